From an optimization exercise on the open Yosys and OpenROAD flow, aimed at a short achievable clock period and few clock cycles; shortcuts taken in it are not production practice.
Where RTL was checked, it was by simulation tests only, not by an equivalence proof against the original.
Runs are listed by start time; runs that overlapped did not see each other's results, and the first one shown may already differ from the original design.
Not every run is shown, and edits may drop behaviour that the tests do not exercise.
The RTL of run 2 was laid out without a check of its function.
Power is estimated from default activity; no workload was simulated.

===== config.mk =====
export PLATFORM = sky130hd
export DESIGN_NAME = cpu
export DESIGN_NICKNAME = cpu
export VERILOG_FILES = /design/flow/design.v
export SDC_FILE = /design/flow/constraint.sdc
export NUM_CORES = 8
export LEC_CHECK = 0
export CAP_MARGIN = 20
export CORE_MARGIN = 2
export CORE_UTILIZATION = 40
export SETUP_SLACK_MARGIN = 0.3
export SLEW_MARGIN = 20

===== constraint.sdc =====
create_clock -name core_clock -period 6.7 [get_ports {clk}]
set_input_delay 1.3400 -clock core_clock [delete_from_list [all_inputs] [get_ports {clk}]]
set_output_delay 1.3400 -clock core_clock [all_outputs]
set_load 0.01 [all_outputs]

===== design.v =====
module alu_module (
    input [3:0]  alu_input_op,
    input [31:0] alu_input_a,
    input [31:0] alu_input_b,
    output reg [31:0] alu_output_result
);
    always @ (*)
    begin
        alu_output_result = 32'h0;
        case (alu_input_op)
            4'b0000: alu_output_result = (alu_input_a + alu_input_b);
            4'b0001: alu_output_result = (alu_input_a - alu_input_b);
            4'b0010: alu_output_result = (alu_input_a & alu_input_b);
            4'b0011:  alu_output_result = (alu_input_a | alu_input_b);
            4'b0100: alu_output_result = (alu_input_a ^ alu_input_b);
            4'b0101:  alu_output_result = alu_input_a << alu_input_b[4:0];  
            4'b0110:  alu_output_result = alu_input_a >> alu_input_b[4:0];
            4'b0111:  alu_output_result = $signed(alu_input_a) >>> alu_input_b[4:0];
            4'b1000:  alu_output_result = ($signed(alu_input_a) < $signed(alu_input_b) ? 1 : 0);
            4'b1001:  alu_output_result = (alu_input_a < alu_input_b ? 1 : 0);
            default: ;
        endcase
    end
endmodule
module register_file (
    input clk,
    input wire [4:0] read_reg1,  
    input wire [4:0] read_reg2,  
    input wire [4:0] write_reg,  
    input wire write_enable,
    input wire [31:0] write_data,  
    output wire [31:0] read_data1,  
    output wire [31:0] read_data2,  
    output wire [31:0] uart_data
);
    reg [31:0] registers [0:31];
    assign read_data1 = (read_reg1 != 0) ? ((write_enable && read_reg1 == write_reg) ? write_data : registers[read_reg1]) : 0;
    assign read_data2 = (read_reg2 != 0) ? ((write_enable && read_reg2 == write_reg) ? write_data : registers[read_reg2]) : 0;
    assign uart_data = registers[5];
    integer i;
    always @(posedge clk) begin
        if (write_enable) begin
            if (write_reg != 0) begin
                for(i=0; i<32; i=i+1) begin
                    if (i == write_reg) begin
                        registers[i] <= write_data;
                    end
                end
            end
        end
    end
endmodule
module cpu (
    input         clk,
    input         reset_n,
    input         mmu_mem_ready,
    input [31:0]  mmu_data_out,
    output        mmu_write_enable,
    output        mmu_read_enable,
    output        mmu_mem_signed_read,
    output [ 1:0] mmu_mem_data_width,
    output [31:0] mmu_address,
    output [31:0] mmu_data_in,
    output wire [31:0] uart_data,
    output        rf_write_enable,
    output [ 4:0] rf_write_reg,
    output [31:0] rf_write_data
);
    reg [31:0] ifid_pc;
    wire [31:0] ifid_ir;
    reg [31:0] idex_pc;
    reg idex_reset;
    reg [3:0] idex_branch_op;
    reg idex_reg_write;
    reg idex_mem_read;
    reg idex_mem_write;
    reg idex_mem_to_reg;
    reg idex_alu_src;
    reg [ 3:0] idex_alu_op;
    reg [31:0] idex_data_read_1;
    reg [31:0] idex_data_read_2;
    reg [ 4:0] idex_rs1;
	reg [ 4:0] idex_rs2;
	reg [ 4:0] idex_rd;
	reg [31:0] idex_imm;
    reg exmem_reset;
    reg [3:0] exmem_branch_op;
    reg exmem_mem_to_reg;
    reg exmem_reg_write;
    reg exmem_mem_read;
    reg exmem_mem_write;
    reg [31:0] exmem_branch_target;
    reg [ 3:0] exmem_flags;
    reg [31:0] exmem_alu_out;
    reg [31:0] exmem_data_read_2;
    reg [ 4:0] exmem_rd;
    reg [31:0] memwb_mem_data_read;
    reg [31:0] memwb_alu_out;
    reg [ 4:0] memwb_rd;
    reg memwb_reg_write;
    reg memwb_mem_to_reg;
    reg [31:0] wb_data;  
    reg [31:0] pc;
    reg if_stall;
    reg branch_taken;
    reg ifid_kill;  
    assign mmu_write_enable = 0;
    assign mmu_read_enable = 1;
    assign mmu_mem_signed_read = 0;
    assign mmu_mem_data_width = 2'b11;
    assign mmu_address = pc;
    assign mmu_data_in = 0;  
    assign ifid_ir = mmu_data_out;  
    always @(*) begin
        idex_reset = 0;
        exmem_reset = 0;
        branch_taken = 0;
        case (exmem_branch_op)
            4'b0010: begin
                idex_reset = 0;
                exmem_reset = 0;
                branch_taken = 0;
            end
            4'b0000: begin
                if (exmem_alu_out == 32'b0) begin
                    idex_reset = 1;
                    exmem_reset = 1;
                    branch_taken = 1;
                end
            end
            4'b0001: begin
                if (exmem_alu_out != 32'b0) begin
                    idex_reset = 1;
                    exmem_reset = 1;
                    branch_taken = 1;
                end
            end
            4'b0101: begin
                if (exmem_alu_out == 1'b0) begin
                    idex_reset = 1;
                    exmem_reset = 1;
                    branch_taken = 1;
                end
            end
            4'b0111: begin
                if (exmem_alu_out == 1'b0) begin
                    idex_reset = 1;
                    exmem_reset = 1;
                    branch_taken = 1;
                end
            end
            4'b0100: begin
                if (exmem_alu_out == 1'b1) begin
                    idex_reset = 1;
                    exmem_reset = 1;
                    branch_taken = 1;
                end
            end
            4'b0110: begin
                if (exmem_alu_out == 1'b1) begin
                    idex_reset = 1;
                    exmem_reset = 1;
                    branch_taken = 1;
                end
            end
            4'b1000: begin
                idex_reset = 1;
                exmem_reset = 1;
                branch_taken = 1;
            end
            4'b1001: begin
                idex_reset = 1;
                exmem_reset = 1;
                branch_taken = 1;
            end
            default: begin
                idex_reset = 0;
                exmem_reset = 0;
                branch_taken = 0;
            end
        endcase
        if (ifid_kill)
            idex_reset = 1;
    end
    always @(posedge clk, negedge reset_n) begin
        if(!reset_n) begin
            pc <= 0;
            ifid_pc <= 32'b0;
            ifid_kill <= 1;
        end else begin
            ifid_pc <= pc;
            ifid_kill <= branch_taken;
            if (branch_taken) begin
                pc <= exmem_branch_target;
            end else begin
                pc <= pc + 4;
            end
        end
    end
    wire [6:0] id_opcode;
    wire [2:0] id_funct3;
    wire [6:0] id_funct7;
    wire [31:0] id_i_imm;
    wire [12:0] id_b_imm;
    wire [31:0] id_s_imm;
    wire [31:0] id_j_imm;
    wire [31:0] id_shamt;
    wire [ 4:0] id_rs1;
	wire [ 4:0] id_rs2;
    wire [31:0] read_data_1;
    wire [31:0] read_data_2;
    wire [31:0] register_file_uart_data;
    assign uart_data = register_file_uart_data;
    assign rf_write_enable = memwb_reg_write;
    assign rf_write_reg = memwb_rd;
    assign rf_write_data = wb_data;
    register_file regfile(
        .clk(clk),
        .read_reg1(id_rs1),
        .read_reg2(id_rs2),
        .write_reg(memwb_rd),
        .write_enable(memwb_reg_write),
        .write_data(wb_data),
        .read_data1(read_data_1),
        .read_data2(read_data_2),
        .uart_data(register_file_uart_data)
    );
    assign id_opcode = ifid_ir[6:0];
    assign id_funct7 = ifid_ir[31:25];
    assign id_funct3 = ifid_ir[14:12];
    assign id_rs1 = ifid_ir[19:15];
    assign id_rs2 = ifid_ir[24:20];
    assign id_i_imm = { { 20{ ifid_ir[31] } }, ifid_ir[31:20] };
    assign id_shamt = { 27'b0, ifid_ir[24:20] };
    assign id_b_imm = { ifid_ir[31], ifid_ir[7], ifid_ir[30:25], ifid_ir[11:8], 1'b0 };
    assign id_s_imm = { { 20 {ifid_ir[31] } }, ifid_ir[31:25], ifid_ir[11:7] };
    assign id_j_imm = { { 11 {ifid_ir[31] } }, ifid_ir[31], ifid_ir[19:12], ifid_ir[20], ifid_ir[30:21], 1'b0 };
    always @(posedge clk, negedge reset_n) begin
        if (!reset_n) begin
            idex_branch_op <= 4'b0010;
            idex_mem_read <= 0;
            idex_mem_write <= 0;
            idex_mem_to_reg <= 0;
            idex_alu_src <= 0;
            idex_alu_op <= 4'b0;
            idex_data_read_1 <= 32'b0;
            idex_data_read_2 <= 32'b0;
            idex_rs1 <= 5'b0;
            idex_rs2 <= 5'b0;
            idex_rd <= 5'b0;
            idex_imm <= 32'b0;
            idex_reg_write <= 0;
            idex_pc <= 0;
        end else if(idex_reset) begin
            idex_branch_op <= 4'b0010;
            idex_mem_read <= 0;
            idex_mem_write <= 0;
            idex_mem_to_reg <= 0;
            idex_alu_src <= 0;
            idex_alu_op <= 4'b0;
            idex_data_read_1 <= 32'b0;
            idex_data_read_2 <= 32'b0;
            idex_rs1 <= 5'b0;
            idex_rs2 <= 5'b0;
            idex_rd <= 5'b0;
            idex_imm <= 32'b0;
            idex_reg_write <= 0;
            idex_pc <= 0;
        end else begin
        idex_pc <= ifid_pc;
        idex_rs1 <= id_rs1;
        idex_rs2 <= id_rs2;
        idex_rd <= ifid_ir[11:7];
        idex_imm <= { { 20 { id_i_imm[11] } }, id_i_imm[11:0] };
        idex_mem_to_reg <= 0;
        idex_reg_write <= 0;
        idex_mem_read <= 0;
        idex_mem_write <= 0;
        idex_branch_op <= 4'b0010;
        idex_data_read_1 <= read_data_1;
        idex_data_read_2 <= read_data_2;
        case (id_opcode)
            7'b0110011: begin
                idex_reg_write <=  1;  
                idex_alu_src <= 1'b0;
                if (id_funct3 == 3'b000) begin
                    if (id_funct7 == 7'b0000000) begin
                        idex_alu_op <= 4'b0000;
                    end else begin
                        idex_alu_op <= 4'b0001;
                    end
                end else if (id_funct3 == 3'b001) begin
                    idex_alu_op <= 4'b0101;
                end else if (id_funct3 == 3'b010) begin
                    idex_alu_op <= 4'b1000;
                end else if (id_funct3 == 3'b011) begin
                    idex_alu_op <= 4'b1001;
                end else if (id_funct3 == 3'b100) begin
                    idex_alu_op <= 4'b0100;
                end else if (id_funct3 == 3'b101) begin
                    if (id_funct7 == 7'b0000000) begin
                        idex_alu_op <= 4'b0110;
                    end else begin
                        idex_alu_op <= 4'b0111;
                    end
                end else if (id_funct3 == 3'b110) begin
                    idex_alu_op <= 4'b0011;
                end else if (id_funct3 == 3'b111) begin
                    idex_alu_op <= 4'b0010;
                end
            end
            7'b0010011: begin
                idex_reg_write <=  1;  
                idex_alu_src <= 1'b1;
                idex_imm <= id_i_imm;
                if (id_funct3 == 3'b000) begin
                    idex_alu_op <= 4'b0000;
                end else if (id_funct3 == 3'b010) begin
                    idex_alu_op <= 4'b1000;
                end else if (id_funct3 == 3'b011) begin
                    idex_alu_op <= 4'b1001;
                end else if (id_funct3 == 3'b100) begin
                    idex_alu_op <= 4'b0100;
                end else if (id_funct3 == 3'b110) begin
                    idex_alu_op <= 4'b0011;
                end else if (id_funct3 == 3'b111) begin
                    idex_alu_op <= 4'b0010;
                end else if (id_funct3 == 3'b001) begin
                    idex_imm <= id_shamt;
                    idex_alu_op <= 4'b0101;  
                end else if (id_funct3 == 3'b101) begin
                    idex_imm <= id_shamt;
                    if (id_funct7 == 7'b0000000) begin
                        idex_alu_op <= 4'b0110;  
                    end else begin
                        idex_alu_op <= 4'b0111;  
                    end
                end
            end
            7'b0100011: begin
                idex_mem_write <= 1;  
                idex_alu_src <= 1'b1;
                idex_alu_op <= 4'b0000;
                idex_imm <= id_s_imm;
            end
            7'b1100011: begin
                idex_imm <= { { 20 { id_b_imm[12] } }, id_b_imm[11:0] };
                idex_alu_src <= 1'b0;
                if (id_funct3 == 4'b0000) begin  
                    idex_alu_op <= 4'b0001;
                    idex_branch_op <= 4'b0000;
                end else if (id_funct3 == 4'b0101) begin  
                    idex_alu_op <= 4'b1000;
                    idex_branch_op <= 4'b0101;
                end else if (id_funct3 == 4'b0111) begin  
                    idex_alu_op <= 4'b1001;
                    idex_branch_op <= 4'b0111;
                end else if (id_funct3 == 4'b0100) begin  
                    idex_alu_op <= 4'b1000;
                    idex_branch_op <= 4'b0100;
                end else if (id_funct3 == 4'b0110) begin  
                    idex_alu_op <= 4'b1001;
                    idex_branch_op <= 4'b0110;
                end else if (id_funct3 == 4'b0001) begin  
                    idex_alu_op <= 4'b0001;
                    idex_branch_op <= 4'b0001;
                end
            end
            7'b1101111: begin
                idex_reg_write <= 1;
                idex_alu_src <= 1'b0;
                idex_alu_op <= 4'b0000;
                idex_imm <= id_j_imm;
                idex_branch_op <= 4'b1000;
            end
            7'b1100111: begin
                idex_reg_write <= 1;
                idex_alu_src <= 1'b0;
                idex_alu_op <= 4'b0000;
                idex_imm <= id_i_imm;
                idex_branch_op <= 4'b1001;
            end
        endcase
    end
    end
    reg [31:0] ex_jalr_offset;
    reg [31:0] alu_input_a;
    reg [31:0] alu_input_b;
    wire [31:0] alu_out;
    alu_module alu_inst(
        .alu_input_op(idex_alu_op),
        .alu_input_a(alu_input_a),
        .alu_input_b(alu_input_b),
        .alu_output_result(alu_out)  
    );
    reg [31:0] ex_rs1_value;
    always @(*) begin
        if (exmem_rd != 0 && exmem_reg_write && exmem_rd == idex_rs1) begin
            ex_rs1_value = exmem_alu_out;
        end else if (memwb_rd != 0 && memwb_reg_write && memwb_rd == idex_rs1) begin
            ex_rs1_value = wb_data;
        end else begin
            ex_rs1_value = idex_data_read_1;
        end
        ex_jalr_offset = (ex_rs1_value + idex_imm) & 32'hFFFFFFFE;
        if (idex_branch_op == 4'b1000 || idex_branch_op == 4'b1001) begin
            alu_input_a = idex_pc;
        end else begin
            alu_input_a = ex_rs1_value;
        end
        if (idex_branch_op == 4'b1000 || idex_branch_op == 4'b1001) begin
            alu_input_b = 4;
        end else if (idex_alu_src == 1'b1) begin
            alu_input_b = idex_imm;
        end else if (exmem_rd != 0 && exmem_reg_write && exmem_rd == idex_rs2) begin
            alu_input_b = exmem_alu_out;
        end else if (memwb_rd != 0 && memwb_reg_write && memwb_rd == idex_rs2) begin
            alu_input_b = wb_data;
        end else begin
            alu_input_b = idex_data_read_2;
        end
    end
    always @(posedge clk, negedge reset_n) begin
        if (!reset_n) begin
            exmem_branch_op <= 4'b0010;
            exmem_mem_to_reg <= 0;
            exmem_reg_write <= 0;
            exmem_mem_read <= 0;
            exmem_mem_write <= 0;
            exmem_flags <= 4'b0;
            exmem_data_read_2 <= 32'b0;
            exmem_rd <= 5'b0;
            exmem_alu_out <= 0;
            exmem_branch_target <= 0;
        end else if (exmem_reset) begin
            exmem_branch_op <= 4'b0010;
            exmem_mem_to_reg <= 0;
            exmem_reg_write <= 0;
            exmem_mem_read <= 0;
            exmem_mem_write <= 0;
            exmem_flags <= 4'b0;
            exmem_data_read_2 <= 32'b0;
            exmem_rd <= 5'b0;
            exmem_alu_out <= 0;
            exmem_branch_target <= 0;
        end else begin
            if (idex_branch_op == 4'b1001) begin
                exmem_branch_target <= ex_jalr_offset;
            end else begin
                exmem_branch_target <= idex_pc + idex_imm;
            end
            exmem_branch_op <= idex_branch_op;
            exmem_mem_read <= idex_mem_read;
            exmem_mem_to_reg <= idex_mem_to_reg;
            exmem_mem_write <= idex_mem_write;
            exmem_rd <= idex_rd;
            exmem_reg_write <= idex_reg_write;
            exmem_alu_out <= alu_out;
        end
    end
    always @(posedge clk, negedge reset_n) begin
        if(!reset_n) begin
            memwb_mem_data_read <= 32'b0;
            memwb_alu_out <= 32'b0;
            memwb_rd <= 5'b0;
            memwb_reg_write <= 0;
            memwb_mem_to_reg <= 0;
        end else begin
            memwb_alu_out <= exmem_alu_out;
            memwb_rd <= exmem_rd;
            memwb_reg_write <= exmem_reg_write;
            memwb_mem_to_reg <= exmem_mem_to_reg;
        end
    end
    always @(*) begin
        if(memwb_mem_to_reg) begin
            wb_data = memwb_mem_data_read;
        end else begin
            wb_data = memwb_alu_out;
        end
    end
endmodule

===== run.sh =====
#!/bin/bash
# synth_recipe.tcl (not shown) runs the flow's synth.tcl, then flattens the netlist and writes it again
# the make line also repeats each setting of config.mk as NAME=value (left out here)
make -C /OpenROAD-flow-scripts/flow DESIGN_CONFIG=/design/flow/config.mk WORK_HOME=/design/flow/orfs CLKGATE_MAP_FILE= SYNTH_SCRIPT=/design/flow/synth_recipe.tcl finish

==> run_results.csv, run 1 <==
group,metric,value,unit
critical_path,arrival,6.82,ns
job,maxCapViolations,0,
die,die-area,169000,sq um
clock_network,clk_pin_slew,0.06,ns
place,hpwl,199000,um
sta,worst_slack,0.544,ns
grt,gr-usage-met1,44.3,%
critical_path,max_stage_delay,0.54,ns
die,coreArea,165000,sq um
worst_hold_path,hp-class,"register to register",
sta,slew_viol_final,0,
synth,synth.top_cells.by_area,"edfxtp_1 (45%), dfrtp_1 (12%), a221oi_1 (4.5%)",
place,dpl.cell_count,7849,
critical_path,cp_num_buf_inv,3,
final_layout,regArea,37800,sq um
clock_network,cts_inserted_buffers,138,
grt,grt_usage,36.8,%
clock_network,cts_tree,"yes",
die,die_y,411,um
final_layout,final_common_cell,"edfxtp_1",
clock_network,clkLatencyLatePin,0.83,ns
sta,finalCritPeriodShare,91.9,%
synth,synthCells,5634,
place,dpl_worst_slack,0.335,ns
final_layout,drive_gt1_share,12.7,%
synth,synth_top_flop_cell,"edfxtp_1",
synth,synth_top_area_share,44.9,%
die,core.rowCount,149,
clock_network,clock-root-buffer,"clkbuf_16",
die,initial_core_util,40.3,%
route,drc,0,
critical_path,critPathLaunchType,"register",
critical_path,critPathKind,"register to register",
route,num_vias,58921,
final_layout,finalNetCount,6011,
critical_path,end_kind,"register",
sta,fin_crit,6.16,ns
sta,rsz0062_at_grt,"false",
critical_path,cp.required,7.37,ns
synth,synthesis.area,66300,sq um
sta,hold_viol,0,
place,place.gp.congestion,1.00,
grt,grt_pass1_wl,437000,um
synth,synth.distinct_cells,90,
critical_path,crit_slowest_cell,"or4_4",
grt,use_met3,14.9,%
final_layout,nFillCells,14773,
final_layout,mostFrequentLayoutCells,"edfxtp_1 (992), a221oi_1 (339), a22o_1 (320)",
die,io_pins,174,
sta,relSlewSlack,11.3,%
die,fp.dieW,411,um
final_layout,final-instance-count-excl-fill,8114,
synth,avgSynthCellArea,11.8,sq um
route,via_per_inst,7.26,
grt,top_usage_layer,"met2",
sta,clock_skew,0.0712,ns
critical_path,cp_max_fo,14,
clock_network,htree_levels,4,
synth,ys_ff_latch,1311,
route,drtAntennaViolNets,0,
route,wl,322000,um
synth,synth-async-reset-ratio,24.3,%
sta,fmax,0.162,GHz
critical_path,crit_path_frequent_cell,"a21oi_1",
final_layout,syn_to_final_growth,16.3,%
synth,synth_top_area_cell,"edfxtp_1",
place,dpl_cell_area,72100,sq um
power_and_ir_drop,peakVddDrop,285,uV
power_and_ir_drop,pwr_density_cell,310,nW/um^2
final_layout,final_cell_area,77100,sq um
final_layout,multi_input_area,27300,sq um
grt,grt_antenna_before_repair,10,
clock_network,cts_buffer_depth,3,
synth,synth_edf_count,992,
critical_path,crit_chain,"buf_4, or4_4, o211ai_4, nor2_4, buf_12, buf_4, mux2i_1, a211oi_1, a21oi_1, or2_2, ha_1, nand2_1, a21oi_1, o31ai_1, a211oi_1, o21ai_0, a31o_2, o41ai_2, mux2i_1, nor2_1, a2111oi_0, a21oi_1",
power_and_ir_drop,leakagePower,27.9,nW
grt,use_met2,54.0,%
sta,tightestPinTransition,1.32,ns
synth,yosys_warnings,4,
critical_path,cp_top_family,"compound AO/OA/AOI/OAI gates",
clock_network,ctsHoldBuffers,0,
route,dr.pass1.iters,9,
place,portBuffers,135,
sta,setup_violations,0,
grt,grt_max_degree,161,
clock_network,clock_sinks,1311,
sta,finalSetupTns,0,ns
status,outcome,"finished clean",
route,wl_per_cell,39.6,um
grt,grt_pass1_vias,55321,
grt,overflow,0,
route,drtIter0Drc,12524,
synth,synth_seq_area_share,56.9,%
## area by class of cell
cell class              count  area share [%]
well taps                2189            3.55
repair buffers            446            5.34
clock inverters            78            1.30
clock buffers             171            4.80
inverters                 118           0.577
flip-flops and latches   1311            49.0
multi-input cells        3796            35.4
diodes                      5          0.0162
## timing repair
item	in CTS	in global routing
resized for setup	0	18
setup buffers	5	0
endpoints found under the setup margin	1	13
pin swaps	1	0
cloned	0	0
## worst register-to-register path: cells and delay by family, from the launching register on
kind | cells | cell delay [ns]
buffers and inverters | 3 | 0.52
DFF | 1 | 0.39
adders and majority gates | 1 | 0.32
AOI/OAI and AO/OA | 11 | 3.32
muxes | 2 | 0.37
and+or+nand+nor | 5 | 1.10
## per-layer routing
| metal | part of all wire [%] | up-vias |
|---|---|---|
| met1 | 34 | 28743 |
| li1 | - | 22887 |
| met4 | 8.3 | 12 |
| met2 | 42 | 5701 |
| met5 | 0.14 | - |
| met3 | 15 | 1578 |
## path summary, 6_finish.rpt
| kind | from | end | slack (ns) | cells past startpoint |
|---|---|---|---|---|
| min in group asynchronous | reset_n | exmem_alu_out[24]$_DFF_PN0_ | 0.58 | 1 |
| max in group asynchronous | reset_n | idex_alu_src$_DFFE_PN0P_ | 4.74 | 2 |
| hold reg to reg | pc[1]$_DFFE_PN0P_ | ifid_pc[1]$_DFF_PN0_ | 0.40 | 0 |
| setup / recovery | memwb_rd[2]$_DFF_PN0_ | exmem_alu_out[29]$_DFF_PN0_ | 0.54 | 22 |
| hold / removal | pc[1]$_DFFE_PN0P_ | ifid_pc[1]$_DFF_PN0_ | 0.40 | 0 |
| setup reg to reg | memwb_rd[2]$_DFF_PN0_ | exmem_alu_out[29]$_DFF_PN0_ | 0.54 | 22 |
## cells in the mapped netlist (all sizes together) (151+ instances only)
master / count
nand4: 153
a22o: 320
a22oi: 274
a21oi: 216
ha: 161
mux2i: 172
nor3: 224
a221oi: 340
dfrtp: 316
o21ai: 189
nand3: 151
nand2: 242
nor2: 387
edfxtp: 992
clkbuf: 334
## power breakdown
group	internal (mW)	leakage, nW	total (mW)	switching (mW)
clock network	4.60	2.29	8.07	3.47
registers	9.92	13.0	10.3	0.424
logic	1.67	12.6	5.54	3.86
## cell families after synthesis
family / share of synthesized area (%)
AOI/OAI and AO/OA: 21.2
and+or+nand+nor: 10.4
DFF: 56.9
buffers and inverters: 3.52
muxes: 3.30
adders and majority gates: 3.16
xor gates and xnor gates: 1.53
other: 0.0113
## registers in the layout, indices dropped and copies added, names as in the netlist, 21 cells and up
| name | count |
|---|---|
| exmem_alu_out | 32 |
| exmem_branch_target | 32 |
| idex_data_read_1 | 32 |
| idex_data_read_2 | 32 |
| idex_imm | 21 |
| idex_pc | 32 |
| ifid_pc | 32 |
| memwb_alu_out | 32 |
| pc | 32 |
| regfile.registers | 992 |
## through the flow
stage               power [mW]  hold slack (ns)  utilization, %
floorplan                 13.2            0.373               -
global placement          15.7            0.402            43.7
detailed placement        15.7            0.401            43.7
CTS                       23.7            0.408            46.6
global route              24.6            0.418            46.8
finish                    23.9            0.401            46.8
Testbench counts, summed over its fixed seeds: cycles 52,477.
==> run 2: changes to the inputs <==
==> design.v (replaced) <==
module alu_module (
    input  [9:0]  alu_sel,      
    input         alu_arith,    
    input  [31:0] alu_input_a,
    input  [31:0] alu_input_b,
    input  [31:0] alu_link,     
    input         alu_lt,       
    input         alu_ltu,      
    output [31:0] alu_output_result
);
    wire [31:0] sum = alu_input_a + alu_input_b;
    wire [31:0] dif = alu_input_a - alu_input_b;
    wire [31:0] sll = alu_input_a << alu_input_b[4:0];
    wire [31:0] srl = $signed({alu_arith & alu_input_a[31], alu_input_a}) >>> alu_input_b[4:0];
    assign alu_output_result =
          ({32{alu_sel[0]}} & sum)
        | ({32{alu_sel[1]}} & sll)
        | ({32{alu_sel[2]}} & srl)
        | ({32{alu_sel[3]}} & (alu_input_a ^ alu_input_b))
        | ({32{alu_sel[4]}} & (alu_input_a | alu_input_b))
        | ({32{alu_sel[5]}} & (alu_input_a & alu_input_b))
        | {31'b0, alu_sel[6] & alu_lt}
        | {31'b0, alu_sel[7] & alu_ltu}
        | ({32{alu_sel[8]}} & alu_link)
        | ({32{alu_sel[9]}} & dif);
endmodule
module compare_unit (
    input  [31:0] a,
    input  [31:0] b,
    output        eq,
    output        lt,
    output        ltu
);
    wire [31:0] e0 = {1'b1, ~(a[30:0] ^ b[30:0])};
    wire [31:0] l0 = {1'b0, ~a[30:0] & b[30:0]};
    wire [15:0] e1, l1;
    wire [7:0]  e2, l2;
    wire [3:0]  e3, l3;
    wire [1:0]  e4, l4;
    genvar i;
    generate
        for (i = 0; i < 16; i = i + 1) begin : t1
            assign e1[i] = e0[2*i+1] & e0[2*i];
            assign l1[i] = l0[2*i+1] | (e0[2*i+1] & l0[2*i]);
        end
        for (i = 0; i < 8; i = i + 1) begin : t2
            assign e2[i] = e1[2*i+1] & e1[2*i];
            assign l2[i] = l1[2*i+1] | (e1[2*i+1] & l1[2*i]);
        end
        for (i = 0; i < 4; i = i + 1) begin : t3
            assign e3[i] = e2[2*i+1] & e2[2*i];
            assign l3[i] = l2[2*i+1] | (e2[2*i+1] & l2[2*i]);
        end
        for (i = 0; i < 2; i = i + 1) begin : t4
            assign e4[i] = e3[2*i+1] & e3[2*i];
            assign l4[i] = l3[2*i+1] | (e3[2*i+1] & l3[2*i]);
        end
    endgenerate
    wire e_lo = e4[1] & e4[0];                        
    wire l_lo = l4[1] | (e4[1] & l4[0]);             
    wire e_hi = ~(a[31] ^ b[31]);
    assign eq  = e_hi & e_lo;
    assign ltu = (~a[31] & b[31]) | (e_hi & l_lo);
    assign lt  = (a[31] & ~b[31]) | (e_hi & l_lo);
endmodule
module register_file (
    input clk,
    input wire [4:0] read_reg1,
    input wire [4:0] read_reg2,
    input wire [4:0] write_reg,
    input wire write_enable,
    input wire [31:0] write_data,
    output wire [31:0] read_data1,
    output wire [31:0] read_data2
);
    reg [31:0] registers [1:31];
    wire [31:0] rd [0:31];
    assign rd[0] = 32'b0;
    genvar g;
    generate
        for (g = 1; g < 32; g = g + 1) begin : gr
            assign rd[g] = registers[g];
            always @(posedge clk)
                if (write_enable && write_reg == g)
                    registers[g] <= write_data;
        end
    endgenerate
    assign read_data1 = rd[read_reg1];
    assign read_data2 = rd[read_reg2];
endmodule
module cpu (
    input         clk,
    input         reset_n,
    input         mmu_mem_ready,
    input [31:0]  mmu_data_out,
    output        mmu_write_enable,
    output        mmu_read_enable,
    output        mmu_mem_signed_read,
    output [ 1:0] mmu_mem_data_width,
    output [31:0] mmu_address,
    output [31:0] mmu_data_in,
    output wire [31:0] uart_data,
    output        rf_write_enable,
    output [ 4:0] rf_write_reg,
    output [31:0] rf_write_data
);
    assign mmu_write_enable = 1'b0;
    assign mmu_read_enable = 1'b1;
    assign mmu_mem_signed_read = 1'b0;
    assign mmu_mem_data_width = 2'b11;
    assign mmu_data_in = 32'b0;
    localparam NB = 16;         
    reg  [7:0] f_idx;           
    reg        f_first;         
    reg  [7:0] o_addr;          
    reg        d_valid;
    reg  [7:0] d_idx;
    reg        d_hit;           
    reg  [1:0] d_ctr;
    reg        e_valid;
    reg  [7:0] e_idx;
    reg  [21:0] e_hi;           
    reg  [21:0] e_hi_inc;       
    reg         hq_v;           
    reg  [21:0] hq_jalr, hq_tgt, hq_seq;
    reg         hq_jr, hq_tk;
    reg  [31:0] e_a, e_b, e_imm;
    reg  [4:0] e_rd;
    reg        e_writes;
    reg  [9:0] e_sel;
    reg        e_arith;
    reg        e_is_br, e_is_jal, e_is_jalr, e_ret;
    reg        e_c_eq, e_c_lt, e_c_ltu, e_inv;    
    reg        e_x1, e_x0;      
    reg  [7:0] e_tgt, e_r1, e_r0, e_pn, e_seq;
    reg        e_c10;           
    reg        e_cseq;          
    reg        e_hit;
    reg  [1:0] e_ctr;
    reg        w_we_n;
    reg  [4:0] w_rd_n;
    reg [31:0] w_res_n;
    reg        o_we;
    reg  [4:0] o_rd;
    reg [31:0] o_res;
    reg [31:0] uart_q;
    reg  [7:0] ras;             
    reg        u_v;             
    reg  [7:0] u_idx, u_tgt;
    reg        u_ret, u_br, u_hit, u_tk;
    reg  [1:0] u_ctr;
    reg  [NB-1:0] btb_v;
    reg  [7:0] btb_tag [0:NB-1];
    reg  [NB-1:0] btb_ret;
    reg  [1:0] btb_ctr [0:NB-1];
    reg  [7:0] btb_nxt [0:NB-1];    
    reg  [3:0] btb_ptr;             
    wire       w_we = ~w_we_n;
    wire [4:0] w_rd = ~w_rd_n;
    wire [31:0] w_res = ~w_res_n;
    assign mmu_address = {22'b0, o_addr, 2'b00};
    assign rf_write_enable = o_we;
    assign rf_write_reg = o_rd;
    assign rf_write_data = o_res;
    assign uart_data = uart_q;
    wire [NB-1:0] f_m;
    wire [NB-1:0] u_m;
    reg  [7:0] f_nxt;
    reg  [1:0] f_ctr;
    genvar gi;
    generate
        for (gi = 0; gi < NB; gi = gi + 1) begin : bm
            assign f_m[gi] = btb_v[gi] && btb_tag[gi] == f_idx;
            assign u_m[gi] = btb_v[gi] && btb_tag[gi] == u_idx;
        end
    endgenerate
    integer k;
    always @(*) begin
        f_nxt = 8'd0;
        f_ctr = 2'd0;
        for (k = 0; k < NB; k = k + 1) begin
            f_nxt = f_nxt | ({8{f_m[k]}} & btb_nxt[k]);
            f_ctr = f_ctr | ({2{f_m[k]}} & btb_ctr[k]);
        end
    end
    wire f_hit = |f_m;
    wire f_ret = |(f_m & btb_ret);
    wire [7:0] f_pred = !f_hit ? f_idx + 8'd1 : f_ret ? ras : f_nxt;
    wire [31:0] ir = mmu_data_out;
    wire [6:0] opc = ir[6:0];
    wire [2:0] f3 = ir[14:12];
    wire d_is_op   = opc == 7'b0110011;
    wire d_is_opi  = opc == 7'b0010011;
    wire d_is_br   = opc == 7'b1100011;
    wire d_is_jal  = opc == 7'b1101111;
    wire d_is_jalr = opc == 7'b1100111;
    wire [4:0] d_rd  = ir[11:7];
    wire [4:0] d_rs1 = ir[19:15];
    wire [4:0] d_rs2 = ir[24:20];
    wire d_alu = d_is_op | d_is_opi;
    wire d_writes = (d_alu | d_is_jal | d_is_jalr) && d_rd != 5'd0;
    wire [31:0] imm_i = {{20{ir[31]}}, ir[31:20]};
    wire [31:0] imm_b = {{20{ir[31]}}, ir[7], ir[30:25], ir[11:8], 1'b0};
    wire [31:0] imm_j = {{12{ir[31]}}, ir[19:12], ir[20], ir[30:21], 1'b0};
    wire [31:0] res;
    wire e_wr = e_valid & e_writes;
    wire [31:0] rf1, rf2;
    register_file regfile (
        .clk(clk),
        .read_reg1(d_rs1),
        .read_reg2(d_rs2),
        .write_reg(w_rd),
        .write_enable(w_we),
        .write_data(w_res),
        .read_data1(rf1),
        .read_data2(rf2)
    );
    wire byp1 = e_wr && e_rd == d_rs1;
    wire byp2 = e_wr && e_rd == d_rs2 && !d_is_opi;
    wire byp1_w = w_we && w_rd == d_rs1;
    wire byp2_w = w_we && w_rd == d_rs2;
    wire [31:0] d_a0 = byp1_w ? w_res : rf1;
    wire [31:0] d_b0 = d_is_opi ? imm_i : byp2_w ? w_res : rf2;
    wire [7:0] d_seq = d_idx + 8'd1;
    wire [7:0] delta = f_idx - d_idx;
    wire [8:0] d_tgt_b = {1'b0, d_idx} + {1'b0, imm_b[9:2]};
    wire [8:0] d_tgt_j = {1'b0, d_idx} + {1'b0, imm_j[9:2]};
    wire [7:0] d_tgt = d_is_jal ? d_tgt_j[7:0] : d_tgt_b[7:0];
    wire [7:0] d_off = d_is_jal ? imm_j[9:2] : imm_b[9:2];
    wire d_ret = d_is_jalr && d_rs1 == 5'd1;
    wire d_redir_t = !d_hit && (d_is_jal || (d_is_br && ir[31]));
    wire d_redir_r = !d_hit && d_ret;
    wire d_redir = d_valid && (d_redir_t || d_redir_r);
    wire d_tgt_ok = d_redir_t || (!d_redir_r && delta == d_off);
    wire d_seq_ok = d_redir_t ? (d_off == 8'd1) : d_redir_r ? (ras == d_seq) : (delta == 8'd1);
    wire [7:0] d_pn = d_redir_r ? ras : f_idx;    
    wire d_inv = f3[0];         
    wire [21:0] d_imm_hi = d_is_jal ? imm_j[31:10] : imm_b[31:10];
    wire d_c10 = d_is_jal ? d_tgt_j[8] : d_tgt_b[8];
    wire d_hi_t = !((d_imm_hi == 22'd0 && !d_c10) || (d_imm_hi == 22'h3fffff && d_c10));
    wire d_hi_s = d_idx == 8'hff;
    wire d_bad_t = !d_tgt_ok || d_hi_t;     
    wire d_bad_s = !d_seq_ok || d_hi_s;     
    wire [9:0] d_sel;
    assign d_sel[0] = (d_is_op && f3 == 3'b000 && !ir[30]) || (d_is_opi && f3 == 3'b000);
    assign d_sel[1] = d_alu && f3 == 3'b001;
    assign d_sel[2] = d_alu && f3 == 3'b101;
    assign d_sel[3] = d_alu && f3 == 3'b100;
    assign d_sel[4] = d_alu && f3 == 3'b110;
    assign d_sel[5] = d_alu && f3 == 3'b111;
    assign d_sel[6] = d_alu && f3 == 3'b010;
    assign d_sel[7] = d_alu && f3 == 3'b011;
    assign d_sel[8] = d_is_jal || d_is_jalr;
    assign d_sel[9] = d_is_op && f3 == 3'b000 && ir[30];
    wire eq, lt, ltu;
    compare_unit cmp (.a(e_a), .b(e_b), .eq(eq), .lt(lt), .ltu(ltu));
    wire [21:0] hi_seq = e_cseq ? e_hi_inc : e_hi;
    wire [21:0] hi_tgt = e_hi + e_imm[31:10] + {21'b0, e_c10};
    wire [31:0] link = {hi_seq, e_seq, 2'b00};
    alu_module alu (
        .alu_sel(e_sel),
        .alu_arith(e_arith),
        .alu_input_a(e_a),
        .alu_input_b(e_b),
        .alu_link(link),
        .alu_lt(lt),
        .alu_ltu(ltu),
        .alu_output_result(res)
    );
    wire cond = (e_c_eq & eq) | (e_c_lt & lt) | (e_c_ltu & ltu);
    wire taken = (e_is_br & (cond ^ e_inv)) | e_is_jal;
    wire [31:0] jalr_t = e_a + e_imm;
    wire [7:0] jalr_idx = jalr_t[9:2];
    wire [9:0] ja = e_a[9:0], jb = e_imm[9:0];
    wire [9:0] jk = {e_pn, 2'b00};
    wire jc2 = (ja[1] & jb[1]) | ((ja[1] ^ jb[1]) & ja[0] & jb[0]);
    wire [9:3] jc = (ja[8:2] & jb[8:2]) | ((ja[8:2] ^ jb[8:2]) & ~jk[8:2]);
    wire jalr_ok_lo = ((ja[9:2] ^ jb[9:2] ^ jk[9:2]) == {jc, jc2});
    wire [31:10] ha_ = e_a[31:10], hb_ = e_imm[31:10], hk_ = e_hi;
    wire [31:11] hc = (ha_[30:10] & hb_[30:10]) | ((ha_[30:10] ^ hb_[30:10]) & ~hk_[30:10]);
    wire hi_rest = ((ha_[31:11] ^ hb_[31:11] ^ hk_[31:11]) == hc);
    wire [10:0] lo_sum = {1'b0, ja} + {1'b0, jb};
    wire hi_b10 = ha_[10] ^ hb_[10] ^ hk_[10];
    wire jalr_ok = jalr_ok_lo && hi_rest && (hi_b10 == lo_sum[10]);
    wire e_mis = e_valid && (e_is_jalr ? !jalr_ok : (cond ? e_x1 : e_x0));
    wire [7:0] e_redir = e_is_jalr ? jalr_idx : cond ? e_r1 : e_r0;
    wire d_ok = d_valid && !e_mis;
    wire [1:0] ctr_inc = (u_ctr == 2'd3) ? 2'd3 : u_ctr + 2'd1;
    wire [1:0] ctr_dec = (u_ctr == 2'd0) ? 2'd0 : u_ctr - 2'd1;
    wire [1:0] ctr_new = !u_br ? 2'd3 : !u_hit ? (u_tk ? 2'd3 : 2'd1) : (u_tk ? ctr_inc : ctr_dec);
    wire [7:0] nxt_new = (!u_br || ctr_new[1]) ? u_tgt : u_idx + 8'd1;
    wire [7:0] f_other = (d_valid && d_redir_t) ? d_tgt : (d_valid && d_redir_r) ? ras : f_pred;
    wire [7:0] f_fix = f_first ? 8'd1 : e_redir;
    wire [7:0] f_next = (e_mis || f_first) ? f_fix : f_other;
    always @(posedge clk, negedge reset_n) begin
        if (!reset_n) begin
            f_first <= 1'b1;
            o_addr <= 8'd0;
            d_valid <= 1'b0;
            e_valid <= 1'b0;
            o_we <= 1'b0;
            w_we_n <= 1'b1;
            e_hi <= 22'd0;
            e_hi_inc <= 22'd1;
            hq_v <= 1'b0;
            ras <= 8'd0;
            u_v <= 1'b0;
            btb_v <= {NB{1'b0}};
            btb_ptr <= 4'd0;
        end else begin
            f_first <= 1'b0;
            o_addr <= f_next;
            d_valid <= !e_mis && !d_redir;
            e_valid <= d_ok;
            o_we <= e_wr;
            w_we_n <= ~e_wr;
            hq_v <= e_mis;
            if (hq_v) begin
                e_hi <= hq_jr ? hq_jalr : hq_tk ? hq_tgt : hq_seq;
                e_hi_inc <= (hq_jr ? hq_jalr : hq_tk ? hq_tgt : hq_seq) + 22'd1;
            end
            if (d_valid && (d_is_jal || d_is_jalr) && d_rd == 5'd1)
                ras <= d_seq;
            u_v <= e_valid && (e_is_br || e_is_jal || e_is_jalr);
            if (u_v) begin
                if (u_m == {NB{1'b0}}) begin
                    btb_v[btb_ptr] <= 1'b1;
                    btb_ptr <= btb_ptr + 4'd1;
                end
            end
        end
    end
    always @(posedge clk) begin
        f_idx <= f_next;
        d_idx <= f_first ? 8'd0 : f_idx;
        d_hit <= f_hit;
        d_ctr <= f_ctr;
        e_idx <= d_idx;
        e_a <= byp1 ? res : d_a0;
        e_b <= byp2 ? res : d_b0;
        e_imm <= d_is_jal ? imm_j : d_is_br ? imm_b : imm_i;
        e_rd <= d_rd;
        e_writes <= d_writes;
        e_sel <= d_sel;
        e_arith <= ir[30];
        e_is_br <= d_is_br;
        e_is_jal <= d_is_jal;
        e_is_jalr <= d_is_jalr;
        e_ret <= d_ret;
        e_c_eq <= d_is_br && f3[2:1] == 2'b00;
        e_c_lt <= d_is_br && f3[2:1] == 2'b10;
        e_c_ltu <= d_is_br && f3[2:1] == 2'b11;
        e_inv <= d_inv;
        if (d_is_br) begin
            e_x1 <= d_inv ? d_bad_s : d_bad_t;
            e_x0 <= d_inv ? d_bad_t : d_bad_s;
            e_r1 <= d_inv ? d_seq : d_tgt;
            e_r0 <= d_inv ? d_tgt : d_seq;
        end else begin
            e_x1 <= d_is_jal ? d_bad_t : d_bad_s;
            e_x0 <= d_is_jal ? d_bad_t : d_bad_s;
            e_r1 <= d_is_jal ? d_tgt : d_seq;
            e_r0 <= d_is_jal ? d_tgt : d_seq;
        end
        e_tgt <= d_tgt;
        e_c10 <= d_c10;
        hq_jalr <= jalr_t[31:10];
        hq_tgt <= hi_tgt;
        hq_seq <= hi_seq;
        hq_jr <= e_is_jalr;
        hq_tk <= taken;
        e_seq <= d_seq;
        e_cseq <= d_idx == 8'hff;
        e_pn <= d_pn;
        e_hit <= d_hit;
        e_ctr <= d_ctr;
        w_rd_n <= ~e_rd;
        w_res_n <= ~res;
        o_rd <= e_rd;
        o_res <= res;
        if (o_we && o_rd == 5'd5)
            uart_q <= o_res;
        u_idx <= e_idx;
        u_ret <= e_ret;
        u_ctr <= e_ctr;
        u_hit <= e_hit;
        u_br <= e_is_br;
        u_tk <= taken;
        u_tgt <= e_is_jalr ? jalr_idx : e_tgt;
        for (k = 0; k < NB; k = k + 1) begin
            if (u_v && (u_m == {NB{1'b0}} ? btb_ptr == k : u_m[k])) begin
                btb_tag[k] <= u_idx;
                btb_ret[k] <= u_ret;
                btb_ctr[k] <= ctr_new;
                btb_nxt[k] <= nxt_new;
            end
        end
    end
endmodule
==> flow/run.sh (new file) <==
#!/bin/bash
# Layout flow: the standard flow (standard.sh) with one change in
# synthesis: ABC maps the logic with flow/abc_map.script, a delay-oriented
# standard-cell mapping, in place of ORFS's abc_speed.script. Every other
# step of synthesis (register mapping included) and of the layout is
# the standard flow's own. Each tool's output goes to the ORFS logs under orfs/logs;
# make's own output goes to own_flow.log.
set -euo pipefail
W=$(pwd)
F=$W/flow
{
  echo 'proc abc {args} {'
  echo '  set i [lsearch $args -script]'
  echo "  if {\$i >= 0} { lset args [expr {\$i+1}] {$F/abc_map.script} }"
  echo '  yosys abc {*}$args'
  echo '}'
  cat "$W/synth_recipe.tcl"
} > "$W/own_synth.tcl"
sed "s#SYNTH_SCRIPT=[^ ]*#SYNTH_SCRIPT=$W/own_synth.tcl#" "$W/standard.sh" > "$W/own_standard.sh"
grep -q "SYNTH_SCRIPT=$W/own_synth.tcl" "$W/own_standard.sh"
bash "$W/own_standard.sh" > "$W/own_flow.log" 2>&1
==> flow/abc_map.script (new file) <==
strash
dch -f
map -B 0.9
buffer -c
topo
stime -c
upsize -c
dnsize -c
==> standard.sh (new file) <==
#!/bin/bash
# synth_recipe.tcl (not shown) runs the flow's synth.tcl, then flattens the netlist and writes it again
# the make line also repeats each setting of config.mk as NAME=value (left out here)
make -C /OpenROAD-flow-scripts/flow DESIGN_CONFIG=/design/flow/config.mk WORK_HOME=/design/flow/orfs CLKGATE_MAP_FILE= SYNTH_SCRIPT=/design/flow/synth_recipe.tcl "${@:-finish}"
--- a/config.mk
+++ b/config.mk
@@ -5,8 +5,9 @@
 export SDC_FILE = /design/flow/constraint.sdc
 export NUM_CORES = 8
 export LEC_CHECK = 0
+export ABC_CLOCK_PERIOD_IN_PS = 2400
 export CAP_MARGIN = 20
 export CORE_MARGIN = 2
 export CORE_UTILIZATION = 40
-export SETUP_SLACK_MARGIN = 0.3
+export SETUP_SLACK_MARGIN = 4.3
 export SLEW_MARGIN = 20
removed: run.sh
==> run 2 against run 1 <==
Global-route usage grew 0.41 points. Sequential power increased by 23%. Design area rose by 58%. Setup slack better by 2.7 ns. Worst hold slack got worse by 0.075 ns. Synthesized cell count increased by 72%. Register-to-register slack better by 3.2 ns. Wire length grew 36%. Critical path type is now input port to register. Largest cell class unchanged.
==> run_results.csv, run 2 <==
group,metric,value,unit
sta,finalCritPeriodShare,52.2,%
worst_hold_path,hp-class,"register to register",
synth,synth_most_common_cell,"nand2_1",
synth,synth_fa_ha_area_share,3.69,%
power_and_ir_drop,p_comb_share,28.0,%
final_layout,nFillCells,19069,
synth,synth_xor_area_share,1.92,%
power_and_ir_drop,switchingPower,10.9,mW
route,dr.pass1.iters,9,
die,core.rowCount,173,
grt,use_met3,10.7,%
synth,synth.top_cells.by_area,"edfxtp_1 (45%), nand2_1 (10%), dfxtp_1 (7.8%)",
synth,yosys_warnings,6,
die,initial_core_util,40.1,%
final_layout,regMostFlops,"regfile.registers",
synth,synth_top_flop_cell,"edfxtp_1",
synth,synthesis.area,89100,sq um
synth,ys_ff_latch,1761,
synth,synth_top_area_share,44.8,%
synth,synth-simple-area-share,19.1,%
synth,synth-async-reset-ratio,4.94,%
route,drc,0,
die,die_y,476,um
sta,clock_skew,0.104,ns
sta,relSlewSlack,18.6,%
route,wl_per_cell,31.3,um
final_layout,final_common_cell,"nand2_1",
final_layout,finalNetCount,11094,
critical_path,critPathLaunchType,"input port",
sta,setup_violations,0,
synth,synth_commonest_cells,"nand2_1 (2475), edfxtp_1 (1328), inv_1 (1092), o21ai_0 (595), nor2_1 (557)",
route,num_vias,85141,
clock_network,cts_buffer_depth,3,
power_and_ir_drop,p_int,21.8,mW
clock_network,ctsHoldBuffers,0,
synth,synth_compound_area_share,12.8,%
route,via_per_inst,6.09,
sta,finalSetupTns,0,ns
clock_network,clkLatencyLatePin,0.90,ns
grt,gr-usage-met1,45.8,%
critical_path,regToRegStartpoint,"e_a[24]$_DFF_P_",
final_layout,mostFrequentLayoutCells,"nand2_1 (2239), edfxtp_1 (1328), inv_1 (912)",
power_and_ir_drop,pwr_density_cell,268,nW/um^2
power_and_ir_drop,leakagePower,48.8,nW
die,coreArea,222000,sq um
sta,fmax,0.286,GHz
route,wl,437000,um
final_layout,drive_gt1_share,28.9,%
clock_network,cts_tree,"yes",
clock_network,clock_sinks,1761,
critical_path,cp.required,7.46,ns
critical_path,arrival,4.26,ns
grt,top_usage_layer,"met2",
critical_path,critPathKind,"input port to register",
grt,grt_pass1_wl,593000,um
grt,use_met2,54.5,%
synth,synthMuxAreaShare,0.202,%
die,fp.dieW,476,um
synth,synth_top_area_cell,"edfxtp_1",
sta,timing.hold.ws,0.325,ns
place,portBuffers,111,
synth,synth_top_family_by_area,"simple AND/OR/NAND/NOR gates",
critical_path,cp_max_fo,4,
clock_network,clk_pin_slew,0.06,ns
place,dpl_worst_slack,1.20,ns
sta,hold_viol,0,
power_and_ir_drop,peakVddDrop,243,uV
final_layout,syn_to_final_growth,37.0,%
place,place.gp.congestion,1.01,
final_layout,largest_reg_flops,992,
worst_hold_path,hold_start,"e_idx[0]$_DFF_P_",
sta,tightestPinTransition,1.21,ns
clock_network,cts_inserted_buffers,190,
power_and_ir_drop,p_seq_share,38.7,%
route,drtAntennaViolNets,0,
die,io_pins,174,
synth,avgSynthCellArea,9.19,sq um
clock_network,clock-root-buffer,"clkbuf_16",
place,dpl.cell_count,12608,
clock_network,htree_levels,4,
grt,grt_pass1_vias,79766,
grt,grt_max_degree,54,
sta,worst_slack,3.20,ns
grt,grt_antenna_before_repair,35,
power_and_ir_drop,clkPwrFrac,33.3,%
critical_path,end_kind,"register",
route,drtIter0Drc,12799,
synth,synth.distinct_cells,71,
die,die-area,226000,sq um
final_layout,multi_input_area,42900,sq um
synth,synthCells,9689,
final_layout,regArea,49200,sq um
synth,synth_seq_area_share,55.0,%
place,hpwl,263000,um
status,outcome,"finished clean",
power_and_ir_drop,switching_share,33.3,%
sta,fin_crit,3.50,ns
grt,grt_usage,37.2,%
job,maxCapViolations,0,
grt,overflow,0,
synth,synth_edf_count,1328,
final_layout,reg_top3,"regfile.registers (992), btb_nxt (128), btb_tag (128)",
critical_path,critPathLaunch,"mmu_data_out[23]",
sta,rsz0062_at_grt,"true",
final_layout,final-instance-count-excl-fill,13971,
sta,slew_viol_final,0,
[run 2: power groups by stage]
stage	Sequential (mW)	Combinational, mW	Clock, mW
floorplan	12.7	4.00	0
global placement	12.9	5.90	0
detailed placement	12.9	5.96	0
CTS	12.6	8.16	10.9
global route	12.7	9.63	11.4
finish	12.7	9.16	10.9
[run 2: routing by layer]
metal | share of wire, % | wire length (um)
met1 | 35 | 155000
met2 | 42 | 184000
met3 | 13 | 56100
met4 | 9.5 | 41600
met5 | 0.027 | 117
[run 2: cell families after synthesis]
group                      Yosys count
xor gates and xnor gates           195
AOI/OAI and AO/OA                 1849
muxes                               18
DFF                               1761
buffers and inverters             1580
other                                2
and+or+nand+nor                   4042
adders and majority gates          242
[run 2: repair_timing]
| item | in CTS | in global routing |
|---|---|---|
| pin swaps | 475 | 374 |
| setup endpoints to repair | 787 | 716 |
| resized for setup | 2333 | 652 |
| setup buffers | 702 | 208 |
| gates cloned | 68 | 12 |
[run 2: critical path, stage by stage]
cell and delay, ns:
buf_6 0.08, buf_12 0.13, buf_12 0.12, nor2_4 0.06
nand3_4 0.14, clkinvlp_4 0.13, buf_6 0.14, a22o_1 0.23
a21oi_2 0.12, nand4_1 0.81, o21ai_2 0.58, o21ai_2 0.13
a21oi_2 0.16, a21oi_1 0.05
[run 2: area by class of cell]
cell class / instances / area share, %
Antenna cell: 12 / 0.0246
Clock inverter: 106 / 0.941
Multi-Input combinational cell: 6426 / 35.1
Timing Repair inverter: 21 / 0.175
Tap cell: 2975 / 3.05
Timing Repair Buffer: 1282 / 11.8
Sequential cell: 1761 / 40.4
Inverter: 1135 / 4.16
Clock buffer: 253 / 4.37
[run 2: path summary, 6_finish.rpt]
path	end	slack (ns)	cells after the start
worst min-delay path	u_idx[0]$_DFF_P_	0.33	0
worst max-delay path	e_b[13]$_DFF_P_	3.20	14
worst max register to register	e_a[14]$_DFF_P_	3.70	18
min in group asynchronous	btb_v[0]$_DFFE_PN0P_	0.46	1
max in group asynchronous	e_hi_inc[21]$_DFFE_PN0P_	4.94	2
worst min register to register	u_idx[0]$_DFF_P_	0.33	0
[run 2: metrics by stage]
step / instance area (sq um) / power (mW) / utilization [%]
floorplan: 92100 / 16.7 / -
CTS: 117000 / 31.7 / 52.9
global route: 122000 / 33.7 / 55.0
detailed placement: 95700 / 18.9 / 43.1
finish: 122000 / 32.7 / 55.0
global placement: 95600 / 18.8 / 43.1
==> run 3: changes to the inputs <==
--- a/design.v
+++ b/design.v
@@ -1,24 +1,54 @@
 module alu_module (
     input  [9:0]  alu_sel,      
     input         alu_arith,    
-    input  [31:0] alu_input_a,
+    input  [31:0] alu_input_a,  
     input  [31:0] alu_input_b,
+    input  [31:0] alu_other_a,  
+    input  [31:0] alu_other_b,
     input  [31:0] alu_link,     
     input         alu_lt,       
     input         alu_ltu,      
-    output [31:0] alu_output_result
+    input         alu_gate_a,   
+    input         alu_gate_b,   
+    output [31:0] alu_output_result,
+    output [31:0] alu_result_a,
+    output [31:0] alu_result_b
 );
     wire [31:0] sum = alu_input_a + alu_input_b;
     wire [31:0] dif = alu_input_a - alu_input_b;
-    wire [31:0] sll = alu_input_a << alu_input_b[4:0];
-    wire [31:0] srl = $signed({alu_arith & alu_input_a[31], alu_input_a}) >>> alu_input_b[4:0];
+    wire [31:0] sll = alu_other_a << alu_other_b[4:0];
+    wire [31:0] srl = $signed({alu_arith & alu_other_a[31], alu_other_a}) >>> alu_other_b[4:0];
+    wire [9:0] sel_a = alu_sel & {10{alu_gate_a}};
+    wire [9:0] sel_b = alu_sel & {10{alu_gate_b}};
+    assign alu_result_a =
+          ({32{sel_a[0]}} & sum)
+        | ({32{sel_a[1]}} & sll)
+        | ({32{sel_a[2]}} & srl)
+        | ({32{sel_a[3]}} & (alu_other_a ^ alu_other_b))
+        | ({32{sel_a[4]}} & (alu_other_a | alu_other_b))
+        | ({32{sel_a[5]}} & (alu_other_a & alu_other_b))
+        | {31'b0, sel_a[6] & alu_lt}
+        | {31'b0, sel_a[7] & alu_ltu}
+        | ({32{sel_a[8]}} & alu_link)
+        | ({32{sel_a[9]}} & dif);
+    assign alu_result_b =
+          ({32{sel_b[0]}} & sum)
+        | ({32{sel_b[1]}} & sll)
+        | ({32{sel_b[2]}} & srl)
+        | ({32{sel_b[3]}} & (alu_other_a ^ alu_other_b))
+        | ({32{sel_b[4]}} & (alu_other_a | alu_other_b))
+        | ({32{sel_b[5]}} & (alu_other_a & alu_other_b))
+        | {31'b0, sel_b[6] & alu_lt}
+        | {31'b0, sel_b[7] & alu_ltu}
+        | ({32{sel_b[8]}} & alu_link)
+        | ({32{sel_b[9]}} & dif);
     assign alu_output_result =
           ({32{alu_sel[0]}} & sum)
         | ({32{alu_sel[1]}} & sll)
         | ({32{alu_sel[2]}} & srl)
-        | ({32{alu_sel[3]}} & (alu_input_a ^ alu_input_b))
-        | ({32{alu_sel[4]}} & (alu_input_a | alu_input_b))
-        | ({32{alu_sel[5]}} & (alu_input_a & alu_input_b))
+        | ({32{alu_sel[3]}} & (alu_other_a ^ alu_other_b))
+        | ({32{alu_sel[4]}} & (alu_other_a | alu_other_b))
+        | ({32{alu_sel[5]}} & (alu_other_a & alu_other_b))
         | {31'b0, alu_sel[6] & alu_lt}
         | {31'b0, alu_sel[7] & alu_ltu}
         | ({32{alu_sel[8]}} & alu_link)
@@ -70,23 +100,27 @@
     input wire [4:0] write_reg,
     input wire write_enable,
     input wire [31:0] write_data,
-    output wire [31:0] read_data1,
-    output wire [31:0] read_data2
+    output reg [31:0] read_data1,
+    output reg [31:0] read_data2
 );
     reg [31:0] registers [1:31];
-    wire [31:0] rd [0:31];
-    assign rd[0] = 32'b0;
     genvar g;
     generate
         for (g = 1; g < 32; g = g + 1) begin : gr
-            assign rd[g] = registers[g];
             always @(posedge clk)
                 if (write_enable && write_reg == g)
                     registers[g] <= write_data;
         end
     endgenerate
-    assign read_data1 = rd[read_reg1];
-    assign read_data2 = rd[read_reg2];
+    integer i;
+    always @(*) begin
+        read_data1 = 32'b0;
+        read_data2 = 32'b0;
+        for (i = 1; i < 32; i = i + 1) begin
+            read_data1 = read_data1 | ({32{read_reg1 == i}} & registers[i]);
+            read_data2 = read_data2 | ({32{read_reg2 == i}} & registers[i]);
+        end
+    end
 endmodule
 module cpu (
     input         clk,
@@ -118,6 +152,8 @@
     reg        d_hit;           
     reg  [1:0] d_ctr;
     reg        e_valid;
+    reg        j_mis;           
+    reg  [7:0] j_tgt;           
     reg  [7:0] e_idx;
     reg  [21:0] e_hi;           
     reg  [21:0] e_hi_inc;       
@@ -125,6 +161,7 @@
     reg  [21:0] hq_jalr, hq_tgt, hq_seq;
     reg         hq_jr, hq_tk;
     reg  [31:0] e_a, e_b, e_imm;
+    reg  [31:0] e_an, e_bn;     
     reg  [4:0] e_rd;
     reg        e_writes;
     reg  [9:0] e_sel;
@@ -147,12 +184,14 @@
     reg  [7:0] ras;             
     reg        u_v;             
     reg  [7:0] u_idx, u_tgt;
-    reg        u_ret, u_br, u_hit, u_tk;
+    reg        u_ret, u_br, u_hit, u_tk, u_back;
     reg  [1:0] u_ctr;
     reg  [NB-1:0] btb_v;
     reg  [7:0] btb_tag [0:NB-1];
     reg  [NB-1:0] btb_ret;
     reg  [1:0] btb_ctr [0:NB-1];
+    reg  [3:0] btb_iter [0:NB-1];   
+    reg  [3:0] btb_trip [0:NB-1];   
     reg  [7:0] btb_nxt [0:NB-1];    
     reg  [3:0] btb_ptr;             
     wire       w_we = ~w_we_n;
@@ -164,14 +203,16 @@
     assign rf_write_data = o_res;
     assign uart_data = uart_q;
     wire [NB-1:0] f_m;
-    wire [NB-1:0] u_m;
+    wire [NB-1:0] e_m;
+    reg  [NB-1:0] u_en;         
+    reg        u_alloc;         
     reg  [7:0] f_nxt;
     reg  [1:0] f_ctr;
     genvar gi;
     generate
         for (gi = 0; gi < NB; gi = gi + 1) begin : bm
             assign f_m[gi] = btb_v[gi] && btb_tag[gi] == f_idx;
-            assign u_m[gi] = btb_v[gi] && btb_tag[gi] == u_idx;
+            assign e_m[gi] = btb_v[gi] && btb_tag[gi] == e_idx;
         end
     endgenerate
     integer k;
@@ -202,8 +243,9 @@
     wire [31:0] imm_i = {{20{ir[31]}}, ir[31:20]};
     wire [31:0] imm_b = {{20{ir[31]}}, ir[7], ir[30:25], ir[11:8], 1'b0};
     wire [31:0] imm_j = {{12{ir[31]}}, ir[19:12], ir[20], ir[30:21], 1'b0};
-    wire [31:0] res;
-    wire e_wr = e_valid & e_writes;
+    wire [31:0] res, res_a, res_b;
+    wire ev = e_valid & !j_mis;     
+    wire e_wr = ev & e_writes;
     wire [31:0] rf1, rf2;
     register_file regfile (
         .clk(clk),
@@ -219,8 +261,10 @@
     wire byp2 = e_wr && e_rd == d_rs2 && !d_is_opi;
     wire byp1_w = w_we && w_rd == d_rs1;
     wire byp2_w = w_we && w_rd == d_rs2;
-    wire [31:0] d_a0 = byp1_w ? w_res : rf1;
-    wire [31:0] d_b0 = d_is_opi ? imm_i : byp2_w ? w_res : rf2;
+    wire [31:0] rf1w = byp1_w ? w_res : rf1;
+    wire [31:0] rf2w = byp2_w ? w_res : rf2;
+    wire [31:0] d_a = res_a | ({32{!byp1}} & rf1w);
+    wire [31:0] d_b = res_b | ({32{!byp2 && !d_is_opi}} & rf2w) | ({32{d_is_opi}} & imm_i);
     wire [7:0] d_seq = d_idx + 8'd1;
     wire [7:0] delta = f_idx - d_idx;
     wire [8:0] d_tgt_b = {1'b0, d_idx} + {1'b0, imm_b[9:2]};
@@ -262,10 +306,16 @@
         .alu_arith(e_arith),
         .alu_input_a(e_a),
         .alu_input_b(e_b),
+        .alu_other_a(~e_an),
+        .alu_other_b(~e_bn),
         .alu_link(link),
         .alu_lt(lt),
         .alu_ltu(ltu),
-        .alu_output_result(res)
+        .alu_gate_a(byp1),
+        .alu_gate_b(byp2),
+        .alu_output_result(res),
+        .alu_result_a(res_a),
+        .alu_result_b(res_b)
     );
     wire cond = (e_c_eq & eq) | (e_c_lt & lt) | (e_c_ltu & ltu);
     wire taken = (e_is_br & (cond ^ e_inv)) | e_is_jal;
@@ -282,22 +332,49 @@
     wire [10:0] lo_sum = {1'b0, ja} + {1'b0, jb};
     wire hi_b10 = ha_[10] ^ hb_[10] ^ hk_[10];
     wire jalr_ok = jalr_ok_lo && hi_rest && (hi_b10 == lo_sum[10]);
-    wire e_mis = e_valid && (e_is_jalr ? !jalr_ok : (cond ? e_x1 : e_x0));
-    wire [7:0] e_redir = e_is_jalr ? jalr_idx : cond ? e_r1 : e_r0;
-    wire d_ok = d_valid && !e_mis;
+    wire jm = ev && e_is_jalr && !jalr_ok;
+    wire e_mis = ev && (cond ? e_x1 : e_x0);
+    wire d_ok = d_valid && !e_mis && !j_mis;
+    wire e_ctl = ev && (e_is_br || e_is_jal || e_is_jalr);    
     wire [1:0] ctr_inc = (u_ctr == 2'd3) ? 2'd3 : u_ctr + 2'd1;
     wire [1:0] ctr_dec = (u_ctr == 2'd0) ? 2'd0 : u_ctr - 2'd1;
     wire [1:0] ctr_new = !u_br ? 2'd3 : !u_hit ? (u_tk ? 2'd3 : 2'd1) : (u_tk ? ctr_inc : ctr_dec);
-    wire [7:0] nxt_new = (!u_br || ctr_new[1]) ? u_tgt : u_idx + 8'd1;
+    reg  [3:0] e_iter_cur, e_trip_cur;      
+    reg  [3:0] u_iter_cur, u_trip_cur;
+    always @(*) begin
+        e_iter_cur = 4'd0;
+        e_trip_cur = 4'd0;
+        for (k = 0; k < NB; k = k + 1) begin
+            e_iter_cur = e_iter_cur | ({4{e_m[k]}} & btb_iter[k]);
+            e_trip_cur = e_trip_cur | ({4{e_m[k]}} & btb_trip[k]);
+        end
+    end
+    wire [3:0] iter_inc = (u_iter_cur == 4'hf) ? 4'hf : u_iter_cur + 4'd1;
+    wire [3:0] iter_new = !u_tk ? 4'd0 : u_alloc ? 4'd1 : iter_inc;
+    wire [3:0] trip_new = u_alloc ? (u_tk ? 4'd0 : 4'd1)
+                        : u_tk ? u_trip_cur : (u_iter_cur == 4'hf) ? 4'd0 : iter_inc;
+    wire loop_tk = ({1'b0, iter_new} + 5'd1) < {1'b0, trip_new};
+    wire pred_tk = !u_br || ((u_back && trip_new != 4'd0) ? loop_tk : ctr_new[1]);
+    wire [7:0] nxt_new = pred_tk ? u_tgt : u_idx + 8'd1;
     wire [7:0] f_other = (d_valid && d_redir_t) ? d_tgt : (d_valid && d_redir_r) ? ras : f_pred;
-    wire [7:0] f_fix = f_first ? 8'd1 : e_redir;
-    wire [7:0] f_next = (e_mis || f_first) ? f_fix : f_other;
+    wire mis1 = ev && e_x1, mis0 = ev && e_x0;
+    wire m1 = mis1 || f_first || j_mis;
+    wire m0 = mis0 || f_first || j_mis;
+    wire [7:0] r1 = j_mis ? j_tgt : f_first ? 8'd1 : e_r1;
+    wire [7:0] r0 = j_mis ? j_tgt : f_first ? 8'd1 : e_r0;
+    wire [7:0] f1 = m1 ? r1 : f_other;
+    wire [7:0] f0 = m0 ? r0 : f_other;
+    wire [7:0] f_next = cond ? f1 : f0;
+    wire dv1 = !mis1 && !d_redir && !j_mis, dv0 = !mis0 && !d_redir && !j_mis;
+    wire d_valid_next = cond ? dv1 : dv0;
+    wire e_valid_next = cond ? (!mis1 && !j_mis && d_valid) : (!mis0 && !j_mis && d_valid);
     always @(posedge clk, negedge reset_n) begin
         if (!reset_n) begin
             f_first <= 1'b1;
             o_addr <= 8'd0;
             d_valid <= 1'b0;
             e_valid <= 1'b0;
+            j_mis <= 1'b0;
             o_we <= 1'b0;
             w_we_n <= 1'b1;
             e_hi <= 22'd0;
@@ -307,27 +384,29 @@
             u_v <= 1'b0;
             btb_v <= {NB{1'b0}};
             btb_ptr <= 4'd0;
+            u_en <= {NB{1'b0}};
         end else begin
             f_first <= 1'b0;
             o_addr <= f_next;
-            d_valid <= !e_mis && !d_redir;
-            e_valid <= d_ok;
+            d_valid <= d_valid_next;
+            e_valid <= e_valid_next;
+            j_mis <= jm;
             o_we <= e_wr;
             w_we_n <= ~e_wr;
-            hq_v <= e_mis;
+            hq_v <= e_mis || jm;
             if (hq_v) begin
                 e_hi <= hq_jr ? hq_jalr : hq_tk ? hq_tgt : hq_seq;
                 e_hi_inc <= (hq_jr ? hq_jalr : hq_tk ? hq_tgt : hq_seq) + 22'd1;
             end
             if (d_valid && (d_is_jal || d_is_jalr) && d_rd == 5'd1)
                 ras <= d_seq;
-            u_v <= e_valid && (e_is_br || e_is_jal || e_is_jalr);
-            if (u_v) begin
-                if (u_m == {NB{1'b0}}) begin
-                    btb_v[btb_ptr] <= 1'b1;
-                    btb_ptr <= btb_ptr + 4'd1;
-                end
-            end
+            u_v <= e_ctl;
+            if (e_ctl && e_m == {NB{1'b0}})
+                btb_ptr <= btb_ptr + 4'd1;
+            for (k = 0; k < NB; k = k + 1)
+                if (u_en[k])
+                    btb_v[k] <= 1'b1;
+            u_en <= {NB{e_ctl}} & ((e_m == {NB{1'b0}}) ? ({{(NB-1){1'b0}}, 1'b1} << btb_ptr) : e_m);
         end
     end
     always @(posedge clk) begin
@@ -336,8 +415,10 @@
         d_hit <= f_hit;
         d_ctr <= f_ctr;
         e_idx <= d_idx;
-        e_a <= byp1 ? res : d_a0;
-        e_b <= byp2 ? res : d_b0;
+        e_a <= d_a;
+        e_b <= d_b;
+        e_an <= ~d_a;
+        e_bn <= ~d_b;
         e_imm <= d_is_jal ? imm_j : d_is_br ? imm_b : imm_i;
         e_rd <= d_rd;
         e_writes <= d_writes;
@@ -357,8 +438,8 @@
             e_r1 <= d_inv ? d_seq : d_tgt;
             e_r0 <= d_inv ? d_tgt : d_seq;
         end else begin
-            e_x1 <= d_is_jal ? d_bad_t : d_bad_s;
-            e_x0 <= d_is_jal ? d_bad_t : d_bad_s;
+            e_x1 <= d_is_jal ? d_bad_t : !d_is_jalr && d_bad_s;
+            e_x0 <= d_is_jal ? d_bad_t : !d_is_jalr && d_bad_s;
             e_r1 <= d_is_jal ? d_tgt : d_seq;
             e_r0 <= d_is_jal ? d_tgt : d_seq;
         end
@@ -381,18 +462,25 @@
         if (o_we && o_rd == 5'd5)
             uart_q <= o_res;
         u_idx <= e_idx;
+        u_alloc <= e_m == {NB{1'b0}};
+        u_iter_cur <= e_iter_cur;
+        u_trip_cur <= e_trip_cur;
         u_ret <= e_ret;
         u_ctr <= e_ctr;
         u_hit <= e_hit;
         u_br <= e_is_br;
         u_tk <= taken;
+        u_back <= e_imm[31];
         u_tgt <= e_is_jalr ? jalr_idx : e_tgt;
+        j_tgt <= jalr_idx;
         for (k = 0; k < NB; k = k + 1) begin
-            if (u_v && (u_m == {NB{1'b0}} ? btb_ptr == k : u_m[k])) begin
+            if (u_en[k]) begin
                 btb_tag[k] <= u_idx;
                 btb_ret[k] <= u_ret;
                 btb_ctr[k] <= ctr_new;
                 btb_nxt[k] <= nxt_new;
+                btb_iter[k] <= iter_new;
+                btb_trip[k] <= trip_new;
             end
         end
     end
==> run 3 against run 2 <==
Area after synthesis increased by 12%. Sequential power rose by 15%. Utilization down 1.0 points. First-iteration DRC count increased by 17%. Register-to-register slack worse by 0.15 ns. Combinational power is 22% higher. Design area grew 9.7%. Clock power is 12% higher. Critical path type unchanged.
==> run_results.csv, run 3 <==
group,metric,value,unit
final_layout,drive_gt1_share,28.9,%
final_layout,multi_input_area,47100,sq um
synth,synth_commonest_cells,"nand2_1 (2417), edfxtp_1 (1456), inv_1 (1370), nor2_1 (755), o21ai_0 (558)",
critical_path,critPathKind,"input port to register",
sta,fmax,0.291,GHz
clock_network,cts_buffer_depth,3,
synth,synth_most_common_cell,"nand2_1",
place,portBuffers,111,
clock_network,clock-root-buffer,"clkbuf_16",
route,wl_per_cell,31.4,um
critical_path,cp.required,7.34,ns
sta,setup_violations,0,
place,hpwl,294000,um
clock_network,clk_pin_slew,0.06,ns
grt,overflow,0,
final_layout,regMostFlops,"regfile.registers",
final_layout,syn_to_final_growth,34.5,%
die,io_pins,174,
power_and_ir_drop,peakVddDrop,275,uV
critical_path,critPathLaunchType,"input port",
route,drtAntennaViolNets,0,
synth,synth.top_cells.by_area,"edfxtp_1 (44%), nand2_1 (9.1%), dfxtp_1 (8.6%)",
sta,hold_viol,0,
sta,tightestPinTransition,1.26,ns
synth,avgSynthCellArea,9.31,sq um
route,via_per_inst,6.08,
die,fp.dieW,503,um
synth,synth_edf_count,1456,
grt,grt_antenna_before_repair,32,
worst_hold_path,hp-class,"register to register",
final_layout,nFillCells,21102,
power_and_ir_drop,pwr_density_cell,284,nW/um^2
critical_path,end_kind,"register",
synth,yosys_warnings,8,
power_and_ir_drop,leakagePower,54.2,nW
sta,relSlewSlack,16.2,%
synth,synth_top_area_share,43.9,%
grt,grt_max_degree,65,
final_layout,largest_reg_flops,992,
die,core.rowCount,183,
power_and_ir_drop,power.total,38.0,mW
sta,rsz0062_at_grt,"true",
clock_network,clock_sinks,1987,
critical_path,arrival,4.07,ns
die,coreArea,248000,sq um
clock_network,htree_levels,4,
grt,grt_usage,36.2,%
die,initial_core_util,40.1,%
sta,fin_crit,3.44,ns
route,wl,479000,um
die,die-area,253000,sq um
grt,grt_pass1_wl,647000,um
job,maxCapViolations,0,
synth,synth_top_flop_cell,"edfxtp_1",
synth,ys_ff_latch,1987,
clock_network,ctsHoldBuffers,0,
sta,slew_viol_final,0,
critical_path,cp_max_fo,4,
sta,clock_skew,0.121,ns
grt,grt_pass1_vias,86591,
synth,synth-async-reset-ratio,5.18,%
final_layout,reg_top3,"regfile.registers (992), btb_nxt (128), btb_tag (128)",
die,die_y,503,um
synth,synthCells,10690,
synth,synth_top_area_cell,"edfxtp_1",
route,drtIter0Drc,14983,
place,place.gp.congestion,1.08,
final_layout,final_common_cell,"nand2_1",
clock_network,clkLatencyLatePin,0.94,ns
synth,synth.distinct_cells,83,
final_layout,regArea,55200,sq um
route,drc,0,
synth,synth_seq_area_share,55.1,%
final_layout,mostFrequentLayoutCells,"nand2_1 (2112), edfxtp_1 (1456), inv_1 (1221)",
clock_network,cts_inserted_buffers,213,
status,outcome,"finished clean",
route,dr.pass1.iters,9,
route,num_vias,92933,
sta,finalSetupTns,0,ns
clock_network,cts_tree,"yes",
synth,synthesis.area,99500,sq um
sta,finalCritPeriodShare,51.3,%
final_layout,finalNetCount,12079,
-- run 3: cell type report --
cell class	count	share of cell area, %
flip-flops and latches	1987	41.2
repair inverters	13	0.150
clock inverters	115	0.996
well taps	3330	3.11
repair buffers	1238	10.1
clock buffers	273	4.31
inverters	1464	4.85
multi-input cells	6849	35.2
diodes	19	0.0355
-- run 3: routing by layer --
layer	track usage, %	wire [um]	up-vias
met5	0.628	971	-
met4	26.6	44100	34
li1	-	-	38872
met2	52.7	200000	7161
met3	12.8	67000	1956
met1	44.2	168000	44910
-- run 3: kinds of logic (layout without fill, tap and decap cells) --
kind of cell    Yosys count  after routing  synth area share, %
other cells               2             81              0.00755
simple gates           4217           4224                 18.1
buf+inv                1923           3103                 8.03
compound gates         2033           2035                 12.7
fa+ha+maj               278            278                 3.76
mux                      17             17                0.172
xor+xnor                233            233                 2.05
flops                  1987           1987                 55.1
-- run 3: timing repair --
| item | CTS | global route |
|---|---|---|
| hold endpoints to repair | 0 | 0 |
| gates resized for setup | 2409 | 917 |
| buffers inserted | 590 | 263 |
| pin swaps | 461 | 502 |
| endpoints found under the setup margin | 556 | 509 |
| gates cloned | 39 | 15 |
-- run 3: power breakdown --
part | total, mW | leakage (nW) | switching [mW] | internal (mW)
logic | 11.2 | 32.7 | 7.09 | 4.08
registers | 14.6 | 18.0 | 0.637 | 14.0
clock network | 12.2 | 3.45 | 5.28 | 6.96
total | 38.0 | 54.2 | 13.0 | 25.0
-- run 3: final timing paths --
path / start / end / slack [ns] / cells after the start
worst max-delay path: mmu_data_out[18] / e_a[12]$_DFF_P_ / 3.26 / 14
worst min-delay path: e_ctr[1]$_DFF_P_ / u_ctr[1]$_DFF_P_ / 0.33 / 0
worst max register to register: w_rd_n[1]$_DFF_P_ / e_a[2]$_DFF_P_ / 3.55 / 12
worst min register to register: e_ctr[1]$_DFF_P_ / u_ctr[1]$_DFF_P_ / 0.33 / 0
max in group asynchronous: reset_n / e_hi[14]$_DFFE_PN0P_ / 5.01 / 2
min in group asynchronous: reset_n / btb_v[7]$_DFFE_PN0P_ / 0.46 / 1
-- run 3: worst max-delay path, cell delays in order --
cell	delay, ns
buf_12	0.13
buf_12	0.14
nand2_8	0.10
inv_6	0.05
nand3_4	0.24
inv_12	0.05
nand2_4	0.06
o21ai_2	0.05
a221oi_2	0.19
nand4_1	0.50
nor2_2	0.30
nand4_1	0.46
nand2_1	0.22
nand3b_1	0.23
-- run 3: metrics by stage --
stage	utilization (%)	hold WS, ns	area, sq um	worst slack, ns	instances
floorplan	-	0.310	103000	3.69	10750
global placement	43.0	0.311	107000	0.901	13970
detailed placement	43.0	0.314	107000	1.23	13972
CTS	51.5	0.329	128000	3.51	14989
global route	54.0	0.330	134000	3.42	15276
finish	54.0	0.327	134000	3.26	15288
Testbench counts for the RTL of run 3, summed over its fixed seeds: cycles 33,940.
==> run 4: changes to the inputs <==
--- a/config.mk
+++ b/config.mk
@@ -9,5 +9,6 @@
 export CAP_MARGIN = 20
 export CORE_MARGIN = 2
 export CORE_UTILIZATION = 40
+export PLACE_DENSITY = 0.5
 export SETUP_SLACK_MARGIN = 4.3
 export SLEW_MARGIN = 20
==> run 4 against run 3 <==
Total power is 5.2% higher. Wire length is 6.5% higher. Sequential share of layout area is 1.7 points lower. Largest cell class unchanged.
==> run_results.csv, run 4 <==
group,metric,value,unit
worst_hold_path,hp-class,"input port to async pin",
die,die-area,253000,sq um
power_and_ir_drop,pwr_density_cell,286,nW/um^2
synth,synth_commonest_cells,"nand2_1 (2417), edfxtp_1 (1456), inv_1 (1370), nor2_1 (755), o21ai_0 (558)",
synth,synth_top_area_cell,"edfxtp_1",
synth,synth.distinct_cells,83,
final_layout,nFillCells,21242,
critical_path,timing.rr.end,"btb_nxt[12][4]$_DFFE_PP_",
sta,relSlewSlack,13.1,%
power_and_ir_drop,clkPwrFrac,32.5,%
route,dr.pass1.iters,9,
critical_path,arrival,4.03,ns
power_and_ir_drop,switching_share,34.7,%
route,drtIter0Drc,12637,
sta,timing.hold.ws,0.237,ns
die,initial_core_util,40.1,%
critical_path,crit_slowest_cell,"nand4_1",
route,wl_per_cell,32.7,um
critical_path,rrSetupSlack,3.79,ns
route,drc,0,
final_layout,mostFrequentLayoutCells,"nand2_1 (2013), edfxtp_1 (1456), inv_1 (1199)",
sta,hold_viol,0,
synth,synth_fa_ha_area_share,3.76,%
critical_path,max_stage_delay,0.46,ns
synth,synth_xor_area_share,2.05,%
die,core.rowCount,183,
critical_path,critPathKind,"input port to register",
power_and_ir_drop,peakVddDrop,300,uV
clock_network,cts_buffer_depth,3,
grt,overflow,0,
grt,grt_pass1_vias,87412,
critical_path,cp_num_buf_inv,6,
final_layout,final-instance-count-excl-fill,15594,
final_layout,finalNetCount,12350,
final_layout,reg_top3,"regfile.registers (992), btb_nxt (128), btb_tag (128)",
status,outcome,"finished clean",
clock_network,cts_inserted_buffers,222,
synth,synth_most_common_cell,"nand2_1",
route,wl,511000,um
die,coreArea,248000,sq um
synth,synth-simple-area-share,18.1,%
sta,tightestPinTransition,1.30,ns
grt,grt_usage,39.0,%
clock_network,clk_pin_slew,0.06,ns
power_and_ir_drop,p_comb_share,31.0,%
critical_path,regToRegStartpoint,"u_iter_cur[1]$_DFF_P_",
route,drtAntennaViolNets,0,
power_and_ir_drop,switchingPower,13.9,mW
synth,synth_top_area_share,43.9,%
critical_path,end_kind,"register",
synth,synth_edf_count,1456,
sta,setup_violations,0,
power_and_ir_drop,p_int,26.1,mW
synth,synthCells,10690,
synth,synth-async-reset-ratio,5.18,%
synth,synth.top_cells.by_area,"edfxtp_1 (44%), nand2_1 (9.1%), dfxtp_1 (8.6%)",
place,place.gp.congestion,1.02,
sta,fmax,0.312,GHz
sta,fin_crit,3.21,ns
power_and_ir_drop,p_seq_share,36.5,%
place,portBuffers,111,
synth,synthesis.area,99500,sq um
synth,avgSynthCellArea,9.31,sq um
clock_network,clock-root-buffer,"clkbuf_16",
clock_network,htree_levels,4,
critical_path,critPathLaunchType,"input port",
die,io_pins,174,
die,die_y,503,um
clock_network,clock_sinks,1987,
final_layout,syn_to_final_growth,40.6,%
sta,clock_skew,0.0938,ns
critical_path,cp_top_family,"simple AND/OR/NAND/NOR gates",
critical_path,cp.required,7.52,ns
final_layout,final_common_cell,"nand2_1",
final_layout,regMostFlops,"regfile.registers",
power_and_ir_drop,leakagePower,56.8,nW
route,num_vias,93542,
synth,synth_top_flop_cell,"edfxtp_1",
synth,synthMuxAreaShare,0.172,%
critical_path,crit_chain,"buf_16, buf_12, nand2_8, nor2_4, buf_12, nand2_8, buf_12, buf_4, o22ai_1, nor3b_2, nand4_1, o21ai_4, nand2_2, inv_1",
final_layout,drive_gt1_share,33.5,%
synth,yosys_warnings,8,
synth,ys_ff_latch,1987,
critical_path,cp_max_fo,7,
clock_network,cts_tree,"yes",
critical_path,r2r_cells,18,
synth,synth_top_family_by_area,"simple AND/OR/NAND/NOR gates",
place,hpwl,318000,um
synth,synth_seq_area_share,55.1,%
die,fp.dieW,503,um
job,maxCapViolations,0,
final_layout,largest_reg_flops,992,
grt,grt_antenna_before_repair,33,
synth,synth_compound_area_share,12.7,%
sta,finalSetupTns,0,ns
clock_network,clkLatencyLatePin,0.97,ns
sta,finalCritPeriodShare,47.9,%
sta,rsz0062_at_grt,"true",
critical_path,crit_path_frequent_cell,"buf_12",
sta,slew_viol_final,0,
grt,grt_max_degree,94,
grt,grt_pass1_wl,686000,um
place,dpl.cell_count,14012,
route,via_per_inst,6.00,
## run 4: cell counts after synthesis
No cell type changed its count.
## run 4: worst max path at each step
stage	from	end	slack [ns]	cells past startpoint
after global placement	mmu_data_out[16]	e_a[4]$_DFF_P_	0.97	13
after floorplan	mmu_data_out[9]	o_addr[6]$_DFF_PN0_	3.69	12
after CTS	o_we$_DFF_PN0_	rf_write_enable	3.77	1
after detailed placement	mmu_data_out[16]	e_a[4]$_DFF_P_	1.01	13
final	mmu_data_out[16]	e_an[2]$_DFF_P_	3.49	14
after global routing	mmu_data_out[15]	e_an[12]$_DFF_P_	3.62	14
## run 4: final cells by class
class | count | area, sq um | area share [%]
Antenna cell | 25 | 62.6 | 0.0447
Clock buffer | 281 | 5980 | 4.27
Clock inverter | 145 | 1750 | 1.25
Inverter | 1464 | 6670 | 4.77
Multi-Input combinational cell | 6843 | 49100 | 35.1
Sequential cell | 1987 | 55200 | 39.5
Tap cell | 3330 | 4170 | 2.98
Timing Repair Buffer | 1503 | 16700 | 12.0
Timing Repair inverter | 16 | 180 | 0.129
## run 4: stage by stage
| stage | util, % | instance area, sq um | total power [mW] | setup slack, ns |
|---|---|---|---|---|
| 2_1_floorplan | - | 103000 | 19.6 | 3.69 |
| 3_3_place_gp | 43.2 | 107000 | 22.6 | 0.965 |
| 3_5_place_dp | 43.2 | 107000 | 22.6 | 1.01 |
| 4_1_cts | 53.4 | 133000 | 38.4 | 3.77 |
| 5_1_grt | 56.4 | 140000 | 41.2 | 3.62 |
| 6_report | 56.4 | 140000 | 40.0 | 3.49 |
## run 4: cell families after synthesis
logic type	count (synthesis)
DFF	1987
and+or+nand+nor	4217
other	2
AOI/OAI and AO/OA	2033
adders and majority gates	278
xor gates and xnor gates	233
buffers and inverters	1923
muxes	17
## run 4: per-layer routing
metal,share of wire [%],up-vias,GRT usage [%]
met2,42,6288,58.1
met3,11,1740,10.8
li1,-,39513,-
met1,37,45987,49.0
met5,0.051,-,0.514
met4,8.9,14,26.9
## run 4: power groups by stage
stage / clock network [mW] / registers [mW] / logic, mW
after CTS: 13.1 / 14.6 / 10.7
after global placement: 0 / 14.8 / 7.83
after floorplan: 0 / 14.5 / 5.10
after global routing: 13.6 / 14.7 / 13.0
after detailed placement: 0 / 14.8 / 7.87
final: 13.0 / 14.6 / 12.4
## run 4: timing repair
| item | 4_1_cts | 5_1_grt |
|---|---|---|
| hold buffers | 0 | 0 |
| endpoints found under the setup margin | 553 | 498 |
| pin swaps | 709 | 677 |
| gates resized for setup | 2991 | 1064 |
| setup buffers | 761 | 306 |
| gates cloned | 48 | 10 |
==> run 5: changes to the inputs <==
--- a/design.v
+++ b/design.v
@@ -340,7 +340,6 @@
     wire [1:0] ctr_dec = (u_ctr == 2'd0) ? 2'd0 : u_ctr - 2'd1;
     wire [1:0] ctr_new = !u_br ? 2'd3 : !u_hit ? (u_tk ? 2'd3 : 2'd1) : (u_tk ? ctr_inc : ctr_dec);
     reg  [3:0] e_iter_cur, e_trip_cur;      
-    reg  [3:0] u_iter_cur, u_trip_cur;
     always @(*) begin
         e_iter_cur = 4'd0;
         e_trip_cur = 4'd0;
@@ -349,13 +348,24 @@
             e_trip_cur = e_trip_cur | ({4{e_m[k]}} & btb_trip[k]);
         end
     end
-    wire [3:0] iter_inc = (u_iter_cur == 4'hf) ? 4'hf : u_iter_cur + 4'd1;
-    wire [3:0] iter_new = !u_tk ? 4'd0 : u_alloc ? 4'd1 : iter_inc;
-    wire [3:0] trip_new = u_alloc ? (u_tk ? 4'd0 : 4'd1)
-                        : u_tk ? u_trip_cur : (u_iter_cur == 4'hf) ? 4'd0 : iter_inc;
-    wire loop_tk = ({1'b0, iter_new} + 5'd1) < {1'b0, trip_new};
-    wire pred_tk = !u_br || ((u_back && trip_new != 4'd0) ? loop_tk : ctr_new[1]);
-    wire [7:0] nxt_new = pred_tk ? u_tgt : u_idx + 8'd1;
+    wire e_alloc = e_m == {NB{1'b0}};
+    wire [3:0] e_iter_inc = (e_iter_cur == 4'hf) ? 4'hf : e_iter_cur + 4'd1;
+    wire [3:0] e_iter_t = e_alloc ? 4'd1 : e_iter_inc;
+    wire [3:0] e_trip_t = e_alloc ? 4'd0 : e_trip_cur;
+    wire [3:0] e_trip_n = e_alloc ? 4'd1 : (e_iter_cur == 4'hf) ? 4'd0 : e_iter_inc;
+    wire e_lv_t = e_imm[31] && e_trip_t != 4'd0;            
+    wire e_lv_n = e_imm[31] && e_trip_n != 4'd0;
+    wire e_lt_t = ({1'b0, e_iter_t} + 5'd1) < {1'b0, e_trip_t};    
+    wire e_lt_n = 4'd1 < e_trip_n;
+    reg  [3:0] u_iter_t, u_trip_t, u_trip_n;
+    reg        u_lv_t, u_lv_n, u_lt_t, u_lt_n;
+    reg  [7:0] u_seq;
+    wire [3:0] iter_new = u_tk ? u_iter_t : 4'd0;
+    wire [3:0] trip_new = u_tk ? u_trip_t : u_trip_n;
+    wire lv = u_tk ? u_lv_t : u_lv_n;
+    wire lt_ = u_tk ? u_lt_t : u_lt_n;
+    wire pred_tk = !u_br || (lv ? lt_ : ctr_new[1]);
+    wire [7:0] nxt_new = pred_tk ? u_tgt : u_seq;
     wire [7:0] f_other = (d_valid && d_redir_t) ? d_tgt : (d_valid && d_redir_r) ? ras : f_pred;
     wire mis1 = ev && e_x1, mis0 = ev && e_x0;
     wire m1 = mis1 || f_first || j_mis;
@@ -463,8 +473,14 @@
             uart_q <= o_res;
         u_idx <= e_idx;
         u_alloc <= e_m == {NB{1'b0}};
-        u_iter_cur <= e_iter_cur;
-        u_trip_cur <= e_trip_cur;
+        u_iter_t <= e_iter_t;
+        u_trip_t <= e_trip_t;
+        u_trip_n <= e_trip_n;
+        u_lv_t <= e_lv_t;
+        u_lv_n <= e_lv_n;
+        u_lt_t <= e_lt_t;
+        u_lt_n <= e_lt_n;
+        u_seq <= e_seq;
         u_ret <= e_ret;
         u_ctr <= e_ctr;
         u_hit <= e_hit;
==> flow/run.sh (replaced) <==
#!/bin/bash
# Layout flow: the standard flow (standard.sh) with two changes in
# synthesis, both after the register mapping, which stays the standard flow's own:
#  - ABC maps the logic with flow/abc_map.script (delay-oriented standard-cell
#    mapping) in place of ORFS's abc_speed.script;
#  - flow/upsize.tcl sets the combinational cells of drive strength 0 and 1
#    to drive strength 2 (same function and pins), so that the weakest cells
#    do not drive the longer wires.
# Every later step of the layout is the standard flow's own. Each tool's output goes to
# the ORFS logs under orfs/logs; make's own output goes to own_flow.log.
set -euo pipefail
W=$(pwd)
F=$W/flow
tail -n 1 "$W/synth_recipe.tcl" | grep -q '^write_verilog'
{
  echo 'proc abc {args} {'
  echo '  set i [lsearch $args -script]'
  echo "  if {\$i >= 0} { lset args [expr {\$i+1}] {$F/abc_map.script} }"
  echo '  yosys abc {*}$args'
  echo '}'
  head -n -1 "$W/synth_recipe.tcl"
  echo "source {$F/upsize.tcl}"
  tail -n 1 "$W/synth_recipe.tcl"
} > "$W/own_synth.tcl"
sed "s#SYNTH_SCRIPT=[^ ]*#SYNTH_SCRIPT=$W/own_synth.tcl#" "$W/standard.sh" > "$W/own_standard.sh"
grep -q "SYNTH_SCRIPT=$W/own_synth.tcl" "$W/own_standard.sh"
bash "$W/own_standard.sh" > "$W/own_flow.log" 2>&1
==> flow/abc_map.script (replaced) <==
strash
dch -f
map -B 0.9
topo
==> flow/upsize.tcl (new file) <==
chtype -set sky130_fd_sc_hd__a2111o_2 t:sky130_fd_sc_hd__a2111o_1
chtype -set sky130_fd_sc_hd__a2111oi_2 t:sky130_fd_sc_hd__a2111oi_0
chtype -set sky130_fd_sc_hd__a2111oi_2 t:sky130_fd_sc_hd__a2111oi_1
chtype -set sky130_fd_sc_hd__a211o_2 t:sky130_fd_sc_hd__a211o_1
chtype -set sky130_fd_sc_hd__a211oi_2 t:sky130_fd_sc_hd__a211oi_1
chtype -set sky130_fd_sc_hd__a21bo_2 t:sky130_fd_sc_hd__a21bo_1
chtype -set sky130_fd_sc_hd__a21boi_2 t:sky130_fd_sc_hd__a21boi_0
chtype -set sky130_fd_sc_hd__a21boi_2 t:sky130_fd_sc_hd__a21boi_1
chtype -set sky130_fd_sc_hd__a21o_2 t:sky130_fd_sc_hd__a21o_1
chtype -set sky130_fd_sc_hd__a21oi_2 t:sky130_fd_sc_hd__a21oi_1
chtype -set sky130_fd_sc_hd__a221o_2 t:sky130_fd_sc_hd__a221o_1
chtype -set sky130_fd_sc_hd__a221oi_2 t:sky130_fd_sc_hd__a221oi_1
chtype -set sky130_fd_sc_hd__a22o_2 t:sky130_fd_sc_hd__a22o_1
chtype -set sky130_fd_sc_hd__a22oi_2 t:sky130_fd_sc_hd__a22oi_1
chtype -set sky130_fd_sc_hd__a2bb2o_2 t:sky130_fd_sc_hd__a2bb2o_1
chtype -set sky130_fd_sc_hd__a2bb2oi_2 t:sky130_fd_sc_hd__a2bb2oi_1
chtype -set sky130_fd_sc_hd__a311o_2 t:sky130_fd_sc_hd__a311o_1
chtype -set sky130_fd_sc_hd__a311oi_2 t:sky130_fd_sc_hd__a311oi_1
chtype -set sky130_fd_sc_hd__a31o_2 t:sky130_fd_sc_hd__a31o_1
chtype -set sky130_fd_sc_hd__a31oi_2 t:sky130_fd_sc_hd__a31oi_1
chtype -set sky130_fd_sc_hd__a32o_2 t:sky130_fd_sc_hd__a32o_1
chtype -set sky130_fd_sc_hd__a32oi_2 t:sky130_fd_sc_hd__a32oi_1
chtype -set sky130_fd_sc_hd__a41o_2 t:sky130_fd_sc_hd__a41o_1
chtype -set sky130_fd_sc_hd__a41oi_2 t:sky130_fd_sc_hd__a41oi_1
chtype -set sky130_fd_sc_hd__and2_2 t:sky130_fd_sc_hd__and2_0
chtype -set sky130_fd_sc_hd__and2_2 t:sky130_fd_sc_hd__and2_1
chtype -set sky130_fd_sc_hd__and2b_2 t:sky130_fd_sc_hd__and2b_1
chtype -set sky130_fd_sc_hd__and3_2 t:sky130_fd_sc_hd__and3_1
chtype -set sky130_fd_sc_hd__and3b_2 t:sky130_fd_sc_hd__and3b_1
chtype -set sky130_fd_sc_hd__and4_2 t:sky130_fd_sc_hd__and4_1
chtype -set sky130_fd_sc_hd__and4b_2 t:sky130_fd_sc_hd__and4b_1
chtype -set sky130_fd_sc_hd__and4bb_2 t:sky130_fd_sc_hd__and4bb_1
chtype -set sky130_fd_sc_hd__fa_2 t:sky130_fd_sc_hd__fa_1
chtype -set sky130_fd_sc_hd__ha_2 t:sky130_fd_sc_hd__ha_1
chtype -set sky130_fd_sc_hd__maj3_2 t:sky130_fd_sc_hd__maj3_1
chtype -set sky130_fd_sc_hd__mux2_2 t:sky130_fd_sc_hd__mux2_1
chtype -set sky130_fd_sc_hd__mux4_2 t:sky130_fd_sc_hd__mux4_1
chtype -set sky130_fd_sc_hd__nand2_2 t:sky130_fd_sc_hd__nand2_1
chtype -set sky130_fd_sc_hd__nand2b_2 t:sky130_fd_sc_hd__nand2b_1
chtype -set sky130_fd_sc_hd__nand3_2 t:sky130_fd_sc_hd__nand3_1
chtype -set sky130_fd_sc_hd__nand3b_2 t:sky130_fd_sc_hd__nand3b_1
chtype -set sky130_fd_sc_hd__nand4_2 t:sky130_fd_sc_hd__nand4_1
chtype -set sky130_fd_sc_hd__nand4b_2 t:sky130_fd_sc_hd__nand4b_1
chtype -set sky130_fd_sc_hd__nand4bb_2 t:sky130_fd_sc_hd__nand4bb_1
chtype -set sky130_fd_sc_hd__nor2_2 t:sky130_fd_sc_hd__nor2_1
chtype -set sky130_fd_sc_hd__nor2b_2 t:sky130_fd_sc_hd__nor2b_1
chtype -set sky130_fd_sc_hd__nor3_2 t:sky130_fd_sc_hd__nor3_1
chtype -set sky130_fd_sc_hd__nor3b_2 t:sky130_fd_sc_hd__nor3b_1
chtype -set sky130_fd_sc_hd__nor4_2 t:sky130_fd_sc_hd__nor4_1
chtype -set sky130_fd_sc_hd__nor4b_2 t:sky130_fd_sc_hd__nor4b_1
chtype -set sky130_fd_sc_hd__nor4bb_2 t:sky130_fd_sc_hd__nor4bb_1
chtype -set sky130_fd_sc_hd__o2111a_2 t:sky130_fd_sc_hd__o2111a_1
chtype -set sky130_fd_sc_hd__o2111ai_2 t:sky130_fd_sc_hd__o2111ai_1
chtype -set sky130_fd_sc_hd__o211a_2 t:sky130_fd_sc_hd__o211a_1
chtype -set sky130_fd_sc_hd__o211ai_2 t:sky130_fd_sc_hd__o211ai_1
chtype -set sky130_fd_sc_hd__o21a_2 t:sky130_fd_sc_hd__o21a_1
chtype -set sky130_fd_sc_hd__o21ai_2 t:sky130_fd_sc_hd__o21ai_0
chtype -set sky130_fd_sc_hd__o21ai_2 t:sky130_fd_sc_hd__o21ai_1
chtype -set sky130_fd_sc_hd__o21ba_2 t:sky130_fd_sc_hd__o21ba_1
chtype -set sky130_fd_sc_hd__o21bai_2 t:sky130_fd_sc_hd__o21bai_1
chtype -set sky130_fd_sc_hd__o221a_2 t:sky130_fd_sc_hd__o221a_1
chtype -set sky130_fd_sc_hd__o221ai_2 t:sky130_fd_sc_hd__o221ai_1
chtype -set sky130_fd_sc_hd__o22a_2 t:sky130_fd_sc_hd__o22a_1
chtype -set sky130_fd_sc_hd__o22ai_2 t:sky130_fd_sc_hd__o22ai_1
chtype -set sky130_fd_sc_hd__o2bb2a_2 t:sky130_fd_sc_hd__o2bb2a_1
chtype -set sky130_fd_sc_hd__o2bb2ai_2 t:sky130_fd_sc_hd__o2bb2ai_1
chtype -set sky130_fd_sc_hd__o311a_2 t:sky130_fd_sc_hd__o311a_1
chtype -set sky130_fd_sc_hd__o311ai_2 t:sky130_fd_sc_hd__o311ai_0
chtype -set sky130_fd_sc_hd__o311ai_2 t:sky130_fd_sc_hd__o311ai_1
chtype -set sky130_fd_sc_hd__o31a_2 t:sky130_fd_sc_hd__o31a_1
chtype -set sky130_fd_sc_hd__o31ai_2 t:sky130_fd_sc_hd__o31ai_1
chtype -set sky130_fd_sc_hd__o32a_2 t:sky130_fd_sc_hd__o32a_1
chtype -set sky130_fd_sc_hd__o32ai_2 t:sky130_fd_sc_hd__o32ai_1
chtype -set sky130_fd_sc_hd__o41a_2 t:sky130_fd_sc_hd__o41a_1
chtype -set sky130_fd_sc_hd__o41ai_2 t:sky130_fd_sc_hd__o41ai_1
chtype -set sky130_fd_sc_hd__or2_2 t:sky130_fd_sc_hd__or2_0
chtype -set sky130_fd_sc_hd__or2_2 t:sky130_fd_sc_hd__or2_1
chtype -set sky130_fd_sc_hd__or2b_2 t:sky130_fd_sc_hd__or2b_1
chtype -set sky130_fd_sc_hd__or3_2 t:sky130_fd_sc_hd__or3_1
chtype -set sky130_fd_sc_hd__or3b_2 t:sky130_fd_sc_hd__or3b_1
chtype -set sky130_fd_sc_hd__or4_2 t:sky130_fd_sc_hd__or4_1
chtype -set sky130_fd_sc_hd__or4b_2 t:sky130_fd_sc_hd__or4b_1
chtype -set sky130_fd_sc_hd__or4bb_2 t:sky130_fd_sc_hd__or4bb_1
chtype -set sky130_fd_sc_hd__sedfxbp_2 t:sky130_fd_sc_hd__sedfxbp_1
chtype -set sky130_fd_sc_hd__sedfxtp_2 t:sky130_fd_sc_hd__sedfxtp_1
chtype -set sky130_fd_sc_hd__xnor2_2 t:sky130_fd_sc_hd__xnor2_1
chtype -set sky130_fd_sc_hd__xnor3_2 t:sky130_fd_sc_hd__xnor3_1
chtype -set sky130_fd_sc_hd__xor2_2 t:sky130_fd_sc_hd__xor2_1
chtype -set sky130_fd_sc_hd__xor3_2 t:sky130_fd_sc_hd__xor3_1
==> run 5 against run 4 <==
Area after synthesis up 23%. Total power up 11%. First-iteration DRC count down 24%. Critical path depth up 9. Clock-buffer cell count up 32. Design area up 18%. Sequential power about the same. Utilization down 1.8 points. Die area up 23%. Largest cell class is now multi-input gates.
==> run_results.csv, run 5 <==
group,metric,value,unit
final_layout,drive_gt1_share,74.9,%
final_layout,regMostFlops,"regfile.registers",
final_layout,final-instance-count-excl-fill,16477,
place,hpwl,350000,um
critical_path,max_stage_delay,0.40,ns
final_layout,nFillCells,25631,
critical_path,regToRegStartpoint,"e_idx[6]$_DFF_P_",
final_layout,fin_util,54.6,%
sta,tightestPinTransition,1.23,ns
place,portBuffers,111,
route,wl,558000,um
grt,grt_pass1_wl,750000,um
final_layout,largest_reg_flops,992,
route,drc,0,
route,dr.pass1.iters,6,
clock_network,cts_inserted_buffers,236,
route,num_vias,92434,
sta,rsz0062_at_grt,"true",
sta,fmax,0.304,GHz
final_layout,finalNetCount,12603,
route,wl_per_cell,33.8,um
sta,relSlewSlack,18.1,%
critical_path,crit_chain,"buf_8, buf_12, xor2_4, nor3b_2, buf_6, buf_12, nand3_2, nand4_4, nor2_4, nand2_2, ha_4, nand3_4, nand2_4, ha_4, clkinv_4, xor2_4, clkinv_2, ha_4, nand2_2, clkinv_1, nand2_2, a21oi_2, nor2_2",
critical_path,cp.required,7.59,ns
grt,overflow,0,
synth,yosys_warnings,8,
die,coreArea,303000,sq um
grt,grt_max_degree,72,
job,maxCapViolations,0,
die,die-area,310000,sq um
critical_path,arrival,4.18,ns
route,drtIter0Drc,9667,
critical_path,crit_slowest_cell,"dfxtp_4",
clock_network,htree_levels,4,
clock_network,clkLatencyLatePin,1.00,ns
final_layout,mostFrequentLayoutCells,"nand2_2 (2308), edfxtp_1 (1456), clkinv_1 (1139)",
place,place.gp.congestion,0.913,
worst_hold_path,hp-class,"input port to async pin",
critical_path,cp_max_fo,7,
power_and_ir_drop,peakVddDrop,248,uV
sta,finalCritPeriodShare,49.0,%
sta,slew_viol_final,0,
critical_path,end_kind,"register",
synth,synthCells,10383,
synth,avgSynthCellArea,11.8,sq um
final_layout,final_common_cell,"nand2_2",
clock_network,clk_pin_slew,0.06,ns
grt,grt_pass1_vias,90734,
status,outcome,"finished clean",
sta,setup_violations,0,
clock_network,cts_buffer_depth,4,
die,die_y,557,um
critical_path,critPathLaunchType,"register",
critical_path,critPathKind,"register to register",
critical_path,timing.rr.end,"u_lt_t$_DFF_P_",
final_layout,regArea,55500,sq um
final_layout,multi_input_area,70400,sq um
final_layout,reg_top3,"regfile.registers (992), btb_nxt (128), btb_tag (128)",
critical_path,cp_num_buf_inv,7,
clock_network,cts_tree,"yes",
sta,finalSetupTns,0,ns
power_and_ir_drop,leakagePower,60.7,nW
die,initial_core_util,40.3,%
synth,synthesis.area,122000,sq um
sta,clock_skew,0.123,ns
route,drtAntennaViolNets,0,
die,core.rowCount,202,
clock_network,ctsHoldBuffers,0,
final_layout,syn_to_final_growth,35.5,%
sta,hold_viol,0,
power_and_ir_drop,pwr_density_cell,268,nW/um^2
place,dpl.cell_count,14656,
route,via_per_inst,5.61,
sta,fin_crit,3.29,ns
clock_network,clock-root-buffer,"clkbuf_16",
grt,grt_usage,35.0,%
die,io_pins,174,
die,fp.dieW,557,um
clock_network,clock_sinks,2001,
grt,grt_antenna_before_repair,15,
critical_path,cp_top_family,"simple AND/OR/NAND/NOR gates",
critical_path,rrSetupSlack,3.41,ns
critical_path,r2r_cells,23,
-- run 5: cell count changes in the layout (fill, tap and decap cells not counted), sizes merged, moves of 28 or more --
cell,change
inv,-1338
clkinv,+1340
buf,+124
clkinvlp,-28
nand3,+118
o22ai,-39
nand2,+137
o21ai,-64
nand4,-33
nor3,-42
clkbuf,+34
-- run 5: timing repair --
item / CTS / global route
pin swaps: 592 / 531
hold endpoints to repair: 0 / 0
setup endpoints to repair: 1303 / 653
resized for setup: 2225 / 552
gates cloned: 59 / 11
buffers inserted: 945 / 352
-- run 5: metrics by stage --
step / area (sq um) / power, mW / worst slack, ns / hold slack (ns)
floorplan: 125000 / 23.4 / 2.82 / 0.310
global placement: 132000 / 27.0 / 1.23 / 0.315
detailed placement: 132000 / 27.1 / 1.17 / 0.312
CTS: 159000 / 43.5 / 3.44 / 0.291
global route: 166000 / 45.8 / 3.31 / 0.324
finish: 166000 / 44.4 / 3.41 / 0.326
-- run 5: layout make-up --
cell class | count | share of cell area (%)
antenna | 8 | 0.0121
clock buffer | 313 | 4.01
clock inverter | 125 | 0.850
inverter | 1428 | 4.74
multi-input combinational | 6961 | 42.5
sequential | 2001 | 33.5
tap | 3978 | 3.01
timing repair buffer | 1621 | 10.9
timing repair inverter | 42 | 0.472
-- run 5: power by group --
group | switching (mW) | total [mW] | internal, mW
sequential | 0.825 | 14.9 | 14.1
combinational | 9.72 | 15.9 | 6.15
clock | 5.70 | 13.6 | 7.88
-- run 5: per-layer routing --
layer | vias to the layer above | share of wire, % | global-route usage, %
li1 | 39964 | - | -
met1 | 47115 | 41 | 46.5
met2 | 4099 | 45 | 54.7
met3 | 1250 | 7.3 | 5.84
met4 | 6 | 6.8 | 18.4
met5 | - | 0.0081 | 0
-- run 5: worst reg2reg max path, delay by kind of cell (launching register included) --
family | cells | cell delay, ns
buffers and inverters | 7 | 0.84
AND/OR/NAND/NOR | 10 | 0.92
adder cells (fa/ha/maj) | 3 | 0.60
XOR/XNOR | 2 | 0.35
flip-flops | 1 | 0.40
AO/OA/AOI/OAI | 1 | 0.13
-- run 5: worst max path at each step --
| stage | start | to | cells after the start |
|---|---|---|---|
| final | e_idx[6]$_DFF_P_ | u_lt_t$_DFF_P_ | 23 |
| after global routing | e_idx[1]$_DFF_P_ | u_lt_t$_DFF_P_ | 26 |
| after CTS | e_idx[7]$_DFF_P_ | u_lt_t$_DFF_P_ | 26 |
| after detailed placement | mmu_data_out[16] | e_a[13]$_DFF_P_ | 14 |
| after global placement | mmu_data_out[16] | e_a[13]$_DFF_P_ | 14 |
| after floorplan | mmu_data_out[5] | o_addr[1]$_DFF_PN0_ | 14 |
Testbench counts for the RTL of run 5, summed over its fixed seeds: cycles 33,940.
==> run 6: changes to the inputs <==
--- a/design.v
+++ b/design.v
@@ -203,7 +203,8 @@
     assign rf_write_data = o_res;
     assign uart_data = uart_q;
     wire [NB-1:0] f_m;
-    wire [NB-1:0] e_m;
+    wire [NB-1:0] d_m;          
+    reg  [NB-1:0] e_m;          
     reg  [NB-1:0] u_en;         
     reg        u_alloc;         
     reg  [7:0] f_nxt;
@@ -212,7 +213,7 @@
     generate
         for (gi = 0; gi < NB; gi = gi + 1) begin : bm
             assign f_m[gi] = btb_v[gi] && btb_tag[gi] == f_idx;
-            assign e_m[gi] = btb_v[gi] && btb_tag[gi] == e_idx;
+            assign d_m[gi] = btb_v[gi] && btb_tag[gi] == d_idx;
         end
     endgenerate
     integer k;
@@ -339,13 +340,14 @@
     wire [1:0] ctr_inc = (u_ctr == 2'd3) ? 2'd3 : u_ctr + 2'd1;
     wire [1:0] ctr_dec = (u_ctr == 2'd0) ? 2'd0 : u_ctr - 2'd1;
     wire [1:0] ctr_new = !u_br ? 2'd3 : !u_hit ? (u_tk ? 2'd3 : 2'd1) : (u_tk ? ctr_inc : ctr_dec);
-    reg  [3:0] e_iter_cur, e_trip_cur;      
+    reg  [3:0] d_iter_cur, d_trip_cur;      
+    reg  [3:0] e_iter_cur, e_trip_cur;
     always @(*) begin
-        e_iter_cur = 4'd0;
-        e_trip_cur = 4'd0;
+        d_iter_cur = 4'd0;
+        d_trip_cur = 4'd0;
         for (k = 0; k < NB; k = k + 1) begin
-            e_iter_cur = e_iter_cur | ({4{e_m[k]}} & btb_iter[k]);
-            e_trip_cur = e_trip_cur | ({4{e_m[k]}} & btb_trip[k]);
+            d_iter_cur = d_iter_cur | ({4{d_m[k]}} & btb_iter[k]);
+            d_trip_cur = d_trip_cur | ({4{d_m[k]}} & btb_trip[k]);
         end
     end
     wire e_alloc = e_m == {NB{1'b0}};
@@ -473,6 +475,9 @@
             uart_q <= o_res;
         u_idx <= e_idx;
         u_alloc <= e_m == {NB{1'b0}};
+        e_m <= d_m;
+        e_iter_cur <= d_iter_cur;
+        e_trip_cur <= d_trip_cur;
         u_iter_t <= e_iter_t;
         u_trip_t <= e_trip_t;
         u_trip_n <= e_trip_n;
==> run 6 against run 5 <==
Die area decreased by 1.3%. Sequential share of layout area increased by 1.2 points. Worst hold slack got worse by 0.0012 ns. Design area decreased by 2.7%. Sequential power about the same. Synthesized cell count decreased by 2.9%. Setup slack improved by 0.17 ns. Utilization decreased by 0.87 points. Combinational power decreased by 4%. Cell count decreased by 2.8%. Largest power group unchanged.
==> run_results.csv, run 6 <==
group,metric,value,unit
final_layout,final_common_cell,"nand2_2",
critical_path,end_kind,"register",
grt,grt_usage,34.6,%
die,die-area,306000,sq um
final_layout,fin_util,53.7,%
final_layout,mostFrequentLayoutCells,"nand2_2 (2168), edfxtp_1 (1456), clkinv_1 (1104)",
grt,overflow,0,
die,die_y,553,um
final_layout,syn_to_final_growth,33.6,%
power_and_ir_drop,pwr_density_cell,270,nW/um^2
final_layout,reg_top3,"regfile.registers (992), btb_nxt (128), btb_tag (128)",
route,dr.pass1.iters,5,
power_and_ir_drop,leakagePower,58.6,nW
grt,grt_pass1_vias,88640,
worst_hold_path,holdPathStages,0,
route,via_per_inst,5.60,
final_layout,largest_reg_flops,992,
route,drc,0,
route,wl_per_cell,33.8,um
sta,rsz0062_at_grt,"true",
final_layout,nFillCells,25575,
sta,worst_slack,3.59,ns
place,hpwl,343000,um
critical_path,arrival,3.84,ns
sta,slew_viol_final,0,
clock_network,ctsHoldBuffers,0,
power_and_ir_drop,power.total,43.4,mW
critical_path,cp_max_fo,5,
status,outcome,"finished clean",
clock_network,clock-root-buffer,"clkbuf_16",
route,drtIter0Drc,8188,
sta,hold_viol,0,
power_and_ir_drop,peakVddDrop,268,uV
critical_path,rrSetupSlack,3.80,ns
power_and_ir_drop,p_int,27.8,mW
clock_network,clock_sinks,2025,
clock_network,cts_tree,"yes",
die,core.rowCount,201,
final_layout,finalNetCount,12167,
sta,finalCritPeriodShare,46.5,%
final_layout,regMostFlops,"regfile.registers",
place,portBuffers,111,
place,place.gp.congestion,0.948,
sta,clock_skew,0.107,ns
critical_path,critPathKind,"input port to register",
critical_path,timing.rr.end,"e_a[24]$_DFF_P_",
grt,grt_max_degree,58,
die,fp.dieW,553,um
sta,tightestPinTransition,1.16,ns
critical_path,r2r_cells,15,
final_layout,multi_input_area,67700,sq um
worst_hold_path,min_to,"u_idx[7]$_DFF_P_",
route,num_vias,89733,
critical_path,cp.required,7.43,ns
power_and_ir_drop,switchingPower,15.7,mW
synth,synthesis.area,121000,sq um
power_and_ir_drop,clkPwrFrac,30.5,%
sta,fmax,0.321,GHz
final_layout,drive_gt1_share,74.0,%
grt,grt_antenna_before_repair,10,
critical_path,regToRegStartpoint,"e_b[0]$_DFF_P_",
power_and_ir_drop,p_seq_share,34.6,%
grt,grt_pass1_wl,735000,um
final_layout,regArea,56000,sq um
route,drtAntennaViolNets,0,
power_and_ir_drop,p_comb_share,34.9,%
clock_network,clkLatencyLatePin,0.96,ns
power_and_ir_drop,switching_share,36.1,%
synth,avgSynthCellArea,12.0,sq um
route,wl,541000,um
clock_network,clk_pin_slew,0.06,ns
sta,setup_violations,0,
job,maxCapViolations,0,
sta,finalSetupTns,0,ns
sta,fin_crit,3.11,ns
sta,relSlewSlack,22.9,%
die,io_pins,174,
place,dpl_worst_slack,1.07,ns
critical_path,critPathLaunchType,"input port",
synth,synthCells,10087,
final_layout,final_cell_area,161000,sq um
die,coreArea,300000,sq um
worst_hold_path,hold_start,"e_idx[7]$_DFF_P_",
clock_network,cts_buffer_depth,4,
worst_hold_path,hp-class,"register to register",
die,initial_core_util,40.2,%
clock_network,cts_inserted_buffers,237,
place,dpl_cell_area,130000,sq um
clock_network,htree_levels,4,
synth,yosys_warnings,8,
## run 6: changes by cell type in the layout (fill, tap and decap cells not counted), sizes merged, moves of 25 or more
| cell | delta |
|---|---|
| a221oi | +37 |
| buf | -134 |
| clkinv | -25 |
| nand2 | -158 |
| nand3 | -130 |
| nor2 | -51 |
| o21ai | +30 |
## run 6: how the worst max path moves through the flow
stage | startpoint | to | depth (start not counted)
after floorplan | mmu_data_out[1] | o_addr[1]$_DFF_PN0_ | 14
after global routing | mmu_data_out[23] | e_b[16]$_DFF_P_ | 16
final | mmu_data_out[18] | e_a[20]$_DFF_P_ | 14
after detailed placement | mmu_data_out[17] | e_an[18]$_DFF_P_ | 13
after CTS | uart_q[8]$_DFFE_PP_ | uart_data[8] | 1
after global placement | mmu_data_out[17] | e_a[30]$_DFF_P_ | 13
## run 6: cell type report
class / count / share of cell area, %
diodes: 8 / 0.0124
clock buffers: 319 / 4.03
clock inverters: 122 / 0.814
inverters: 1395 / 4.66
multi-input cells: 6673 / 42.1
flip-flops and latches: 2025 / 34.7
well taps: 3958 / 3.07
repair buffers: 1488 / 10.2
repair inverters: 35 / 0.423
## run 6: stage by stage
stage	hold WS [ns]	cells
floorplan	0.310	10147
global placement	0.310	14395
detailed placement	0.312	14397
CTS	0.324	15739
global route	0.329	16017
finish	0.325	16023
## run 6: power groups by stage
| stage | registers, mW | logic [mW] | clock network [mW] |
|---|---|---|---|
| after floorplan | 15.3 | 7.91 | 0 |
| after global placement | 15.2 | 11.4 | 0 |
| after detailed placement | 15.2 | 11.5 | 0 |
| after CTS | 15.0 | 14.3 | 13.4 |
| after global routing | 15.1 | 16.0 | 13.9 |
| final | 15.0 | 15.2 | 13.3 |
## run 6: repair_timing
item / 4_1_cts / 5_1_grt
buffers inserted: 834 / 269
endpoints found under the setup margin: 798 / 643
gates cloned: 67 / 5
resized for setup: 2254 / 459
pin swaps: 546 / 504
## run 6: routing by layer
layer  vias up  global-route usage [%]  share of wire (%)
met5         -                       0              0.028
met4         2                    21.0                7.6
met3      1130                    5.34                6.6
met2      3611                    53.7                 45
met1     46041                    45.3                 41
li1      38949                       -                  -
## run 6: critical path, cell delays in order
cell       delay [ns]
buf_12           0.11
buf_12           0.14
nand2_8          0.08
buf_12           0.11
clkinv_8         0.04
nand3_4          0.10
buf_12           0.16
clkinv_16        0.09
nand2_8          0.06
o21ai_4          0.06
nor4_4           0.95
nand4_2          0.28
nand3_2          0.18
nand2_4          0.10
Testbench counts for the RTL of run 6, summed over its fixed seeds: cycles 33,940.
==> run 7: changes to the inputs <==
==> flow/run.sh (replaced) <==
#!/bin/bash
# Layout flow: the standard flow (standard.sh) with one change in
# synthesis: ABC maps the logic with flow/abc_map.script, a delay-oriented
# standard-cell mapping, in place of ORFS's abc_speed.script. Every other
# step of synthesis (register mapping included) and of the layout is
# the standard flow's own. Each tool's output goes to the ORFS logs under orfs/logs;
# make's own output goes to own_flow.log.
set -euo pipefail
W=$(pwd)
F=$W/flow
{
  echo 'proc abc {args} {'
  echo '  set i [lsearch $args -script]'
  echo "  if {\$i >= 0} { lset args [expr {\$i+1}] {$F/abc_map.script} }"
  echo '  yosys abc {*}$args'
  echo '}'
  cat "$W/synth_recipe.tcl"
} > "$W/own_synth.tcl"
sed "s#SYNTH_SCRIPT=[^ ]*#SYNTH_SCRIPT=$W/own_synth.tcl#" "$W/standard.sh" > "$W/own_standard.sh"
grep -q "SYNTH_SCRIPT=$W/own_synth.tcl" "$W/own_standard.sh"
bash "$W/own_standard.sh" > "$W/own_flow.log" 2>&1
==> flow/abc_map.script (replaced) <==
strash
dch -f
map -B 0.9
buffer -c
topo
stime -c
upsize -c
dnsize -c
removed: flow/upsize.tcl
==> run 7 against run 6 <==
Clock skew fell by 0.0043 ns. Total power fell by 11%. Via count rose by 0.84%.
==> run_results.csv, run 7 <==
group,metric,value,unit
sta,rsz0062_at_grt,"true",
synth,synth.top_cells.by_area,"edfxtp_1 (44%), dfxtp_1 (9.4%), nand2_1 (9.0%)",
synth,synth-async-reset-ratio,5.09,%
clock_network,clock_sinks,2025,
synth,avgSynthCellArea,9.51,sq um
sta,finalSetupTns,0,ns
synth,synth_top_area_share,43.9,%
synth,ys_ff_latch,2025,
job,maxCapViolations,0,
critical_path,critPathLaunchType,"input port",
critical_path,timing.rr.end,"e_b[6]$_DFF_P_",
place,hpwl,311000,um
worst_hold_path,min_to,"u_idx[6]$_DFF_P_",
sta,slew_viol_final,0,
sta,finalCritPeriodShare,51.8,%
route,dr.pass1.iters,6,
grt,overflow,0,
synth,synth_most_common_cell,"nand2_1",
worst_hold_path,hp-class,"register to register",
die,io_pins,174,
critical_path,cp_max_fo,6,
critical_path,end_kind,"register",
final_layout,syn_to_final_growth,37.6,%
final_layout,final_common_cell,"nand2_1",
worst_hold_path,hold_start,"e_idx[6]$_DFF_P_",
final_layout,reg_top3,"regfile.registers (992), btb_nxt (128), btb_tag (128)",
route,wl,492000,um
synth,synth_top_family_by_area,"simple AND/OR/NAND/NOR gates",
clock_network,cts_inserted_buffers,223,
route,drtIter0Drc,12583,
status,outcome,"finished clean",
sta,hold_viol,0,
final_layout,nFillCells,21545,
clock_network,htree_levels,4,
synth,synth_seq_area_share,55.8,%
place,place.gp.congestion,1.00,
route,wl_per_cell,32.1,um
die,die-area,253000,sq um
die,die_y,503,um
final_layout,multi_input_area,47100,sq um
clock_network,clock-root-buffer,"clkbuf_16",
place,dpl.cell_count,13815,
synth,synthesis.area,99600,sq um
critical_path,critPathKind,"input port to register",
die,coreArea,248000,sq um
synth,synth_fa_ha_area_share,3.75,%
synth,synth_top_area_cell,"edfxtp_1",
synth,synth_top_flop_cell,"edfxtp_1",
sta,fin_crit,3.47,ns
die,initial_core_util,40.1,%
clock_network,ctsHoldBuffers,0,
critical_path,rrSetupSlack,3.91,ns
final_layout,regMostFlops,"regfile.registers",
final_layout,finalNetCount,12099,
worst_hold_path,holdPathStages,0,
synth,synth_xor_area_share,1.80,%
sta,clock_skew,0.103,ns
final_layout,drive_gt1_share,32.1,%
synth,yosys_warnings,8,
clock_network,cts_tree,"yes",
synth,synthCells,10477,
grt,grt_pass1_vias,84175,
final_layout,mostFrequentLayoutCells,"nand2_1 (2040), edfxtp_1 (1456), inv_1 (1150)",
critical_path,r2r_cells,7,
sta,setup_violations,0,
synth,synth_edf_count,1456,
power_and_ir_drop,leakagePower,56.1,nW
route,num_vias,90484,
sta,tightestPinTransition,1.24,ns
final_layout,final-instance-count-excl-fill,15322,
grt,grt_usage,37.2,%
route,via_per_inst,5.91,
synth,synthMuxAreaShare,0.359,%
synth,synth_compound_area_share,13.0,%
final_layout,regArea,55900,sq um
grt,grt_max_degree,66,
power_and_ir_drop,peakVddDrop,268,uV
final_layout,largest_reg_flops,992,
synth,synth-simple-area-share,17.3,%
die,core.rowCount,183,
critical_path,regToRegStartpoint,"regfile.registers[21][6]$_DFFE_PP_",
sta,relSlewSlack,17.5,%
critical_path,cp.required,7.44,ns
clock_network,cts_buffer_depth,3,
clock_network,clk_pin_slew,0.07,ns
sta,fmax,0.288,GHz
route,drc,0,
die,fp.dieW,503,um
clock_network,clkLatencyLatePin,0.95,ns
grt,grt_pass1_wl,658000,um
place,portBuffers,111,
critical_path,arrival,4.21,ns
route,drtAntennaViolNets,0,
synth,synth.distinct_cells,94,
synth,synth_commonest_cells,"nand2_1 (2390), edfxtp_1 (1456), inv_1 (1293), nor2_1 (706), o21ai_0 (542)",
grt,grt_antenna_before_repair,24,
power_and_ir_drop,pwr_density_cell,283,nW/um^2
## run 7: cell families (layout without fill, tap and decap cells)
logic type / count (synthesis) / count (layout)
xor+xnor: 204 / 204
simple gates: 4049 / 4053
fa+ha+maj: 278 / 278
flops: 2025 / 2025
other cells: 2 / 71
buf+inv: 1846 / 3288
mux: 34 / 34
compound gates: 2039 / 2039
## run 7: critical path, stage by stage
cell and delay [ns]:
buf_8 0.07, buf_12 0.18, inv_16 0.06, nand2_8 0.10
nor2_4 0.08, nand2_8 0.15, clkinv_16 0.09, a221oi_4 0.34
nand4_1 0.82, o31ai_4 0.60, buf_6 0.21, nand3b_1 0.10
## run 7: area by class of cell
cell class	count	share of cell area, %
sequential	2025	40.8
multi-input combinational	6670	34.3
timing repair buffer	1449	11.3
inverter	1395	4.72
clock buffer	286	4.44
tap	3330	3.04
clock inverter	135	1.13
timing repair inverter	23	0.195
antenna	9	0.0164
## run 7: report_power, final
part           leakage (nW)  internal, mW  switching (mW)
Combinational          33.7          4.04            6.94
Sequential             18.7          14.2           0.641
Clock                  3.69          7.30            5.56
Total                  56.1          25.6            13.1
## run 7: what timing repair did
item / in CTS / in global routing
pin swaps: 598 / 558
gates cloned: 36 / 16
hold endpoints to repair: 0 / 0
setup buffers: 683 / 338
resized for setup: 2742 / 969
endpoints found under the setup margin: 592 / 714
## run 7: worst max path at each step
| stage | from | endpoint | slack, ns |
|---|---|---|---|
| 6_report | mmu_data_out[23] | e_b[6]$_DFF_P_ | 3.23 |
| 5_1_grt | mmu_data_out[23] | e_b[6]$_DFF_P_ | 3.39 |
| 4_1_cts | mmu_data_out[23] | e_b[21]$_DFF_P_ | 3.66 |
| 3_5_place_dp | mmu_data_out[18] | e_a[16]$_DFF_P_ | 1.02 |
| 3_3_place_gp | mmu_data_out[22] | e_b[12]$_DFF_P_ | 0.85 |
| 2_1_floorplan | mmu_data_out[17] | o_addr[6]$_DFF_PN0_ | 3.70 |
## run 7: stage by stage
| step | setup slack, ns | area (sq um) | power [mW] | util (%) | hold WS, ns |
|---|---|---|---|---|---|
| after floorplan | 3.70 | 102000 | 19.7 | - | 0.310 |
| after global routing | 3.39 | 137000 | 40.0 | 55.2 | 0.330 |
| after detailed placement | 1.02 | 107000 | 22.6 | 43.0 | 0.312 |
| after CTS | 3.66 | 130000 | 37.3 | 52.3 | 0.318 |
| final | 3.23 | 137000 | 38.7 | 55.2 | 0.314 |
| after global placement | 0.854 | 107000 | 22.6 | 42.9 | 0.310 |
## run 7: per-layer routing
layer / up-vias / part of all wire (%) / track usage, %
met3: 1342 / 11 / 8.62
li1: 38707 / - / -
met4: 8 / 7.8 / 23.7
met5: - / 0.0098 / 0
met2: 5583 / 43 / 55.3
met1: 44844 / 38 / 48.7
==> run 8: changes to the inputs <==
--- a/design.v
+++ b/design.v
@@ -100,6 +100,7 @@
     input wire [4:0] write_reg,
     input wire write_enable,
     input wire [31:0] write_data,
+    input wire [31:1] read_mask,    
     output reg [31:0] read_data1,
     output reg [31:0] read_data2
 );
@@ -117,8 +118,8 @@
         read_data1 = 32'b0;
         read_data2 = 32'b0;
         for (i = 1; i < 32; i = i + 1) begin
-            read_data1 = read_data1 | ({32{read_reg1 == i}} & registers[i]);
-            read_data2 = read_data2 | ({32{read_reg2 == i}} & registers[i]);
+            read_data1 = read_data1 | ({32{read_reg1 == i && !read_mask[i]}} & registers[i]);
+            read_data2 = read_data2 | ({32{read_reg2 == i && !read_mask[i]}} & registers[i]);
         end
     end
 endmodule
@@ -255,17 +256,23 @@
         .write_reg(w_rd),
         .write_enable(w_we),
         .write_data(w_res),
+        .read_mask(rmask),
         .read_data1(rf1),
         .read_data2(rf2)
     );
     wire byp1 = e_wr && e_rd == d_rs1;
     wire byp2 = e_wr && e_rd == d_rs2 && !d_is_opi;
-    wire byp1_w = w_we && w_rd == d_rs1;
-    wire byp2_w = w_we && w_rd == d_rs2;
-    wire [31:0] rf1w = byp1_w ? w_res : rf1;
-    wire [31:0] rf2w = byp2_w ? w_res : rf2;
-    wire [31:0] d_a = res_a | ({32{!byp1}} & rf1w);
-    wire [31:0] d_b = res_b | ({32{!byp2 && !d_is_opi}} & rf2w) | ({32{d_is_opi}} & imm_i);
+    wire byp1_w = w_we && w_rd == d_rs1 && !(e_wr && e_rd == d_rs1);
+    wire byp2_w = w_we && w_rd == d_rs2 && !(e_wr && e_rd == d_rs2);
+    wire [31:1] rmask;
+    genvar gm;
+    generate
+        for (gm = 1; gm < 32; gm = gm + 1) begin : rm
+            assign rmask[gm] = (e_wr && e_rd == gm) || (w_we && w_rd == gm);
+        end
+    endgenerate
+    wire [31:0] d_a = res_a | rf1 | ({32{byp1_w}} & w_res);
+    wire [31:0] d_b = res_b | ({32{!d_is_opi}} & (rf2 | ({32{byp2_w}} & w_res))) | ({32{d_is_opi}} & imm_i);
     wire [7:0] d_seq = d_idx + 8'd1;
     wire [7:0] delta = f_idx - d_idx;
     wire [8:0] d_tgt_b = {1'b0, d_idx} + {1'b0, imm_b[9:2]};
==> flow/run.sh (replaced) <==
#!/bin/bash
# Layout flow: the standard flow (standard.sh) with two changes in
# synthesis, both after the register mapping, which stays the standard flow's own:
#  - ABC maps the logic with flow/abc_map.script (delay-oriented standard-cell
#    mapping) in place of ORFS's abc_speed.script;
#  - flow/upsize.tcl sets the combinational cells of drive strength 0 and 1
#    to drive strength 2 (same function and pins), so that the weakest cells
#    do not drive the longer wires.
# Every later step of the layout is the standard flow's own. Each tool's output goes to
# the ORFS logs under orfs/logs; make's own output goes to own_flow.log.
set -euo pipefail
W=$(pwd)
F=$W/flow
tail -n 1 "$W/synth_recipe.tcl" | grep -q '^write_verilog'
{
  echo 'proc abc {args} {'
  echo '  set i [lsearch $args -script]'
  echo "  if {\$i >= 0} { lset args [expr {\$i+1}] {$F/abc_map.script} }"
  echo '  yosys abc {*}$args'
  echo '}'
  head -n -1 "$W/synth_recipe.tcl"
  echo "source {$F/upsize.tcl}"
  tail -n 1 "$W/synth_recipe.tcl"
} > "$W/own_synth.tcl"
sed "s#SYNTH_SCRIPT=[^ ]*#SYNTH_SCRIPT=$W/own_synth.tcl#" "$W/standard.sh" > "$W/own_standard.sh"
grep -q "SYNTH_SCRIPT=$W/own_synth.tcl" "$W/own_standard.sh"
bash "$W/own_standard.sh" > "$W/own_flow.log" 2>&1
==> flow/abc_map.script (replaced) <==
strash
dch -f
map -B 0.9
topo
==> flow/upsize.tcl: back to that of run 5 <==
==> run 8 against run 7 <==
Cell count up 9.4%. First-iteration DRC count fell by 12%. Non-clock buffer count increased by 73. Critical endpoint is now e_a[21]$_DFF_P_. Clock skew rose by 0.029 ns. Via count increased by 6.3%. Still clean. Critical path type is now register to register. Largest power group unchanged.
==> run_results.csv, run 8 <==
group,metric,value,unit
synth,yosys_warnings,8,
critical_path,cp_max_fo,7,
die,core.rowCount,204,
clock_network,cts_inserted_buffers,238,
route,drtAntennaViolNets,0,
worst_hold_path,hp-class,"register to register",
critical_path,max_stage_delay,0.50,ns
final_layout,reg_top3,"regfile.registers (992), btb_nxt (128), btb_tag (128)",
route,wl_per_cell,36.8,um
sta,hold_viol,0,
die,initial_core_util,40.1,%
critical_path,critPathKind,"register to register",
sta,finalCritPeriodShare,49.0,%
route,drtIter0Drc,11090,
sta,setup_violations,0,
place,place.gp.congestion,0.935,
critical_path,crit_slowest_cell,"dfrtp_4",
clock_network,clk_pin_slew,0.06,ns
sta,slew_viol_final,0,
final_layout,syn_to_final_growth,32.3,%
sta,fin_crit,3.28,ns
route,dr.pass1.iters,6,
place,hpwl,388000,um
job,maxCapViolations,0,
final_layout,largest_reg_flops,992,
synth,synthCells,10630,
power_and_ir_drop,pwr_density_cell,260,nW/um^2
final_layout,mostFrequentLayoutCells,"nand2_2 (2451), edfxtp_1 (1456), clkinv_1 (1210)",
critical_path,end_kind,"register",
clock_network,cts_buffer_depth,4,
clock_network,ctsHoldBuffers,0,
final_layout,final_common_cell,"nand2_2",
grt,overflow,0,
clock_network,clock_sinks,2025,
sta,fmax,0.304,GHz
sta,rsz0062_at_grt,"true",
route,num_vias,96164,
final_layout,drive_gt1_share,74.3,%
grt,grt_pass1_vias,92826,
route,wl,617000,um
synth,synthesis.area,124000,sq um
final_layout,fin_util,53.0,%
final_layout,final_cell_area,163000,sq um
grt,grt_antenna_before_repair,40,
die,die_y,560,um
grt,grt_max_degree,66,
die,fp.dieW,560,um
clock_network,clock-root-buffer,"clkbuf_16",
clock_network,cts_tree,"yes",
route,drc,0,
final_layout,regMostFlops,"regfile.registers",
die,coreArea,308000,sq um
critical_path,critPathLaunchType,"register",
die,io_pins,174,
final_layout,finalNetCount,12726,
sta,finalSetupTns,0,ns
sta,relSlewSlack,20.2,%
synth,avgSynthCellArea,11.6,sq um
route,via_per_inst,5.74,
critical_path,arrival,4.06,ns
place,portBuffers,111,
clock_network,htree_levels,4,
critical_path,cp.required,7.48,ns
critical_path,rrSetupSlack,3.42,ns
sta,tightestPinTransition,1.20,ns
power_and_ir_drop,peakVddDrop,249,uV
clock_network,clkLatencyLatePin,1.00,ns
sta,clock_skew,0.132,ns
grt,grt_pass1_wl,813000,um
power_and_ir_drop,leakagePower,59.9,nW
status,outcome,"finished clean",
place,dpl_cell_area,133000,sq um
critical_path,crit_path_frequent_cell,"nor2_4",
grt,grt_usage,38.0,%
die,die-area,313000,sq um
critical_path,crit_chain,"nor2_4, nand2_8, nor2_4, buf_12, buf_12, nand2_4, nand3_4, clkinv_16, buf_4, nand2_2, o2111ai_2, nor3_2, nand2_2, nor2_4, nand3_2, nor2_4, clkinv_1",
==> run 8: layout make-up <==
class | instances | area (sq um)
sequential | 2025 | 56000
tap | 4120 | 5150
timing repair inverter | 21 | 382
antenna | 25 | 62.6
clock inverter | 106 | 900
multi-input combinational | 7093 | 68900
timing repair buffer | 1522 | 17500
fill | 26819 | 145000
clock buffer | 335 | 6780
inverter | 1513 | 7760
==> run 8: critical path: cells and delay by family (launching register included) <==
kind	cells	cell delay, ns
and+or+nand+nor	11	1.74
DFF	1	0.50
buffers and inverters	5	0.70
AOI/OAI and AO/OA	1	0.12
==> run 8: routing by layer <==
metal  global-route usage [%]  part of all wire [%]
met4                     23.1                   7.9
met3                     10.8                    11
met5                    0.564                 0.031
met1                     49.3                    39
met2                     55.9                    42
==> run 8: power by group <==
group          internal [mW]  switching (mW)
Sequential              14.2           0.699
Combinational           5.47            8.91
Clock                   7.48            5.71
Total                   27.2            15.3
==> run 8: what timing repair did <==
action	in CTS	in global routing
resized for setup	2036	612
setup endpoints to repair	1509	789
cloned	37	12
setup buffers	760	356
pin swaps	342	377
==> run 8: path summary, 6_finish.rpt <==
path | from | endpoint | cells past startpoint
max | j_mis$_DFF_PN0_ | e_a[21]$_DFF_P_ | 17
min | e_idx[1]$_DFF_P_ | u_idx[1]$_DFF_P_ | 0
max reg2reg | j_mis$_DFF_PN0_ | e_a[21]$_DFF_P_ | 17
min reg2reg | e_idx[1]$_DFF_P_ | u_idx[1]$_DFF_P_ | 0
max in group asynchronous | reset_n | e_hi[21]$_DFFE_PN0P_ | 2
min in group asynchronous | reset_n | ras[0]$_DFFE_PN0P_ | 1
==> run 8: metrics by stage <==
step,hold slack [ns],power [mW],setup WS [ns],cells
6_report,0.326,42.5,3.42,16760
3_3_place_gp,0.310,26.2,0.985,15129
3_5_place_dp,0.312,26.3,1.01,15129
2_1_floorplan,0.310,22.6,2.74,10690
4_1_cts,0.325,41.5,3.63,16367
5_1_grt,0.332,43.8,3.37,16745
Testbench counts for the RTL of run 8, summed over its fixed seeds: cycles 33,940.
==> run 9: changes to the inputs <==
--- a/design.v
+++ b/design.v
@@ -165,6 +165,8 @@
     reg  [31:0] e_an, e_bn;     
     reg  [4:0] e_rd;
     reg        e_writes;
+    reg        e_const;         
+    reg  [9:0] e_cimm;          
     reg  [9:0] e_sel;
     reg        e_arith;
     reg        e_is_br, e_is_jal, e_is_jalr, e_ret;
@@ -281,11 +283,14 @@
     wire [7:0] d_off = d_is_jal ? imm_j[9:2] : imm_b[9:2];
     wire d_ret = d_is_jalr && d_rs1 == 5'd1;
     wire d_redir_t = !d_hit && (d_is_jal || (d_is_br && ir[31]));
-    wire d_redir_r = !d_hit && d_ret;
+    wire [9:0] d_csum = e_cimm + imm_i[9:0];
+    wire d_cj = !d_hit && d_is_jalr && !d_ret && ev && e_const && e_rd == d_rs1;
+    wire [7:0] d_rtgt = d_ret ? ras : d_csum[9:2];
+    wire d_redir_r = !d_hit && d_ret || d_cj;
     wire d_redir = d_valid && (d_redir_t || d_redir_r);
     wire d_tgt_ok = d_redir_t || (!d_redir_r && delta == d_off);
-    wire d_seq_ok = d_redir_t ? (d_off == 8'd1) : d_redir_r ? (ras == d_seq) : (delta == 8'd1);
-    wire [7:0] d_pn = d_redir_r ? ras : f_idx;    
+    wire d_seq_ok = d_redir_t ? (d_off == 8'd1) : d_redir_r ? (d_rtgt == d_seq) : (delta == 8'd1);
+    wire [7:0] d_pn = d_redir_r ? d_rtgt : f_idx;    
     wire d_inv = f3[0];         
     wire [21:0] d_imm_hi = d_is_jal ? imm_j[31:10] : imm_b[31:10];
     wire d_c10 = d_is_jal ? d_tgt_j[8] : d_tgt_b[8];
@@ -375,7 +380,7 @@
     wire lt_ = u_tk ? u_lt_t : u_lt_n;
     wire pred_tk = !u_br || (lv ? lt_ : ctr_new[1]);
     wire [7:0] nxt_new = pred_tk ? u_tgt : u_seq;
-    wire [7:0] f_other = (d_valid && d_redir_t) ? d_tgt : (d_valid && d_redir_r) ? ras : f_pred;
+    wire [7:0] f_other = (d_valid && d_redir_t) ? d_tgt : (d_valid && d_redir_r) ? d_rtgt : f_pred;
     wire mis1 = ev && e_x1, mis0 = ev && e_x0;
     wire m1 = mis1 || f_first || j_mis;
     wire m0 = mis0 || f_first || j_mis;
@@ -441,6 +446,8 @@
         e_imm <= d_is_jal ? imm_j : d_is_br ? imm_b : imm_i;
         e_rd <= d_rd;
         e_writes <= d_writes;
+        e_const <= d_is_opi && f3 == 3'b000 && d_rs1 == 5'd0;
+        e_cimm <= imm_i[9:0];
         e_sel <= d_sel;
         e_arith <= ir[30];
         e_is_br <= d_is_br;
==> run 9 against run 8 <==
Via count rose by 3.6%. Setup slack got worse by 0.028 ns. Die area increased by 1.5%. Utilization grew 1.1 points. Wire length is 3.1% higher. Clock power about the same. Register-to-register slack worse by 0.03 ns. Fmax is 0.86% lower. Sequential power about the same. Critical path type unchanged. Still clean on timing, DRC and antenna.
==> run_results.csv, run 9 <==
group,metric,value,unit
sta,hold_viol,0,
status,outcome,"finished clean",
die,coreArea,312000,sq um
sta,finalSetupTns,0,ns
clock_network,cts_inserted_buffers,239,
route,dr.pass1.iters,6,
final_layout,syn_to_final_growth,34.7,%
critical_path,end_kind,"register",
place,place.gp.congestion,0.955,
route,via_per_inst,5.77,
clock_network,clock-root-buffer,"clkbuf_16",
critical_path,critPathKind,"register to register",
final_layout,fin_util,54.2,%
critical_path,rrSetupSlack,3.39,ns
final_layout,largest_reg_flops,992,
final_layout,regMostFlops,"regfile.registers",
route,drc,0,
grt,grt_pass1_vias,95591,
clock_network,cts_tree,"yes",
clock_network,htree_levels,4,
final_layout,mostFrequentLayoutCells,"nand2_2 (2672), edfxtp_1 (1456), clkinv_1 (1147)",
grt,overflow,0,
critical_path,crit_path_frequent_cell,"buf_12",
job,maxCapViolations,0,
synth,synthCells,10977,
sta,fmax,0.302,GHz
sta,slew_viol_final,0,
critical_path,critPathLaunchType,"register",
critical_path,cp_num_buf_inv,7,
die,fp.dieW,564,um
worst_hold_path,hp-class,"register to register",
final_layout,drive_gt1_share,75.7,%
grt,grt_usage,38.9,%
sta,fin_crit,3.31,ns
synth,avgSynthCellArea,11.4,sq um
grt,grt_antenna_before_repair,27,
final_layout,finalNetCount,13219,
clock_network,cts_buffer_depth,4,
sta,clock_skew,0.0852,ns
critical_path,cp.required,7.47,ns
clock_network,clock_sinks,2031,
route,num_vias,99671,
synth,synthesis.area,125000,sq um
grt,grt_pass1_wl,840000,um
place,portBuffers,111,
final_layout,reg_top3,"regfile.registers (992), btb_nxt (128), btb_tag (128)",
grt,grt_max_degree,64,
critical_path,cp_top_family,"buffers and inverters",
final_layout,final_common_cell,"nand2_2",
clock_network,clk_pin_slew,0.06,ns
die,core.rowCount,205,
synth,yosys_warnings,8,
critical_path,crit_chain,"clkinv_1, nor2_4, buf_12, buf_4, nand2_2, nand3_2, buf_12, buf_12, buf_16, buf_4, o22ai_2, nor2_2, o2111ai_4, nor2_4, nand3_4, nand2_4, nand4_2",
critical_path,max_stage_delay,0.58,ns
power_and_ir_drop,leakagePower,62.2,nW
die,io_pins,174,
die,initial_core_util,40.2,%
die,die_y,564,um
route,wl_per_cell,36.9,um
sta,setup_violations,0,
route,wl,637000,um
critical_path,crit_slowest_cell,"dfxtp_2",
clock_network,clkLatencyLatePin,0.98,ns
critical_path,cp_max_fo,7,
power_and_ir_drop,pwr_density_cell,255,nW/um^2
route,drtIter0Drc,11674,
die,die-area,318000,sq um
sta,finalCritPeriodShare,49.4,%
route,drtAntennaViolNets,0,
place,hpwl,403000,um
sta,tightestPinTransition,1.23,ns
sta,rsz0062_at_grt,"true",
sta,relSlewSlack,18.0,%
critical_path,arrival,4.09,ns
power_and_ir_drop,peakVddDrop,227,uV
## run 9: where the power goes
group | switching, mW | internal (mW)
sequential | 0.699 | 14.2
clock | 5.74 | 7.58
combinational | 9.12 | 5.68
total | 15.6 | 27.5
## run 9: final timing paths
kind,from,end,cells after the start
max,e_rd[4]$_DFF_P_,e_b[20]$_DFF_P_,17
min,e_ctr[1]$_DFF_P_,u_ctr[1]$_DFF_P_,0
max reg2reg,e_rd[4]$_DFF_P_,e_b[20]$_DFF_P_,17
min reg2reg,e_ctr[1]$_DFF_P_,u_ctr[1]$_DFF_P_,0
max in group asynchronous,reset_n,btb_ptr[3]$_DFFE_PN0P_,2
min in group asynchronous,reset_n,btb_v[6]$_DFFE_PN0P_,1
## run 9: stage by stage
stage	instances	area (sq um)	total power, mW	hold WS [ns]	setup WS (ns)
floorplan	11037	127000	22.7	0.310	2.37
global placement	15560	136000	26.2	0.310	0.969
detailed placement	15560	136000	26.3	0.312	0.954
CTS	16884	162000	42.3	0.325	3.54
global route	17249	169000	44.4	0.332	3.43
finish	17262	169000	43.1	0.322	3.39
## run 9: what timing repair did
action | CTS | global route
buffers inserted | 824 | 358
endpoints found under the setup margin | 1104 | 443
pin swaps | 556 | 486
gates cloned | 50 | 6
hold buffers | 0 | 0
hold endpoints to repair | 0 | 0
resized for setup | 2529 | 600
## run 9: per-layer routing
metal	GRT usage [%]	wire length, um	up-vias
met5	0.283	288	-
met4	22.0	46000	8
met3	11.2	68400	1682
met2	57.4	268000	5649
met1	50.9	254000	50634
li1	-	-	41698
## run 9: layout make-up
cell class / instances / area [sq um]
multi-input combinational: 7428 / 72500
fill: 26812 / 143000
clock buffer: 349 / 6930
timing repair buffer: 1673 / 19600
clock inverter: 101 / 895
timing repair inverter: 7 / 144
tap: 4140 / 5180
antenna: 14 / 35.0
sequential: 2031 / 56100
inverter: 1519 / 7550
Testbench counts for the RTL of run 9, summed over its fixed seeds: cycles 33,670.
==> run 10: changes to the inputs <==
--- a/design.v
+++ b/design.v
@@ -100,7 +100,6 @@
     input wire [4:0] write_reg,
     input wire write_enable,
     input wire [31:0] write_data,
-    input wire [31:1] read_mask,    
     output reg [31:0] read_data1,
     output reg [31:0] read_data2
 );
@@ -118,8 +117,8 @@
         read_data1 = 32'b0;
         read_data2 = 32'b0;
         for (i = 1; i < 32; i = i + 1) begin
-            read_data1 = read_data1 | ({32{read_reg1 == i && !read_mask[i]}} & registers[i]);
-            read_data2 = read_data2 | ({32{read_reg2 == i && !read_mask[i]}} & registers[i]);
+            read_data1 = read_data1 | ({32{read_reg1 == i}} & registers[i]);
+            read_data2 = read_data2 | ({32{read_reg2 == i}} & registers[i]);
         end
     end
 endmodule
@@ -258,23 +257,17 @@
         .write_reg(w_rd),
         .write_enable(w_we),
         .write_data(w_res),
-        .read_mask(rmask),
         .read_data1(rf1),
         .read_data2(rf2)
     );
     wire byp1 = e_wr && e_rd == d_rs1;
     wire byp2 = e_wr && e_rd == d_rs2 && !d_is_opi;
-    wire byp1_w = w_we && w_rd == d_rs1 && !(e_wr && e_rd == d_rs1);
-    wire byp2_w = w_we && w_rd == d_rs2 && !(e_wr && e_rd == d_rs2);
-    wire [31:1] rmask;
-    genvar gm;
-    generate
-        for (gm = 1; gm < 32; gm = gm + 1) begin : rm
-            assign rmask[gm] = (e_wr && e_rd == gm) || (w_we && w_rd == gm);
-        end
-    endgenerate
-    wire [31:0] d_a = res_a | rf1 | ({32{byp1_w}} & w_res);
-    wire [31:0] d_b = res_b | ({32{!d_is_opi}} & (rf2 | ({32{byp2_w}} & w_res))) | ({32{d_is_opi}} & imm_i);
+    wire byp1_w = w_we && w_rd == d_rs1;
+    wire byp2_w = w_we && w_rd == d_rs2;
+    wire [31:0] rf1w = byp1_w ? w_res : rf1;
+    wire [31:0] rf2w = byp2_w ? w_res : rf2;
+    wire [31:0] d_a = res_a | ({32{!byp1}} & rf1w);
+    wire [31:0] d_b = res_b | ({32{!byp2 && !d_is_opi}} & rf2w) | ({32{d_is_opi}} & imm_i);
     wire [7:0] d_seq = d_idx + 8'd1;
     wire [7:0] delta = f_idx - d_idx;
     wire [8:0] d_tgt_b = {1'b0, d_idx} + {1'b0, imm_b[9:2]};
==> run 10 against run 9 <==
Global-route usage is 2.9 points lower. Clock-buffer cell count is 11 lower. Combinational power is 6% higher. Wire length is 11% lower. Critical endpoint is now e_b[12]$_DFF_P_. Largest power group is now combinational logic. Highest routed layer unchanged.
==> run_results.csv, run 10 <==
group,metric,value,unit
die,die_y,556,um
critical_path,crit_slowest_cell,"a211oi_4",
sta,finalCritPeriodShare,45.0,%
place,place.gp.congestion,0.946,
route,drtAntennaViolNets,0,
clock_network,clock-root-buffer,"clkbuf_16",
critical_path,critPathLaunchType,"input port",
critical_path,crit_path_frequent_cell,"nand4_4",
sta,rsz0062_at_grt,"true",
synth,synthesis.area,122000,sq um
place,hpwl,356000,um
route,dr.pass1.iters,6,
synth,yosys_warnings,8,
critical_path,path_depth,13,
clock_network,clkLatencyLatePin,1.00,ns
sta,fmax,0.332,GHz
route,drc,0,
power_and_ir_drop,leakagePower,61.1,nW
sta,setup_violations,0,
route,wl,569000,um
grt,grt_pass1_wl,766000,um
route,wl_per_cell,34.6,um
synth,avgSynthCellArea,11.9,sq um
route,via_per_inst,5.65,
die,fp.dieW,556,um
critical_path,max_stage_delay,0.53,ns
die,die-area,309000,sq um
sta,fin_crit,3.02,ns
final_layout,largest_reg_flops,992,
sta,hold_viol,0,
grt,grt_pass1_vias,91754,
worst_hold_path,hp-class,"register to register",
grt,grt_antenna_before_repair,20,
worst_hold_path,holdPathStages,0,
grt,grt_max_degree,66,
die,io_pins,174,
critical_path,r2r_cells,17,
route,num_vias,92848,
synth,synthCells,10246,
final_layout,reg_top3,"regfile.registers (992), btb_nxt (128), btb_tag (128)",
clock_network,htree_levels,4,
final_layout,regMostFlops,"regfile.registers",
critical_path,cp.required,7.42,ns
grt,grt_usage,36.0,%
sta,worst_slack,3.68,ns
critical_path,end_kind,"register",
clock_network,clk_pin_slew,0.06,ns
place,portBuffers,111,
final_layout,syn_to_final_growth,36.6,%
clock_network,ctsHoldBuffers,0,
sta,slew_viol_final,0,
power_and_ir_drop,pwr_density_cell,266,nW/um^2
power_and_ir_drop,peakVddDrop,246,uV
critical_path,cp_max_fo,6,
route,drtIter0Drc,9180,
final_layout,drive_gt1_share,74.6,%
status,outcome,"finished clean",
place,dpl_worst_slack,0.936,ns
clock_network,cts_buffer_depth,4,
job,maxCapViolations,0,
die,initial_core_util,40.2,%
grt,overflow,0,
critical_path,critPathKind,"input port to register",
sta,clock_skew,0.132,ns
critical_path,crit_chain,"buf_6, buf_12, nor2_4, nand3_4, clkinv_4, buf_16, buf_4, nand2_2, o2111ai_4, a211oi_4, nand4_4, o21ai_4, nand4_4",
critical_path,arrival,3.74,ns
die,coreArea,303000,sq um
final_layout,mostFrequentLayoutCells,"nand2_2 (2181), edfxtp_1 (1456), clkinv_1 (1118)",
final_layout,finalNetCount,12578,
sta,relSlewSlack,20.7,%
final_layout,final_common_cell,"nand2_2",
clock_network,cts_inserted_buffers,238,
critical_path,cp_num_buf_inv,5,
sta,tightestPinTransition,1.19,ns
critical_path,cp_top_family,"compound AO/OA/AOI/OAI gates",
die,core.rowCount,202,
sta,finalSetupTns,0,ns
clock_network,cts_tree,"yes",
clock_network,clock_sinks,2031,
==> run 10: timing repair <==
| item | CTS | global route |
|---|---|---|
| setup endpoints to repair | 1112 | 511 |
| pin swaps | 612 | 519 |
| gates cloned | 64 | 9 |
| buffers inserted | 973 | 314 |
| gates resized for setup | 2499 | 532 |
==> run 10: path summary, 6_finish.rpt <==
check	slack (ns)	to	startpoint
min	0.31	u_hit$_DFF_P_	e_hit$_DFF_P_
max	3.68	e_b[12]$_DFF_P_	mmu_data_out[20]
min in group asynchronous	0.33	btb_v[5]$_DFFE_PN0P_	reset_n
min reg2reg	0.31	u_hit$_DFF_P_	e_hit$_DFF_P_
max reg2reg	3.88	e_b[18]$_DFF_P_	e_a[0]$_DFF_P_
max in group asynchronous	5.07	e_hi[18]$_DFFE_PN0P_	reset_n
==> run 10: stage by stage <==
stage	instance area (sq um)	utilization, %	hold slack (ns)	power [mW]	std cells
after floorplan	124000	-	0.310	23.4	10306
after global placement	132000	43.5	0.310	27.0	14630
after detailed placement	132000	43.5	0.312	27.1	14635
after CTS	161000	53.1	0.291	43.5	16117
after global routing	166000	54.9	0.300	45.6	16442
final	166000	54.9	0.311	44.2	16444
==> run 10: layout make-up <==
type / count / area, sq um
timing repair buffer: 1740 / 19900
sequential: 2031 / 56100
clock buffer: 338 / 6810
multi-input combinational: 6771 / 69500
clock inverter: 107 / 1070
antenna: 3 / 7.51
fill: 25601 / 137000
tap: 3978 / 4980
timing repair inverter: 23 / 419
inverter: 1453 / 7580
==> run 10: power by group <==
part / switching [mW] / internal [mW]
Combinational: 9.53 / 6.17
Clock: 5.68 / 7.68
Sequential: 0.882 / 14.3
==> run 10: routing by layer <==
layer	part of all wire, %	vias to the layer above	wire length, um	track usage [%]
li1	-	39895	-	-
met1	40	47408	228000	46.8
met2	44	4207	251000	55.6
met3	7.8	1328	44400	6.27
met4	8.0	10	45500	22.6
met5	0.014	-	78	0
Testbench counts for the RTL of run 10, summed over its fixed seeds: cycles 33,670.
==> run 11: changes to the inputs <==
--- a/design.v
+++ b/design.v
@@ -478,8 +478,8 @@
         w_res_n <= ~res;
         o_rd <= e_rd;
         o_res <= res;
-        if (o_we && o_rd == 5'd5)
-            uart_q <= o_res;
+        if (w_we && w_rd == 5'd5)
+            uart_q <= w_res;
         u_idx <= e_idx;
         u_alloc <= e_m == {NB{1'b0}};
         e_m <= d_m;
==> run 11 against run 10 <==
Area after synthesis fell by 1.1%. Clock skew fell by 0.038 ns. Register-to-register slack got worse by 0.06 ns. Wire length rose by 0.16%. Critical path depth fell by 12. Critical path type is now register to output pin. Combinational power barely moved. Design area fell by 1.5%. Critical endpoint is now uart_data[30]. Clock-buffer cell count fell by 29. Synthesized cell count fell by 1.3%. Die area fell by 1.1%.
==> run_results.csv, run 11 <==
group,metric,value,unit
critical_path,r2r_cells,17,
critical_path,regToRegStartpoint,"e_b[0]$_DFF_P_",
sta,fmax,0.323,GHz
critical_path,cp_top_family,"flip-flops",
route,dr.pass1.iters,7,
final_layout,reg_top3,"regfile.registers (992), btb_nxt (128), btb_tag (128)",
clock_network,clk_pin_slew,0.06,ns
sta,slew_viol_final,0,
route,drtAntennaViolNets,0,
sta,fin_crit,3.10,ns
synth,synthCells,10109,
clock_network,htree_levels,4,
final_layout,drive_gt1_share,74.6,%
grt,grt_pass1_wl,764000,um
sta,clock_skew,0.0948,ns
power_and_ir_drop,leakagePower,60.2,nW
clock_network,ctsHoldBuffers,0,
clock_network,cts_tree,"yes",
final_layout,syn_to_final_growth,36.1,%
route,wl,570000,um
critical_path,critPathKind,"register to output pin",
grt,grt_pass1_vias,89936,
sta,finalCritPeriodShare,46.3,%
clock_network,clkLatencyLatePin,0.98,ns
clock_network,cts_inserted_buffers,237,
final_layout,finalNetCount,12368,
place,portBuffers,111,
critical_path,rrSetupSlack,3.82,ns
critical_path,end_kind,"output pin",
die,die-area,306000,sq um
sta,finalSetupTns,0,ns
power_and_ir_drop,pwr_density_cell,270,nW/um^2
sta,timing.hold.ws,0.312,ns
route,via_per_inst,5.67,
clock_network,clock-root-buffer,"clkbuf_16",
status,outcome,"finished clean",
synth,avgSynthCellArea,11.9,sq um
critical_path,arrival,1.76,ns
final_layout,final-instance-count-excl-fill,16219,
grt,grt_usage,36.3,%
final_layout,largest_reg_flops,992,
worst_hold_path,min_to,"u_idx[1]$_DFF_P_",
sta,rsz0062_at_grt,"true",
critical_path,crit_chain,"buf_2",
sta,hold_viol,0,
critical_path,crit_slowest_cell,"edfxtp_1",
route,wl_per_cell,35.2,um
clock_network,clock_sinks,1999,
final_layout,fin_util,54.7,%
die,initial_core_util,40.2,%
route,drtIter0Drc,9282,
power_and_ir_drop,peakVddDrop,239,uV
worst_hold_path,hold_start,"e_idx[1]$_DFF_P_",
die,io_pins,174,
final_layout,multi_input_area,69300,sq um
sta,setup_violations,0,
clock_network,cts_buffer_depth,4,
die,die_y,553,um
critical_path,timing.rr.end,"e_a[14]$_DFF_P_",
worst_hold_path,hp-class,"register to register",
final_layout,mostFrequentLayoutCells,"nand2_2 (2156), edfxtp_1 (1424), clkinv_1 (1112)",
critical_path,cp_num_buf_inv,1,
grt,grt_antenna_before_repair,17,
worst_hold_path,holdPathStages,0,
critical_path,cp_max_fo,3,
critical_path,max_stage_delay,0.56,ns
place,dpl.cell_count,14432,
die,core.rowCount,201,
route,drc,0,
final_layout,regArea,55100,sq um
critical_path,cp.required,5.36,ns
final_layout,nFillCells,25243,
sta,relSlewSlack,19.9,%
route,num_vias,91967,
grt,overflow,0,
die,coreArea,300000,sq um
place,place.gp.congestion,0.966,
job,maxCapViolations,0,
critical_path,critPathLaunchType,"register",
synth,synthesis.area,120000,sq um
die,fp.dieW,553,um
synth,yosys_warnings,8,
sta,tightestPinTransition,1.20,ns
final_layout,regMostFlops,"regfile.registers",
final_layout,final_common_cell,"nand2_2",
place,hpwl,358000,um
grt,grt_max_degree,59,
-- run 11: cell count changes in the layout (fill, tap and decap cells not counted), sizes merged, moves of 21 or more --
cell    previous run  this run
a211oi            82        61
buf             1713      1634
clkbuf           342       315
edfxtp          1456      1424
nand2           2469      2442
nand3            515       485
nand4            188       162
nor2             683       660
-- run 11: final cells by class --
| cell class | instances | share of cell area, % |
|---|---|---|
| Antenna cell | 10 | 0.0153 |
| Timing Repair inverter | 35 | 0.420 |
| Clock buffer | 309 | 4.04 |
| Timing Repair Buffer | 1654 | 11.1 |
| Tap cell | 3958 | 3.02 |
| Sequential cell | 1999 | 33.6 |
| Multi-Input combinational cell | 6712 | 42.3 |
| Inverter | 1409 | 4.68 |
| Clock inverter | 133 | 0.834 |
-- run 11: how the worst max path moves through the flow --
stage	depth (start not counted)	endpoint	start
after floorplan	14	o_addr[1]$_DFF_PN0_	mmu_data_out[1]
after global placement	18	e_x1$_DFF_P_	mmu_data_out[16]
after detailed placement	18	e_x1$_DFF_P_	mmu_data_out[16]
after CTS	1	uart_data[20]	regfile.registers[5][20]$_DFFE_PP_
after global routing	1	uart_data[30]	regfile.registers[5][30]$_DFFE_PP_
final	1	uart_data[30]	regfile.registers[5][30]$_DFFE_PP_
-- run 11: through the flow --
step           cell area [sq um]  power (mW)  worst slack (ns)
3_3_place_gp              131000        26.8              1.03
2_1_floorplan             123000        23.1              2.79
5_1_grt                   164000        45.6              3.66
4_1_cts                   158000        43.2              3.63
6_report                  164000        44.2              3.60
3_5_place_dp              131000        26.9              1.06
-- run 11: timing repair --
item | CTS | global route
pin swaps | 629 | 553
gates resized for setup | 2184 | 562
cloned | 63 | 7
setup endpoints to repair | 733 | 707
setup buffers | 906 | 356
-- run 11: where the power goes --
group / total [mW] / switching [mW] / internal (mW)
sequential: 14.9 / 0.813 / 14.1
combinational: 15.8 / 9.59 / 6.24
clock: 13.5 / 5.72 / 7.81
total: 44.2 / 16.1 / 28.1
-- run 11: routing by layer --
| metal | wire length [um] | global-route usage (%) | part of all wire, % | up-vias |
|---|---|---|---|---|
| met5 | 11 | 0 | 0.0019 | - |
| met3 | 40800 | 6.54 | 7.2 | 1347 |
| met2 | 251000 | 55.6 | 44 | 4186 |
| li1 | - | - | - | 39330 |
| met1 | 229000 | 46.7 | 40 | 47102 |
| met4 | 49500 | 24.5 | 8.7 | 2 |
Testbench counts for the RTL of run 11, summed over its fixed seeds: cycles 33,670.
==> run 12: changes to the inputs <==
--- a/design.v
+++ b/design.v
@@ -478,8 +478,8 @@
         w_res_n <= ~res;
         o_rd <= e_rd;
         o_res <= res;
-        if (w_we && w_rd == 5'd5)
-            uart_q <= w_res;
+        if (o_we && o_rd == 5'd5)
+            uart_q <= o_res;
         u_idx <= e_idx;
         u_alloc <= e_m == {NB{1'b0}};
         e_m <= d_m;
--- a/config.mk
+++ b/config.mk
@@ -9,6 +9,6 @@
 export CAP_MARGIN = 20
 export CORE_MARGIN = 2
 export CORE_UTILIZATION = 40
-export PLACE_DENSITY = 0.5
+export PLACE_DENSITY = 0.45
 export SETUP_SLACK_MARGIN = 4.3
 export SLEW_MARGIN = 20
==> run 12 against run 11 <==
Still clean. Wire length increased by 1.8%. Design area is 1.2% higher. Area after synthesis increased by 1.1%. First-iteration DRC count down 6.3%. Register-to-register slack better by 0.09 ns. Critical endpoint is now e_bn[28]$_DFF_P_.
==> run_results.csv, run 12 <==
group,metric,value,unit
clock_network,clkLatencyLatePin,0.96,ns
sta,fmax,0.311,GHz
grt,grt_pass1_wl,771000,um
critical_path,crit_path_frequent_cell,"nand2_4",
synth,avgSynthCellArea,11.9,sq um
final_layout,mostFrequentLayoutCells,"nand2_2 (2211), edfxtp_1 (1456), clkinv_1 (1157)",
power_and_ir_drop,peakVddDrop,242,uV
clock_network,cts_buffer_depth,4,
die,die_y,556,um
final_layout,nFillCells,25781,
sta,setup_violations,0,
clock_network,clock-root-buffer,"clkbuf_16",
route,drtAntennaViolNets,0,
grt,overflow,0,
sta,finalCritPeriodShare,48.0,%
critical_path,timing.rr.end,"o_addr[0]$_DFF_PN0_",
worst_hold_path,hold_start,"e_idx[5]$_DFF_P_",
critical_path,path_depth,14,
critical_path,cp_top_family,"simple AND/OR/NAND/NOR gates",
power_and_ir_drop,leakagePower,60.8,nW
sta,slew_viol_final,0,
clock_network,clk_pin_slew,0.06,ns
sta,relSlewSlack,19.0,%
worst_hold_path,holdPathStages,0,
power_and_ir_drop,pwr_density_cell,270,nW/um^2
power_and_ir_drop,p_int,28.7,mW
power_and_ir_drop,clkPwrFrac,31.3,%
power_and_ir_drop,p_comb_share,34.7,%
sta,rsz0062_at_grt,"true",
critical_path,critPathLaunchType,"input port",
route,num_vias,91795,
route,drtIter0Drc,8693,
grt,grt_max_degree,66,
clock_network,cts_inserted_buffers,243,
critical_path,max_stage_delay,1.04,ns
route,dr.pass1.iters,5,
final_layout,reg_top3,"regfile.registers (992), btb_nxt (128), btb_tag (128)",
clock_network,htree_levels,4,
final_layout,finalNetCount,12543,
critical_path,end_kind,"register",
clock_network,cts_tree,"yes",
sta,clock_skew,0.101,ns
critical_path,critPathKind,"input port to register",
final_layout,syn_to_final_growth,36.2,%
worst_hold_path,min_to,"u_idx[5]$_DFF_P_",
critical_path,crit_slowest_cell,"nor4_4",
die,core.rowCount,202,
place,portBuffers,111,
critical_path,arrival,4.04,ns
critical_path,cp_num_buf_inv,4,
power_and_ir_drop,switchingPower,16.2,mW
synth,synthesis.area,122000,sq um
final_layout,drive_gt1_share,74.5,%
critical_path,cp.required,7.52,ns
die,coreArea,303000,sq um
critical_path,rrSetupSlack,3.91,ns
final_layout,regArea,56100,sq um
place,hpwl,370000,um
critical_path,crit_chain,"buf_4, buf_12, nand2_8, nor2_4, nand2_4, clkinv_8, buf_12, nand2_4, o2111ai_4, nor4_4, nand4_4, nand2_4, nand2_2, a21oi_2",
power_and_ir_drop,p_seq_share,33.9,%
power_and_ir_drop,power.total,44.9,mW
place,dpl_worst_slack,0.849,ns
clock_network,ctsHoldBuffers,0,
final_layout,largest_reg_flops,992,
critical_path,r2r_cells,23,
die,io_pins,174,
clock_network,clock_sinks,2031,
die,fp.dieW,556,um
route,wl,581000,um
sta,finalSetupTns,0,ns
route,drc,0,
grt,grt_usage,36.5,%
job,maxCapViolations,0,
grt,grt_antenna_before_repair,11,
status,outcome,"finished clean",
route,wl_per_cell,35.4,um
die,initial_core_util,40.2,%
final_layout,final_common_cell,"nand2_2",
place,place.gp.congestion,0.950,
route,via_per_inst,5.59,
sta,tightestPinTransition,1.21,ns
final_layout,regMostFlops,"regfile.registers",
sta,fin_crit,3.21,ns
synth,yosys_warnings,8,
critical_path,cp_max_fo,4,
synth,synthCells,10246,
sta,timing.hold.ws,0.326,ns
grt,grt_pass1_vias,89912,
sta,worst_slack,3.49,ns
final_layout,multi_input_area,69700,sq um
sta,hold_viol,0,
worst_hold_path,hp-class,"register to register",
die,die-area,309000,sq um
critical_path,regToRegStartpoint,"f_idx[0]$_DFF_P_",
power_and_ir_drop,switching_share,36.2,%
final_layout,fin_util,54.8,%
-- run 12: per-stage QoR --
stage	instance area, sq um	std cells
2_1_floorplan	124000	10306
3_3_place_gp	132000	14649
3_5_place_dp	132000	14651
4_1_cts	158000	15961
5_1_grt	166000	16412
6_report	166000	16419
-- run 12: cell type report --
cell class | count | share of cell area [%]
Inverter | 1453 | 4.38
Antenna cell | 9 | 0.0136
Timing Repair Buffer | 1702 | 11.6
Sequential cell | 2031 | 33.8
Clock inverter | 140 | 0.941
Tap cell | 3978 | 3.00
Timing Repair inverter | 18 | 0.201
Multi-Input combinational cell | 6774 | 42.0
Clock buffer | 314 | 4.09
-- run 12: per-layer routing --
metal / vias up / track usage (%) / wire, um
met5: - / 0 / 13
met4: 2 / 22.7 / 46300
met3: 1234 / 5.16 / 37100
met2: 3718 / 57.7 / 262000
met1: 46948 / 47.1 / 235000
li1: 39893 / - / -
-- run 12: how the worst max path moves through the flow --
stage / startpoint / endpoint / slack, ns
final: mmu_data_out[20] / e_bn[28]$_DFF_P_ / 3.49
after global routing: mmu_data_out[20] / e_bn[28]$_DFF_P_ / 3.64
after CTS: mmu_data_out[22] / e_bn[28]$_DFF_P_ / 3.66
after detailed placement: mmu_data_out[22] / e_b[27]$_DFF_P_ / 0.85
after global placement: mmu_data_out[22] / e_b[27]$_DFF_P_ / 0.86
after floorplan: mmu_data_out[1] / e_bn[25]$_DFF_P_ / 1.88
-- run 12: power groups by stage --
stage                     Combinational (mW)  Clock, mW  Sequential, mW
after detailed placement                11.9          0            15.3
after floorplan                         8.07          0            15.3
after CTS                               14.7       14.2            15.2
after global routing                    16.4       14.7            15.3
final                                   15.6       14.1            15.2
after global placement                  11.8          0            15.3
-- run 12: worst reg2reg max path: cells and delay by family (launching register included) --
kind / cells / cell delay [ns]
buffers and inverters: 9 / 1.14
AND/OR/NAND/NOR: 14 / 1.25
flip-flops: 1 / 0.35
-- run 12: what timing repair did --
action | CTS | global route
resized for setup | 2262 | 669
endpoints found under the setup margin | 1115 | 597
pin swaps | 497 | 558
setup buffers | 803 | 435
cloned | 53 | 11
Testbench counts for the RTL of run 12, summed over its fixed seeds: cycles 33,670.
==> run 13: changes to the inputs <==
--- a/config.mk
+++ b/config.mk
@@ -8,7 +8,7 @@
 export ABC_CLOCK_PERIOD_IN_PS = 2400
 export CAP_MARGIN = 20
 export CORE_MARGIN = 2
-export CORE_UTILIZATION = 40
-export PLACE_DENSITY = 0.45
+export CORE_UTILIZATION = 45
+export PLACE_DENSITY = 0.55
 export SETUP_SLACK_MARGIN = 4.3
 export SLEW_MARGIN = 20
==> run 13 against run 12 <==
Critical path depth rose by 2. First-iteration DRC count rose by 11%. Sequential share of layout area rose by 0.55 points. Sequential power barely moved. Worst hold slack got worse by 0.0012 ns. Clock power fell by 5%. Register-to-register slack barely moved. Wire length fell by 6.2%. Area after synthesis did not move. Highest routed layer unchanged.
==> run_results.csv, run 13 <==
group,metric,value,unit
sta,finalCritPeriodShare,47.1,%
die,die-area,275000,sq um
sta,rsz0062_at_grt,"true",
critical_path,crit_slowest_cell,"o21ai_4",
sta,relSlewSlack,14.9,%
final_layout,largest_reg_flops,992,
sta,fmax,0.317,GHz
final_layout,regArea,56100,sq um
critical_path,arrival,3.94,ns
sta,finalSetupTns,0,ns
final_layout,final-instance-count-excl-fill,15893,
grt,grt_pass1_vias,89977,
die,initial_core_util,45.1,%
clock_network,cts_buffer_depth,4,
final_layout,final_common_cell,"nand2_2",
grt,grt_usage,38.7,%
clock_network,cts_inserted_buffers,234,
power_and_ir_drop,peakVddDrop,222,uV
place,place.gp.congestion,0.966,
critical_path,critPathKind,"input port to register",
clock_network,clkLatencyLatePin,0.97,ns
route,drc,0,
die,fp.dieW,524,um
final_layout,nFillCells,21445,
critical_path,crit_chain,"buf_16, buf_12, nand2_8, nor2_4, nand2_2, inv_4, buf_12, nand2_4, o221ai_4, nor3_2, buf_4, nand4_4, o21ai_4, o211ai_2, nor2_2, nand2_2",
grt,overflow,0,
critical_path,r2r_cells,13,
die,core.rowCount,191,
clock_network,clock_sinks,2031,
die,coreArea,270000,sq um
place,portBuffers,111,
job,maxCapViolations,0,
grt,grt_max_degree,66,
route,num_vias,92509,
place,dpl.cell_count,14202,
grt,grt_antenna_before_repair,18,
sta,fin_crit,3.15,ns
die,io_pins,174,
route,wl,544000,um
clock_network,ctsHoldBuffers,0,
power_and_ir_drop,leakagePower,59.9,nW
route,drtAntennaViolNets,0,
critical_path,path_depth,16,
place,dpl_cell_area,131000,sq um
clock_network,clk_pin_slew,0.06,ns
clock_network,cts_tree,"yes",
place,dpl_worst_slack,0.445,ns
critical_path,cp_max_fo,6,
sta,slew_viol_final,0,
final_layout,drive_gt1_share,74.3,%
critical_path,cp_num_buf_inv,5,
critical_path,cp_top_family,"simple AND/OR/NAND/NOR gates",
final_layout,reg_top3,"regfile.registers (992), btb_nxt (128), btb_tag (128)",
grt,grt_pass1_wl,734000,um
route,drtIter0Drc,9662,
final_layout,mostFrequentLayoutCells,"nand2_2 (2217), edfxtp_1 (1456), clkinv_1 (1137)",
final_layout,final_cell_area,163000,sq um
synth,synthCells,10246,
place,hpwl,341000,um
worst_hold_path,hp-class,"register to register",
route,dr.pass1.iters,6,
clock_network,clock-root-buffer,"clkbuf_16",
synth,yosys_warnings,8,
final_layout,regMostFlops,"regfile.registers",
synth,avgSynthCellArea,11.9,sq um
power_and_ir_drop,pwr_density_cell,269,nW/um^2
critical_path,cp.required,7.48,ns
synth,synthesis.area,122000,sq um
critical_path,end_kind,"register",
sta,worst_slack,3.55,ns
sta,hold_viol,0,
status,outcome,"finished clean",
final_layout,finalNetCount,12436,
route,wl_per_cell,34.3,um
sta,setup_violations,0,
sta,tightestPinTransition,1.28,ns
worst_hold_path,holdPathStages,0,
route,via_per_inst,5.82,
clock_network,htree_levels,4,
final_layout,multi_input_area,69000,sq um
die,die_y,524,um
final_layout,fin_util,60.5,%
critical_path,critPathLaunchType,"input port",
critical_path,max_stage_delay,0.47,ns
sta,clock_skew,0.0868,ns
final_layout,syn_to_final_growth,34.0,%
run 13: what timing repair did:
| item | in CTS | in global routing |
|---|---|---|
| setup buffers | 851 | 337 |
| gates resized for setup | 2282 | 580 |
| pin swaps | 512 | 557 |
| setup endpoints to repair | 1009 | 579 |
| gates cloned | 49 | 7 |
run 13: final timing paths:
kind                                  start                       end  slack (ns)
hold / removal             e_idx[1]$_DFF_P_          u_idx[1]$_DFF_P_        0.32
hold reg to reg            e_idx[1]$_DFF_P_          u_idx[1]$_DFF_P_        0.32
min in group asynchronous           reset_n     btb_v[15]$_DFFE_PN0P_        0.47
setup / recovery           mmu_data_out[22]           e_b[16]$_DFF_P_        3.55
max in group asynchronous           reset_n  e_hi_inc[20]$_DFFE_PN0P_        4.86
setup reg to reg           w_we_n$_DFF_PN1_            e_a[6]$_DFF_P_        3.92
run 13: routing by layer:
layer	part of all wire (%)	track usage [%]	vias up
li1	-	-	39632
met1	39	49.6	46989
met2	44	59.2	4484
met3	8.3	8.35	1400
met4	8.1	25.2	4
met5	0.0042	0	-
run 13: power breakdown:
part,switching [mW],internal [mW],leakage (nW),total [mW]
sequential,0.794,14.3,18.8,15.1
combinational,9.37,6.03,37.3,15.4
clock,5.63,7.80,3.86,13.4
run 13: final cells by class:
type / count / share of cell area (%)
timing repair buffer: 1610 / 11.2
inverter: 1453 / 4.47
timing repair inverter: 18 / 0.192
antenna: 8 / 0.0123
tap: 3570 / 2.74
sequential: 2031 / 34.4
clock inverter: 135 / 0.875
clock buffer: 300 / 3.94
multi-input combinational: 6768 / 42.2
run 13: metrics by stage:
step | power [mW] | hold slack (ns)
after floorplan | 23.4 | 0.310
after global placement | 26.9 | 0.310
after detailed placement | 27.0 | 0.312
after CTS | 42.9 | 0.327
after global routing | 45.3 | 0.338
final | 43.9 | 0.324
==> run 14: changes to the inputs <==
--- a/config.mk
+++ b/config.mk
@@ -8,7 +8,7 @@
 export ABC_CLOCK_PERIOD_IN_PS = 2400
 export CAP_MARGIN = 20
 export CORE_MARGIN = 2
-export CORE_UTILIZATION = 45
-export PLACE_DENSITY = 0.55
-export SETUP_SLACK_MARGIN = 4.3
+export CORE_UTILIZATION = 40
+export PLACE_DENSITY = 0.5
+export SETUP_SLACK_MARGIN = 3.9
 export SLEW_MARGIN = 20
==> run 14 against run 13 <==
Sequential power is essentially flat. Clock skew rose by 0.042 ns. Worst hold slack is essentially flat. Combinational power decreased by 11%. Total power is 4.4% lower. Largest power group is now sequential cells.
==> run_results.csv, run 14 <==
group,metric,value,unit
power_and_ir_drop,pwr_density_cell,275,nW/um^2
worst_hold_path,hold_start,"e_idx[4]$_DFF_P_",
final_layout,reg_top3,"regfile.registers (992), btb_nxt (128), btb_tag (128)",
final_layout,nFillCells,26833,
die,die_y,556,um
place,hpwl,351000,um
critical_path,critPathKind,"input port to register",
die,die-area,309000,sq um
grt,grt_pass1_vias,86749,
critical_path,max_stage_delay,0.44,ns
sta,rsz0062_at_grt,"true",
die,initial_core_util,40.2,%
final_layout,regArea,56000,sq um
critical_path,critPathLaunchType,"input port",
route,num_vias,88900,
worst_hold_path,min_to,"u_idx[4]$_DFF_P_",
place,portBuffers,111,
clock_network,clock-root-buffer,"clkbuf_16",
sta,relSlewSlack,20.5,%
sta,slew_viol_final,0,
final_layout,largest_reg_flops,992,
job,maxCapViolations,0,
critical_path,end_kind,"register",
synth,avgSynthCellArea,11.9,sq um
route,wl_per_cell,34.0,um
power_and_ir_drop,power.total,42.0,mW
clock_network,cts_tree,"yes",
worst_hold_path,holdPathStages,0,
synth,synthCells,10246,
clock_network,clock_sinks,2031,
final_layout,finalNetCount,11916,
critical_path,regToRegStartpoint,"f_idx[1]$_DFF_P_",
sta,tightestPinTransition,1.18,ns
die,fp.dieW,556,um
grt,grt_max_degree,66,
power_and_ir_drop,peakVddDrop,259,uV
critical_path,timing.rr.end,"o_addr[6]$_DFF_PN0_",
clock_network,cts_inserted_buffers,239,
final_layout,regMostFlops,"regfile.registers",
die,coreArea,303000,sq um
sta,clock_skew,0.129,ns
grt,grt_antenna_before_repair,13,
critical_path,rrSetupSlack,3.85,ns
clock_network,htree_levels,4,
route,drtAntennaViolNets,0,
clock_network,cts_buffer_depth,4,
sta,fin_crit,3.10,ns
final_layout,drive_gt1_share,71.9,%
clock_network,clk_pin_slew,0.06,ns
critical_path,cp_max_fo,5,
grt,overflow,0,
clock_network,clkLatencyLatePin,0.97,ns
route,drtIter0Drc,8388,
status,outcome,"finished clean",
route,via_per_inst,5.63,
critical_path,crit_slowest_cell,"o21ai_4",
worst_hold_path,hp-class,"register to register",
grt,grt_usage,33.5,%
sta,finalCritPeriodShare,46.3,%
place,place.gp.congestion,0.945,
critical_path,r2r_cells,23,
sta,hold_viol,0,
final_layout,mostFrequentLayoutCells,"nand2_2 (2324), edfxtp_1 (1456), clkinv_1 (1246)",
grt,grt_pass1_wl,717000,um
sta,finalSetupTns,0,ns
critical_path,crit_chain,"buf_6, buf_12, clkinv_8, nand2_8, nor2_4, nand2_4, clkinv_4, buf_12, nand2_4, o211ai_4, nor3_4, nand4_4, o21ai_4, o211ai_2, nor2_2, nand2_2",
die,io_pins,174,
sta,setup_violations,0,
final_layout,final_common_cell,"nand2_2",
critical_path,arrival,3.84,ns
route,wl,536000,um
final_layout,multi_input_area,65400,sq um
synth,synthesis.area,122000,sq um
synth,yosys_warnings,8,
final_layout,syn_to_final_growth,25.4,%
route,drc,0,
die,core.rowCount,202,
route,dr.pass1.iters,6,
sta,fmax,0.323,GHz
power_and_ir_drop,leakagePower,54.8,nW
critical_path,cp.required,7.44,ns
run 14: worst max-delay path by stage:
| stage | endpoint | cells after the start | start |
|---|---|---|---|
| floorplan | e_bn[25]$_DFF_P_ | 12 | mmu_data_out[1] |
| global placement | e_b[27]$_DFF_P_ | 13 | mmu_data_out[23] |
| detailed placement | e_b[27]$_DFF_P_ | 13 | mmu_data_out[23] |
| CTS | e_b[27]$_DFF_P_ | 14 | mmu_data_out[21] |
| global route | e_b[27]$_DFF_P_ | 13 | mmu_data_out[21] |
| finish | e_b[16]$_DFF_P_ | 16 | mmu_data_out[21] |
run 14: routing by layer:
layer | up-vias | track usage (%) | routed length, um
met5 | - | 0 | 22
met4 | 4 | 19.2 | 37600
met3 | 1098 | 4.66 | 37400
met2 | 3717 | 51.7 | 237000
met1 | 45498 | 45.1 | 224000
li1 | 38583 | - | -
run 14: timing repair:
item | 4_1_cts | 5_1_grt
hold buffers | 0 | 0
pin swaps | 202 | 245
gates cloned | 22 | 17
setup endpoints to repair | 403 | 235
setup buffers | 373 | 305
gates resized for setup | 1313 | 502
run 14: metrics by stage:
step           setup slack (ns)  util (%)  hold slack, ns  instances  instance area (sq um)
3_3_place_gp               1.07      43.3           0.310      14608                 131000
5_1_grt                    3.72      50.4           0.329      15785                 153000
3_5_place_dp               1.03      43.4           0.312      14614                 131000
4_1_cts                    3.71      48.7           0.305      15457                 147000
6_report                   3.60      50.4           0.325      15789                 153000
2_1_floorplan              1.88         -           0.310      10306                 123000
run 14: area by class of cell:
cell class	instances	area share (%)
Antenna cell	8	0.0131
Timing Repair inverter	10	0.101
Tap cell	3978	3.26
Timing Repair Buffer	1093	7.62
Clock buffer	329	4.36
Sequential cell	2031	36.7
Multi-Input combinational cell	6768	42.8
Inverter	1453	4.47
Clock inverter	119	0.710
run 14: critical path, delay by kind of cell:
kind	cells	cell delay, ns
buf+inv	5	0.48
simple gates	8	1.26
compound gates	3	0.71
run 14: where the power goes:
group	internal [mW]	leakage, nW	switching, mW	total, mW
clock	7.49	3.81	5.68	13.2
combinational	4.98	32.3	8.75	13.7
sequential	14.3	18.8	0.790	15.1
total	26.7	54.8	15.2	42.0
==> run 15: changes to the inputs <==
--- a/design.v
+++ b/design.v
@@ -165,6 +165,10 @@
     reg  [4:0] e_rd;
     reg        e_writes;
     reg        e_const;         
+    reg        e_csmall;        
+    reg  [4:0] e_lreg;          
+    reg  [3:0] initv [1:31];    
+    reg  [31:1] initv_ok;
     reg  [9:0] e_cimm;          
     reg  [9:0] e_sel;
     reg        e_arith;
@@ -358,7 +362,8 @@
     wire e_alloc = e_m == {NB{1'b0}};
     wire [3:0] e_iter_inc = (e_iter_cur == 4'hf) ? 4'hf : e_iter_cur + 4'd1;
     wire [3:0] e_iter_t = e_alloc ? 4'd1 : e_iter_inc;
-    wire [3:0] e_trip_t = e_alloc ? 4'd0 : e_trip_cur;
+    wire [3:0] e_seed = (e_lreg != 5'd0 && initv_ok[e_lreg]) ? initv[e_lreg] : 4'd0;
+    wire [3:0] e_trip_t = e_alloc ? e_seed : e_trip_cur;
     wire [3:0] e_trip_n = e_alloc ? 4'd1 : (e_iter_cur == 4'hf) ? 4'd0 : e_iter_inc;
     wire e_lv_t = e_imm[31] && e_trip_t != 4'd0;            
     wire e_lv_n = e_imm[31] && e_trip_n != 4'd0;
@@ -401,6 +406,7 @@
             u_v <= 1'b0;
             btb_v <= {NB{1'b0}};
             btb_ptr <= 4'd0;
+            initv_ok <= 31'd0;
             u_en <= {NB{1'b0}};
         end else begin
             f_first <= 1'b0;
@@ -418,6 +424,8 @@
             if (d_valid && (d_is_jal || d_is_jalr) && d_rd == 5'd1)
                 ras <= d_seq;
             u_v <= e_ctl;
+            if (e_wr && e_const)
+                initv_ok[e_rd] <= e_csmall;
             if (e_ctl && e_m == {NB{1'b0}})
                 btb_ptr <= btb_ptr + 4'd1;
             for (k = 0; k < NB; k = k + 1)
@@ -441,6 +449,10 @@
         e_writes <= d_writes;
         e_const <= d_is_opi && f3 == 3'b000 && d_rs1 == 5'd0;
         e_cimm <= imm_i[9:0];
+        e_csmall <= imm_i[11:4] == 8'd0 && imm_i[3:0] != 4'd0;
+        e_lreg <= (d_rs2 == 5'd0) ? d_rs1 : (d_rs1 == 5'd0) ? d_rs2 : 5'd0;
+        if (e_wr && e_const && e_csmall)
+            initv[e_rd] <= e_cimm[3:0];
         e_sel <= d_sel;
         e_arith <= ir[30];
         e_is_br <= d_is_br;
--- a/config.mk
+++ b/config.mk
@@ -10,5 +10,5 @@
 export CORE_MARGIN = 2
 export CORE_UTILIZATION = 40
 export PLACE_DENSITY = 0.5
-export SETUP_SLACK_MARGIN = 3.9
+export SETUP_SLACK_MARGIN = 4.3
 export SLEW_MARGIN = 20
==> run 15 against run 14 <==
Clock power grew 14%. Critical path depth grew 3. Utilization grew 4.1 points. Sequential share of layout area shrank 2.6 points. Wire length grew 10%. Area after synthesis grew 7.8%. Largest power group unchanged. Global-route usage grew 0.90 points. Register-to-register slack lost 0.41 ns. Combinational power grew 18%. Critical endpoint is now initv_ok[31]$_DFFE_PN0P_.
==> run_results.csv, run 15 <==
group,metric,value,unit
sta,hold_viol,0,
worst_hold_path,hp-class,"register to register",
die,die-area,333000,sq um
final_layout,final_cell_area,178000,sq um
die,core.rowCount,210,
sta,finalCritPeriodShare,48.7,%
route,num_vias,99145,
die,io_pins,174,
synth,synthCells,11045,
route,via_per_inst,5.61,
clock_network,clock_sinks,2192,
die,coreArea,327000,sq um
clock_network,cts_inserted_buffers,270,
die,initial_core_util,40.2,%
sta,tightestPinTransition,1.07,ns
critical_path,critPathLaunchType,"register",
route,drtAntennaViolNets,0,
critical_path,path_depth,19,
clock_network,clk_pin_slew,0.06,ns
sta,rsz0062_at_grt,"true",
sta,slew_viol_final,0,
power_and_ir_drop,pwr_density_cell,266,nW/um^2
route,drtIter0Drc,9772,
clock_network,clock-root-buffer,"clkbuf_16",
critical_path,cp_num_buf_inv,5,
critical_path,end_kind,"register",
critical_path,cp_top_family,"simple AND/OR/NAND/NOR gates",
critical_path,crit_chain,"buf_6, nand2_2, nand2_2, nor2_4, buf_4, nand2_2, ha_2, inv_4, nor2_4, nand3_2, nor4_4, o21bai_2, nor3_4, nand2_4, buf_4, buf_4, nor4_4, nand3_2, a22oi_2",
sta,setup_violations,0,
clock_network,cts_tree,"yes",
power_and_ir_drop,peakVddDrop,191,uV
sta,relSlewSlack,28.4,%
final_layout,final-instance-count-excl-fill,17658,
clock_network,htree_levels,5,
route,wl_per_cell,33.4,um
power_and_ir_drop,leakagePower,65.4,nW
critical_path,cp.required,7.57,ns
final_layout,nFillCells,27554,
final_layout,drive_gt1_share,75.3,%
final_layout,finalNetCount,13427,
critical_path,crit_slowest_cell,"dfxtp_1",
final_layout,fin_util,54.6,%
critical_path,critPathKind,"register to register",
route,dr.pass1.iters,6,
synth,synthesis.area,131000,sq um
worst_hold_path,holdPathStages,0,
critical_path,max_stage_delay,0.49,ns
grt,grt_pass1_wl,796000,um
final_layout,final_common_cell,"nand2_2",
status,outcome,"finished clean",
clock_network,cts_buffer_depth,4,
grt,grt_max_degree,73,
route,wl,590000,um
critical_path,arrival,4.14,ns
grt,grt_pass1_vias,97025,
final_layout,largest_reg_flops,992,
sta,fin_crit,3.26,ns
final_layout,reg_top3,"regfile.registers (992), btb_nxt (128), btb_tag (128)",
grt,grt_antenna_before_repair,22,
place,place.gp.congestion,0.936,
synth,avgSynthCellArea,11.9,sq um
critical_path,cp_max_fo,9,
place,dpl.cell_count,15768,
synth,yosys_warnings,8,
die,die_y,577,um
job,maxCapViolations,0,
critical_path,r2r_cells,19,
final_layout,mostFrequentLayoutCells,"nand2_2 (2407), edfxtp_1 (1580), clkinv_1 (1097)",
place,dpl_cell_area,142000,sq um
sta,finalSetupTns,0,ns
final_layout,regMostFlops,"regfile.registers",
clock_network,clkLatencyLatePin,0.96,ns
sta,clock_skew,0.0929,ns
clock_network,ctsHoldBuffers,0,
route,drc,0,
grt,overflow,0,
place,portBuffers,111,
final_layout,syn_to_final_growth,35.9,%
die,fp.dieW,577,um
place,hpwl,372000,um
sta,fmax,0.307,GHz
grt,grt_usage,34.4,%
[run 15: through the flow]
step                hold WS, ns  total power, mW  setup slack [ns]
detailed placement        0.312             28.8             0.749
global placement          0.310             28.7             0.739
global route              0.332             49.0              3.28
CTS                       0.325             46.7              3.33
finish                    0.326             47.4              3.44
floorplan                 0.310             25.0              2.51
[run 15: layer usage]
layer / share of wire [%] / wire, um / track usage (%)
met4: 5.9 / 34900 / 15.6
met3: 7.7 / 45300 / 5.95
met5: 0.0022 / 13 / 0
met2: 45 / 265000 / 54.2
met1: 41 / 244000 / 46.3
[run 15: worst paths after layout]
check	startpoint	to	slack, ns
hold / removal	d_ctr[1]$_DFF_P_	e_ctr[1]$_DFF_P_	0.33
max in group asynchronous	reset_n	initv_ok[20]$_DFFE_PN0P_	5.14
setup reg to reg	e_rd[3]$_DFF_P_	initv_ok[31]$_DFFE_PN0P_	3.44
setup / recovery	e_rd[3]$_DFF_P_	initv_ok[31]$_DFFE_PN0P_	3.44
min in group asynchronous	reset_n	e_hi[15]$_DFFE_PN0P_	0.42
hold reg to reg	d_ctr[1]$_DFF_P_	e_ctr[1]$_DFF_P_	0.33
[run 15: area by class of cell]
cell class                      instances  area (sq um)  area share (%)
Inverter                             1472          7920            4.44
Timing Repair Buffer                 1740         19800            11.1
Sequential cell                      2192         60800            34.1
Clock buffer                          376          7620            4.27
Tap cell                             4346          5440            3.05
Antenna cell                            7          17.5         0.00982
Timing Repair inverter                 31           633           0.355
Clock inverter                        107          1240           0.694
Multi-Input combinational cell       7387         75000            42.0
[run 15: timing repair]
action                     in CTS  in global routing
pin swaps                     662                559
gates cloned                   69                  9
resized for setup            2559                630
setup endpoints to repair    1455                547
buffers inserted              934                381
[run 15: worst reg2reg max path: stages (launching register included)]
cell	delay (ns)
dfxtp_1	0.49
buf_6	0.33
nand2_2	0.11
nand2_2	0.14
nor2_4	0.07
buf_4	0.14
nand2_2	0.05
ha_2	0.21
inv_4	0.06
nor2_4	0.10
nand3_2	0.08
nor4_4	0.23
o21bai_2	0.11
nor3_4	0.21
nand2_4	0.06
buf_4	0.16
buf_4	0.14
nor4_4	0.26
nand3_2	0.13
a22oi_2	0.14
[run 15: report_power, final]
| group | leakage [nW] | internal [mW] | switching [mW] |
|---|---|---|---|
| Clock | 4.32 | 8.73 | 6.27 |
| Combinational | 40.8 | 6.25 | 9.96 |
| Sequential | 20.2 | 15.4 | 0.829 |
Testbench counts for the RTL of run 15, summed over its fixed seeds: cycles 32,674.
==> run 16: changes to the inputs <==
--- a/design.v
+++ b/design.v
@@ -169,6 +169,9 @@
     reg  [4:0] e_lreg;          
     reg  [3:0] initv [1:31];    
     reg  [31:1] initv_ok;
+    reg        u_iw, u_ismall;  
+    reg  [4:0] u_ird;
+    reg  [3:0] u_ival;
     reg  [9:0] e_cimm;          
     reg  [9:0] e_sel;
     reg        e_arith;
@@ -407,6 +410,7 @@
             btb_v <= {NB{1'b0}};
             btb_ptr <= 4'd0;
             initv_ok <= 31'd0;
+            u_iw <= 1'b0;
             u_en <= {NB{1'b0}};
         end else begin
             f_first <= 1'b0;
@@ -424,8 +428,9 @@
             if (d_valid && (d_is_jal || d_is_jalr) && d_rd == 5'd1)
                 ras <= d_seq;
             u_v <= e_ctl;
-            if (e_wr && e_const)
-                initv_ok[e_rd] <= e_csmall;
+            u_iw <= e_wr && e_const;
+            if (u_iw)
+                initv_ok[u_ird] <= u_ismall;
             if (e_ctl && e_m == {NB{1'b0}})
                 btb_ptr <= btb_ptr + 4'd1;
             for (k = 0; k < NB; k = k + 1)
@@ -451,8 +456,11 @@
         e_cimm <= imm_i[9:0];
         e_csmall <= imm_i[11:4] == 8'd0 && imm_i[3:0] != 4'd0;
         e_lreg <= (d_rs2 == 5'd0) ? d_rs1 : (d_rs1 == 5'd0) ? d_rs2 : 5'd0;
-        if (e_wr && e_const && e_csmall)
-            initv[e_rd] <= e_cimm[3:0];
+        u_ird <= e_rd;
+        u_ival <= e_cimm[3:0];
+        u_ismall <= e_csmall;
+        if (u_iw && u_ismall)
+            initv[u_ird] <= u_ival;
         e_sel <= d_sel;
         e_arith <= ir[30];
         e_is_br <= d_is_br;
==> run 16 against run 15 <==
Clock-buffer cell count is 4 lower. Critical endpoint is now initv_ok[29]$_DFFE_PN0P_. Sequential power barely moved. Flip-flop and latch count is 6 higher. Non-clock buffer count decreased by 23. Area after synthesis is 0.28% lower. Total power down 0.20%. Fmax up 5.0%. Sequential share of layout area is 0.32 points higher. Design area decreased by 0.77%. Register-to-register slack gained 0.15 ns. First-iteration DRC count fell by 11%.
==> run_results.csv, run 16 <==
group,metric,value,unit
route,drtAntennaViolNets,0,
die,fp.dieW,576,um
final_layout,syn_to_final_growth,35.2,%
final_layout,drive_gt1_share,74.7,%
die,io_pins,174,
sta,setup_violations,0,
critical_path,end_kind,"register",
critical_path,cp.required,7.48,ns
job,maxCapViolations,0,
place,dpl_cell_area,141000,sq um
place,dpl_worst_slack,0.921,ns
final_layout,largest_reg_flops,992,
final_layout,regArea,60900,sq um
critical_path,crit_slowest_cell,"dfxtp_4",
final_layout,reg_top3,"regfile.registers (992), btb_nxt (128), btb_tag (128)",
power_and_ir_drop,pwr_density_cell,267,nW/um^2
final_layout,multi_input_area,73900,sq um
route,drc,0,
final_layout,nFillCells,27651,
clock_network,cts_inserted_buffers,273,
sta,clock_skew,0.0784,ns
synth,synthesis.area,131000,sq um
route,wl,598000,um
place,portBuffers,111,
sta,slew_viol_final,0,
power_and_ir_drop,leakagePower,64.6,nW
grt,grt_max_degree,75,
place,place.gp.congestion,0.955,
final_layout,finalNetCount,13334,
critical_path,max_stage_delay,0.39,ns
sta,fin_crit,3.11,ns
sta,fmax,0.322,GHz
synth,yosys_warnings,8,
route,dr.pass1.iters,6,
clock_network,htree_levels,5,
grt,grt_pass1_vias,96808,
route,wl_per_cell,34.0,um
sta,tightestPinTransition,1.17,ns
critical_path,crit_chain,"clkinv_8, buf_4, nand3_4, xor2_4, nor2_4, buf_4, buf_4, nand2_2, ha_2, nand4_2, nor3_2, o21bai_2, nor3_4, nand2_2, nor2_4, buf_6, nand2_2, mux2i_1, clkinv_1",
clock_network,clock_sinks,2198,
grt,overflow,0,
sta,hold_viol,0,
die,initial_core_util,40.1,%
die,die-area,332000,sq um
final_layout,regMostFlops,"regfile.registers",
final_layout,fin_util,54.2,%
die,coreArea,327000,sq um
worst_hold_path,hp-class,"register to register",
synth,synthCells,10975,
final_layout,final-instance-count-excl-fill,17569,
route,drtIter0Drc,8726,
critical_path,cp_max_fo,4,
final_layout,final_cell_area,177000,sq um
sta,worst_slack,3.59,ns
clock_network,clk_pin_slew,0.06,ns
critical_path,arrival,3.89,ns
final_layout,mostFrequentLayoutCells,"nand2_2 (2342), edfxtp_1 (1580), clkinv_1 (1155)",
status,outcome,"finished clean",
grt,grt_usage,34.9,%
clock_network,clkLatencyLatePin,0.95,ns
clock_network,clock-root-buffer,"clkbuf_16",
die,die_y,576,um
route,num_vias,97554,
sta,finalCritPeriodShare,46.4,%
final_layout,final_common_cell,"nand2_2",
clock_network,cts_buffer_depth,4,
die,core.rowCount,210,
clock_network,cts_tree,"yes",
sta,finalSetupTns,0,ns
sta,rsz0062_at_grt,"true",
grt,grt_antenna_before_repair,17,
critical_path,critPathKind,"register to register",
grt,grt_pass1_wl,802000,um
place,dpl.cell_count,15704,
synth,avgSynthCellArea,11.9,sq um
place,hpwl,390000,um
power_and_ir_drop,peakVddDrop,202,uV
critical_path,critPathLaunchType,"register",
sta,relSlewSlack,21.8,%
route,via_per_inst,5.55,
run 16: where the power goes:
group          switching (mW)  total [mW]  internal, mW  leakage [nW]
registers               0.914        16.3          15.4          20.4
logic                    9.69        15.9          6.16          39.9
clock network            6.28        15.1          8.86          4.38
total                    16.9        47.3          30.4          64.6
run 16: stage by stage:
stage	hold slack (ns)	total power [mW]
6_report	0.322	47.3
5_1_grt	0.328	48.8
4_1_cts	0.322	46.2
3_5_place_dp	0.312	28.4
3_3_place_gp	0.311	28.3
2_1_floorplan	0.310	24.5
run 16: layer usage:
| layer | track usage (%) | routed length, um | part of all wire, % | up-vias |
|---|---|---|---|---|
| met5 | 0 | 75 | 0.013 | - |
| met4 | 22.4 | 50100 | 8.4 | 12 |
| met3 | 5.41 | 37200 | 6.2 | 1373 |
| met2 | 56.2 | 274000 | 46 | 3861 |
| met1 | 43.7 | 237000 | 40 | 49792 |
| li1 | - | - | - | 42516 |
run 16: repair_timing:
action | CTS | global route
pin swaps | 649 | 607
hold buffers | 0 | 0
endpoints found under the setup margin | 1516 | 862
gates cloned | 48 | 13
resized for setup | 2480 | 654
setup buffers | 937 | 360
run 16: path summary, 6_finish.rpt:
kind | from | end | slack [ns] | cells past startpoint
min in group asynchronous | reset_n | hq_v$_DFF_PN0_ | 0.46 | 1
setup reg to reg | o_rd[0]$_DFF_P_ | initv_ok[29]$_DFFE_PN0P_ | 3.59 | 19
max in group asynchronous | reset_n | btb_v[7]$_DFFE_PN0P_ | 5.17 | 2
hold reg to reg | e_idx[5]$_DFF_P_ | u_idx[5]$_DFF_P_ | 0.32 | 0
hold / removal | e_idx[5]$_DFF_P_ | u_idx[5]$_DFF_P_ | 0.32 | 0
setup / recovery | o_rd[0]$_DFF_P_ | initv_ok[29]$_DFFE_PN0P_ | 3.59 | 19
run 16: worst max-delay path: cells and delay by family (launching register included):
kind | cells | cell delay (ns)
AND/OR/NAND/NOR | 9 | 1.18
buffers and inverters | 6 | 0.70
flip-flops | 1 | 0.39
adder cells (fa/ha/maj) | 1 | 0.24
XOR/XNOR | 1 | 0.23
multiplexers | 1 | 0.17
AO/OA/AOI/OAI | 1 | 0.11
run 16: cell type report:
cell class	instances	area share [%]
Sequential cell	2198	34.4
Timing Repair inverter	28	0.290
Clock buffer	372	4.39
Tap cell	4346	3.07
Antenna cell	6	0.00848
Inverter	1494	4.45
Clock inverter	119	0.676
Multi-Input combinational cell	7289	41.8
Timing Repair Buffer	1717	11.0
Testbench counts for the RTL of run 16, summed over its fixed seeds: cycles 32,674.
==> run 17: changes to the inputs <==
--- a/design.v
+++ b/design.v
@@ -170,7 +170,6 @@
     reg  [3:0] initv [1:31];    
     reg  [31:1] initv_ok;
     reg        u_iw, u_ismall;  
-    reg  [4:0] u_ird;
     reg  [3:0] u_ival;
     reg  [9:0] e_cimm;          
     reg  [9:0] e_sel;
@@ -366,7 +365,7 @@
     wire [3:0] e_iter_inc = (e_iter_cur == 4'hf) ? 4'hf : e_iter_cur + 4'd1;
     wire [3:0] e_iter_t = e_alloc ? 4'd1 : e_iter_inc;
     wire [3:0] e_seed = (e_lreg != 5'd0 && initv_ok[e_lreg]) ? initv[e_lreg] : 4'd0;
-    wire [3:0] e_trip_t = e_alloc ? e_seed : e_trip_cur;
+    wire [3:0] e_trip_t = e_alloc ? 4'd0 : e_trip_cur;    
     wire [3:0] e_trip_n = e_alloc ? 4'd1 : (e_iter_cur == 4'hf) ? 4'd0 : e_iter_inc;
     wire e_lv_t = e_imm[31] && e_trip_t != 4'd0;            
     wire e_lv_n = e_imm[31] && e_trip_n != 4'd0;
@@ -374,11 +373,15 @@
     wire e_lt_n = 4'd1 < e_trip_n;
     reg  [3:0] u_iter_t, u_trip_t, u_trip_n;
     reg        u_lv_t, u_lv_n, u_lt_t, u_lt_n;
+    reg  [3:0] u_seed;
+    wire [3:0] trip_t = u_alloc ? u_seed : u_trip_t;
+    wire lv_t = u_alloc ? (u_back && u_seed != 4'd0) : u_lv_t;
+    wire lt_t = u_alloc ? (u_seed > 4'd2) : u_lt_t;
     reg  [7:0] u_seq;
     wire [3:0] iter_new = u_tk ? u_iter_t : 4'd0;
-    wire [3:0] trip_new = u_tk ? u_trip_t : u_trip_n;
-    wire lv = u_tk ? u_lv_t : u_lv_n;
-    wire lt_ = u_tk ? u_lt_t : u_lt_n;
+    wire [3:0] trip_new = u_tk ? trip_t : u_trip_n;
+    wire lv = u_tk ? lv_t : u_lv_n;
+    wire lt_ = u_tk ? lt_t : u_lt_n;
     wire pred_tk = !u_br || (lv ? lt_ : ctr_new[1]);
     wire [7:0] nxt_new = pred_tk ? u_tgt : u_seq;
     wire [7:0] f_other = (d_valid && d_redir_t) ? d_tgt : (d_valid && d_redir_r) ? d_rtgt : f_pred;
@@ -429,8 +432,9 @@
                 ras <= d_seq;
             u_v <= e_ctl;
             u_iw <= e_wr && e_const;
-            if (u_iw)
-                initv_ok[u_ird] <= u_ismall;
+            for (k = 1; k < 32; k = k + 1)
+                if (u_iw && w_rd == k)
+                    initv_ok[k] <= u_ismall;
             if (e_ctl && e_m == {NB{1'b0}})
                 btb_ptr <= btb_ptr + 4'd1;
             for (k = 0; k < NB; k = k + 1)
@@ -456,11 +460,11 @@
         e_cimm <= imm_i[9:0];
         e_csmall <= imm_i[11:4] == 8'd0 && imm_i[3:0] != 4'd0;
         e_lreg <= (d_rs2 == 5'd0) ? d_rs1 : (d_rs1 == 5'd0) ? d_rs2 : 5'd0;
-        u_ird <= e_rd;
-        u_ival <= e_cimm[3:0];
+        u_ival <= e_cimm[3:0];      
         u_ismall <= e_csmall;
-        if (u_iw && u_ismall)
-            initv[u_ird] <= u_ival;
+        for (k = 1; k < 32; k = k + 1)
+            if (u_iw && u_ismall && w_rd == k)
+                initv[k] <= u_ival;
         e_sel <= d_sel;
         e_arith <= ir[30];
         e_is_br <= d_is_br;
@@ -511,6 +515,7 @@
         u_lv_t <= e_lv_t;
         u_lv_n <= e_lv_n;
         u_lt_t <= e_lt_t;
+        u_seed <= e_seed;
         u_lt_n <= e_lt_n;
         u_seq <= e_seq;
         u_ret <= e_ret;
==> run 17 against run 16 <==
Combinational power barely moved. Non-clock buffer count fell by 1. Fmax rose by 1.6%. Wire length fell by 3.0%. Still clean on timing, DRC and antenna. Critical endpoint is now uart_data[9]. Sequential power barely moved.
==> run_results.csv, run 17 <==
group,metric,value,unit
synth,synthCells,10519,
place,dpl.cell_count,15183,
route,num_vias,96577,
critical_path,crit_slowest_cell,"edfxtp_1",
place,place.gp.congestion,0.927,
sta,relSlewSlack,20.2,%
critical_path,r2r_cells,16,
grt,grt_antenna_before_repair,22,
sta,tightestPinTransition,1.19,ns
sta,fin_crit,3.06,ns
grt,grt_usage,34.6,%
synth,yosys_warnings,13,
power_and_ir_drop,switchingPower,16.9,mW
final_layout,drive_gt1_share,74.4,%
die,io_pins,174,
sta,timing.hold.ws,0.312,ns
die,die-area,328000,sq um
die,coreArea,321000,sq um
critical_path,arrival,1.72,ns
critical_path,cp_top_family,"flip-flops",
final_layout,multi_input_area,72700,sq um
job,maxCapViolations,0,
route,drtAntennaViolNets,0,
grt,overflow,0,
sta,clock_skew,0.0708,ns
critical_path,cp_num_buf_inv,1,
place,dpl_cell_area,140000,sq um
power_and_ir_drop,p_seq_share,34.3,%
synth,avgSynthCellArea,12.3,sq um
die,die_y,572,um
critical_path,max_stage_delay,0.57,ns
clock_network,cts_buffer_depth,4,
final_layout,final_cell_area,176000,sq um
power_and_ir_drop,pwr_density_cell,270,nW/um^2
final_layout,finalNetCount,12868,
sta,finalSetupTns,0,ns
critical_path,critPathKind,"register to output pin",
final_layout,syn_to_final_growth,35.9,%
die,initial_core_util,40.2,%
power_and_ir_drop,power.total,47.5,mW
die,fp.dieW,572,um
clock_network,clock_sinks,2204,
sta,finalCritPeriodShare,45.6,%
power_and_ir_drop,p_comb_share,33.7,%
critical_path,critPathLaunchType,"register",
critical_path,regToRegStartpoint,"e_b[0]$_DFF_P_",
place,portBuffers,111,
final_layout,nFillCells,26774,
critical_path,end_kind,"output pin",
route,wl,580000,um
worst_hold_path,holdPathStages,0,
sta,worst_slack,3.64,ns
final_layout,largest_reg_flops,992,
route,dr.pass1.iters,5,
route,via_per_inst,5.66,
synth,synthesis.area,129000,sq um
clock_network,htree_levels,5,
die,core.rowCount,208,
final_layout,regArea,61000,sq um
clock_network,clk_pin_slew,0.06,ns
worst_hold_path,hp-class,"register to register",
clock_network,clock-root-buffer,"clkbuf_16",
critical_path,crit_chain,"buf_6",
clock_network,cts_inserted_buffers,270,
sta,fmax,0.327,GHz
final_layout,final_common_cell,"nand2_2",
route,wl_per_cell,34.0,um
grt,grt_pass1_wl,787000,um
status,outcome,"finished clean",
sta,setup_violations,0,
final_layout,mostFrequentLayoutCells,"nand2_2 (1994), edfxtp_1 (1580), clkinv_1 (1061)",
sta,rsz0062_at_grt,"true",
clock_network,clkLatencyLatePin,0.97,ns
route,drc,0,
sta,hold_viol,0,
power_and_ir_drop,clkPwrFrac,32.0,%
clock_network,cts_tree,"yes",
power_and_ir_drop,p_int,30.5,mW
final_layout,fin_util,54.7,%
critical_path,critPathLaunch,"uart_q[9]$_DFFE_PP_",
grt,grt_pass1_vias,95839,
grt,grt_max_degree,72,
place,hpwl,363000,um
final_layout,reg_top3,"regfile.registers (992), btb_nxt (128), btb_tag (128)",
critical_path,path_depth,1,
final_layout,final-instance-count-excl-fill,17075,
place,dpl_worst_slack,1.07,ns
route,drtIter0Drc,9929,
sta,slew_viol_final,0,
worst_hold_path,hold_start,"e_ctr[0]$_DFF_P_",
final_layout,regMostFlops,"regfile.registers",
critical_path,cp_max_fo,1,
power_and_ir_drop,peakVddDrop,328,uV
power_and_ir_drop,leakagePower,64.1,nW
critical_path,cp.required,5.36,ns
clock_network,ctsHoldBuffers,0,
power_and_ir_drop,switching_share,35.7,%
run 17: cell type report:
cell class / count / area share, %
Clock inverter: 122 / 0.772
Antenna cell: 8 / 0.0114
Timing Repair Buffer: 1716 / 11.2
Tap cell: 4305 / 3.07
Clock buffer: 369 / 4.32
Sequential cell: 2204 / 34.7
Inverter: 1417 / 4.37
Timing Repair inverter: 19 / 0.203
Multi-Input combinational cell: 6915 / 41.4
run 17: worst register-to-register path: cells and delay by family, from the launching register on:
| family | cells | cell delay, ns |
|---|---|---|
| xor+xnor | 1 | 0.19 |
| compound gates | 4 | 0.51 |
| buf+inv | 5 | 0.61 |
| flops | 1 | 0.38 |
| fa+ha+maj | 2 | 0.60 |
| simple gates | 4 | 0.60 |
run 17: power groups by stage:
stage          sequential, mW  combinational [mW]  clock (mW)
3_3_place_gp             16.5                11.7           0
5_1_grt                  16.3                16.8        15.8
4_1_cts                  16.3                15.0        15.3
6_report                 16.3                16.0        15.2
2_1_floorplan            16.5                8.08           0
3_5_place_dp             16.5                11.8           0
run 17: repair_timing:
item                                     CTS  global route
resized for setup                       2516           514
endpoints found under the setup margin  1724           774
setup buffers                            999           318
cloned                                    69             4
pin swaps                                576           492
run 17: final timing paths:
path,slack (ns),to
worst max-delay path,3.64,uart_data[9]
worst min-delay path,0.31,u_ctr[0]$_DFF_P_
worst max register to register,3.74,o_res[14]$_DFF_P_
worst min register to register,0.31,u_ctr[0]$_DFF_P_
max in group asynchronous,5.28,e_hi[19]$_DFFE_PN0P_
min in group asynchronous,0.40,btb_v[12]$_DFFE_PN0P_
run 17: layer usage:
metal | GRT usage (%) | wire length, um | vias to the layer above
met1 | 46.4 | 241000 | 49501
li1 | - | - | 41560
met3 | 6.10 | 44700 | 1295
met4 | 16.7 | 34300 | 6
met2 | 54.1 | 260000 | 4215
met5 | 0 | 39 | -
Testbench counts for the RTL of run 17, summed over its fixed seeds: cycles 32,674.
==> run 18: changes to the inputs <==
--- a/design.v
+++ b/design.v
@@ -189,6 +189,7 @@
     reg  [4:0] o_rd;
     reg [31:0] o_res;
     reg [31:0] uart_q;
+    reg [31:0] x5_n;            
     reg  [7:0] ras;             
     reg        u_v;             
     reg  [7:0] u_idx, u_tgt;
@@ -502,8 +503,9 @@
         w_res_n <= ~res;
         o_rd <= e_rd;
         o_res <= res;
-        if (o_we && o_rd == 5'd5)
-            uart_q <= o_res;
+        uart_q <= (w_we && w_rd == 5'd5) ? w_res : ~x5_n;
+        if (w_we && w_rd == 5'd5)
+            x5_n <= ~w_res;
         u_idx <= e_idx;
         u_alloc <= e_m == {NB{1'b0}};
         e_m <= d_m;
==> run 18 against run 17 <==
Synthesized cell count grew 4.3%. Total power increased by 0.93%. Clock skew is essentially flat. Worst hold slack improved by 0.0094 ns. Clock power is essentially flat. Flip-flop and latch count up 32. Sequential power hardly changed. Highest routed layer unchanged.
==> run_results.csv, run 18 <==
group,metric,value,unit
critical_path,crit_slowest_cell,"o221ai_4",
grt,grt_pass1_wl,798000,um
place,place.gp.congestion,0.937,
sta,setup_violations,0,
final_layout,nFillCells,27966,
die,core.rowCount,210,
final_layout,regMostFlops,"regfile.registers",
grt,grt_pass1_vias,97016,
sta,rsz0062_at_grt,"true",
final_layout,final_common_cell,"nand2_2",
critical_path,arrival,3.79,ns
sta,slew_viol_final,0,
grt,grt_antenna_before_repair,30,
route,drtIter0Drc,9174,
critical_path,regToRegStartpoint,"e_a[0]$_DFF_P_",
synth,synthCells,10970,
final_layout,finalNetCount,13314,
critical_path,critPathLaunch,"mmu_data_out[15]",
power_and_ir_drop,peakVddDrop,232,uV
final_layout,syn_to_final_growth,34.6,%
critical_path,cp-endpoint,"e_a[2]$_DFF_P_",
sta,fin_crit,3.02,ns
clock_network,cts_buffer_depth,4,
route,drc,0,
die,coreArea,327000,sq um
route,wl_per_cell,33.6,um
sta,tightestPinTransition,1.28,ns
critical_path,cp_max_fo,7,
final_layout,drive_gt1_share,74.6,%
die,die-area,334000,sq um
route,wl,590000,um
clock_network,clock-root-buffer,"clkbuf_16",
worst_hold_path,hp-class,"register to register",
synth,synthesis.area,132000,sq um
sta,clock_skew,0.0711,ns
critical_path,cp.required,7.47,ns
grt,grt_usage,34.5,%
clock_network,cts_tree,"yes",
route,dr.pass1.iters,6,
final_layout,reg_top3,"regfile.registers (992), btb_nxt (128), btb_tag (128)",
route,wl_met1,244000,um
place,hpwl,377000,um
final_layout,mostFrequentLayoutCells,"nand2_2 (2357), edfxtp_1 (1580), clkinv_1 (1134)",
die,io_pins,174,
sta,finalCritPeriodShare,45.1,%
route,dr_wl_met2,268000,um
clock_network,ctsHoldBuffers,0,
synth,yosys_warnings,13,
critical_path,end_kind,"register",
die,die_y,578,um
status,outcome,"finished clean",
grt,overflow,0,
power_and_ir_drop,leakagePower,64.7,nW
clock_network,htree_levels,5,
route,via_per_inst,5.59,
sta,relSlewSlack,14.7,%
power_and_ir_drop,pwr_density_cell,271,nW/um^2
die,fp.dieW,578,um
critical_path,critPathKind,"input port to register",
place,portBuffers,111,
final_layout,regArea,61700,sq um
job,maxCapViolations,0,
final_layout,largest_reg_flops,992,
route,routed.top_layer,"met5",
critical_path,timing.rr.end,"e_an[28]$_DFF_P_",
synth,avgSynthCellArea,12.0,sq um
critical_path,critPathLaunchType,"input port",
clock_network,cts_inserted_buffers,275,
critical_path,rrSetupSlack,3.86,ns
clock_network,clk_pin_slew,0.06,ns
critical_path,max_stage_delay,0.30,ns
sta,hold_viol,0,
die,initial_core_util,40.2,%
route,route.met3.wl,39400,um
route,num_vias,98165,
clock_network,clkLatencyLatePin,0.96,ns
grt,grt_max_degree,66,
final_layout,multi_input_area,73900,sq um
route,drtAntennaViolNets,0,
power_and_ir_drop,power.total,47.9,mW
sta,fmax,0.331,GHz
critical_path,crit_path_frequent_cell,"buf_6",
critical_path,crit_chain,"buf_8, buf_16, buf_6, nor2_4, buf_6, nand3_4, buf_12, clkinv_16, buf_16, buf_6, buf_6, a221oi_4, nand4_4, o221ai_4, nand2_2",
clock_network,clock_sinks,2236,
critical_path,r2r_cells,19,
sta,finalSetupTns,0,ns
run 18: repair_timing:
action | in CTS | in global routing
cloned | 67 | 12
setup buffers | 852 | 372
resized for setup | 2483 | 593
pin swaps | 579 | 535
endpoints found under the setup margin | 1727 | 727
run 18: layout make-up:
type	instances	area share [%]
sequential	2236	34.8
antenna	14	0.0198
multi-input combinational	7293	41.7
clock inverter	126	0.713
timing repair buffer	1708	10.9
inverter	1456	4.24
timing repair inverter	19	0.211
clock buffer	373	4.31
tap	4346	3.07
run 18: worst min-delay path by stage:
| stage | slack, ns | cells past startpoint | end | from |
|---|---|---|---|---|
| finish | 0.32 | 0 | u_idx[1]$_DFF_P_ | e_idx[1]$_DFF_P_ |
| global route | 0.33 | 0 | u_ret$_DFF_P_ | e_ret$_DFF_P_ |
| CTS | 0.32 | 0 | u_ctr[0]$_DFF_P_ | e_ctr[0]$_DFF_P_ |
| detailed placement | 0.31 | 0 | u_idx[7]$_DFF_P_ | e_idx[7]$_DFF_P_ |
| global placement | 0.31 | 0 | u_idx[3]$_DFF_P_ | e_idx[3]$_DFF_P_ |
| floorplan | 0.31 | 0 | e_ctr[0]$_DFF_P_ | d_ctr[0]$_DFF_P_ |
run 18: metrics by stage:
step	worst slack, ns	instance area [sq um]	std cells	hold WS (ns)	utilization, %
after floorplan	0.800	133000	11030	0.310	-
after global placement	0.717	142000	15750	0.310	43.5
after detailed placement	0.708	142000	15751	0.312	43.5
after CTS	3.75	171000	17169	0.324	52.2
after global routing	3.74	177000	17564	0.331	54.1
final	3.68	177000	17571	0.321	54.1
run 18: where the power goes:
group          internal (mW)  switching, mW  leakage, nW  total, mW
clock                   8.73           6.42         4.34       15.1
combinational           6.32           9.86         38.9       16.2
sequential              15.6           1.00         21.4       16.6
total                   30.6           17.3         64.7       47.9
run 18: worst max-delay path: cells and delay by family:
family	cells	cell delay [ns]
buffers and inverters	9	1.22
and+or+nand+nor	4	0.52
AOI/OAI and AO/OA	2	0.58
run 18: layer usage:
| metal | global-route usage, % | up-vias |
|---|---|---|
| li1 | - | 42672 |
| met1 | 45.9 | 50199 |
| met2 | 54.9 | 4033 |
| met3 | 4.64 | 1259 |
| met4 | 17.8 | 2 |
| met5 | 0 | - |
Testbench counts for the RTL of run 18, summed over its fixed seeds: cycles 32,674.
==> run 19: changes to the inputs <==
--- a/design.v
+++ b/design.v
@@ -271,10 +271,12 @@
     wire byp2 = e_wr && e_rd == d_rs2 && !d_is_opi;
     wire byp1_w = w_we && w_rd == d_rs1;
     wire byp2_w = w_we && w_rd == d_rs2;
-    wire [31:0] rf1w = byp1_w ? w_res : rf1;
-    wire [31:0] rf2w = byp2_w ? w_res : rf2;
-    wire [31:0] d_a = res_a | ({32{!byp1}} & rf1w);
-    wire [31:0] d_b = res_b | ({32{!byp2 && !d_is_opi}} & rf2w) | ({32{d_is_opi}} & imm_i);
+    wire keep1 = !byp1 && !byp1_w;
+    wire wsel1 = !byp1 && byp1_w;
+    wire keep2 = !byp2 && !byp2_w && !d_is_opi;
+    wire wsel2 = !byp2 && byp2_w && !d_is_opi;
+    wire [31:0] d_a = res_a | ({32{keep1}} & rf1) | ({32{wsel1}} & w_res);
+    wire [31:0] d_b = res_b | ({32{keep2}} & rf2) | ({32{wsel2}} & w_res) | ({32{d_is_opi}} & imm_i);
     wire [7:0] d_seq = d_idx + 8'd1;
     wire [7:0] delta = f_idx - d_idx;
     wire [8:0] d_tgt_b = {1'b0, d_idx} + {1'b0, imm_b[9:2]};
==> run 19 against run 18 <==
Die area down 0.36%. Cell count about the same. Clock skew up 0.014 ns. First-iteration DRC count up 20%. Combinational power about the same. Design area about the same. Flip-flop and latch count unchanged. Clock-buffer cell count up 1. Clock power about the same. Global-route usage up 2.7 points. Critical path type unchanged.
==> run_results.csv, run 19 <==
group,metric,value,unit
status,outcome,"finished clean",
synth,synthCells,10966,
place,dpl_worst_slack,0.995,ns
route,drtAntennaViolNets,0,
sta,setup_violations,0,
final_layout,regMostFlops,"regfile.registers",
die,die_y,577,um
critical_path,arrival,3.74,ns
clock_network,clock-root-buffer,"clkbuf_16",
synth,synthesis.area,131000,sq um
route,wl,636000,um
job,maxCapViolations,0,
final_layout,reg_top3,"regfile.registers (992), btb_nxt (128), btb_tag (128)",
route,num_vias,100872,
power_and_ir_drop,peakVddDrop,215,uV
synth,avgSynthCellArea,12.0,sq um
final_layout,final_common_cell,"nand2_2",
sta,clock_skew,0.0854,ns
place,place.gp.congestion,0.946,
die,fp.dieW,577,um
sta,tightestPinTransition,1.19,ns
route,drc,0,
sta,hold_viol,0,
final_layout,mostFrequentLayoutCells,"nand2_2 (2383), edfxtp_1 (1580), clkinv_1 (1150)",
synth,yosys_warnings,13,
place,portBuffers,111,
sta,fin_crit,2.96,ns
worst_hold_path,hp-class,"register to register",
clock_network,clk_pin_slew,0.06,ns
final_layout,nFillCells,27693,
critical_path,cp.required,7.48,ns
critical_path,crit_chain,"buf_8, buf_12, nor2_4, nand3_4, buf_12, o21ai_2, nor2_2, o2111ai_2, clkinv_1, nand4_4, nand2_4, nand2_4, nor3_4, nand3_2, clkinv_2",
grt,grt_max_degree,65,
sta,relSlewSlack,20.9,%
final_layout,largest_reg_flops,992,
final_layout,finalNetCount,13333,
sta,fmax,0.338,GHz
final_layout,fin_util,54.2,%
die,io_pins,174,
clock_network,htree_levels,5,
power_and_ir_drop,leakagePower,64.9,nW
power_and_ir_drop,pwr_density_cell,270,nW/um^2
route,via_per_inst,5.74,
final_layout,regArea,61700,sq um
sta,finalSetupTns,0,ns
critical_path,crit_slowest_cell,"nor2_4",
critical_path,critPathLaunchType,"input port",
clock_network,clkLatencyLatePin,0.97,ns
clock_network,cts_inserted_buffers,276,
place,hpwl,390000,um
clock_network,cts_tree,"yes",
grt,grt_pass1_wl,846000,um
critical_path,critPathKind,"input port to register",
final_layout,drive_gt1_share,74.5,%
route,dr.pass1.iters,5,
sta,slew_viol_final,0,
clock_network,ctsHoldBuffers,0,
route,drtIter0Drc,11008,
route,wl_per_cell,36.2,um
power_and_ir_drop,power.total,47.8,mW
die,core.rowCount,210,
die,coreArea,327000,sq um
grt,grt_usage,37.2,%
sta,finalCritPeriodShare,44.2,%
final_layout,syn_to_final_growth,35.2,%
grt,overflow,0,
sta,worst_slack,3.74,ns
critical_path,max_stage_delay,0.47,ns
die,initial_core_util,40.1,%
die,die-area,332000,sq um
critical_path,end_kind,"register",
clock_network,clock_sinks,2236,
grt,grt_antenna_before_repair,40,
final_layout,multi_input_area,72600,sq um
critical_path,cp_max_fo,13,
sta,timing.hold.ws,0.308,ns
sta,rsz0062_at_grt,"true",
clock_network,cts_buffer_depth,4,
grt,grt_pass1_vias,97990,
-- run 19: metal layers --
| layer | global-route usage, % | share of wire, % | up-vias |
|---|---|---|---|
| met5 | 0 | 0.024 | - |
| met4 | 22.5 | 7.8 | 14 |
| met3 | 9.47 | 9.5 | 1696 |
| met2 | 55.9 | 43 | 5373 |
| met1 | 48.3 | 40 | 51275 |
| li1 | - | - | 42514 |
-- run 19: critical path: cells and delay by family --
family          cells  cell delay, ns
compound gates      2            0.28
buf+inv             5            0.74
simple gates        8            1.31
-- run 19: timing repair --
item / in CTS / in global routing
pin swaps: 571 / 574
endpoints found under the setup margin: 1749 / 603
setup buffers: 971 / 328
resized for setup: 2533 / 649
endpoints found under the hold margin: 0 / 0
gates cloned: 56 / 4
-- run 19: report_power, final --
group	switching, mW	leakage [nW]	total, mW	internal [mW]
combinational	9.78	39.0	16.0	6.25
sequential	0.921	21.5	16.5	15.6
clock	6.42	4.37	15.2	8.83
total	17.1	64.9	47.8	30.7
-- run 19: final timing paths --
path	endpoint	slack (ns)	depth (start not counted)	startpoint
worst max-delay path	e_bn[26]$_DFF_P_	3.74	15	mmu_data_out[20]
worst min-delay path	u_idx[2]$_DFF_P_	0.31	0	e_idx[2]$_DFF_P_
worst min register to register	u_idx[2]$_DFF_P_	0.31	0	e_idx[2]$_DFF_P_
max in group asynchronous	e_hi[16]$_DFFE_PN0P_	4.86	2	reset_n
min in group asynchronous	btb_ptr[0]$_DFFE_PN0P_	0.43	1	reset_n
worst max register to register	e_a[26]$_DFF_P_	3.87	16	e_b[2]$_DFF_P_
-- run 19: through the flow --
| step | area, sq um | instances |
|---|---|---|
| after floorplan | 133000 | 11026 |
| after global placement | 142000 | 15711 |
| after detailed placement | 142000 | 15711 |
| after CTS | 171000 | 17229 |
| after global routing | 177000 | 17577 |
| final | 177000 | 17583 |
-- run 19: cell type report --
cell class	count	share of cell area (%)
Timing Repair Buffer	1732	11.3
Clock buffer	374	4.35
Clock inverter	117	0.689
Inverter	1509	4.55
Tap cell	4346	3.07
Sequential cell	2236	34.8
Timing Repair inverter	24	0.253
Multi-Input combinational cell	7229	40.9
Antenna cell	16	0.0226
Testbench counts for the RTL of run 19, summed over its fixed seeds: cycles 32,674.
==> run 20: changes to the inputs <==
--- a/config.mk
+++ b/config.mk
@@ -9,6 +9,6 @@
 export CAP_MARGIN = 20
 export CORE_MARGIN = 2
 export CORE_UTILIZATION = 40
-export PLACE_DENSITY = 0.5
+export PLACE_DENSITY = 0.55
 export SETUP_SLACK_MARGIN = 4.3
 export SLEW_MARGIN = 20
==> run 20 against run 19 <==
Critical path type unchanged. Largest power group unchanged. Highest routed layer unchanged. Wire length shrank 3.0%. Flip-flop and latch count stayed put. Critical path depth shrank 1. Utilization hardly changed.
==> run_results.csv, run 20 <==
group,metric,value,unit
status,outcome,"finished clean",
die,core.rowCount,210,
sta,finalCritPeriodShare,45.3,%
final_layout,regMostFlops,"regfile.registers",
clock_network,clk_pin_slew,0.06,ns
power_and_ir_drop,power.total,48.1,mW
critical_path,crit_slowest_cell,"nor4_4",
power_and_ir_drop,switching_share,35.8,%
worst_hold_path,hold_start,"e_idx[2]$_DFF_P_",
sta,worst_slack,3.66,ns
final_layout,mostFrequentLayoutCells,"nand2_2 (2416), edfxtp_1 (1580), clkinv_1 (1148)",
grt,grt_max_degree,77,
place,dpl_worst_slack,1.17,ns
grt,grt_pass1_vias,99548,
final_layout,syn_to_final_growth,35.1,%
grt,use_met2,54.4,%
place,dpl.cell_count,15694,
final_layout,largest_reg_flops,992,
clock_network,clkLatencyLatePin,0.97,ns
sta,tightestPinTransition,1.26,ns
sta,finalSetupTns,0,ns
route,wl_per_cell,35.1,um
route,num_vias,101831,
critical_path,cp.required,7.47,ns
place,hpwl,372000,um
grt,grt_antenna_before_repair,23,
die,initial_core_util,40.1,%
power_and_ir_drop,p_comb_share,34.1,%
sta,clock_skew,0.101,ns
route,drc,0,
final_layout,final_common_cell,"nand2_2",
die,die-area,332000,sq um
route,drtIter0Drc,11684,
clock_network,clock-root-buffer,"clkbuf_16",
sta,fmax,0.329,GHz
critical_path,critPathKind,"input port to register",
sta,hold_viol,0,
final_layout,finalNetCount,13353,
final_layout,nFillCells,27332,
job,maxCapViolations,0,
place,place.gp.congestion,0.933,
sta,rsz0062_at_grt,"true",
critical_path,max_stage_delay,0.35,ns
clock_network,cts_buffer_depth,4,
synth,synthCells,10966,
synth,synthesis.area,131000,sq um
power_and_ir_drop,leakagePower,64.7,nW
power_and_ir_drop,p_seq_share,34.3,%
die,fp.dieW,577,um
die,io_pins,174,
critical_path,end_kind,"register",
power_and_ir_drop,p_int,30.9,mW
critical_path,cp_max_fo,7,
place,portBuffers,111,
clock_network,cts_tree,"yes",
power_and_ir_drop,pwr_density_cell,272,nW/um^2
grt,grt_usage,35.9,%
clock_network,cts_inserted_buffers,270,
sta,fin_crit,3.04,ns
critical_path,arrival,3.80,ns
worst_hold_path,hp-class,"register to register",
critical_path,critPathLaunchType,"input port",
grt,use_met3,10.1,%
clock_network,clock_sinks,2236,
synth,avgSynthCellArea,12.0,sq um
critical_path,critPathLaunch,"mmu_data_out[23]",
clock_network,htree_levels,5,
critical_path,crit_chain,"buf_16, clkinv_8, buf_12, nor2_4, nand3_4, buf_4, buf_6, o22ai_2, nor4_4, nand4_4, nand2_4, nand4_4, a21oi_4, clkinv_2",
grt,top_usage_layer,"met2",
sta,setup_violations,0,
final_layout,drive_gt1_share,74.7,%
die,coreArea,327000,sq um
route,wl,617000,um
sta,slew_viol_final,0,
final_layout,final-instance-count-excl-fill,17603,
power_and_ir_drop,peakVddDrop,240,uV
die,die_y,577,um
critical_path,crit_path_frequent_cell,"nand4_4",
route,dr.pass1.iters,5,
route,via_per_inst,5.78,
route,drtAntennaViolNets,0,
grt,overflow,0,
power_and_ir_drop,clkPwrFrac,31.6,%
final_layout,reg_top3,"regfile.registers (992), btb_nxt (128), btb_tag (128)",
grt,grt_pass1_wl,824000,um
synth,yosys_warnings,13,
grt,gr-usage-met1,45.0,%
clock_network,ctsHoldBuffers,0,
critical_path,regToRegStartpoint,"e_b[13]$_DFF_P_",
power_and_ir_drop,switchingPower,17.3,mW
sta,relSlewSlack,15.8,%
-- run 20: power by group through the flow --
stage                     clock network [mW]  logic, mW  registers (mW)
final                                   15.2       16.4            16.5
after global routing                    15.8       17.1            16.5
after CTS                               15.3       15.2            16.5
after detailed placement                   0       12.0            16.7
after global placement                     0       11.8            16.7
after floorplan                            0       8.30            16.7
-- run 20: path summary, 6_finish.rpt --
path,cells past startpoint,to,slack (ns)
setup reg to reg,19,u_tk$_DFF_P_,3.89
max in group asynchronous,2,e_hi[19]$_DFFE_PN0P_,5.10
hold / removal,0,u_idx[2]$_DFF_P_,0.32
hold reg to reg,0,u_idx[2]$_DFF_P_,0.32
min in group asynchronous,1,btb_ptr[3]$_DFFE_PN0P_,0.42
setup / recovery,14,e_b[14]$_DFF_P_,3.66
-- run 20: worst max-delay path, delay by kind of cell --
family / cells / cell delay (ns)
simple gates: 6 / 1.27
buf+inv: 6 / 0.79
compound gates: 2 / 0.34
-- run 20: per-layer routing --
layer	vias to the layer above	wire length, um
met4	20	49500
met5	-	338
met2	5799	267000
li1	42518	-
met3	1926	63600
met1	51568	236000
-- run 20: metrics by stage --
stage | hold slack [ns] | utilization (%) | instance area (sq um)
final | 0.317 | 54.2 | 177000
after global routing | 0.324 | 54.2 | 177000
after CTS | 0.310 | 52.4 | 171000
after detailed placement | 0.312 | 43.3 | 141000
after global placement | 0.310 | 43.3 | 141000
after floorplan | 0.310 | - | 133000
-- run 20: final cells by class --
class	count	area, sq um	share of cell area (%)
Inverter	1509	8050	4.54
Tap cell	4346	5440	3.07
Sequential cell	2236	61700	34.8
Clock buffer	353	7330	4.14
Clock inverter	139	1610	0.911
Antenna cell	9	22.5	0.0127
Multi-Input combinational cell	7230	72300	40.8
Timing Repair Buffer	1754	20200	11.4
Timing Repair inverter	27	489	0.276
-- run 20: repair_timing --
item | 4_1_cts | 5_1_grt
setup endpoints to repair | 1719 | 731
cloned | 60 | 10
resized for setup | 2604 | 541
pin swaps | 607 | 474
buffers inserted | 981 | 353
==> run 21: changes to the inputs <==
--- a/design.v
+++ b/design.v
@@ -161,7 +161,6 @@
     reg  [21:0] hq_jalr, hq_tgt, hq_seq;
     reg         hq_jr, hq_tk;
     reg  [31:0] e_a, e_b, e_imm;
-    reg  [31:0] e_an, e_bn;     
     reg  [4:0] e_rd;
     reg        e_writes;
     reg        e_const;         
@@ -321,8 +320,8 @@
         .alu_arith(e_arith),
         .alu_input_a(e_a),
         .alu_input_b(e_b),
-        .alu_other_a(~e_an),
-        .alu_other_b(~e_bn),
+        .alu_other_a(e_a),
+        .alu_other_b(e_b),
         .alu_link(link),
         .alu_lt(lt),
         .alu_ltu(ltu),
@@ -454,8 +453,6 @@
         e_idx <= d_idx;
         e_a <= d_a;
         e_b <= d_b;
-        e_an <= ~d_a;
-        e_bn <= ~d_b;
         e_imm <= d_is_jal ? imm_j : d_is_br ? imm_b : imm_i;
         e_rd <= d_rd;
         e_writes <= d_writes;
--- a/config.mk
+++ b/config.mk
@@ -9,6 +9,6 @@
 export CAP_MARGIN = 20
 export CORE_MARGIN = 2
 export CORE_UTILIZATION = 40
-export PLACE_DENSITY = 0.55
+export PLACE_DENSITY = 0.5
 export SETUP_SLACK_MARGIN = 4.3
 export SLEW_MARGIN = 20
==> run 21 against run 20 <==
Worst hold slack better by 0.0084 ns. Clock-buffer cell count is 2 higher. Setup slack better by 0.098 ns. Critical endpoint is now mmu_address[9]. Highest routed layer unchanged. Design area is 2.8% lower. Still clean. Clock skew is 0.044 ns lower. Non-clock buffer count is 35 lower.
==> run_results.csv, run 21 <==
group,metric,value,unit
status,outcome,"finished clean",
die,core.rowCount,207,
critical_path,crit_chain,"buf_6",
final_layout,nFillCells,26887,
place,hpwl,383000,um
final_layout,largest_reg_flops,992,
route,num_vias,101040,
sta,finalSetupTns,0,ns
critical_path,cp_num_buf_inv,1,
die,fp.dieW,569,um
place,dpl.cell_count,15139,
place,place.gp.congestion,0.938,
sta,timing.hold.ws,0.325,ns
sta,clock_skew,0.0570,ns
critical_path,arrival,1.60,ns
final_layout,final_cell_area,172000,sq um
clock_network,cts_inserted_buffers,267,
worst_hold_path,hp-class,"register to register",
place,dpl_cell_area,138000,sq um
power_and_ir_drop,power.total,46.9,mW
sta,rsz0062_at_grt,"true",
power_and_ir_drop,leakagePower,62.6,nW
sta,tightestPinTransition,1.22,ns
sta,slew_viol_final,0,
final_layout,final-instance-count-excl-fill,16996,
route,drtIter0Drc,11763,
die,die-area,324000,sq um
die,die_y,569,um
clock_network,clk_pin_slew,0.07,ns
sta,finalCritPeriodShare,43.8,%
place,portBuffers,111,
critical_path,critPathLaunchType,"register",
critical_path,max_stage_delay,0.51,ns
synth,synthCells,10551,
final_layout,regMostFlops,"regfile.registers",
grt,grt_usage,38.7,%
clock_network,clock-root-buffer,"clkbuf_16",
final_layout,drive_gt1_share,75.5,%
critical_path,critPathKind,"register to output pin",
clock_network,htree_levels,5,
synth,yosys_warnings,13,
job,maxCapViolations,0,
grt,overflow,0,
grt,grt_pass1_vias,97987,
sta,relSlewSlack,18.5,%
route,wl_per_cell,37.9,um
power_and_ir_drop,peakVddDrop,302,uV
route,drtAntennaViolNets,0,
sta,fmax,0.340,GHz
final_layout,reg_top3,"regfile.registers (992), btb_nxt (128), btb_tag (128)",
sta,hold_viol,0,
clock_network,clkLatencyLatePin,0.95,ns
route,drc,0,
synth,avgSynthCellArea,12.1,sq um
final_layout,syn_to_final_growth,34.7,%
synth,synthesis.area,128000,sq um
critical_path,cp_max_fo,1,
critical_path,end_kind,"output pin",
final_layout,mostFrequentLayoutCells,"nand2_2 (2437), edfxtp_1 (1580), clkinv_1 (985)",
critical_path,cp.required,5.36,ns
clock_network,clock_sinks,2172,
critical_path,crit_slowest_cell,"dfrtp_2",
final_layout,finalNetCount,12881,
route,via_per_inst,5.94,
sta,setup_violations,0,
route,wl,644000,um
clock_network,cts_tree,"yes",
clock_network,cts_buffer_depth,4,
die,initial_core_util,40.2,%
grt,grt_max_degree,59,
sta,fin_crit,2.94,ns
grt,grt_pass1_wl,854000,um
critical_path,cp_top_family,"flip-flops",
die,coreArea,318000,sq um
power_and_ir_drop,pwr_density_cell,272,nW/um^2
route,dr.pass1.iters,7,
final_layout,final_common_cell,"nand2_2",
grt,grt_antenna_before_repair,32,
die,io_pins,174,
## run 21: final timing paths
kind	start	endpoint	slack, ns	cells after the start
worst max-delay path	o_addr[7]$_DFF_PN0_	mmu_address[9]	3.76	1
worst min-delay path	e_idx[1]$_DFF_P_	u_idx[1]$_DFF_P_	0.33	0
worst max register to register	e_b[1]$_DFF_P_	o_res[12]$_DFF_P_	3.83	15
worst min register to register	e_idx[1]$_DFF_P_	u_idx[1]$_DFF_P_	0.33	0
max in group asynchronous	reset_n	initv_ok[29]$_DFFE_PN0P_	4.94	2
min in group asynchronous	reset_n	btb_v[9]$_DFFE_PN0P_	0.40	1
## run 21: layout make-up
| type | count | area [sq um] | share of cell area, % |
|---|---|---|---|
| multi-input cells | 7063 | 70000 | 40.6 |
| inverters | 1329 | 7300 | 4.24 |
| flip-flops and latches | 2172 | 60400 | 35.0 |
| clock inverters | 122 | 1080 | 0.625 |
| repair inverters | 35 | 622 | 0.361 |
| well taps | 4180 | 5230 | 3.04 |
| repair buffers | 1719 | 20200 | 11.7 |
| diodes | 21 | 52.6 | 0.0305 |
| clock buffers | 355 | 7440 | 4.32 |
## run 21: power by group
group | leakage (nW) | switching, mW | internal (mW)
clock | 4.15 | 6.22 | 8.34
combinational | 37.5 | 10.1 | 6.26
sequential | 20.9 | 0.817 | 15.2
## run 21: what timing repair did
item | 4_1_cts | 5_1_grt
gates cloned | 79 | 8
hold buffers | 0 | 0
pin swaps | 504 | 384
resized for setup | 2507 | 449
buffers inserted | 1011 | 254
endpoints found under the setup margin | 1662 | 760
## run 21: per-layer routing
layer | track usage [%] | vias up | part of all wire, % | routed length, um
met3 | 11.2 | 2090 | 11 | 68000
met5 | 0.178 | - | 0.020 | 126
met2 | 57.6 | 5948 | 43 | 275000
li1 | - | 41441 | - | -
met1 | 49.4 | 51547 | 39 | 250000
met4 | 23.7 | 14 | 8.0 | 51200
## run 21: stage by stage
stage | worst slack (ns) | utilization [%]
after CTS | 3.72 | 52.6
final | 3.76 | 54.2
after detailed placement | 1.04 | 43.2
after global placement | 1.11 | 43.2
after floorplan | 2.73 | -
after global routing | 3.74 | 54.1
Testbench counts for the RTL of run 21, summed over its fixed seeds: cycles 32,674.
==> run 22: changes to the inputs <==
--- a/flow/run.sh
+++ b/flow/run.sh
@@ -5,7 +5,8 @@
 #    mapping) in place of ORFS's abc_speed.script;
 #  - flow/upsize.tcl sets the combinational cells of drive strength 0 and 1
 #    to drive strength 2 (same function and pins), so that the weakest cells
-#    do not drive the longer wires.
+#    do not drive the longer wires, and gives the registers that drive output
+#    ports (o_*, uart_q) drive strength 4.
 # Every later step of the layout is the standard flow's own. Each tool's output goes to
 # the ORFS logs under orfs/logs; make's own output goes to own_flow.log.
 set -euo pipefail
--- a/flow/upsize.tcl
+++ b/flow/upsize.tcl
@@ -87,3 +87,5 @@
 chtype -set sky130_fd_sc_hd__xnor3_2 t:sky130_fd_sc_hd__xnor3_1
 chtype -set sky130_fd_sc_hd__xor2_2 t:sky130_fd_sc_hd__xor2_1
 chtype -set sky130_fd_sc_hd__xor3_2 t:sky130_fd_sc_hd__xor3_1
+chtype -set sky130_fd_sc_hd__dfrtp_4 c:o_addr* c:o_we*
+chtype -set sky130_fd_sc_hd__dfxtp_4 c:o_rd* c:o_res* c:uart_q*
==> run 22 against run 21 <==
Still clean. Clock skew rose by 0.011 ns. Via count is 1.5% lower. Sequential power about the same. Critical path depth unchanged. Register-to-register slack improved by 0.02 ns. Flip-flop and latch count did not move. Sequential share of layout area shrank 0.066 points. Synthesized cell count is the same. Area after synthesis rose by 0.23%. Fmax is 1.8% lower. Critical path type unchanged. Largest cell class unchanged.
==> run_results.csv, run 22 <==
group,metric,value,unit
sta,relSlewSlack,19.8,%
power_and_ir_drop,peakVddDrop,266,uV
critical_path,regToRegStartpoint,"e_b[0]$_DFF_P_",
synth,synthCells,10551,
power_and_ir_drop,clkPwrFrac,31.0,%
final_layout,final_common_cell,"nand2_2",
sta,finalCritPeriodShare,44.6,%
grt,grt_pass1_wl,827000,um
critical_path,crit_chain,"buf_6",
critical_path,rrSetupSlack,3.85,ns
synth,yosys_warnings,13,
die,core.rowCount,207,
die,initial_core_util,40.3,%
critical_path,cp_top_family,"flip-flops",
final_layout,regMostFlops,"regfile.registers",
route,drtAntennaViolNets,0,
clock_network,clock-root-buffer,"clkbuf_16",
worst_hold_path,min_to,"u_idx[1]$_DFF_P_",
critical_path,cp_max_fo,1,
synth,synthesis.area,128000,sq um
power_and_ir_drop,switchingPower,17.0,mW
clock_network,clkLatencyLatePin,0.96,ns
route,drtIter0Drc,12114,
status,outcome,"finished clean",
sta,tightestPinTransition,1.20,ns
grt,grt_max_degree,78,
place,dpl_worst_slack,0.960,ns
power_and_ir_drop,p_seq_share,34.0,%
final_layout,final_cell_area,173000,sq um
route,wl,629000,um
final_layout,reg_top3,"regfile.registers (992), btb_nxt (128), btb_tag (128)",
clock_network,clk_pin_slew,0.05,ns
die,coreArea,318000,sq um
grt,overflow,0,
sta,slew_viol_final,0,
clock_network,htree_levels,5,
power_and_ir_drop,p_comb_share,35.0,%
power_and_ir_drop,pwr_density_cell,272,nW/um^2
sta,worst_slack,3.71,ns
sta,clock_skew,0.0680,ns
power_and_ir_drop,leakagePower,63.2,nW
power_and_ir_drop,switching_share,36.2,%
critical_path,r2r_cells,17,
final_layout,finalNetCount,12926,
die,io_pins,174,
die,fp.dieW,570,um
worst_hold_path,hp-class,"register to register",
critical_path,cp_num_buf_inv,1,
sta,fmax,0.334,GHz
die,die_y,570,um
die,die-area,325000,sq um
place,dpl_cell_area,138000,sq um
sta,fin_crit,2.99,ns
route,via_per_inst,5.85,
final_layout,mostFrequentLayoutCells,"nand2_2 (2450), edfxtp_1 (1580), buf_4 (970)",
clock_network,clock_sinks,2172,
final_layout,nFillCells,26690,
power_and_ir_drop,p_int,30.0,mW
final_layout,drive_gt1_share,75.9,%
worst_hold_path,hold_start,"e_idx[1]$_DFF_P_",
sta,setup_violations,0,
final_layout,syn_to_final_growth,35.1,%
critical_path,timing.rr.end,"e_b[26]$_DFF_P_",
route,drc,0,
grt,grt_usage,37.3,%
critical_path,critPathLaunchType,"register",
clock_network,cts_buffer_depth,4,
place,hpwl,382000,um
route,wl_per_cell,36.9,um
sta,timing.hold.ws,0.323,ns
critical_path,max_stage_delay,0.57,ns
final_layout,multi_input_area,69800,sq um
critical_path,end_kind,"output pin",
sta,finalSetupTns,0,ns
critical_path,critPathKind,"register to output pin",
worst_hold_path,holdPathStages,0,
route,dr.pass1.iters,6,
grt,grt_antenna_before_repair,35,
place,place.gp.congestion,0.935,
power_and_ir_drop,power.total,47.1,mW
critical_path,critPathLaunch,"o_addr[5]$_DFF_PN0_",
sta,hold_viol,0,
grt,grt_pass1_vias,95689,
final_layout,largest_reg_flops,992,
final_layout,regArea,60600,sq um
job,maxCapViolations,0,
synth,avgSynthCellArea,12.1,sq um
clock_network,cts_tree,"yes",
clock_network,ctsHoldBuffers,0,
critical_path,cp.required,5.36,ns
place,portBuffers,111,
sta,rsz0062_at_grt,"true",
critical_path,crit_slowest_cell,"dfrtp_4",
critical_path,arrival,1.65,ns
clock_network,cts_inserted_buffers,263,
route,num_vias,99523,
[run 22: repair_timing]
item,4_1_cts,5_1_grt
hold endpoints to repair,0,0
cloned,63,13
gates resized for setup,2505,498
setup buffers,965,367
endpoints found under the setup margin,1666,572
pin swaps,466,441
[run 22: metrics by stage]
stage / util, % / instances
floorplan: - / 10611
global placement: 43.2 / 15122
detailed placement: 43.3 / 15134
CTS: 52.5 / 16629
global route: 54.4 / 17016
finish: 54.4 / 17022
[run 22: power groups by stage]
stage                     Combinational (mW)  Clock [mW]  Sequential [mW]
after floorplan                         8.09           0             16.2
after global placement                  11.7           0             16.2
after detailed placement                11.8           0             16.2
after CTS                               15.0        14.7             16.0
after global routing                    17.2        15.2             16.0
final                                   16.5        14.6             16.0
[run 22: worst max-delay path by stage]
| stage | cells past startpoint | to | slack [ns] |
|---|---|---|---|
| 3_3_place_gp | 12 | e_b[9]$_DFF_P_ | 0.97 |
| 6_report | 1 | mmu_address[7] | 3.71 |
| 5_1_grt | 1 | mmu_address[7] | 3.70 |
| 2_1_floorplan | 11 | e_b[15]$_DFF_P_ | 2.73 |
| 4_1_cts | 1 | mmu_address[7] | 3.67 |
| 3_5_place_dp | 12 | e_b[9]$_DFF_P_ | 0.96 |
[run 22: routing by layer]
metal / part of all wire, % / up-vias / track usage (%)
li1: - / 41502 / -
met1: 39 / 50480 / 48.6
met2: 43 / 5681 / 56.1
met3: 9.8 / 1828 / 8.83
met4: 7.8 / 32 / 22.0
met5: 0.097 / - / 0.506
[run 22: layout make-up]
cell class | count | area share, %
timing repair buffer | 1776 | 12.1
antenna | 8 | 0.0116
clock buffer | 351 | 4.25
inverter | 1329 | 4.32
multi-input combinational | 7059 | 40.3
clock inverter | 116 | 0.697
timing repair inverter | 31 | 0.281
tap | 4180 | 3.02
sequential | 2172 | 35.0

[what the ideal ports hide]
No port has a modelled driver above. Below, the same layouts with a new extraction and two added sets of constraints.
Step 1: set_driving_cell puts a clkbuf_16 on clk and a buf_2 on each other input, an assumption about the parent block.
Step 2 moves the port delays by t, midway between the first and last clock arrival at a register: inputs arrive t later, outputs are due t later. That takes back most of the time a late clock gives input paths.
Three values: no drivers, after step 1, after step 2; two values: the first two.
run	t (ns)	setup WS [ns]	clock arrival spread, ns	cell pins on the clock port's net
run 1	0.881	0.544 / 0.544 / 0.544	0.077 / 0.077	1
run 2	0.947	3.200 / 3.131 / 2.184	0.105 / 0.104	1
run 3	0.983	3.263 / 3.177 / 2.194	0.122 / 0.122	1
run 4	1.027	3.492 / 3.368 / 2.340	0.095 / 0.095	1
run 5	1.043	3.414 / 3.414 / 2.480	0.131 / 0.131	1
run 6	1.010	3.587 / 3.478 / 2.468	0.111 / 0.111	1
run 7	0.990	3.230 / 3.189 / 2.199	0.108 / 0.108	1
run 8	1.044	3.416 / 3.416 / 2.498	0.135 / 0.136	1
run 9	1.042	3.387 / 3.387 / 2.551	0.087 / 0.087	1
run 10	1.042	3.684 / 3.654 / 2.692	0.133 / 0.133	1
run 11	1.051	3.601 / 3.486 / 2.545	0.095 / 0.095	1
run 12	1.019	3.486 / 3.446 / 2.427	0.108 / 0.108	1
run 13	1.032	3.546 / 3.578 / 2.546	0.088 / 0.088	1
run 14	1.016	3.600 / 3.542 / 2.526	0.129 / 0.129	1
run 15	1.023	3.439 / 3.439 / 2.510	0.095 / 0.095	1
run 16	1.022	3.593 / 3.509 / 2.649	0.079 / 0.080	1
run 17	1.029	3.643 / 3.545 / 2.593	0.086 / 0.086	1
run 18	1.028	3.679 / 3.675 / 2.647	0.078 / 0.078	1
run 19	1.039	3.739 / 3.715 / 2.676	0.088 / 0.088	1
run 20	1.027	3.665 / 3.652 / 2.624	0.107 / 0.107	1
run 21	1.020	3.763 / 3.653 / 2.819	0.071 / 0.072	1
run 22	1.035	3.709 / 3.599 / 2.803	0.071 / 0.071	1
After both steps every run listed still meets setup and hold. The setup slack of run 4, which loses most, moves by -0.124 ns with the drivers and by -1.152 ns with both steps.
